Background: an optimization exercise with open tools, aiming at small area. Do not read the settings as production practice.
Where RTL was checked, it was by simulation tests only, not by an equivalence proof against the original.
Order is by start time. A run may have started before the one above it ended, and the first run may already hold edits.
The series may have gaps, and a smaller design here may also do less where the tests do not look.
For runs 1, 23 and 24, only the layout was checked, not whether the RTL still works.
No driver is modelled on the clock port, so clocking that relies on it looks cheaper here than on a real chip.

$ cat flow/design.v
module control_unit(
    input clk,
    input reset,
    input dpp_ready_in,
    input nd_ready_in,
    input na_in,
    output reg[1:0] opcode_out
    );
    localparam OP_NOP = 2'b00;
    localparam OP_TXE = 2'b01;
    localparam OP_RXA = 2'b10;
    localparam OP_LOG = 2'b11;
    always @(*) begin 
        if (reset) begin
            opcode_out <= OP_NOP;
        end else begin
            if (na_in && nd_ready_in) begin
                opcode_out <= OP_LOG;      
            end else if (nd_ready_in) begin
                opcode_out <= OP_RXA;
            end else if (dpp_ready_in) begin
                opcode_out <= OP_TXE;
            end else begin
                opcode_out <= OP_NOP;
            end
        end        
    end
endmodule
module stage_1 #(parameter data_size = 32, parameter tag_size = 8) (
    input clk,
    input reset,
    input[1:0] opcode_in,
    output reg[1:0] opcode_out,
    input[(data_size):0] dpp_in,
    output reg[(data_size):0] dpp_out,
    input[(data_size+tag_size-1):0] ndt_in,
    output reg[(data_size+tag_size-1):0] ndt_out
);
    always @(posedge clk) begin
        if (reset) begin
            opcode_out <= 0;
            dpp_out <= 0;
            ndt_out <= 0;
        end else begin
            opcode_out <= opcode_in;
            dpp_out <= dpp_in;
            ndt_out <= ndt_in;
        end
    end
endmodule
module soft_error_detection #(parameter data_size = 32) (
    input clk,
    input reset,
    input[data_size-1:0] data,
    input parity_bit,
    output reg soft_error_flag
    );
    wire calculated_parity = ^data;
    always @(*) begin
        if (reset) begin
            soft_error_flag <= 1'b0;
        end else begin    
            if (calculated_parity == parity_bit) begin
                soft_error_flag <= 1'b0;
            end else begin
                soft_error_flag <= 1'b1;
            end
        end   
    end
endmodule
module stage_2 #(parameter data_size = 32, parameter tag_size = 8) (
    input clk,
    input reset,
    input[1:0] opcode_in,
    output reg[1:0] opcode_out,
    input soft_error_in,
    output reg soft_error_out,
    input[(data_size):0] dpp_in,
    output reg[(data_size):0] dpp_out,
    input[(data_size+tag_size-1):0] ndt_in,
    output reg[(data_size+tag_size-1):0] ndt_out,
    output[(data_size-1):0] rx_data, 
    output[(data_size-1):0] tx_data,
    output[(tag_size-1):0] rx_tag
);
    assign tx_data = dpp_out[(data_size):1];
    assign rx_data = ndt_out[(data_size+tag_size-1):tag_size];
    assign rx_tag = ndt_out[(tag_size-1):0];
    always @(posedge clk) begin
        if (reset) begin
            opcode_out <= 0;
            soft_error_out <= 0;
            dpp_out <= 0;
            ndt_out <= 0;
        end else begin
            opcode_out <= opcode_in;
            soft_error_out <= soft_error_in;
            dpp_out <= dpp_in;
            ndt_out <= ndt_in;
        end
    end
endmodule
module secret_key_register (
    output[15:0] key   
);
    assign key = 16'hDEAD;
endmodule
module tag_generation #(parameter DATA_SIZE = 32, parameter BLOCK_SIZE = DATA_SIZE / 4) (
    input clk,
    input reset,
    input [DATA_SIZE-1:0] data,
    input [15:0] secret_key,
    output reg [BLOCK_SIZE-1:0] tag
);
    wire [BLOCK_SIZE-1:0] bf_block[3:0];
    wire [BLOCK_SIZE-1:0] rls_block[3:0];
    wire [BLOCK_SIZE-1:0] tag_next;
    assign bf_block[0] = (secret_key[0] == 1'b1) ? ~data[BLOCK_SIZE-1:0] : data[BLOCK_SIZE-1:0];
    assign bf_block[1] = (secret_key[1] == 1'b1) ? ~data[2*BLOCK_SIZE-1:BLOCK_SIZE] : data[2*BLOCK_SIZE-1:BLOCK_SIZE];
    assign bf_block[2] = (secret_key[2] == 1'b1) ? ~data[3*BLOCK_SIZE-1:2*BLOCK_SIZE] : data[3*BLOCK_SIZE-1:2*BLOCK_SIZE];
    assign bf_block[3] = (secret_key[3] == 1'b1) ? ~data[4*BLOCK_SIZE-1:3*BLOCK_SIZE] : data[4*BLOCK_SIZE-1:3*BLOCK_SIZE];
    wire [2:0] shift_amount_0 = secret_key[2:0] % BLOCK_SIZE;
    wire [2:0] shift_amount_1 = secret_key[5:3] % BLOCK_SIZE;
    wire [2:0] shift_amount_2 = secret_key[8:6] % BLOCK_SIZE;
    wire [2:0] shift_amount_3 = secret_key[11:9] % BLOCK_SIZE;
    assign rls_block[0] = (bf_block[0] << shift_amount_0) | (bf_block[0] >> (BLOCK_SIZE - shift_amount_0));
    assign rls_block[1] = (bf_block[1] << shift_amount_1) | (bf_block[1] >> (BLOCK_SIZE - shift_amount_1));
    assign rls_block[2] = (bf_block[2] << shift_amount_2) | (bf_block[2] >> (BLOCK_SIZE - shift_amount_2));
    assign rls_block[3] = (bf_block[3] << shift_amount_3) | (bf_block[3] >> (BLOCK_SIZE - shift_amount_3));
    assign tag_next = rls_block[0] ^ rls_block[1] ^ rls_block[2] ^ rls_block[3];
    always @(*) begin
        if (reset) begin
            tag <= 8'hff;
        end else begin    
            tag <= tag_next;
        end
    end
endmodule
module stage_3 #(parameter data_size = 32, parameter tag_size = 8) (
    input clk,
    input reset,
    input[1:0] opcode_in,
    output reg[1:0] opcode_out,
    input soft_error_in,
    output reg soft_error_out,
    input[(data_size-1):0] tx_data_in,
    input[(tag_size-1):0] tx_tag_in,
    output reg[(data_size-1):0] tx_data_out,
    output reg[(tag_size-1):0] tx_tag_out,
    input tag_match_in,
    output reg tag_match_out,
    input[(data_size+tag_size-1):0] ndt_in,
    output reg[(data_size+tag_size-1):0] ndt_out,
    output[(data_size-1):0] rx_data_out,
    output[(data_size+tag_size-1):0] tx_data_plus_tag
);
    assign rx_data_out = ndt_out[(data_size+tag_size-1):tag_size];
    assign tx_data_plus_tag = {tx_data_out,tx_tag_out};
    always @(posedge clk) begin
        if (reset) begin
            opcode_out <= 0;
            soft_error_out <= 0;
            tx_data_out <= 0;
            tx_tag_out <= 0;
            tag_match_out <= 0;
            ndt_out <= 0;
        end else begin
            opcode_out <= opcode_in;
            soft_error_out <= soft_error_in;
            tx_data_out <= tx_data_in;
            tx_tag_out <= tx_tag_in;
            tag_match_out <= tag_match_in;
            ndt_out <= ndt_in;
        end
    end
endmodule
module output_stage #(parameter data_size = 32, parameter tag_size = 8) (
    input clk,
    input reset,
    input[1:0] opcode_in,
    input soft_error_in,
    input[(data_size-1):0] tx_data_in,
    input[(tag_size-1):0] tx_tag_in,
    input[(data_size+tag_size-1):0] tx_data_plus_tag_in,
    input tag_match_in,
    input[(data_size-1):0] rx_data_in,
    input[(data_size+tag_size-1):0] ndt_in,
    output reg parity_error_out,
    output reg host_data_ready_out,
    output reg network_data_ready_out,
    output reg network_ack_out,
    output reg[(data_size-1):0] host_data_out,
    output reg[(data_size+tag_size-1):0] ndt_out
    );
    localparam OP_RXA = 2'b10;
    localparam OP_TXE = 2'b01;
    wire and_gate_1, and_gate_2, and_gate_3, and_gate_4;
    wire or_gate_1, or_gate_2;
    assign and_gate_1 = (opcode_in == OP_RXA);
    assign and_gate_2 = (opcode_in == OP_TXE);
    assign and_gate_3 = (~parity_error_out & and_gate_2);
    assign and_gate_4 = (tag_match_in & and_gate_1);
    assign or_gate_1 = (parity_error_out | and_gate_4);
    assign or_gate_2 = (and_gate_3 | and_gate_4);
    wire [(data_size-1):0] mux_1;
    wire [(data_size+tag_size-1):0] mux_2;
    assign mux_1 = parity_error_out ? tx_data_in : rx_data_in;
    assign mux_2 = (opcode_in == OP_TXE) ? tx_data_plus_tag_in : ndt_in;
    always @(*) begin
        if (reset) begin
            parity_error_out <= 0;
            host_data_ready_out <= 0;
            network_data_ready_out <= 0;
            network_ack_out <= 0;
            host_data_out <= 0;
            ndt_out <= 0;
        end else begin
            parity_error_out <= soft_error_in;
            host_data_ready_out <= or_gate_1;
            network_data_ready_out <= or_gate_2;
            network_ack_out <= and_gate_4; 
            host_data_out <= mux_1;
            ndt_out <= mux_2;
        end
    end
endmodule
module ASP #(parameter data_size = 32, parameter tag_size = 8, parameter mem_depth = 256) (
    input clk,
    input reset,
    input data_parity_ready_in,
    input[(data_size):0] data_parity_in,
    input network_data_ready_in,
    input network_ACK_in,
    input[(data_size+tag_size-1):0] network_data_tag_in,
    output parity_error_out,
    output host_data_ready_out,
    output[(data_size-1):0] host_data_out,
    output network_data_ready_out,
    output network_ACK_out,
    output[(data_size+tag_size-1):0] network_data_tag_out
);
    wire[1:0] ID_opcode;
    wire[1:0] layer1_opcode;
    wire[(data_size):0] layer1_dpp;
    wire[(data_size+tag_size-1):0] layer1_ndt;
    wire layer1_error_detected;
    wire[1:0] layer2_opcode;
    wire[(data_size):0] layer2_dpp;
    wire[(data_size-1):0] layer2_tx_data;
    wire[(data_size-1):0] layer2_rx_data;
    wire[(tag_size-1):0] layer2_rx_tag;
    wire[(tag_size-1):0] layer2_computed_tag;
    wire layer2_tag_match;
    wire[(data_size+tag_size-1):0] layer2_ndt;
    wire layer2_error_detected;
    wire[(data_size-1):0] layer2_TGEN_data_in;
    wire[15:0] secret_key;
    wire[1:0] OL_opcode;
    wire[(data_size-1):0] OL_tx_data;
    wire[(data_size+tag_size-1):0] OL_tx_data_tagged;
    wire[(tag_size-1):0] OL_tx_tag;
    wire OL_tag_match;
    wire[(data_size-1):0] OL_rx_data;
    wire[(data_size+tag_size-1):0] OL_ndt;
    wire OL_error_detected;
    control_unit control_unit_inst(clk, reset, data_parity_ready_in, network_data_ready_in, network_ACK_in, ID_opcode);
    stage_1 #(.data_size(data_size), .tag_size(tag_size)) id_l1_pipeline_reg(clk, reset, ID_opcode, layer1_opcode, data_parity_in, layer1_dpp, network_data_tag_in, layer1_ndt);
    soft_error_detection #(.data_size(data_size)) SED_inst(clk, reset, layer1_dpp[data_size:1], layer1_dpp[0], layer1_error_detected);
    stage_2 #(.data_size(data_size), .tag_size(tag_size)) l1_l2_pipeline_reg(clk, reset, layer1_opcode, layer2_opcode, layer1_error_detected, layer2_error_detected, layer1_dpp, layer2_dpp, layer1_ndt, layer2_ndt, layer2_rx_data, layer2_tx_data, layer2_rx_tag);
    localparam OP_TXE = 2'b01;
    assign layer2_TGEN_data_in = (layer2_opcode == OP_TXE) ? layer2_tx_data : layer2_rx_data;
    secret_key_register skr_inst(secret_key);
    tag_generation #(.DATA_SIZE(data_size)) tag_gen_inst(clk, reset, layer2_TGEN_data_in, secret_key, layer2_computed_tag);
    assign layer2_tag_match = (layer2_computed_tag == layer2_rx_tag);
    stage_3 #(.data_size(data_size), .tag_size(tag_size)) l2_ol_pipeline_reg(clk, reset, layer2_opcode, OL_opcode, layer2_error_detected, OL_error_detected, layer2_tx_data, layer2_computed_tag, OL_tx_data, OL_tx_tag, layer2_tag_match, OL_tag_match, layer2_ndt, OL_ndt, OL_rx_data, OL_tx_data_tagged);
    output_stage output_stage_inst(clk, reset, OL_opcode, OL_error_detected, OL_tx_data, OL_tx_tag, OL_tx_data_tagged, OL_tag_match, OL_rx_data, OL_ndt, parity_error_out, host_data_ready_out, network_data_ready_out, network_ACK_out, host_data_out, network_data_tag_out);
endmodule
$ cat flow/run.sh
#!/bin/bash
# synth_recipe.tcl (not shown) runs the flow's synth.tcl, then flattens the netlist and writes it again
# the make line also repeats each setting of config.mk as NAME=value (left out here)
make -C /OpenROAD-flow-scripts/flow DESIGN_CONFIG=/design/flow/config.mk WORK_HOME=/design/flow/orfs CLKGATE_MAP_FILE= SYNTH_SCRIPT=/design/flow/synth_recipe.tcl finish
$ cat flow/config.mk
export PLATFORM = sky130hd
export DESIGN_NAME = ASP
export DESIGN_NICKNAME = ASP
export VERILOG_FILES = /design/flow/design.v
export SDC_FILE = /design/flow/constraint.sdc
export NUM_CORES = 4
export LEC_CHECK = 0
export CAP_MARGIN = 20
export CORE_MARGIN = 2
export CORE_UTILIZATION = 40
export SLEW_MARGIN = 20
$ cat flow/constraint.sdc
create_clock -name core_clock -period 5.0 [get_ports {clk}]
set_input_delay 1.0000 -clock core_clock [delete_from_list [all_inputs] [get_ports {clk}]]
set_output_delay 1.0000 -clock core_clock [all_outputs]
set_load 0.01 [all_outputs]
==> run summary, run 1 <==
* Core area at between 20000 and 25000 um^2
* H-tree depth at 1
* # resized after CTS at 0
* Sink Count at 234
* Hold Buf Count CTS at 0
* Die Y at between 100 and 150 um
* Syn Inst Count at 807
* Clk Latency, worst-skew pair at around 510 ps
* Seq/Total Area, Yosys at 0.571
* R2R Path Start: l1_l2_pipeline_reg.opcode_out[0]
* Fin crit share at 0.789
* Post-synth cell types at 21
* GPL Wtd Cong at around 0.74
* R2R Path End: l2_ol_pipeline_reg.tag_match_out
* Row count at 52
* Final wirelength at 18.3 mm
* First-iteration detailed-routing DRC count at about 220
* Worst-case reg-to-reg path depth at 5
* I/O Pins at approximately 150
* Post-synth EDFFs at 0
* Most frequent cell after synthesis: dfxtp_1
* Die W at between 100 and 150 um
* GRT Total Usage at 0.168
* Post-synth top area share at 0.571
* Minimum clock period at 3950 ps
* Critical path startpoint category: flop
* Post-synth top cells: dfxtp_1, nor2b_1, nand2_1, xnor2_1
* Post-synth top area cell: dfxtp_1
* Hold WC Path Type: flop to flop
* Ant diodes at 0
* Area grow syn2layout at 31.7%
* DP HPWL at around 13 mm
* Die ar. at 21700 um^2
* Hold Crit Start: id_l1_pipeline_reg.ndt_out[0]
* WP data arrival at ~3000 ps
* Slew @ Worst Pin at between 1000 and 1500 ps
* Routed vias at between 5k and 6k
* Required @ worst endpoint at roughly 4000 ps
* Port bufs at 153
* Average cell area after synthesis at 10.2 um^2
* First-pass GRT wire length at 28.3 mm
* Pins Over Slew Limit at 0
* TritonCTS clock tree: built
* CP max FO at 22
* Gr ovfl total at 0
* Synth Warn # at 7
* Design area at approximately 11000 um^2
* Ratio of cells with drive above 1 in the final layout at 0.0509
* Hold Fails Final Rpt at 0
* Setup Skew at 9.56 ps
* Nature of the critical path endpoint: output pin
* Total CTS buffers at 24
* Post-layout nets at a little over 1k
* Critical path class: flop to output pin
* Hold path cells at 1
* Launch point of the worst path: l2_ol_pipeline_reg.opcode_out[1]
* Pre-Repair DR Iteration Count at 4
* Synth Flop Type: dfxtp_1
* Post-DRT Antenna Nets at 0
* # setup viols final at 0
* Top cells by area, synth: dfxtp_1, nor2b_1, xnor2_1
* Yosys reg bits at 234
* Ys async rst share at 0
* Clock transition at the registers of the reported paths at ~60 ps
* DR WL/cell at roughly 15 um
* Number of global-route vias before repair at ~5.2k
* Setup_tns at 0 ps
* Drt drc at 0
* Max-Slew Margin vs Limit at 0.271
* Max Clk Rate at around 250 MHz
* Initial Utilization at 0.407
* R2r setup slk at 2740 ps
* Initial antenna violation count at 0
* Max-Cap Viols at 0
* Clock Path Buffers at 3
* Status: no timing/DRC/antenna violations
* Largest net degree at the start of global routing at ~130
* Vias per cell at around 4.3
* Hold EP: l1_l2_pipeline_reg.ndt_out[0]
* Placed Area at approximately 10000 um^2
* Post-CTS setup buffers at 0
* Post-synthesis instance area at between 8000 and 9000 um^2
* RSZ-0062 raised after global routing: false
* Clk root buf: clkbuf_16
==> metal layers <==
metal	vias up	global-route usage	wire, um
met1	2369	0.224	8550
met4	0	0.0452	328
li1	2764	-	-
met2	140	0.280	8420
met3	27	0.0326	1010
met5	-	0	0
==> kinds of logic (layout without fill, tap and decap cells) <==
kind of cell	count (synthesis)	count (layout)	synth area share
buffers and inverters	49	204	0.0230
XOR/XNOR	87	87	0.0946
flip-flops	234	234	0.571
AND/OR/NAND/NOR	355	355	0.236
multiplexers	40	40	0.0488
AO/OA/AOI/OAI	42	42	0.0259
==> final cells by class <==
| type | count | area (um^2) |
|---|---|---|
| clock buffer | 35 | 713 |
| clock inverter | 7 | 135 |
| fill | 1834 | 9370 |
| inverter | 1 | 3.75 |
| multi-input combinational | 524 | 3330 |
| sequential | 234 | 4690 |
| tap | 270 | 338 |
| timing repair buffer | 161 | 1600 |
==> state kept, by name, summed over array words and instances, names as in the netlist <==
name,cells
id_l1_pipeline_reg.ndt_out,40
l1_l2_pipeline_reg.ndt_out,40
l2_ol_pipeline_reg.ndt_out,40
id_l1_pipeline_reg.dpp_out,33
l1_l2_pipeline_reg.dpp_out,32
l2_ol_pipeline_reg.tx_data_out,32
l2_ol_pipeline_reg.tx_tag_out,8
id_l1_pipeline_reg.opcode_out,2
l1_l2_pipeline_reg.opcode_out,2
l2_ol_pipeline_reg.opcode_out,2
l1_l2_pipeline_reg.soft_error_out,1
l2_ol_pipeline_reg.soft_error_out,1
l2_ol_pipeline_reg.tag_match_out,1
==> worst max path at each step <==
stage,end,slack (ps),cells past startpoint
after floorplan,host_data_out[10],2060,4
after global placement,host_data_out[1],1400,4
after detailed placement,host_data_out[8],1370,4
after CTS,network_data_tag_out[23],1060,5
after global routing,network_data_tag_out[23],910,5
final,network_data_tag_out[23],1050,5
==> stage by stage <==
stage | setup WS, ps | hold WS, ps | util | cells
floorplan | 2060 | 414 | - | 807
global placement | 1400 | 419 | 0.493 | 1190
detailed placement | 1370 | 420 | 0.493 | 1190
CTS | 1060 | 436 | 0.535 | 1232
global route | 911 | 455 | 0.535 | 1232
finish | 1050 | 433 | 0.535 | 1232
==> worst max-delay path, stage by stage, from the launching register on <==
cell	delay [ps]
dfxtp_1	360
nand2b_1	750
buf_4	400
nand2_1	80
a21oi_1	250
clkdlybuf4s50_1	590
==> layout by cell type (no fill, tap or decap) <==
master | Yosys | layout
a21oi_1 | 40 | 40
buf_4 | 0 | 8
buf_8 | 0 | 1
bufinv_16 | 0 | 4
clkbuf_1 | 39 | 5
clkbuf_16 | 0 | 25
clkbuf_8 | 0 | 5
clkdlybuf4s50_1 | 0 | 152
clkinv_2 | 0 | 3
dfxtp_1 | 234 | 233
dfxtp_2 | 0 | 1
inv_1 | 1 | 1
mux2i_1 | 40 | 40
nand2_1 | 81 | 81
nand2b_1 | 2 | 2
nand3_1 | 1 | 1
nand4_1 | 1 | 1
nand4bb_1 | 1 | 1
nor2_1 | 35 | 35
nor2b_1 | 232 | 231
nor2b_2 | 1 | 2
nor4_1 | 1 | 1
o21ai_1 | 1 | 1
o31ai_1 | 1 | 1
xnor2_1 | 67 | 67
xnor3_1 | 1 | 1
xor2_1 | 19 | 19
Power of run 1 is not shown: the default activity estimate is doubtful for this run.
==> run 2, diff against run 1 <==
==> flow/design.v (replaced) <==
module ASP #(parameter data_size = 32, parameter tag_size = 8, parameter mem_depth = 256) (
    input clk,
    input reset,
    input data_parity_ready_in,
    input[(data_size):0] data_parity_in,
    input network_data_ready_in,
    input network_ACK_in,
    input[(data_size+tag_size-1):0] network_data_tag_in,
    output parity_error_out,
    output host_data_ready_out,
    output[(data_size-1):0] host_data_out,
    output network_data_ready_out,
    output network_ACK_out,
    output[(data_size+tag_size-1):0] network_data_tag_out
);
    function [7:0] tag;
        input [31:0] d;
        reg [7:0] b0, b1, b2, b3;
        begin
            b0 = ~d[7:0];
            b1 = d[15:8];
            b2 = ~d[23:16];
            b3 = ~d[31:24];
            tag = {b0[2:0], b0[7:3]} ^ {b1[2:0], b1[7:3]} ^ {b2[5:0], b2[7:6]} ^ {b3[0], b3[7:1]};
        end
    endfunction
    wire [31:0] h = data_parity_in[32:1];
    wire [31:0] n = network_data_tag_in[39:8];
    wire e_in = ^data_parity_in;
    wire m_in = (tag(n) == network_data_tag_in[7:0]);
    wire a_in = network_data_ready_in & ~network_ACK_in & m_in;
    wire t_in = ~network_data_ready_in & data_parity_ready_in & ~e_in;
    reg [31:0] x1, x2, x3, y1, y2, y3;
    reg e1, e2, e3, a1, a2, a3, t1, t2, t3;
    always @(posedge clk) begin
        x1 <= e_in ? h : n;
        y1 <= network_data_ready_in ? n : h;
        x2 <= x1;
        y2 <= y1;
        x3 <= x2;
        y3 <= y2;
        if (reset) begin
            {e1, a1, t1} <= 3'b000;
            {e2, a2, t2} <= 3'b000;
            {e3, a3, t3} <= 3'b000;
        end else begin
            {e1, a1, t1} <= {e_in, a_in, t_in};
            {e2, a2, t2} <= {e1, a1, t1};
            {e3, a3, t3} <= {e2, a2, t2};
        end
    end
    assign parity_error_out       = ~reset & e3;
    assign host_data_ready_out    = ~reset & (e3 | a3);
    assign network_data_ready_out = ~reset & (t3 | a3);
    assign network_ACK_out        = ~reset & a3;
    assign host_data_out          = x3;
    assign network_data_tag_out   = {y3, tag(y3)};
endmodule
==> run summary, run 2 <==
* Setup Skew at 9.41 ps (-0.152 ps)
* Max incr delay on CP at 700 ps (-50 ps)
* Commonest non-fill, non-tap cell in the layout: dfxtp_1
* Required @ worst endpoint at 4000 ps (about the same)
* Gr ovfl total at 0 (unchanged)
* GPL Wtd Cong at 0.745 (+1.0%)
* Synth Warn # at 1 (-6)
* GRT Total Usage at 0.146 (-0.0217)
* Core area at 13900 um^2 (-31%)
* Max Clk Rate at 279 MHz (+10%)
* Post-synth EDFFs at 0 (unchanged)
* Post-CTS setup buffers at 0 (unchanged)
* Ant diodes at 0 (unchanged)
* Seq/Total Area, Yosys at 0.706 (+0.135)
* Yosys reg bits at 201 (-14%)
* Pins Over Slew Limit at 0 (unchanged)
* Die Y at 123 um (-16%)
* GRT met1 Usage at 0.191 (-0.0339)
* Post-synth top area share at 0.706 (+0.135)
* Largest net degree at the start of global routing at 35 (-73%)
* Number of global-route vias before repair at 3244 (-38%)
* Post-DRT Antenna Nets at 0 (unchanged)
* Critical path class: input pin to output pin
* First-pass GRT wire length at 16.9 mm (-40%)
* Drt drc at 0 (unchanged)
* Post-layout nets at 625 (-39%)
* Final wirelength at 11.0 mm (-40%)
* TritonCTS clock tree: built
* Pre-Repair DR Iteration Count at 4 (unchanged)
* Die ar. at 15200 um^2 (-30%)
* Most frequent cells in the layout: dfxtp_1, clkdlybuf4s50_1, xnor2_1, mux2_2, clkbuf_16
* Top cells by area, synth: dfxtp_1, xnor2_1, mux2_2
* Max-Cap Viols at 0 (unchanged)
* Launch point of the worst path: reset
* Row count at 43 (-17%)
* Total CTS buffers at 20 (-17%)
* Die W at 123 um (-16%)
* Fill cell total of the finished layout at 1163 (-37%)
* Design area at 8050 um^2 (-25%)
* Max-Slew Margin vs Limit at 0.371 (+0.0999)
* CP max FO at 12 (-45%)
* First-iteration detailed-routing DRC count at 134 (-40%)
* Nature of the critical path endpoint: output pin
* Sink Count at 201 (-14%)
* Critical path's most frequent cell: clkdlybuf4s50_1
* Setup_tns at 0 ps (unchanged)
* Clock transition at the registers of the reported paths at 60 ps (about the same)
* RSZ-0062 raised after global routing: false
* GRT busiest layer: met2
* GR Util met3 at 0.0470 (+0.0144)
* Clk Latency, worst-skew pair at 460 ps (-50 ps)
* Crit path max-delay cell type: clkdlybuf4s50_1
* Critical path startpoint category: input pin
* Post-synth top cells: dfxtp_1, xnor2_1, mux2_2, nor2b_1
* Synth Flop Type: dfxtp_1
* Cells after DPL at 705 (-41%)
* H-tree depth at 1 (unchanged)
* Minimum clock period at 3580 ps (-367 ps)
* CP Cell Sequence: clkdlybuf4s50_1, nor2b_1, or2_2, clkdlybuf4s50_1
* Initial Utilization at 0.410 (+0.00389)
* Ys async rst share at 0 (unchanged)
* Routed vias at 3097 (-42%)
* Ratio of cells with drive above 1 in the final layout at 0.177 (+0.126)
* Slew @ Worst Pin at 943 ps (-150 ps)
* Post-synthesis instance area at 5700 um^2 (-31%)
* Clock Path Buffers at 3 (unchanged)
* Average cell area after synthesis at 15.0 um^2 (+48%)
* Initial antenna violation count at 0 (unchanged)
* Syn Inst Count at 380 (-53%)
* DR WL/cell at 14.9 um (+0.16%)
* GR Util met2 at 0.233 (-0.0467)
* Clk root buf: clkbuf_16
* R2R Path Start: e1
* Status: no timing/DRC/antenna violations
* Vias per cell at 4.19 (-2.7%)
* Final Non-Filler Cells at 740 (-40%)
* Hold Crit Start: y1[2]
* Post-synth cell types at 18 (-14%)
* R2r setup slk at 4460 ps (+1720 ps)
* Hold Fails Final Rpt at 0 (unchanged)
* Fin crit share at 0.716 (-0.0733)
* I/O Pins at 154 (unchanged)
* Post-synth top area cell: dfxtp_1
* Hold WC Path Type: flop to flop
* # resized after CTS at 0 (unchanged)
* Area grow syn2layout at 41.4%
* Most frequent cell after synthesis: dfxtp_1
* Util after Layout at 0.580 (+0.0446)
* DP HPWL at 7.95 mm (-39%)
* Placed Area at 7400 um^2 (-26%)
* Port bufs at 153 (unchanged)
* Hold Buf Count CTS at 0 (unchanged)
* # setup viols final at 0 (unchanged)
* WP data arrival at 2580 ps (-370 ps)
run 2: kinds of logic (layout without fill, tap and decap cells):
| group | count (synthesis) | count (layout) | share of synthesized area |
|---|---|---|---|
| xor+xnor | 88 | 88 | 0.138 |
| fa+ha+maj | 1 | 1 | 0.00176 |
| buf+inv | 8 | 188 | 0.00922 |
| flops | 201 | 201 | 0.706 |
| mux | 63 | 63 | 0.127 |
| simple gates | 19 | 19 | 0.0182 |
run 2: critical path: cells and delay by family:
family / cells / cell delay [ps]
buffers and inverters: 2 / 1180
and+or+nand+nor: 2 / 410
run 2: path summary, 6_finish.rpt:
| path | end | cells after the start |
|---|---|---|
| setup reg to reg | e2 | 1 |
| setup / recovery | host_data_ready_out | 4 |
| hold reg to reg | y2[2] | 0 |
| hold / removal | y2[2] | 0 |
run 2: cell type report:
class	count	area, um^2	share of cell area
timing repair buffer	153	1530	0.190
tap	180	225	0.0280
multi-input combinational	171	1620	0.201
clock inverter	7	65.1	0.00808
clock buffer	28	592	0.0735
sequential	201	4020	0.500
run 2: per-layer routing:
metal / up-vias / share of wire
met4: 0 / 0.016
met5: - / 0
met1: 1412 / 0.45
met3: 18 / 0.083
met2: 111 / 0.46
li1: 1556 / -
run 2: stage by stage:
stage / hold slack, ps / setup WS (ps)
after floorplan: 310 / 2280
after global routing: 327 / 1320
final: 319 / 1420
after detailed placement: 312 / 1070
after global placement: 310 / 1090
after CTS: 324 / 1400
Power of run 2 is not shown: the default activity estimate is doubtful for this run.
==> run 3, diff against run 2 <==
==> flow/flow/run.sh (new file) <==
#!/bin/bash
set -euo pipefail
export BUFFER_PORTS_ARGS="-buffer_cell sky130_fd_sc_hd__buf_1"
bash standard.sh > standard.log 2>&1
==> flow/standard.sh (new file) <==
#!/bin/bash
# synth_recipe.tcl (not shown) runs the flow's synth.tcl, then flattens the netlist and writes it again
# the make line also repeats each setting of config.mk as NAME=value (left out here)
make -C /OpenROAD-flow-scripts/flow DESIGN_CONFIG=/design/flow/config.mk WORK_HOME=/design/flow/orfs CLKGATE_MAP_FILE= SYNTH_SCRIPT=/design/flow/synth_recipe.tcl "${@:-finish}"
removed: flow/run.sh
==> run summary, run 3 <==
* Clk Latency, worst-skew pair at 470 ps (about the same)
* Pins Over Slew Limit at 0 (unchanged)
* Minimum clock period at 3050 ps (-529 ps)
* Post-synthesis instance area at 5700 um^2 (unchanged)
* Ant diodes at 0 (unchanged)
* Largest net degree at the start of global routing at 35 (unchanged)
* R2r setup slk at 4460 ps (about the same)
* Post-synth top area cell: dfxtp_1
* Max incr delay on CP at 900 ps (+200 ps)
* Most frequent cells in the layout: dfxtp_1, buf_1, xnor2_1, mux2_2, clkbuf_16
* Row count at 43 (unchanged)
* Die ar. at 15200 um^2 (unchanged)
* Initial antenna violation count at 0 (unchanged)
* Initial Utilization at 0.410 (unchanged)
* Seq/Total Area, Yosys at 0.706 (unchanged)
* Port bufs at 153 (unchanged)
* Post-synth top area share at 0.706 (unchanged)
* Synth Flop Type: dfxtp_1
* Syn Inst Count at 380 (unchanged)
* Hold Buf Count CTS at 0 (unchanged)
* Critical path startpoint category: input pin
* Max-Slew Margin vs Limit at 0.307 (-0.0640)
* CP Cell Sequence: buf_1, xor2_1, xnor2_1, xnor2_1, xnor2_1, xnor3_2, mux2_2
* Register area at 4020 um^2 (unchanged)
* Sink Count at 201 (unchanged)
* Max-Cap Viols at 0 (unchanged)
* Routed vias at 3134 (+1.2%)
* Vias per cell at 4.22 (+0.92%)
* Ys async rst share at 0 (unchanged)
* I/O Pins at 154 (unchanged)
* Fill cell total of the finished layout at 1276 (+9.7%)
* WP data arrival at 3400 ps (+820 ps)
* DR WL/cell at 14.3 um (-4.2%)
* Crit path max-delay cell type: xnor3_2
* Slew @ Worst Pin at 1040 ps (+96.0 ps)
* Setup_tns at 0 ps (unchanged)
* Average cell area after synthesis at 15.0 um^2 (unchanged)
* Post-synth EDFFs at 0 (unchanged)
* Die W at 123 um (unchanged)
* Final wirelength at 10.6 mm (-3.9%)
* Pre-Repair DR Iteration Count at 2 (-2)
* Hold path cells at 0 (unchanged)
* Status: no timing/DRC/antenna violations
* Area of the multi-input gates at 1620 um^2 (unchanged)
* Post-DRT Antenna Nets at 0 (unchanged)
* Number of global-route vias before repair at 3147 (-3.0%)
* Hold Fails Final Rpt at 0 (unchanged)
* Core area at 13900 um^2 (unchanged)
* R2R Path End: a3
* Clock transition at the registers of the reported paths at 60 ps (about the same)
* Ratio of cells with drive above 1 in the final layout at 0.178 (+0.00115)
* Clock Path Buffers at 3 (unchanged)
* GRT Total Usage at 0.137 (-0.00951)
* RSZ-0062 raised after global routing: false
* Hold EP: x2[28]
* Hold Crit Start: x1[28]
* Post-CTS setup buffers at 0 (unchanged)
* Post-synth top cells: dfxtp_1, xnor2_1, mux2_2, nor2b_1
* Hold WC Path Type: flop to flop
* Worst-case reg-to-reg path depth at 1 (unchanged)
* Critical path class: input pin to flop
* DP HPWL at 7.50 mm (-5.6%)
* Area grow syn2layout at 25.1%
* Most frequent cell after synthesis: dfxtp_1
* H-tree depth at 1 (unchanged)
* Max Clk Rate at 328 MHz (+17%)
* Post-layout nets at 626 (+0.16%)
* Total CTS buffers at 21 (+5.0%)
* Fin crit share at 0.610 (-0.106)
* # setup viols final at 0 (unchanged)
* First-pass GRT wire length at 15.8 mm (-6.8%)
* Clk root buf: clkbuf_16
* Drt drc at 0 (unchanged)
* First-iteration detailed-routing DRC count at 95 (-29%)
* Post-synth cell types at 18 (unchanged)
* # resized after CTS at 0 (unchanged)
* TritonCTS clock tree: built
* Die Y at 123 um (unchanged)
* Gr ovfl total at 0 (unchanged)
* R2R Path Start: a2
* GPL Wtd Cong at 0.721 (-3.2%)
* Critical path's most frequent cell: xnor2_1
* Synth Warn # at 1 (unchanged)
* Top cells by area, synth: dfxtp_1, xnor2_1, mux2_2
* Required @ worst endpoint at 5350 ps (+1350 ps)
* Setup Skew at 8.56 ps (-0.845 ps)
* Commonest non-fill, non-tap cell in the layout: dfxtp_1
* Yosys reg bits at 201 (unchanged)
* CP max FO at 33 (+21)
* Nature of the critical path endpoint: flop
==> run 3: cell counts after synthesis <==
Identical to the previous run, type by type.
==> run 3: how the worst max path moves through the flow <==
stage                     depth (start not counted)     end               start  slack (ps)
after detailed placement                          7   x1[5]  data_parity_in[16]        1360
after floorplan                                   7  x1[23]  data_parity_in[21]        2280
after CTS                                         7   x1[5]  data_parity_in[16]        1860
after global placement                            7   x1[7]  data_parity_in[16]        1420
final                                             7  x1[17]  data_parity_in[16]        1950
after global routing                              7  x1[17]  data_parity_in[16]        1820
==> run 3: final cells by class <==
type | count | share of cell area
clock buffers | 31 | 0.0874
clock inverters | 6 | 0.00860
multi-input cells | 171 | 0.227
flip-flops and latches | 201 | 0.564
well taps | 180 | 0.0316
repair buffers | 153 | 0.0807
==> run 3: kinds of logic (layout without fill, tap and decap cells) <==
group	Yosys count	after routing	synth area share
flops	201	201	0.706
fa+ha+maj	1	1	0.00176
buf+inv	8	190	0.00922
xor+xnor	88	88	0.138
simple gates	19	19	0.0182
mux	63	63	0.127
==> run 3: routing by layer <==
| layer | up-vias | GRT usage | part of all wire |
|---|---|---|---|
| met5 | - | 0 | 0 |
| met3 | 14 | 0.0424 | 0.084 |
| met1 | 1441 | 0.174 | 0.44 |
| met4 | 0 | 0.0405 | 0.014 |
| met2 | 112 | 0.224 | 0.46 |
| li1 | 1567 | - | - |
==> run 3: worst max-delay path: cells and delay by family <==
kind                   cells  cell delay (ps)
buffers and inverters      1              220
multiplexers               1              420
XOR/XNOR                   5             1750
==> run 3: stage by stage <==
step           setup slack, ps  utilization  hold WS (ps)  area, um^2  cells
6_report                  1950        0.514           314        7130    742
5_1_grt                   1820        0.514           320        7130    742
4_1_cts                   1860        0.514           317        7130    742
3_5_place_dp              1360        0.464           312        6440    705
3_3_place_gp              1420        0.464           310        6440    705
2_1_floorplan             2280            -           310        5700    380
Power of run 3 is not shown: the default activity estimate is doubtful for this run.
==> run 4, diff against run 3 <==
--- a/flow/config.mk
+++ b/flow/config.mk
@@ -5,7 +5,9 @@
 export SDC_FILE = /design/flow/constraint.sdc
 export NUM_CORES = 4
 export LEC_CHECK = 0
+export ABC_AREA = 1
 export CAP_MARGIN = 20
 export CORE_MARGIN = 2
 export CORE_UTILIZATION = 40
+export CTS_BUF_LIST = sky130_fd_sc_hd__clkbuf_4
 export SLEW_MARGIN = 20
==> run summary, run 4 <==
* GPL Wtd Cong at 0.830 (+15%)
* Core area at 15900 um^2 (+15%)
* Average cell area after synthesis at 9.87 um^2 (-34%)
* Hold slack at 312 ps (-1.67 ps)
* Port bufs at 153 (unchanged)
* DR WL/cell at 13.1 um (-8.0%)
* Hold path cells at 0 (unchanged)
* Top cells by area, synth: dfxtp_1, nand2_1, xnor2_1
* WP data arrival at 1660 ps (-1740 ps)
* Post-synth EDFFs at 0 (unchanged)
* Syn Inst Count at 664 (+75%)
* Hold WC Path Type: flop to flop
* Pre-Repair DR Iteration Count at 4 (+2)
* Yosys reg bits at 201 (unchanged)
* Critical path class: input pin to output pin
* Required @ worst endpoint at 4000 ps (-1350 ps)
* Pins Over Slew Limit at 0 (unchanged)
* Number of global-route vias before repair at 4643 (+48%)
* First-pass GRT wire length at 23.4 mm (+49%)
* Minimum clock period at 2660 ps (-395 ps)
* # setup viols final at 0 (unchanged)
* Post-synth top area cell: dfxtp_1
* Die W at 132 um (+7.0%)
* Hold Crit Start: x1[24]
* Ratio of cells with drive above 1 in the final layout at 0.141 (-0.0372)
* Initial antenna violation count at 1 (+1)
* Post-CTS setup buffers at 0 (unchanged)
* Die ar. at 17400 um^2 (+15%)
* Most frequent cells in the layout: nand2_1, dfxtp_1, buf_1, clkbuf_4, xnor2_1
* Worst-case reg-to-reg path depth at 2 (+1)
* CP max FO at 13 (-61%)
* # resized after CTS at 0 (unchanged)
* Vias per cell at 4.28 (+1.2%)
* Clk Latency, worst-skew pair at 610 ps (+140 ps)
* Setup Skew at 21.2 ps (+12.7 ps)
* Slew @ Worst Pin at 801 ps (-238 ps)
* Max-Cap Viols at 0 (unchanged)
* Post-DRT Antenna Nets at 0 (unchanged)
* Largest net degree at the start of global routing at 55 (+57%)
* Total CTS buffers at 50 (+140%)
* RSZ-0062 raised after global routing: false
* Post-synth cell types at 24 (+6)
* Gr ovfl total at 0 (unchanged)
* First-iteration detailed-routing DRC count at 146 (+54%)
* Seq/Total Area, Yosys at 0.614 (-0.0924)
* Setup_tns at 0 ps (unchanged)
* Row count at 46 (+7.0%)
* Clock Path Buffers at 3 (unchanged)
* R2R Path Start: a1
* Post-synth top area share at 0.614 (-0.0924)
* Clk root buf: clkbuf_4
* Final wirelength at 14.4 mm (+36%)
* Post-synthesis instance area at 6550 um^2 (+15%)
* Synth Warn # at 1 (unchanged)
* Routed vias at 4695 (+50%)
* Fin crit share at 0.531 (-0.0790)
* I/O Pins at 154 (unchanged)
* Sink Count at 201 (unchanged)
* Die Y at 132 um (+7.0%)
* Nature of the critical path endpoint: output pin
* Hold Fails Final Rpt at 0 (unchanged)
* DP HPWL at 10.3 mm (+37%)
* Hold EP: x2[24]
* Critical path startpoint category: input pin
* GRT Total Usage at 0.171 (+0.0336)
* Max Clk Rate at 376 MHz (+15%)
* Max-Slew Margin vs Limit at 0.465 (+0.158)
* Area grow syn2layout at 19.6%
* R2R Path End: a2
* Drt drc at 0 (unchanged)
* Status: no timing/DRC/antenna violations
* R2r setup slk at 4480 ps (+20 ps)
* Clock transition at the registers of the reported paths at 60 ps (about the same)
* Post-layout nets at 928 (+48%)
* Ys async rst share at 0 (unchanged)
* H-tree depth at 2 (+1)
* Most frequent cell after synthesis: nand2_1
* Initial Utilization at 0.411 (+0.000679)
* Synth Flop Type: dfxtp_1
* Hold Buf Count CTS at 0 (unchanged)
* TritonCTS clock tree: built
* Post-synth top cells: nand2_1, dfxtp_1, xnor2_1, inv_1, nand3_1
* Commonest non-fill, non-tap cell in the layout: nand2_1
## run 4: cells by family after synthesis
| family | synth area share |
|---|---|
| AOI/OAI and AO/OA | 0.0233 |
| buffers and inverters | 0.0504 |
| and+or+nand+nor | 0.227 |
| DFF | 0.614 |
| xor gates and xnor gates | 0.0850 |
## run 4: routing by layer
layer  track usage  vias to the layer above  wire, um
li1              -                     2459         -
met1         0.211                     2064      6430
met2         0.278                      151      6690
met3        0.0523                       21      1010
met4        0.0664                        0       270
met5             0                        -         0
## run 4: critical path, stage by stage
cell and delay, ps:
buf_1 410, nor2_1 100, buf_1 150
## run 4: metrics by stage
| step | worst slack (ps) | cells | instance area, um^2 | util |
|---|---|---|---|---|
| finish | 2340 | 1098 | 7840 | 0.492 |
| global route | 2230 | 1098 | 7840 | 0.492 |
| CTS | 2320 | 1097 | 7830 | 0.491 |
| detailed placement | 1830 | 1014 | 7240 | 0.454 |
| global placement | 1870 | 1014 | 7240 | 0.454 |
| floorplan | 2600 | 664 | 6550 | - |
## run 4: worst max-delay path by stage
stage,from,end,slack (ps),cells past startpoint
floorplan,reset,host_data_ready_out,2600,2
global placement,data_parity_in[20],x1[22],1870,11
detailed placement,data_parity_in[12],x1[8],1830,14
CTS,reset,network_data_ready_out,2320,3
global route,data_parity_in[15],x1[20],2230,14
finish,reset,network_data_ready_out,2340,3
## run 4: area by class of cell
cell class                      count  area (um^2)
Clock buffer                       67          503
Clock inverter                     16         92.6
Fill cell                        1557         8110
Sequential cell                   201         4020
Antenna cell                        1         2.50
Tap cell                          216          270
Timing Repair Buffer              154          583
Multi-Input combinational cell    400         2200
Inverter                           43          161
Power of run 4 is not shown: the default activity estimate is doubtful for this run.
==> run 5, diff against run 4 <==
==> flow/flow/run.sh (replaced) <==
#!/bin/bash
set -euo pipefail
export BUFFER_PORTS_ARGS="-buffer_cell sky130_fd_sc_hd__buf_1"
export CTS_ARGS="-sink_clustering_enable -repair_clock_nets -dont_use_dummy_load -buf_list sky130_fd_sc_hd__clkbuf_8 -sink_clustering_size 24 -sink_clustering_max_diameter 50"
bash standard.sh > standard.log 2>&1
==> flow/config.mk (replaced) <==
export PLATFORM = sky130hd
export DESIGN_NAME = ASP
export DESIGN_NICKNAME = ASP
export VERILOG_FILES = /design/flow/design.v
export SDC_FILE = /design/flow/constraint.sdc
export NUM_CORES = 4
export LEC_CHECK = 0
export CAP_MARGIN = 20
export CORE_MARGIN = 2
export CORE_UTILIZATION = 60
export SLEW_MARGIN = 20
==> run summary, run 5 <==
* Post-place setup slack at 1470 ps (-358 ps)
* Hold WC Path Type: flop to flop
* Yosys reg bits at 201 (unchanged)
* Crit path max-delay cell type: xnor3_2
* Pre-Repair DR Iteration Count at 4 (unchanged)
* Post-synth top area cell: dfxtp_1
* Port bufs at 153 (unchanged)
* Post-layout nets at 618 (-33%)
* Synth Warn # at 1 (unchanged)
* Minimum clock period at 3010 ps (+350 ps)
* Top cells by area, synth: dfxtp_1, xnor2_1, mux2_2
* Clock transition at the registers of the reported paths at 100 ps (+40 ps)
* Launch point of the worst path: data_parity_in[24]
* Core area at 9240 um^2 (-42%)
* DR WL/cell at 13.7 um (+4.6%)
* Post-DRT Antenna Nets at 0 (unchanged)
* Slew @ Worst Pin at 979 ps (+178 ps)
* Fill cell total of the finished layout at 677 (-57%)
* Synth Flop Type: dfxtp_1
* Die Y at 101 um (-23%)
* Pins Over Slew Limit at 0 (unchanged)
* R2R Path Start: t1
* Syn Inst Count at 380 (-43%)
* Setup Skew at 27.7 ps (+6.47 ps)
* First-iteration detailed-routing DRC count at 33 (-77%)
* Setup_tns at 0 ps (unchanged)
* Critical path's most frequent cell: xnor2_1
* Max-Slew Margin vs Limit at 0.347 (-0.118)
* Max incr delay on CP at 920 ps (+510 ps)
* Post-synth cell types at 18 (-25%)
* Status: no timing/DRC/antenna violations
* Clk root buf: clkbuf_8
* Ratio of cells with drive above 1 in the final layout at 0.149 (+0.00795)
* Largest net degree at the start of global routing at 35 (-36%)
* Routed length on met1 at 3.92 mm (-39%)
* Critical path class: input pin to flop
* # resized after CTS at 0 (unchanged)
* Row count at 35 (-24%)
* WP data arrival at 3330 ps (+1670 ps)
* Max-Cap Viols at 0 (unchanged)
* Post-CTS setup buffers at 0 (unchanged)
* Vias per cell at 4.50 (+5.3%)
* Hold Fails Final Rpt at 0 (unchanged)
* Hold Buf Count CTS at 0 (unchanged)
* Clk Latency, worst-skew pair at 460 ps (-150 ps)
* Post-synth top cells: dfxtp_1, xnor2_1, mux2_2, nor2b_1
* RSZ-0062 raised after global routing: false
* Area grow syn2layout at 15.2%
* Post-synth EDFFs at 0 (unchanged)
* Most frequent cell after synthesis: dfxtp_1
* I/O Pins at 154 (unchanged)
* Critical path startpoint category: input pin
* GPL Wtd Cong at 0.724 (-13%)
* TritonCTS clock tree: built
* # setup viols final at 0 (unchanged)
* GRT Total Usage at 0.176 (+0.00597)
* WL met2 at 4.33 mm (-35%)
* Routed vias at 3003 (-36%)
* Fin crit share at 0.601 (+0.0700)
* Final wirelength at 9.15 mm (-36%)
* Initial Utilization at 0.617 (+0.205)
* Average cell area after synthesis at 15.0 um^2 (+52%)
* Most frequent cells in the layout: dfxtp_1, buf_1, xnor2_1, mux2_2, clkbuf_8
* Clock Path Buffers at 3 (unchanged)
* Ant diodes at 0 (-1)
* Area of the multi-input gates at 1620 um^2 (-26%)
* WP buf/inv at 1 (-1)
* Nature of the critical path endpoint: flop
* Post-synthesis instance area at 5700 um^2 (-13%)
* Ys async rst share at 0 (unchanged)
* Die W at 101 um (-23%)
* Die ar. at 10300 um^2 (-41%)
* Sink Count at 201 (unchanged)
* CP Cell Sequence: buf_1, xor2_1, xnor2_1, xnor2_1, xnor2_1, xnor3_2, mux2_2
* Drt drc at 0 (unchanged)
* Required @ worst endpoint at 5320 ps (+1320 ps)
* Initial antenna violation count at 0 (-1)
* Seq/Total Area, Yosys at 0.706 (+0.0924)
* Post-synth top area share at 0.706 (+0.0924)
* H-tree depth at 1 (-1)
* Total CTS buffers at 13 (-74%)
* Number of global-route vias before repair at 2938 (-37%)
* CP max FO at 33 (+20)
* Register area at 4020 um^2 (unchanged)
* First-pass GRT wire length at 13.9 mm (-41%)
* Highest metal used: met4
* Metal3 WL at 813 um (-20%)
* CP delay by family, top: XOR/XNOR gates
* Final worst slack at 1990 ps (-350 ps)
* Commonest non-fill, non-tap cell in the layout: dfxtp_1
* Hold Crit Start: y2[30]
* Max Clk Rate at 333 MHz (-12%)
* DP HPWL at 6.74 mm (-34%)
* Gr ovfl total at 0 (unchanged)
==> run 5: cell count changes after synthesis, moves of 33 or more <==
cell,change
nand2_1,-203
inv_1,-42
nand3_2,-33
nand3_1,-35
xnor2_1,+36
mux2_2,+60
==> run 5: routing by layer <==
| layer | up-vias | global-route usage |
|---|---|---|
| met3 | 10 | 0.0587 |
| met5 | - | 0 |
| li1 | 1526 | - |
| met4 | 0 | 0.0447 |
| met2 | 102 | 0.302 |
| met1 | 1365 | 0.216 |
==> run 5: kinds of logic (layout without fill, tap and decap cells) <==
logic type    after synthesis  in the layout  share of synthesized area
flops                     201            201                      0.706
mux                        63             63                      0.127
simple gates               19             19                     0.0182
buf+inv                     8            166                    0.00922
fa+ha+maj                   1              1                    0.00176
xor+xnor                   88             88                      0.138
==> run 5: path summary, 6_finish.rpt <==
kind / to / slack (ps) / depth (start not counted)
worst max register to register: t2 / 4450 / 1
worst max-delay path: x1[15] / 1990 / 7
worst min register to register: y3[30] / 310 / 0
worst min-delay path: y3[30] / 310 / 0
==> run 5: per-stage QoR <==
step / hold WS [ps] / instance area (um^2) / std cells / utilization
after floorplan: 310 / 5700 / 380 / -
after global placement: 310 / 6380 / 654 / 0.691
after detailed placement: 312 / 6380 / 654 / 0.691
after CTS: 308 / 6560 / 667 / 0.710
after global routing: 307 / 6560 / 667 / 0.710
final: 307 / 6560 / 667 / 0.710
==> run 5: area by class of cell <==
| class | count | share of cell area |
|---|---|---|
| timing repair buffer | 153 | 0.0877 |
| multi-input combinational | 171 | 0.247 |
| clock buffer | 13 | 0.0273 |
| tap | 129 | 0.0246 |
| sequential | 201 | 0.613 |
Power of run 5 is not shown: the default activity estimate is doubtful for this run.
==> run 6, diff against run 5 <==
==> flow/flow/run.sh (replaced) <==
#!/bin/bash
set -euo pipefail
export BUFFER_PORTS_ARGS="-buffer_cell sky130_fd_sc_hd__buf_1"
export CTS_ARGS="-sink_clustering_enable -repair_clock_nets -dont_use_dummy_load "
bash standard.sh > standard.log 2>&1
==> run summary, run 6 <==
* Clock Path Buffers at 3 (unchanged)
* Post-layout nets at 624 (+0.97%)
* Gr ovfl total at 0 (unchanged)
* Ys async rst share at 0 (unchanged)
* Synth Flop Type: dfxtp_1
* Pre-Repair DR Iteration Count at 4 (unchanged)
* Post-DRT Antenna Nets at 0 (unchanged)
* WP data arrival at 3340 ps (about the same)
* Die Y at 101 um (unchanged)
* Synth Warn # at 1 (unchanged)
* Critical path startpoint category: input pin
* Syn Inst Count at 380 (unchanged)
* Seq/Total Area, Yosys at 0.706 (unchanged)
* Ant diodes at 0 (unchanged)
* Routed vias at 3067 (+2.1%)
* Util after Layout at 0.738 (+0.0284)
* Minimum clock period at 2980 ps (-29.8 ps)
* # setup viols final at 0 (unchanged)
* Worst-case reg-to-reg path depth at 1 (unchanged)
* Clk root buf: clkbuf_8
* Fin crit share at 0.595 (-0.00596)
* Post-synth top area cell: dfxtp_1
* Pins Over Slew Limit at 0 (unchanged)
* Required @ worst endpoint at 5360 ps (+40 ps)
* Critical path class: input pin to flop
* Top cells by area, synth: dfxtp_1, xnor2_1, mux2_2
* CP max FO at 33 (unchanged)
* Number of global-route vias before repair at 3006 (+2.3%)
* Total CTS buffers at 19 (+6)
* Ratio of cells with drive above 1 in the final layout at 0.158 (+0.00939)
* Hold WC Path Type: flop to flop
* Initial antenna violation count at 0 (unchanged)
* Nature of the critical path endpoint: flop
* Max-Cap Viols at 0 (unchanged)
* Post-CTS setup buffers at 0 (unchanged)
* Max Clk Rate at 336 MHz (+1.0%)
* Average cell area after synthesis at 15.0 um^2 (unchanged)
* DP HPWL at 6.74 mm (unchanged)
* Setup_tns at 0 ps (unchanged)
* DR WL/cell at 13.9 um (+1.2%)
* Port bufs at 153 (unchanged)
* Largest net degree at the start of global routing at 35 (unchanged)
* Die ar. at 10300 um^2 (unchanged)
* GRT Total Usage at 0.181 (+0.00444)
* Hold path cells at 0 (unchanged)
* RSZ-0062 raised after global routing: false
* Status: no timing/DRC/antenna violations
* Post-synthesis instance area at 5700 um^2 (unchanged)
* Post-synth top cells: dfxtp_1, xnor2_1, mux2_2, nor2b_1
* Clk Latency, worst-skew pair at 520 ps (+60 ps)
* Post-synth cell types at 18 (unchanged)
* H-tree depth at 1 (unchanged)
* Row count at 35 (unchanged)
* Initial Utilization at 0.617 (unchanged)
* Cells after DPL at 654 (unchanged)
* Sink Count at 201 (unchanged)
* Setup Skew at 46.3 ps (+18.6 ps)
* Clock transition at the registers of the reported paths at 60 ps (-40 ps)
* Max-Slew Margin vs Limit at 0.340 (-0.00775)
* # resized after CTS at 0 (unchanged)
* Post-synth EDFFs at 0 (unchanged)
* Area grow syn2layout at 19.8%
* Hold Buf Count CTS at 0 (unchanged)
* First-iteration detailed-routing DRC count at 32 (-3.0%)
* Hold Fails Final Rpt at 0 (unchanged)
* GPL Wtd Cong at 0.724 (unchanged)
* Most frequent cell after synthesis: dfxtp_1
* Die W at 101 um (unchanged)
* I/O Pins at 154 (unchanged)
* Final Non-Filler Cells at 673 (+0.90%)
* Fill cell total of the finished layout at 633 (-6.5%)
* Commonest non-fill, non-tap cell in the layout: dfxtp_1
* Yosys reg bits at 201 (unchanged)
* Final wirelength at 9.35 mm (+2.2%)
* Post-synth top area share at 0.706 (unchanged)
* Core area at 9240 um^2 (unchanged)
* Vias per cell at 4.56 (+1.2%)
* First-pass GRT wire length at 14.3 mm (+2.7%)
* Slew @ Worst Pin at 991 ps (+11.6 ps)
* Drt drc at 0 (unchanged)
* Most frequent cells in the layout: dfxtp_1, buf_1, xnor2_1, mux2_2, clkbuf_16
* TritonCTS clock tree: built
==> run 6: cell counts after synthesis <==
Identical to the previous run, type by type.
==> run 6: critical path, cell delays in order <==
cell and delay (ps):
buf_1 170, xor2_1 220, xnor2_1 120, xnor2_1 260, xnor2_1 220, xnor3_2 920
mux2_2 410
==> run 6: stage by stage <==
step                      instance area, um^2  setup slack (ps)  hold WS [ps]
final                                    6820              2020           284
after global routing                     6820              1880           292
after CTS                                6820              1980           280
after detailed placement                 6380              1470           312
after global placement                   6380              1520           310
after floorplan                          5700              2280           310
==> run 6: final timing paths <==
| path | start | endpoint | slack [ps] |
|---|---|---|---|
| worst max-delay path | data_parity_in[24] | x1[26] | 2020 |
| worst min-delay path | y1[24] | y2[24] | 280 |
| worst max register to register | e1 | e2 | 4460 |
| worst min register to register | y1[24] | y2[24] | 280 |
==> run 6: area by class of cell <==
type	instances	area, um^2	area share
timing repair buffer	153	576	0.0844
multi-input combinational	171	1620	0.237
tap	129	161	0.0237
clock buffer	19	442	0.0647
sequential	201	4020	0.590
==> run 6: cell families (layout without fill, tap and decap cells) <==
kind of cell / after synthesis / count (layout) / share of synthesized area
simple gates: 19 / 19 / 0.0182
flops: 201 / 201 / 0.706
fa+ha+maj: 1 / 1 / 0.00176
buf+inv: 8 / 172 / 0.00922
xor+xnor: 88 / 88 / 0.138
mux: 63 / 63 / 0.127
==> run 6: layer usage <==
metal	track usage	vias to the layer above	wire, um
met5	0	-	0
met3	0.0600	14	796
li1	-	1545	-
met1	0.221	1395	3980
met2	0.306	113	4450
met4	0.0541	0	120
Power of run 6 is not shown: the default activity estimate is doubtful for this run.
==> run 7, diff against run 6 <==
==> flow/flow/run.sh (replaced) <==
#!/bin/bash
set -euo pipefail
export BUFFER_PORTS_ARGS="-buffer_cell sky130_fd_sc_hd__buf_1"
export CTS_ARGS="-sink_clustering_enable -repair_clock_nets -dont_use_dummy_load -buf_list sky130_fd_sc_hd__clkbuf_4 -sink_clustering_size 12 -sink_clustering_max_diameter 40"
bash standard.sh > standard.log 2>&1
==> run summary, run 7 <==
* Status: no timing/DRC/antenna violations
* Slew @ Worst Pin at 977 ps (-13.5 ps)
* Hold Crit Start: y1[24]
* R2R Path Start: e2
* Ys async rst share at 0 (unchanged)
* R2R Path End: e3
* Fill cell total of the finished layout at 687 (+8.5%)
* Most frequent cells in the layout: dfxtp_1, buf_1, xnor2_1, mux2_2, clkbuf_4
* Die ar. at 10300 um^2 (unchanged)
* CP delay by family, top: buffers and inverters
* DR WL/cell at 13.5 um (-2.6%)
* Area grow syn2layout at 14.9%
* H-tree depth at 1 (unchanged)
* Most frequent cell after synthesis: dfxtp_1
* Die W at 101 um (unchanged)
* Hold path cells at 0 (unchanged)
* # resized after CTS at 0 (unchanged)
* Ant diodes at 0 (unchanged)
* Largest net degree at the start of global routing at 35 (unchanged)
* Average cell area after synthesis at 15.0 um^2 (unchanged)
* Row count at 35 (unchanged)
* # setup viols final at 0 (unchanged)
* Post-layout nets at 627 (+0.48%)
* Top cells by area, synth: dfxtp_1, xnor2_1, mux2_2
* First-iteration detailed-routing DRC count at 29 (-9.4%)
* Final wirelength at 9.15 mm (-2.2%)
* Critical path's most frequent cell: buf_1
* Crit path max-delay cell type: buf_1
* Max Clk Rate at 340 MHz (+1.1%)
* Fin crit share at 0.589 (-0.00676)
* Hold EP: y2[24]
* Minimum clock period at 2940 ps (-33.8 ps)
* Commonest non-fill, non-tap cell in the layout: dfxtp_1
* Total CTS buffers at 22 (+3)
* Clk root buf: clkbuf_4
* Post-synth cell types at 18 (unchanged)
* Synth Flop Type: dfxtp_1
* WP data arrival at 1940 ps (-1400 ps)
* Critical path class: input pin to output pin
* GRT Total Usage at 0.178 (-0.00248)
* R2r setup slk at 4420 ps (-40 ps)
* Clock Path Buffers at 3 (unchanged)
* I/O Pins at 154 (unchanged)
* Post-synth top area share at 0.706 (unchanged)
* Routed vias at 3052 (-0.49%)
* Hold Fails Final Rpt at 0 (unchanged)
* Gr ovfl total at 0 (unchanged)
* Post-DRT Antenna Nets at 0 (unchanged)
* Syn Inst Count at 380 (unchanged)
* Post-synth top cells: dfxtp_1, xnor2_1, mux2_2, nor2b_1
* Vias per cell at 4.51 (-0.93%)
* Synth Warn # at 1 (unchanged)
* Initial antenna violation count at 0 (unchanged)
* Seq/Total Area, Yosys at 0.706 (unchanged)
* Initial Utilization at 0.617 (unchanged)
* Pre-Repair DR Iteration Count at 4 (unchanged)
* Nature of the critical path endpoint: output pin
* Hold WC Path Type: flop to flop
* Sink Count at 201 (unchanged)
* Setup_tns at 0 ps (unchanged)
* Worst-case reg-to-reg path depth at 1 (unchanged)
* First-pass GRT wire length at 14.1 mm (-1.3%)
* Post-synthesis instance area at 5700 um^2 (unchanged)
* Ratio of cells with drive above 1 in the final layout at 0.163 (+0.00462)
* WP buf/inv at 2 (+1)
* Critical path startpoint category: input pin
* Post-synth top area cell: dfxtp_1
* Port bufs at 153 (unchanged)
* Setup Skew at 34.5 ps (-11.7 ps)
* CP Cell Sequence: buf_1, nor2b_1, or2_2, buf_1
* Drt drc at 0 (unchanged)
* GPL Wtd Cong at 0.724 (unchanged)
* Yosys reg bits at 201 (unchanged)
* Hold slack at 291 ps (+7.12 ps)
* Post-synth EDFFs at 0 (unchanged)
* Max incr delay on CP at 370 ps (-550 ps)
* Die Y at 101 um (unchanged)
* RSZ-0062 raised after global routing: false
* Clock transition at the registers of the reported paths at 110 ps (+50 ps)
* Max-Slew Margin vs Limit at 0.349 (+0.00899)
* Number of global-route vias before repair at 3002 (-0.13%)
* Pins Over Slew Limit at 0 (unchanged)
* Hold Buf Count CTS at 0 (unchanged)
* Core area at 9240 um^2 (unchanged)
* DP HPWL at 6.74 mm (unchanged)
* Max-Cap Viols at 0 (unchanged)
* Required @ worst endpoint at 4000 ps (-1360 ps)
* Post-CTS setup buffers at 0 (unchanged)
* Clk Latency, worst-skew pair at 550 ps (+30 ps)
* CP max FO at 12 (-64%)
* TritonCTS clock tree: built
run 7: metrics by stage:
| stage | instance area (um^2) | util | std cells | setup slack, ps |
|---|---|---|---|---|
| floorplan | 5700 | - | 380 | 2280 |
| global placement | 6380 | 0.691 | 654 | 1520 |
| detailed placement | 6380 | 0.691 | 654 | 1470 |
| CTS | 6550 | 0.708 | 676 | 2040 |
| global route | 6550 | 0.708 | 676 | 1970 |
| finish | 6550 | 0.708 | 676 | 2060 |
run 7: area by class of cell:
cell class,instances,area [um^2],share of cell area
clock buffer,22,165,0.0252
multi-input combinational,171,1620,0.248
timing repair buffer,153,576,0.0879
sequential,201,4020,0.615
tap,129,161,0.0247
run 7: worst max path at each step:
stage	start	endpoint	slack, ps	cells past startpoint
after CTS	reset	host_data_ready_out	2040	4
after floorplan	data_parity_in[21]	x1[23]	2280	7
after detailed placement	data_parity_in[24]	x1[21]	1470	7
after global placement	data_parity_in[23]	x1[26]	1520	7
final	reset	host_data_ready_out	2060	4
after global routing	data_parity_in[24]	x1[18]	1970	7
run 7: kinds of logic (layout without fill, tap and decap cells):
kind of cell,Yosys count,in the layout,synth area share
muxes,63,63,0.127
and+or+nand+nor,19,19,0.0182
adders and majority gates,1,1,0.00176
buffers and inverters,8,175,0.00922
DFF,201,201,0.706
xor gates and xnor gates,88,88,0.138
run 7: per-layer routing:
metal	up-vias	GRT usage	wire length [um]
met1	1376	0.216	3860
met3	9	0.0663	843
met5	-	0	0
met2	113	0.302	4350
met4	0	0.0489	90
li1	1554	-	-
Power of run 7 is not shown: the default activity estimate is doubtful for this run.
==> run 8, diff against run 7 <==
--- a/flow/design.v
+++ b/flow/design.v
@@ -24,19 +24,17 @@
             tag = {b0[2:0], b0[7:3]} ^ {b1[2:0], b1[7:3]} ^ {b2[5:0], b2[7:6]} ^ {b3[0], b3[7:1]};
         end
     endfunction
-    wire [31:0] h = data_parity_in[32:1];
-    wire [31:0] n = network_data_tag_in[39:8];
     wire e_in = ^data_parity_in;
-    wire m_in = (tag(n) == network_data_tag_in[7:0]);
+    wire m_in = (network_data_tag_in[7:0] == tag(network_data_tag_in[39:8]));
     wire a_in = network_data_ready_in & ~network_ACK_in & m_in;
     wire t_in = ~network_data_ready_in & data_parity_ready_in & ~e_in;
-    reg [31:0] x1, x2, x3, y1, y2, y3;
+    reg [31:0] h1, n1, x2, x3, y2, y3;
     reg e1, e2, e3, a1, a2, a3, t1, t2, t3;
     always @(posedge clk) begin
-        x1 <= e_in ? h : n;
-        y1 <= network_data_ready_in ? n : h;
-        x2 <= x1;
-        y2 <= y1;
+        h1 <= data_parity_in[32:1];
+        n1 <= network_data_tag_in[39:8];
+        x2 <= ({32{e1}} & h1) | ({32{a1 & ~e1}} & n1);
+        y2 <= ({32{a1}} & n1) | ({32{t1}} & h1);
         x3 <= x2;
         y3 <= y2;
         if (reset) begin
==> run summary, run 8 <==
* Clock Path Buffers at 3 (unchanged)
* Metal3 WL at 676 um (-20%)
* CP max FO at 13 (+1)
* Required @ worst endpoint at 4000 ps (about the same)
* Ant diodes at 0 (unchanged)
* Clk Latency, worst-skew pair at 560 ps (about the same)
* Final wirelength at 9.96 mm (+8.9%)
* TritonCTS clock tree: built
* Post-synth top cells: dfxtp_1, nand2_1, xnor2_1, o21ai_0, clkbuf_1
* Top cells by area, synth: dfxtp_1, xnor2_1, nand2_1
* Area grow syn2layout at 15.2%
* Max incr delay on CP at 390 ps (+20 ps)
* H-tree depth at 1 (unchanged)
* Most frequent cell after synthesis: dfxtp_1
* Critical path class: input pin to output pin
* Max-Cap Viols at 0 (unchanged)
* GPL Wtd Cong at 0.834 (+15%)
* Syn Inst Count at 485 (+28%)
* Ys async rst share at 0 (unchanged)
* DR WL/cell at 13.2 um (-2.8%)
* WL met2 at 4.41 mm (+1.3%)
* Row count at 35 (unchanged)
* Die Y at 101 um (-0.50%)
* Gr ovfl total at 0 (unchanged)
* Post-synth EDFFs at 0 (unchanged)
* WP data arrival at 1960 ps (+20 ps)
* Initial Utilization at 0.613 (-0.00346)
* Slew @ Worst Pin at 519 ps (-458 ps)
* Initial antenna violation count at 0 (unchanged)
* Routed length on met1 at 4.63 mm (+20%)
* CP Cell Sequence: buf_1, nor2b_1, or2_2, buf_1
* Die W at 101 um (-0.50%)
* Clock transition at the registers of the reported paths at 110 ps (about the same)
* Synth Warn # at 1 (unchanged)
* Die ar. at 10200 um^2 (-0.99%)
* Clk root buf: clkbuf_4
* Register area at 4030 um^2 (about the same)
* Max Clk Rate at 338 MHz (-0.57%)
* Post-synth cell types at 17 (-1)
* Post-layout nets at 726 (+16%)
* Hold Buf Count CTS at 0 (unchanged)
* Average cell area after synthesis at 11.6 um^2 (-22%)
* Largest net degree at the start of global routing at 66 (+89%)
* First-pass GRT wire length at 15.1 mm (+7.2%)
* Routed vias at 3468 (+14%)
* RSZ-0062 raised after global routing: false
* WP buf/inv at 2 (unchanged)
* Commonest non-fill, non-tap cell in the layout: dfxtp_1
* I/O Pins at 154 (unchanged)
* Post-CTS setup buffers at 0 (unchanged)
* Crit path max-delay cell type: buf_1
* Setup Skew at 59.8 ps (+25.3 ps)
* Pins Over Slew Limit at 0 (unchanged)
* Vias per cell at 4.58 (+1.5%)
* Hold WC Path Type: flop to flop
* Sink Count at 201 (unchanged)
* Highest metal used: met4
* Status: no timing/DRC/antenna violations
* # resized after CTS at 0 (unchanged)
* DP HPWL at 7.21 mm (+7.1%)
* GRT Total Usage at 0.194 (+0.0157)
* Total CTS buffers at 21 (-4.5%)
* Core area at 9200 um^2 (-0.47%)
* Pre-Repair DR Iteration Count at 4 (unchanged)
* Fill cell total of the finished layout at 717 (+4.4%)
* Ratio of cells with drive above 1 in the final layout at 0.0418 (-0.121)
* Critical path's most frequent cell: buf_1
* Post-synth top area cell: dfxtp_1
* Post-DRT Antenna Nets at 0 (unchanged)
* CP delay by family, top: buffers and inverters
* Fin crit share at 0.592 (+0.00338)
* Setup_tns at 0 ps (unchanged)
* Yosys reg bits at 201 (unchanged)
* Most frequent cells in the layout: dfxtp_1, buf_1, nand2_1, xnor2_1, o21ai_0
* Port bufs at 153 (unchanged)
* Nature of the critical path endpoint: output pin
* Critical path startpoint category: input pin
* Post-synth top area share at 0.714 (+0.00737)
* Seq/Total Area, Yosys at 0.714 (+0.00737)
* Number of global-route vias before repair at 3106 (+3.5%)
* Synth Flop Type: dfxtp_1
* # setup viols final at 0 (unchanged)
* Post-synthesis instance area at 5640 um^2 (-1.0%)
* Drt drc at 0 (unchanged)
* Hold Fails Final Rpt at 0 (unchanged)
* Max-Slew Margin vs Limit at 0.654 (+0.305)
* First-iteration detailed-routing DRC count at 82 (+180%)
* Area of the multi-input gates at 1550 um^2 (-4.1%)
* Minimum clock period at 2960 ps (+16.9 ps)
[run 8: changes by cell type in the layout (fill, tap and decap cells not counted), sizes merged, moves of 2 or more]
cell,delta
mux2,-62
nand2,+129
o21ai,+32
xor2,-2
clkbuf,-2
xnor2,-2
buf,+4
[run 8: stage by stage]
| stage | instances | utilization | worst slack, ps | hold WS [ps] | instance area [um^2] |
|---|---|---|---|---|---|
| final | 757 | 0.706 | 2040 | 260 | 6490 |
| after global routing | 757 | 0.706 | 1970 | 257 | 6490 |
| after CTS | 756 | 0.703 | 2070 | 257 | 6460 |
| after detailed placement | 735 | 0.686 | 2070 | 312 | 6310 |
| after global placement | 735 | 0.686 | 2120 | 311 | 6310 |
| after floorplan | 485 | - | 2620 | 310 | 5640 |
[run 8: path summary, 6_finish.rpt]
| path | start | to | slack [ps] | cells after the start |
|---|---|---|---|---|
| setup / recovery | reset | host_data_ready_out | 2040 | 4 |
| hold / removal | x2[30] | x3[30] | 260 | 0 |
| setup reg to reg | a1 | x2[12] | 3720 | 3 |
| hold reg to reg | x2[30] | x3[30] | 260 | 0 |
[run 8: layout make-up]
cell class                      instances  area share
Clock buffer                           21      0.0243
Multi-Input combinational cell        268       0.239
Sequential cell                       201       0.620
Tap cell                              111      0.0214
Timing Repair Buffer                  156      0.0950
[run 8: worst register-to-register path, delay by kind of cell, from the launching register on]
| family | cells | cell delay [ps] |
|---|---|---|
| compound gates | 1 | 180 |
| buf+inv | 1 | 360 |
| flops | 1 | 560 |
| simple gates | 1 | 130 |
[run 8: cell families (layout without fill, tap and decap cells)]
group,after synthesis,after routing,synth area share
AOI/OAI and AO/OA,32,32,0.0284
muxes,2,2,0.00444
buffers and inverters,16,177,0.0107
DFF,201,201,0.714
xor gates and xnor gates,85,85,0.137
and+or+nand+nor,149,149,0.106
[run 8: layer usage]
layer	global-route usage	vias up
li1	-	1821
met1	0.261	1503
met2	0.312	121
met3	0.0479	23
met4	0.0603	0
met5	0	-
Power of run 8 is not shown: the default activity estimate is doubtful for this run.
==> run 9, diff against run 8 <==
==> flow/flow/run.sh (replaced) <==
#!/bin/bash
# The standard layout, with three changes:
#  - the combinational logic of the standard synthesis is mapped again by ABC for area
#    (flip-flops untouched: same cells, same names);
#  - the port buffers are inserted as the smallest buffer cell;
#  - the clock tree uses small clustered buffers and no dummy loads.
set -euo pipefail
export BUFFER_PORTS_ARGS="-buffer_cell sky130_fd_sc_hd__buf_1"
export CTS_ARGS="-sink_clustering_enable -repair_clock_nets -dont_use_dummy_load -buf_list sky130_fd_sc_hd__clkbuf_4 -sink_clustering_size 12 -sink_clustering_max_diameter 40"
R=orfs/results/$FLOW_PLATFORM/ASP/base
LIB=$FLOW_HOME/platforms/$FLOW_PLATFORM/lib/sky130_fd_sc_hd__tt_025C_1v80.lib

bash standard.sh synth > standard_synth.log 2>&1

python3 flow/comblib.py $LIB comb.lib > comblib.log 2>&1
DU=$(sed -n '/DONT_USE_CELLS/,/^#/p' $FLOW_HOME/platforms/$FLOW_PLATFORM/config.mk | grep -o 'sky130_fd_sc_hd__[A-Za-z0-9_]*' | sed 's/^/-dont_use /' | tr '\n' ' ')
cp $R/1_2_yosys.v standard_1_2_yosys.v
cat > resynth.ys <<EOY
read_liberty -ignore_miss_func comb.lib
read_liberty -lib -nooverwrite $LIB
read_verilog standard_1_2_yosys.v
hierarchy -top $FLOW_TOP
flatten
rename -hide w:*.*
opt_clean
abc -liberty $LIB $DU -script flow/area.script
read_liberty -lib -overwrite $LIB
hierarchy -top $FLOW_TOP
splitnets
opt_clean -purge
hilomap -singleton -hicell sky130_fd_sc_hd__conb_1 HI -locell sky130_fd_sc_hd__conb_1 LO
insbuf -buf sky130_fd_sc_hd__buf_4 A X
check -assert -mapped
stat -liberty $LIB
write_verilog -noattr -nohex -nodec resynth.v
EOY
yosys -s resynth.ys > resynth.log 2>&1
cp resynth.v $R/1_2_yosys.v

bash standard.sh > standard.log 2>&1
==> flow/flow/area.script (new file) <==
strash
dch
amap
strash
dch
amap
topo
==> flow/flow/comblib.py (new file) <==
# Writes comb.lib: the platform's liberty file with only its combinational cells, so that
# Yosys can read their functions while the flip-flop cells stay black boxes.
import re, sys
src, dst = sys.argv[1], sys.argv[2]
t = open(src).read()
m = re.search(r'\n\s*cell\s*\(', t)
head, pos, keep = t[:m.start()], m.start(), []
while True:
    m = re.search(r'\n\s*cell\s*\(', t[pos:])
    if not m:
        break
    s = pos + m.start()
    k, d = t.index('{', s), 0
    while True:
        if t[k] == '{':
            d += 1
        elif t[k] == '}':
            d -= 1
            if d == 0:
                break
        k += 1
    cell = t[s:k + 1]
    if not re.search(r'\b(ff|latch|statetable)\s*\(', cell):
        keep.append(cell)
    pos = k + 1
open(dst, 'w').write(head + ''.join(keep) + t[pos:])
--- a/flow/config.mk
+++ b/flow/config.mk
@@ -7,5 +7,5 @@
 export LEC_CHECK = 0
 export CAP_MARGIN = 20
 export CORE_MARGIN = 2
-export CORE_UTILIZATION = 60
+export CORE_UTILIZATION = 40
 export SLEW_MARGIN = 20
==> run summary, run 9 <==
* Post-layout nets at 774 (+6.6%)
* Die ar. at 14700 um^2 (+44%)
* H-tree depth at 1 (unchanged)
* CP Cell Sequence: buf_1, nor2b_1, or2_0, buf_1
* Max-Slew Margin vs Limit at 0.335 (-0.319)
* I/O Pins at 154 (unchanged)
* Syn Inst Count at 513 (+5.8%)
* Max-Cap Viols at 0 (unchanged)
* Average cell area after synthesis at 10.7 um^2 (-7.8%)
* Critical path's most frequent cell: buf_1
* Largest net degree at the start of global routing at 34 (-48%)
* Critical path class: input pin to output pin
* Post-CTS setup buffers at 0 (unchanged)
* Row count at 42 (+20%)
* Hold Buf Count CTS at 0 (unchanged)
* Final wirelength at 12.0 mm (+21%)
* Ant diodes at 0 (unchanged)
* Die Y at 121 um (+20%)
* CP delay by family, top: buffers and inverters
* Post-synthesis instance area at 5500 um^2 (-2.5%)
* DR WL/cell at 13.8 um (+5.0%)
* Die W at 121 um (+20%)
* Status: no timing/DRC/antenna violations
* Clock transition at the registers of the reported paths at 100 ps (about the same)
* Fill cell total of the finished layout at 1287 (+79%)
* Sink Count at 201 (unchanged)
* Area grow syn2layout at 18.3%
* # setup viols final at 0 (unchanged)
* # resized after CTS at 0 (unchanged)
* Clk root buf: clkbuf_4
* Most frequent cells in the layout: dfxtp_1, buf_1, nor2_1, nand2_1, a21oi_1
* Synth Warn # at 1 (unchanged)
* Fin crit share at 0.561 (-0.0310)
* Minimum clock period at 2800 ps (-155 ps)
* Commonest non-fill, non-tap cell in the layout: dfxtp_1
* Pre-Repair DR Iteration Count at 4 (unchanged)
* Total CTS buffers at 25 (+19%)
* WP data arrival at 1800 ps (-160 ps)
* Number of global-route vias before repair at 3739 (+20%)
* GRT Total Usage at 0.164 (-0.0297)
* Crit path max-delay cell type: buf_1
* Post-DRT Antenna Nets at 0 (unchanged)
* Setup Skew at 46.3 ps (-13.5 ps)
* Slew @ Worst Pin at 992 ps (+473 ps)
* CP max FO at 12 (-1)
* GPL Wtd Cong at 0.804 (-3.6%)
* Clock Path Buffers at 3 (unchanged)
* TritonCTS clock tree: built
* Vias per cell at 4.56 (-0.39%)
* Gr ovfl total at 0 (unchanged)
* Drt drc at 0 (unchanged)
* DP HPWL at 8.53 mm (+18%)
* Max incr delay on CP at 340 ps (-50 ps)
* Routed vias at 3970 (+14%)
* Max Clk Rate at 357 MHz (+5.5%)
* Pins Over Slew Limit at 0 (unchanged)
* Ratio of cells with drive above 1 in the final layout at 0.0403 (-0.00145)
* WP buf/inv at 2 (unchanged)
* Clk Latency, worst-skew pair at 610 ps (+50 ps)
* Port bufs at 153 (unchanged)
* Initial Utilization at 0.412 (-0.201)
* RSZ-0062 raised after global routing: false
* Critical path startpoint category: input pin
* Setup_tns at 0 ps (unchanged)
* Required @ worst endpoint at 4000 ps (about the same)
* First-pass GRT wire length at 18.7 mm (+24%)
* Hold WC Path Type: flop to flop
* Nature of the critical path endpoint: output pin
* Hold Fails Final Rpt at 0 (unchanged)
* Initial antenna violation count at 0 (unchanged)
* Core area at 13300 um^2 (+45%)
* First-iteration detailed-routing DRC count at 192 (+130%)
-- run 9: final timing paths --
| kind | cells past startpoint | slack [ps] | from | to |
|---|---|---|---|---|
| max | 4 | 2200 | reset | host_data_ready_out |
| min | 0 | 300 | x2[17] | x3[17] |
| max reg2reg | 2 | 3420 | t1 | y2[15] |
| min reg2reg | 0 | 300 | x2[17] | x3[17] |
-- run 9: through the flow --
stage	worst slack, ps	hold slack (ps)	util	instances	cell area, um^2
floorplan	2580	310	-	513	5500
global placement	1850	310	0.473	845	6310
detailed placement	1910	312	0.473	845	6310
CTS	2200	297	0.487	870	6500
global route	2080	301	0.487	870	6500
finish	2200	295	0.487	870	6500
-- run 9: final cells by class --
cell class,instances,area [um^2],share of cell area
clock buffer,25,188,0.0289
inverter,34,128,0.0196
multi-input combinational,278,1350,0.207
sequential,201,4020,0.619
tap,176,220,0.0339
timing repair buffer,156,597,0.0918
-- run 9: metal layers --
layer | global-route usage | share of wire | vias to the layer above
li1 | - | - | 2082
met1 | 0.200 | 0.44 | 1734
met2 | 0.285 | 0.47 | 127
met3 | 0.0399 | 0.065 | 27
met4 | 0.0546 | 0.026 | 0
met5 | 0 | 0 | -
Power of run 9 is not shown: the default activity estimate is doubtful for this run.
==> run 10, diff against run 9 <==
--- a/flow/config.mk
+++ b/flow/config.mk
@@ -7,5 +7,5 @@
 export LEC_CHECK = 0
 export CAP_MARGIN = 20
 export CORE_MARGIN = 2
-export CORE_UTILIZATION = 40
+export CORE_UTILIZATION = 75
 export SLEW_MARGIN = 20
==> run summary, run 10 <==
* # resized after CTS at 0 (unchanged)
* Core area at 7180 um^2 (-46%)
* Total CTS buffers at 20 (-20%)
* Average cell area after synthesis at 10.7 um^2 (unchanged)
* Commonest non-fill, non-tap cell in the layout: dfxtp_1
* DR WL/cell at 15.0 um (+8.2%)
* Gr ovfl total at 0 (unchanged)
* Clock transition at the registers of the reported paths at 120 ps (+20 ps)
* First-pass GRT wire length at 17.3 mm (-7.7%)
* Crit path max-delay cell type: buf_1
* Ant diodes at 0 (unchanged)
* Pre-Repair DR Iteration Count at 5 (+1)
* Slew @ Worst Pin at 939 ps (-53.1 ps)
* Number of global-route vias before repair at 3962 (+6.0%)
* First-iteration detailed-routing DRC count at 169 (-12%)
* Max-Cap Viols at 0 (unchanged)
* Max Clk Rate at 354 MHz (-0.64%)
* Die Y at 89.6 um (-26%)
* Die W at 89.6 um (-26%)
* Nature of the critical path endpoint: output pin
* Drt drc at 0 (unchanged)
* Routed vias at 4216 (+6.2%)
* CP Cell Sequence: buf_1, nor2b_1, or2_0, buf_1
* Clk Latency, worst-skew pair at 550 ps (-60 ps)
* Post-layout nets at 769 (-0.65%)
* Hold Fails Final Rpt at 0 (unchanged)
* WP buf/inv at 2 (unchanged)
* Initial antenna violation count at 0 (unchanged)
* Max-Slew Margin vs Limit at 0.370 (+0.0356)
* Largest net degree at the start of global routing at 34 (unchanged)
* Critical path's most frequent cell: buf_1
* Clock Path Buffers at 3 (unchanged)
* Post-DRT Antenna Nets at 0 (unchanged)
* Ratio of cells with drive above 1 in the final layout at 0.0334 (-0.00696)
* Required @ worst endpoint at 4000 ps (about the same)
* Vias per cell at 5.35 (+17%)
* Setup_tns at 0 ps (unchanged)
* CP delay by family, top: buffers and inverters
* Critical path startpoint category: input pin
* RSZ-0062 raised after global routing: false
* Critical path class: input pin to output pin
* H-tree depth at 1 (unchanged)
* Post-synthesis instance area at 5500 um^2 (unchanged)
* Hold WC Path Type: flop to flop
* # setup viols final at 0 (unchanged)
* Area grow syn2layout at 16.2%
* Minimum clock period at 2820 ps (+18.1 ps)
* GPL Wtd Cong at 0.810 (+0.71%)
* GRT Total Usage at 0.283 (+0.118)
* Pins Over Slew Limit at 0 (unchanged)
* Synth Warn # at 1 (unchanged)
* DP HPWL at 8.51 mm (-0.24%)
* Setup Skew at 20.0 ps (-26.3 ps)
* Fin crit share at 0.565 (+0.00362)
* Initial Utilization at 0.766 (+0.354)
* WP data arrival at 1820 ps (+20 ps)
* Port bufs at 153 (unchanged)
* CP max FO at 12 (unchanged)
* Sink Count at 201 (unchanged)
* Syn Inst Count at 513 (unchanged)
* Final wirelength at 11.8 mm (-2.0%)
* Clk root buf: clkbuf_4
* Row count at 31 (-26%)
* Max incr delay on CP at 340 ps (about the same)
* Die ar. at 8030 um^2 (-45%)
* I/O Pins at 154 (unchanged)
* Hold Buf Count CTS at 0 (unchanged)
* Post-CTS setup buffers at 0 (unchanged)
* TritonCTS clock tree: built
* Status: no timing/DRC/antenna violations
* Most frequent cells in the layout: dfxtp_1, buf_1, nor2_1, nand2_1, a21oi_1
==> run 10: cell count changes in the layout (fill, tap and decap cells not counted) <==
cell / before / now
clkbuf_4: 25 / 20
buf_16: 0 / 1
buf_4: 3 / 2
==> run 10: per-layer routing <==
layer | wire length (um) | global-route usage | share of wire
met5 | 0 | 0 | 0
met4 | 275 | 0.106 | 0.023
met3 | 881 | 0.0530 | 0.075
met2 | 6290 | 0.541 | 0.53
met1 | 4340 | 0.306 | 0.37
==> run 10: path summary, 6_finish.rpt <==
path | slack [ps] | start | end | depth (start not counted)
worst max-delay path | 2180 | reset | host_data_ready_out | 4
worst min-delay path | 330 | x2[12] | x3[12] | 0
worst max register to register | 3360 | t1 | y2[19] | 2
worst min register to register | 330 | x2[12] | x3[12] | 0
==> run 10: per-stage QoR <==
step                      area, um^2  worst slack [ps]  hold slack, ps  std cells   util
after CTS                       6360              2190             329        787  0.886
final                           6390              2180             330        788  0.890
after floorplan                 5500              2580             310        513      -
after global placement          6210              2220             310        767  0.865
after global routing            6390              2100             337        788  0.890
after detailed placement        6210              1970             312        767  0.865
==> run 10: area by class of cell <==
class / instances / area [um^2]
flip-flops and latches: 201 / 4020
multi-input cells: 278 / 1350
inverters: 34 / 128
clock buffers: 20 / 150
fillers: 378 / 788
repair buffers: 156 / 617
well taps: 99 / 124
Power of run 10 is not shown: the default activity estimate is doubtful for this run.
==> run 11, diff against run 10 <==
--- a/flow/flow/run.sh
+++ b/flow/flow/run.sh
@@ -6,7 +6,7 @@
 #  - the clock tree uses small clustered buffers and no dummy loads.
 set -euo pipefail
 export BUFFER_PORTS_ARGS="-buffer_cell sky130_fd_sc_hd__buf_1"
-export CTS_ARGS="-sink_clustering_enable -repair_clock_nets -dont_use_dummy_load -buf_list sky130_fd_sc_hd__clkbuf_4 -sink_clustering_size 12 -sink_clustering_max_diameter 40"
+export CTS_ARGS="-sink_clustering_enable -repair_clock_nets -dont_use_dummy_load -buf_list sky130_fd_sc_hd__clkbuf_16 -sink_clustering_size 45 -sink_clustering_max_diameter 60"
 R=orfs/results/$FLOW_PLATFORM/ASP/base
 LIB=$FLOW_HOME/platforms/$FLOW_PLATFORM/lib/sky130_fd_sc_hd__tt_025C_1v80.lib
 
--- a/flow/config.mk
+++ b/flow/config.mk
@@ -7,5 +7,5 @@
 export LEC_CHECK = 0
 export CAP_MARGIN = 20
 export CORE_MARGIN = 2
-export CORE_UTILIZATION = 75
+export CORE_UTILIZATION = 70
 export SLEW_MARGIN = 20
==> run summary, run 11 <==
* # setup viols final at 0 (unchanged)
* Sink Count at 201 (unchanged)
* Critical path class: input pin to output pin
* Critical path's most frequent cell: buf_1
* CP delay by family, top: buffers and inverters
* Die Y at 92.6 um (+3.4%)
* Setup Skew at 39.8 ps (+19.7 ps)
* R2r setup slk at 3300 ps (-60 ps)
* Nature of the critical path endpoint: output pin
* Minimum clock period at 2810 ps (-9.30 ps)
* Core area at 7650 um^2 (+6.6%)
* Most frequent cells in the layout: dfxtp_1, buf_1, nor2_1, nand2_1, a21oi_1
* TritonCTS clock tree: built
* Max Clk Rate at 355 MHz (+0.33%)
* Post-CTS setup buffers at 0 (unchanged)
* Vias per cell at 5.20 (-2.9%)
* Hold Buf Count CTS at 0 (unchanged)
* H-tree depth at 1 (unchanged)
* Initial antenna violation count at 0 (unchanged)
* CP Cell Sequence: buf_1, nor2b_1, or2_0, buf_1
* R2R Path End: y2[14]
* Clock Path Buffers at 3 (unchanged)
* Hold slack at 286 ps (-44.6 ps)
* WP buf/inv at 2 (unchanged)
* Drt drc at 0 (unchanged)
* Ant diodes at 0 (unchanged)
* Hold Crit Start: y2[17]
* First-pass GRT wire length at 18.0 mm (+3.9%)
* First-iteration detailed-routing DRC count at 134 (-21%)
* Average cell area after synthesis at 10.7 um^2 (unchanged)
* Port bufs at 153 (unchanged)
* GRT Total Usage at 0.268 (-0.0146)
* Routed vias at 4059 (-3.7%)
* RSZ-0062 raised after global routing: false
* Worst-case reg-to-reg path depth at 2 (unchanged)
* Status: no timing/DRC/antenna violations
* Fill cell total of the finished layout at 448 (+19%)
* Post-synthesis instance area at 5500 um^2 (unchanged)
* Synth Warn # at 1 (unchanged)
* Area grow syn2layout at 18.1%
* Final wirelength at 11.7 mm (-0.72%)
* Initial Utilization at 0.719 (-0.0472)
* Required @ worst endpoint at 4000 ps (about the same)
* Critical path startpoint category: input pin
* Max-Cap Viols at 0 (unchanged)
* Largest net degree at the start of global routing at 39 (+15%)
* Register area at 4020 um^2 (unchanged)
* Clk root buf: clkbuf_16
* Ratio of cells with drive above 1 in the final layout at 0.0206 (-0.0128)
* Post-layout nets at 759 (-1.3%)
* Hold Fails Final Rpt at 0 (unchanged)
* Die W at 92.6 um (+3.4%)
* I/O Pins at 154 (unchanged)
* Row count at 32 (+3.2%)
* DR WL/cell at 15.0 um (+0.17%)
* Hold EP: y3[17]
* Critical Path Stages at 4 (unchanged)
* Pins Over Slew Limit at 0 (unchanged)
* Pre-Repair DR Iteration Count at 4 (-1)
* WP data arrival at 1810 ps (about the same)
* Post-DRT Antenna Nets at 0 (unchanged)
* # resized after CTS at 0 (unchanged)
* Hold path cells at 0 (unchanged)
* R2R Path Start: t1
* Commonest non-fill, non-tap cell in the layout: dfxtp_1
* Clock transition at the registers of the reported paths at 120 ps (about the same)
* Gr ovfl total at 0 (unchanged)
* Number of global-route vias before repair at 3965 (+0.076%)
* Clk Latency, worst-skew pair at 460 ps (-90 ps)
* Fin crit share at 0.563 (-0.00186)
* DP HPWL at 8.02 mm (-5.7%)
* Setup_tns at 0 ps (unchanged)
* CP max FO at 12 (unchanged)
* Area of the multi-input gates at 1350 um^2 (unchanged)
* GPL Wtd Cong at 0.858 (+6.0%)
* Total CTS buffers at 11 (-45%)
* Syn Inst Count at 513 (unchanged)
* Hold WC Path Type: flop to flop
* Die ar. at 8580 um^2 (+6.8%)
* Slew @ Worst Pin at 992 ps (+53.3 ps)
* Placed Area at 6210 um^2 (about the same)
* Max incr delay on CP at 340 ps (about the same)
* Max-Slew Margin vs Limit at 0.335 (-0.0357)
* Design area at 6490 um^2 (+1.6%)
* Util after Layout at 0.848 (-0.0417)
* Crit path max-delay cell type: buf_1
[run 11: layout make-up]
type,instances,share of cell area
clock buffers,11,0.0424
inverters,34,0.0197
multi-input cells,278,0.207
flip-flops and latches,201,0.620
well taps,102,0.0197
repair buffers,155,0.0908
[run 11: how the worst max path moves through the flow]
stage,from,slack (ps),endpoint
after global routing,reset,2120,host_data_ready_out
after detailed placement,data_parity_in[2],2110,t1
after CTS,reset,2190,host_data_ready_out
final,reset,2190,host_data_ready_out
after floorplan,reset,2580,host_data_ready_out
after global placement,network_data_tag_in[33],2190,a1
[run 11: routing by layer]
metal  global-route usage  share of wire  up-vias
met4               0.0833          0.021        0
met1                0.305           0.39     1853
met5                    0              0        -
met3               0.0521          0.061       22
li1                     -              -     2049
met2                0.506           0.53      135
[run 11: metrics by stage]
| step | worst slack [ps] | std cells |
|---|---|---|
| floorplan | 2580 | 513 |
| global placement | 2190 | 770 |
| detailed placement | 2110 | 770 |
| CTS | 2190 | 781 |
| global route | 2120 | 781 |
| finish | 2190 | 781 |
Power of run 11 is not shown: the default activity estimate is doubtful for this run.
==> run 12, diff against run 11 <==
--- a/flow/flow/run.sh
+++ b/flow/flow/run.sh
@@ -6,7 +6,7 @@
 #  - the clock tree uses small clustered buffers and no dummy loads.
 set -euo pipefail
 export BUFFER_PORTS_ARGS="-buffer_cell sky130_fd_sc_hd__buf_1"
-export CTS_ARGS="-sink_clustering_enable -repair_clock_nets -dont_use_dummy_load -buf_list sky130_fd_sc_hd__clkbuf_16 -sink_clustering_size 45 -sink_clustering_max_diameter 60"
+export CTS_ARGS="-sink_clustering_enable -repair_clock_nets -dont_use_dummy_load -buf_list sky130_fd_sc_hd__clkbuf_8 -sink_clustering_size 20 -sink_clustering_max_diameter 45"
 R=orfs/results/$FLOW_PLATFORM/ASP/base
 LIB=$FLOW_HOME/platforms/$FLOW_PLATFORM/lib/sky130_fd_sc_hd__tt_025C_1v80.lib
 
==> run summary, run 12 <==
* Hold Fails Final Rpt at 0 (unchanged)
* Most frequent cells in the layout: dfxtp_1, buf_1, nor2_1, nand2_1, a21oi_1
* Util after Layout at 0.839 (-0.00900)
* Gr ovfl total at 0 (unchanged)
* Post-layout nets at 763 (+0.53%)
* # setup viols final at 0 (unchanged)
* Max incr delay on CP at 330 ps (about the same)
* Clock transition at the registers of the reported paths at 110 ps (about the same)
* GPL Wtd Cong at 0.858 (unchanged)
* Final worst slack at 2190 ps (+5.97 ps)
* Critical path's most frequent cell: buf_1
* WP buf/inv at 2 (unchanged)
* Drt drc at 0 (unchanged)
* WP data arrival at 1810 ps (about the same)
* First-iteration detailed-routing DRC count at 137 (+2.2%)
* Ratio of cells with drive above 1 in the final layout at 0.0264 (+0.00574)
* Crit path max-delay cell type: buf_1
* RSZ-0062 raised after global routing: false
* Critical path endpoint: host_data_ready_out
* Die Y at 92.6 um (unchanged)
* Critical Path Stages at 4 (unchanged)
* Post-synthesis instance area at 5500 um^2 (unchanged)
* Ant diodes at 0 (unchanged)
* Launch point of the worst path: reset
* DR WL/cell at 14.4 um (-4.2%)
* CP Cell Sequence: buf_1, nor2b_1, or2_0, buf_1
* Minimum clock period at 2810 ps (-5.97 ps)
* Critical path startpoint category: input pin
* Status: no timing/DRC/antenna violations
* GRT Total Usage at 0.259 (-0.00900)
* Syn Inst Count at 513 (unchanged)
* Design area at 6420 um^2 (-1.1%)
* Setup_tns at 0 ps (unchanged)
* Clk Latency, worst-skew pair at 480 ps (+20 ps)
* Pre-Repair DR Iteration Count at 4 (unchanged)
* Initial Utilization at 0.719 (unchanged)
* Core area at 7650 um^2 (unchanged)
* Routed vias at 4046 (-0.32%)
* # resized after CTS at 0 (unchanged)
* Hold WC Path Type: flop to flop
* I/O Pins at 154 (unchanged)
* Max-Slew Margin vs Limit at 0.356 (+0.0214)
* Row count at 32 (unchanged)
* Critical path class: input pin to output pin
* TritonCTS clock tree: built
* Worst-case reg-to-reg path depth at 2 (unchanged)
* R2R Path Start: t1
* CP max FO at 12 (unchanged)
* Port bufs at 153 (unchanged)
* Fin crit share at 0.562 (-0.00119)
* Commonest non-fill, non-tap cell in the layout: dfxtp_1
* Setup Skew at 49.5 ps (+9.70 ps)
* DP HPWL at 8.02 mm (unchanged)
* Nature of the critical path endpoint: output pin
* Die ar. at 8580 um^2 (unchanged)
* Die W at 92.6 um (unchanged)
* Largest net degree at the start of global routing at 34 (-13%)
* Sink Count at 201 (unchanged)
* Synth Warn # at 1 (unchanged)
* Placed Area at 6210 um^2 (unchanged)
* R2R Path End: y2[25]
* Max-Cap Viols at 0 (unchanged)
* First-pass GRT wire length at 17.4 mm (-3.2%)
* Clock Path Buffers at 3 (unchanged)
* Pins Over Slew Limit at 0 (unchanged)
* Area grow syn2layout at 16.8%
* Post-CTS setup buffers at 0 (unchanged)
* Required @ worst endpoint at 4000 ps (about the same)
* Final wirelength at 11.3 mm (-3.7%)
* CP delay by family, top: buffers and inverters
* H-tree depth at 1 (unchanged)
* Number of global-route vias before repair at 3845 (-3.0%)
* Max Clk Rate at 356 MHz (+0.21%)
* Initial antenna violation count at 0 (unchanged)
* Total CTS buffers at 15 (+4)
* Vias per cell at 5.15 (-0.83%)
* Slew @ Worst Pin at 960 ps (-31.8 ps)
* Clk root buf: clkbuf_8
* R2r setup slk at 3320 ps (+20 ps)
* Hold Buf Count CTS at 0 (unchanged)
* Average cell area after synthesis at 10.7 um^2 (unchanged)
* Post-place setup slack at 2110 ps (unchanged)
* Post-DRT Antenna Nets at 0 (unchanged)
run 12: worst min-delay path by stage:
stage               startpoint     end  slack [ps]  cells past startpoint
floorplan                x2[0]   x3[0]         310                      0
global placement         y2[3]   y3[3]         310                      0
detailed placement      x2[10]  x3[10]         310                      0
CTS                     x2[11]  x3[11]         300                      0
global route            x2[11]  x3[11]         300                      0
finish                  x2[11]  x3[11]         310                      0
run 12: routing by layer:
layer | wire [um] | vias to the layer above | GRT usage
li1 | - | 2059 | -
met1 | 4570 | 1836 | 0.303
met2 | 5810 | 135 | 0.477
met3 | 736 | 16 | 0.0537
met4 | 159 | 0 | 0.0797
met5 | 0 | - | 0
run 12: cell type report:
cell class	count	area [um^2]
clock buffers	15	206
well taps	102	128
flip-flops and latches	201	4020
inverters	34	128
repair buffers	155	589
multi-input cells	278	1350
fillers	470	1230
run 12: stage by stage:
stage	cells	hold WS [ps]
floorplan	513	310
global placement	770	310
detailed placement	770	312
CTS	785	297
global route	785	301
finish	785	305
Power of run 12 is not shown: the default activity estimate is doubtful for this run.
==> run 13, diff against run 12 <==
--- a/flow/design.v
+++ b/flow/design.v
@@ -30,10 +30,12 @@
     wire t_in = ~network_data_ready_in & data_parity_ready_in & ~e_in;
     reg [31:0] h1, n1, x2, x3, y2, y3;
     reg e1, e2, e3, a1, a2, a3, t1, t2, t3;
+    reg xn1;   
     always @(posedge clk) begin
         h1 <= data_parity_in[32:1];
         n1 <= network_data_tag_in[39:8];
-        x2 <= ({32{e1}} & h1) | ({32{a1 & ~e1}} & n1);
+        xn1 <= a_in & ~e_in;
+        x2 <= ({32{e1}} & h1) | ({32{xn1}} & n1);
         y2 <= ({32{a1}} & n1) | ({32{t1}} & h1);
         x3 <= x2;
         y3 <= y2;
==> flow/flow/run.sh (replaced) <==
#!/bin/bash
set -euo pipefail
export BUFFER_PORTS_ARGS="-buffer_cell sky130_fd_sc_hd__buf_1"
export CTS_ARGS="-sink_clustering_enable -repair_clock_nets -dont_use_dummy_load -buf_list sky130_fd_sc_hd__clkbuf_4 -sink_clustering_size 10 -sink_clustering_max_diameter 40"
bash standard.sh > standard.log 2>&1
removed: flow/flow/area.script
removed: flow/flow/comblib.py
==> run summary, run 13 <==
* Status: no timing/DRC/antenna violations
* Minimum clock period at 2900 ps (+88.4 ps)
* Fin crit share at 0.579 (+0.0177)
* Row count at 32 (unchanged)
* # setup viols final at 0 (unchanged)
* Initial antenna violation count at 0 (unchanged)
* Hold Fails Final Rpt at 0 (unchanged)
* Seq/Total Area, Yosys at 0.728
* TritonCTS clock tree: built
* Gr ovfl total at 0 (unchanged)
* Die W at 93.1 um (+0.53%)
* Clk root buf: clkbuf_4
* Post-layout nets at 633 (-17%)
* Max-Cap Viols at 0 (unchanged)
* Max-Slew Margin vs Limit at 0.416 (+0.0597)
* Setup_tns at 0 ps (unchanged)
* Final wirelength at 10.5 mm (-6.5%)
* Post-synth top cells: dfxtp_1, xnor2_1, a22o_1, clkbuf_1, xor2_1
* Post-place setup slack at 2100 ps (-6.53 ps)
* Area grow syn2layout at 15.3%
* Post-CTS setup buffers at 0 (unchanged)
* Pre-Repair DR Iteration Count at 4 (unchanged)
* Hold slack at 326 ps (+20.5 ps)
* First-pass GRT wire length at 16.3 mm (-6.4%)
* Total CTS buffers at 24 (+9)
* Clock transition at the registers of the reported paths at 100 ps (about the same)
* H-tree depth at 1 (unchanged)
* Post-synth cell types at 14
* Top cells by area, synth: dfxtp_1, xnor2_1, a22o_1
* DR WL/cell at 16.1 um (+12%)
* First-iteration detailed-routing DRC count at 101 (-26%)
* Clk Latency, worst-skew pair at 560 ps (+80 ps)
* Die ar. at 8670 um^2 (+1.1%)
* Max Clk Rate at 345 MHz (-3.1%)
* Largest net degree at the start of global routing at 24 (-29%)
* Synth Warn # at 1 (unchanged)
* CP max FO at 12 (unchanged)
* Routed vias at 3343 (-17%)
* Nature of the critical path endpoint: output pin
* Most frequent cells in the layout: dfxtp_1, buf_1, xnor2_1, a22o_1, clkbuf_4
* Post-synthesis instance area at 5560 um^2 (+1.1%)
* Vias per cell at 5.10 (-0.98%)
* Sink Count at 202 (+0.50%)
* Post-DRT Antenna Nets at 0 (unchanged)
* RSZ-0062 raised after global routing: false
* Post-synth EDFFs at 0
* Clock Path Buffers at 3 (unchanged)
* Design area at 6410 um^2 (-0.16%)
* Most frequent cell after synthesis: dfxtp_1
* Post-synth top area cell: dfxtp_1
* Port bufs at 153 (unchanged)
* Ys async rst share at 0
* Syn Inst Count at 388 (-24%)
* DP HPWL at 7.88 mm (-1.8%)
* WP data arrival at 1900 ps (+90 ps)
* Ratio of cells with drive above 1 in the final layout at 0.0542 (+0.0279)
* Hold Buf Count CTS at 0 (unchanged)
* Initial Utilization at 0.719 (about the same)
* Number of global-route vias before repair at 3384 (-12%)
* Hold WC Path Type: flop to flop
* Critical path class: input pin to output pin
* # resized after CTS at 0 (unchanged)
* Ant diodes at 0 (unchanged)
* Pins Over Slew Limit at 0 (unchanged)
* Placed Area at 6230 um^2 (+0.26%)
* Setup Skew at 42.6 ps (-6.91 ps)
* Drt drc at 0 (unchanged)
* Average cell area after synthesis at 14.3 um^2 (+34%)
* Required @ worst endpoint at 4000 ps (about the same)
* GRT Total Usage at 0.246 (-0.0134)
* Final worst slack at 2100 ps (-88.4 ps)
* Commonest non-fill, non-tap cell in the layout: dfxtp_1
* Slew @ Worst Pin at 875 ps (-84.9 ps)
* Core area at 7730 um^2 (+1.0%)
* I/O Pins at 154 (unchanged)
* Post-synth top area share at 0.728
* Critical path startpoint category: input pin
* GPL Wtd Cong at 0.792 (-7.7%)
* Die Y at 93.1 um (+0.53%)
* Yosys reg bits at roughly 200
* Synth Flop Type: dfxtp_1
run 13: kinds of logic after synthesis:
group           after synthesis  synth area share
flops                       202             0.728
buf+inv                      16            0.0108
compound gates               64             0.101
xor+xnor                     87             0.141
simple gates                 19            0.0198
run 13: final cells by class:
cell class	instances	area, um^2
timing repair buffer	157	604
clock buffer	24	180
sequential	202	4040
fill	460	1320
tap	102	128
multi-input combinational	170	1450
run 13: worst max-delay path, cell delays in order:
cell and delay, ps:
buf_1 350, nor2b_1 110, or2_2 310, buf_1 130
run 13: metal layers:
metal,up-vias,share of wire,wire length [um],global-route usage
met1,1549,0.39,4100,0.281
met5,-,0,0,0
met2,136,0.52,5510,0.447
li1,1638,-,-,-
met3,20,0.062,657,0.0588
met4,0,0.025,266,0.0870
run 13: worst paths after layout:
| check | from | endpoint | slack [ps] | cells after the start |
|---|---|---|---|---|
| max | reset | host_data_ready_out | 2100 | 4 |
| min | y2[4] | y3[4] | 330 | 0 |
| max reg2reg | t1 | y2[7] | 3470 | 2 |
| min reg2reg | y2[4] | y3[4] | 330 | 0 |
run 13: through the flow:
step / util / cells
6_report: 0.830 / 655
5_1_grt: 0.830 / 655
4_1_cts: 0.830 / 655
3_5_place_dp: 0.806 / 631
3_3_place_gp: 0.806 / 631
2_1_floorplan: - / 388
Power of run 13 is not shown: the default activity estimate is doubtful for this run.
==> run 14, diff against run 13 <==
==> flow/flow/run.sh (replaced) <==
#!/bin/bash
set -euo pipefail
export BUFFER_PORTS_ARGS="-buffer_cell sky130_fd_sc_hd__buf_1"
export CTS_ARGS="-sink_clustering_enable -repair_clock_nets -dont_use_dummy_load -buf_list sky130_fd_sc_hd__clkbuf_4 -sink_clustering_size 12 -sink_clustering_max_diameter 40"
bash standard.sh > standard.log 2>&1
==> run summary, run 14 <==
* Status: no timing/DRC/antenna violations
* DR WL/cell at 16.2 um (+0.81%)
* H-tree depth at 1 (unchanged)
* Post-DRT Antenna Nets at 0 (unchanged)
* Post-synth top cells: dfxtp_1, xnor2_1, a22o_1, clkbuf_1, xor2_1
* Area grow syn2layout at 14.8%
* Post-synth top area share at 0.728 (unchanged)
* DP HPWL at 7.88 mm (unchanged)
* Seq/Total Area, Yosys at 0.728 (unchanged)
* Most frequent cells in the layout: dfxtp_1, buf_1, xnor2_1, a22o_1, clkbuf_4
* CP delay by family, top: buffers and inverters
* Sink Count at 202 (unchanged)
* First-pass GRT wire length at 16.3 mm (-0.13%)
* First-iteration detailed-routing DRC count at 123 (+22%)
* Ys async rst share at 0 (unchanged)
* Setup_tns at 0 ps (unchanged)
* Hold Fails Final Rpt at 0 (unchanged)
* Minimum clock period at 2900 ps (+7.59 ps)
* Setup Skew at 22.7 ps (-19.9 ps)
* Clk root buf: clkbuf_4
* Fin crit share at 0.581 (+0.00152)
* Util after Layout at 0.826 (-0.00389)
* Critical path class: input pin to output pin
* Commonest non-fill, non-tap cell in the layout: dfxtp_1
* WP data arrival at 1900 ps (about the same)
* Largest net degree at the start of global routing at 24 (unchanged)
* Critical path startpoint category: input pin
* Number of global-route vias before repair at 3355 (-0.86%)
* Post-synth cell types at 14 (unchanged)
* Post-synthesis instance area at 5560 um^2 (unchanged)
* Total CTS buffers at 20 (-17%)
* # resized after CTS at 0 (unchanged)
* Hold Buf Count CTS at 0 (unchanged)
* Post-synth EDFFs at 0 (unchanged)
* Post-layout nets at 629 (-0.63%)
* Max-Slew Margin vs Limit at 0.412 (-0.00371)
* Synth Warn # at 1 (unchanged)
* Max Clk Rate at 344 MHz (-0.26%)
* TritonCTS clock tree: built
* I/O Pins at 154 (unchanged)
* Final worst slack at 2100 ps (-7.59 ps)
* Crit path max-delay cell type: buf_1
* Post-synth top area cell: dfxtp_1
* Pre-Repair DR Iteration Count at 4 (unchanged)
* Ant diodes at 0 (unchanged)
* GRT Total Usage at 0.246 (+0.000481)
* Port bufs at 153 (unchanged)
* Post-place setup slack at 2100 ps (unchanged)
* Syn Inst Count at 388 (unchanged)
* Die Y at 93.1 um (unchanged)
* Hold WC Path Type: flop to flop
* Slew @ Worst Pin at 881 ps (+5.56 ps)
* Row count at 32 (unchanged)
* Yosys reg bits at 202 (unchanged)
* Synth Flop Type: dfxtp_1
* CP max FO at 12 (unchanged)
* GPL Wtd Cong at 0.792 (unchanged)
* # setup viols final at 0 (unchanged)
* Max incr delay on CP at 350 ps (about the same)
* Ratio of cells with drive above 1 in the final layout at 0.0474 (-0.00689)
* Nature of the critical path endpoint: output pin
* Final wirelength at 10.6 mm (+0.20%)
* Drt drc at 0 (unchanged)
* Core area at 7730 um^2 (unchanged)
* Clock Path Buffers at 3 (unchanged)
* Top cells by area, synth: dfxtp_1, xnor2_1, a22o_1
* Critical path's most frequent cell: buf_1
* Max-Cap Viols at 0 (unchanged)
* Vias per cell at 5.11 (about the same)
* Design area at 6380 um^2 (-0.47%)
* Die W at 93.1 um (unchanged)
* Gr ovfl total at 0 (unchanged)
* Average cell area after synthesis at 14.3 um^2 (unchanged)
* Required @ worst endpoint at 4000 ps (about the same)
* Clock transition at the registers of the reported paths at 110 ps (about the same)
* Placed Area at 6230 um^2 (unchanged)
* Most frequent cell after synthesis: dfxtp_1
* Clk Latency, worst-skew pair at 550 ps (about the same)
* Initial antenna violation count at 0 (unchanged)
* Post-CTS setup buffers at 0 (unchanged)
* RSZ-0062 raised after global routing: false
* Pins Over Slew Limit at 0 (unchanged)
* WP buf/inv at 2 (unchanged)
* Initial Utilization at 0.719 (unchanged)
* Die ar. at 8670 um^2 (unchanged)
* Routed vias at 3324 (-0.57%)
* CP Cell Sequence: buf_1, nor2b_1, or2_2, buf_1
[run 14: worst register-to-register path: stages, from the launching register on]
cell     delay, ps
dfxtp_1        910
buf_4          350
a22o_1         200
[run 14: final timing paths]
check              start                   to  slack, ps  depth (start not counted)
hold reg to reg   x2[29]               x3[29]        320                          0
setup reg to reg      t1                y2[7]       3490                          2
setup / recovery   reset  host_data_ready_out       2100                          4
hold / removal    x2[29]               x3[29]        320                          0
[run 14: metal layers]
layer	track usage	wire [um]
met1	0.285	4120
met2	0.444	5480
met3	0.0548	650
met4	0.0944	310
met5	0	0
[run 14: area by class of cell]
type / count / area, um^2
repair buffers: 157 / 604
well taps: 102 / 128
clock buffers: 20 / 150
flip-flops and latches: 202 / 4040
multi-input cells: 170 / 1450
fillers: 458 / 1350
[run 14: cells by family (layout without fill, tap and decap cells)]
logic type,Yosys count,after routing,synth area share
AO/OA/AOI/OAI,64,64,0.101
XOR/XNOR,87,87,0.141
buffers and inverters,16,177,0.0108
flip-flops,202,202,0.728
AND/OR/NAND/NOR,19,19,0.0198
[run 14: metrics by stage]
step,hold WS (ps),std cells
finish,316,651
global route,315,651
CTS,323,651
detailed placement,312,631
global placement,310,631
floorplan,310,388
Power of run 14 is not shown: the default activity estimate is doubtful for this run.
==> run 15, diff against run 14 <==
--- a/flow/config.mk
+++ b/flow/config.mk
@@ -5,7 +5,7 @@
 export SDC_FILE = /design/flow/constraint.sdc
 export NUM_CORES = 4
 export LEC_CHECK = 0
-export CAP_MARGIN = 20
+export CAP_MARGIN = 0
 export CORE_MARGIN = 2
 export CORE_UTILIZATION = 70
-export SLEW_MARGIN = 20
+export SLEW_MARGIN = 0
==> run summary, run 15 <==
* Area grow syn2layout at 14.8% (unchanged)
* Synth Flop Type: dfxtp_1
* Hold slack at 316 ps (unchanged)
* Port bufs at 153 (unchanged)
* Vias per cell at 5.11 (unchanged)
* GPL Wtd Cong at 0.792 (unchanged)
* Die ar. at 8670 um^2 (unchanged)
* Final wirelength at 10.6 mm (unchanged)
* Pre-Repair DR Iteration Count at 4 (unchanged)
* Post-synth EDFFs at 0 (unchanged)
* Pins Over Slew Limit at 0 (unchanged)
* Hold WC Path Type: flop to flop
* Clock transition at the registers of the reported paths at 110 ps (about the same)
* DR WL/cell at 16.2 um (unchanged)
* Most frequent cell after synthesis: dfxtp_1
* Post-synth cell types at 14 (unchanged)
* Max-Cap Viols at 0 (unchanged)
* Design area at 6380 um^2 (unchanged)
* Setup_tns at 0 ps (unchanged)
* Minimum clock period at 2900 ps (unchanged)
* Max-Slew Margin vs Limit at 0.412 (unchanged)
* Max Clk Rate at 344 MHz (unchanged)
* DP HPWL at 7.88 mm (unchanged)
* Slew @ Worst Pin at 881 ps (unchanged)
* Core area at 7730 um^2 (unchanged)
* Required @ worst endpoint at 4000 ps (about the same)
* Clk root buf: clkbuf_4
* TritonCTS clock tree: built
* Top cells by area, synth: dfxtp_1, xnor2_1, a22o_1
* Initial antenna violation count at 0 (unchanged)
* # resized after CTS at 0 (unchanged)
* Status: no timing/DRC/antenna violations
* Clock Path Buffers at 3 (unchanged)
* First-pass GRT wire length at 16.3 mm (unchanged)
* R2R Path Start: t1
* R2r setup slk at 3490 ps (about the same)
* Drt drc at 0 (unchanged)
* Final worst slack at 2100 ps (unchanged)
* H-tree depth at 1 (unchanged)
* Fill cell total of the finished layout at 458 (unchanged)
* # setup viols final at 0 (unchanged)
* Setup Skew at 22.7 ps (unchanged)
* Initial Utilization at 0.719 (unchanged)
* Gr ovfl total at 0 (unchanged)
* Most frequent cells in the layout: dfxtp_1, buf_1, xnor2_1, a22o_1, clkbuf_4
* Post-DRT Antenna Nets at 0 (unchanged)
* Row count at 32 (unchanged)
* RSZ-0062 raised after global routing: false
* CP max FO at 12 (unchanged)
* Worst-case reg-to-reg path depth at 2 (unchanged)
* Register area at 4040 um^2 (unchanged)
* Average cell area after synthesis at 14.3 um^2 (unchanged)
* Hold Fails Final Rpt at 0 (unchanged)
* Commonest non-fill, non-tap cell in the layout: dfxtp_1
* Fin crit share at 0.581 (unchanged)
* Placed Area at 6230 um^2 (unchanged)
* Largest net degree at the start of global routing at 24 (unchanged)
* Hold Buf Count CTS at 0 (unchanged)
* Post-synth top area cell: dfxtp_1
* Ys async rst share at 0 (unchanged)
* Seq/Total Area, Yosys at 0.728 (unchanged)
* Routed vias at 3324 (unchanged)
* Syn Inst Count at 388 (unchanged)
* Post-synthesis instance area at 5560 um^2 (unchanged)
* Post-CTS setup buffers at 0 (unchanged)
* Post-place setup slack at 2100 ps (unchanged)
* Die W at 93.1 um (unchanged)
* Number of global-route vias before repair at 3355 (unchanged)
* Critical path class: input pin to output pin
* Die Y at 93.1 um (unchanged)
* Ant diodes at 0 (unchanged)
* Total CTS buffers at 20 (unchanged)
* Nature of the critical path endpoint: output pin
* Post-layout nets at 629 (unchanged)
* Critical path endpoint: host_data_ready_out
* Post-synth top area share at 0.728 (unchanged)
* Yosys reg bits at 202 (unchanged)
* Synth Warn # at 1 (unchanged)
* Launch point of the worst path: reset
* I/O Pins at 154 (unchanged)
* Area of the multi-input gates at 1450 um^2 (unchanged)
* Ratio of cells with drive above 1 in the final layout at 0.0474 (unchanged)
* Sink Count at 202 (unchanged)
* GRT Total Usage at 0.246 (unchanged)
* First-iteration detailed-routing DRC count at 123 (unchanged)
* Clk Latency, worst-skew pair at 550 ps (about the same)
* WP data arrival at 1900 ps (about the same)
* Post-synth top cells: dfxtp_1, xnor2_1, a22o_1, clkbuf_1, xor2_1
* R2R Path End: y2[7]
* Critical path startpoint category: input pin
## run 15: cell counts in the layout (fill, tap and decap cells not counted)
No cell type changed its count.
## run 15: how the worst min path moves through the flow
| stage | startpoint | to | slack, ps | cells after the start |
|---|---|---|---|---|
| floorplan | x2[0] | x3[0] | 310 | 0 |
| global placement | x2[4] | x3[4] | 310 | 0 |
| detailed placement | y2[23] | y3[23] | 310 | 0 |
| CTS | x2[29] | x3[29] | 320 | 0 |
| global route | x2[29] | x3[29] | 320 | 0 |
| finish | x2[29] | x3[29] | 320 | 0 |
## run 15: stage by stage
step                      cells  utilization
after CTS                   651        0.826
after global routing        651        0.826
final                       651        0.826
after global placement      631        0.806
after floorplan             388            -
after detailed placement    631        0.806
## run 15: critical path, stage by stage
cell     delay (ps)
buf_1           350
nor2b_1         120
or2_2           310
buf_1           130
## run 15: area by class of cell
| cell class | instances | share of cell area |
|---|---|---|
| Clock buffer | 20 | 0.0235 |
| Multi-Input combinational cell | 170 | 0.228 |
| Sequential cell | 202 | 0.634 |
| Tap cell | 102 | 0.0200 |
| Timing Repair Buffer | 157 | 0.0947 |
## run 15: kinds of logic (layout without fill, tap and decap cells)
family                 after synthesis  count (layout)  share of synthesized area
AO/OA/AOI/OAI                       64              64                      0.101
XOR/XNOR                            87              87                      0.141
buffers and inverters               16             177                     0.0108
flip-flops                         202             202                      0.728
AND/OR/NAND/NOR                     19              19                     0.0198
## run 15: routing by layer
metal  GRT usage  part of all wire
met1       0.285              0.39
met5           0                 0
met2       0.444              0.52
met4      0.0944             0.029
met3      0.0548             0.062
Power of run 15 is not shown: the default activity estimate is doubtful for this run.
==> run 16, diff against run 15 <==
==> flow/flow/run.sh (replaced) <==
#!/bin/bash
set -euo pipefail
export BUFFER_PORTS_ARGS="-buffer_cell sky130_fd_sc_hd__buf_1"
export CTS_ARGS="-sink_clustering_enable -repair_clock_nets -dont_use_dummy_load -buf_list sky130_fd_sc_hd__clkbuf_4 -sink_clustering_size 12 -sink_clustering_max_diameter 50"
bash standard.sh > standard.log 2>&1
--- a/flow/config.mk
+++ b/flow/config.mk
@@ -5,7 +5,7 @@
 export SDC_FILE = /design/flow/constraint.sdc
 export NUM_CORES = 4
 export LEC_CHECK = 0
-export CAP_MARGIN = 0
+export CAP_MARGIN = 20
 export CORE_MARGIN = 2
 export CORE_UTILIZATION = 70
-export SLEW_MARGIN = 0
+export SLEW_MARGIN = 20
==> run summary, run 16 <==
* Top cells by area, synth: dfxtp_1, xnor2_1, a22o_1
* Core area at 7730 um^2 (unchanged)
* Design area at 6380 um^2 (unchanged)
* Final Non-Filler Cells at 651 (unchanged)
* Pins Over Slew Limit at 0 (unchanged)
* Gr ovfl total at 0 (unchanged)
* Hold Fails Final Rpt at 0 (unchanged)
* Setup Skew at 20.0 ps (-2.65 ps)
* GRT Total Usage at 0.243 (-0.00280)
* Required @ worst endpoint at 4000 ps (about the same)
* Area grow syn2layout at 14.8% (unchanged)
* Syn Inst Count at 388 (unchanged)
* Clk root buf: clkbuf_4
* Total CTS buffers at 20 (unchanged)
* # setup viols final at 0 (unchanged)
* I/O Pins at 154 (unchanged)
* Synth Area in Adders at 0 (unchanged)
* Most frequent cells in the layout: dfxtp_1, buf_1, xnor2_1, a22o_1, clkbuf_4
* Clk Latency, worst-skew pair at 540 ps (about the same)
* R2R Path End: y2[7]
* Critical path endpoint: host_data_ready_out
* Ant diodes at 0 (unchanged)
* Max-Cap Viols at 0 (unchanged)
* Max Clk Rate at 346 MHz (+0.34%)
* Post-synth top area share at 0.728 (unchanged)
* Pre-Repair DR Iteration Count at 4 (unchanged)
* Minimum clock period at 2890 ps (-9.75 ps)
* RSZ-0062 raised after global routing: false
* Post-synth top cells: dfxtp_1, xnor2_1, a22o_1, clkbuf_1, xor2_1
* DP HPWL at 7.88 mm (unchanged)
* Drt drc at 0 (unchanged)
* Final wirelength at 10.6 mm (+0.12%)
* Fin crit share at 0.579 (-0.00195)
* Initial antenna violation count at 0 (unchanged)
* Die W at 93.1 um (unchanged)
* Largest net degree at the start of global routing at 24 (unchanged)
* # resized after CTS at 0 (unchanged)
* R2r setup slk at 3450 ps (-40 ps)
* Post-CTS setup buffers at 0 (unchanged)
* Number of global-route vias before repair at 3326 (-0.86%)
* Critical path class: input pin to output pin
* Port bufs at 153 (unchanged)
* Row count at 32 (unchanged)
* Crit path max-delay cell type: buf_1
* Xor and xnor area share after synthesis at 0.141 (unchanged)
* First-pass GRT wire length at 16.2 mm (-0.47%)
* Status: no timing/DRC/antenna violations
* CP Cell Sequence: buf_1, nor2b_1, or2_2, buf_1
* Cells after DPL at 631 (unchanged)
* Hold WC Path Type: flop to flop
* Yosys reg bits at 202 (unchanged)
* Average cell area after synthesis at 14.3 um^2 (unchanged)
* Largest family of logic cells by synthesized area: XOR/XNOR gates
* Clock Path Buffers at 3 (unchanged)
* Slew @ Worst Pin at 893 ps (+12.1 ps)
* Synth Flop Type: dfxtp_1
* Setup_tns at 0 ps (unchanged)
* TritonCTS clock tree: built
* Placed Area at 6230 um^2 (unchanged)
* Clock transition at the registers of the reported paths at 110 ps (about the same)
* Synth Warn # at 1 (unchanged)
* Max-Slew Margin vs Limit at 0.404 (-0.00807)
* Max incr delay on CP at 350 ps (about the same)
* Routed vias at 3298 (-0.78%)
* Mux cell area share after synthesis at 0 (unchanged)
* Post-DRT Antenna Nets at 0 (unchanged)
* Critical path startpoint category: input pin
* Critical path's most frequent cell: buf_1
* Post-synth cell types at 14 (unchanged)
* Post-synthesis instance area at 5560 um^2 (unchanged)
* Most frequent cell after synthesis: dfxtp_1
* Nature of the critical path endpoint: output pin
* Vias per cell at 5.07 (-0.78%)
* Post-layout nets at 629 (unchanged)
* Post-synth top area cell: dfxtp_1
* Launch point of the worst path: reset
* CP max FO at 12 (unchanged)
* First-iteration detailed-routing DRC count at 114 (-7.3%)
* Seq/Total Area, Yosys at 0.728 (unchanged)
* Simple-Gate Fraction of Synth Area at 0.0198 (unchanged)
* Post-synth EDFFs at 0 (unchanged)
* WP data arrival at 1890 ps (about the same)
* Initial Utilization at 0.719 (unchanged)
* Die Y at 93.1 um (unchanged)
* DR WL/cell at 16.2 um (+0.12%)
* Commonest non-fill, non-tap cell in the layout: dfxtp_1
* R2R Path Start: t1
* Die ar. at 8670 um^2 (unchanged)
* Sink Count at 202 (unchanged)
* H-tree depth at 1 (unchanged)
* Hold Buf Count CTS at 0 (unchanged)
* Ratio of cells with drive above 1 in the final layout at 0.0474 (unchanged)
* GPL Wtd Cong at 0.792 (unchanged)
* Compound-Gate Fraction of Synth Area at 0.101 (unchanged)
* Worst-case reg-to-reg path depth at 2 (unchanged)
* Ys async rst share at 0 (unchanged)
[run 16: final cells by class]
class	count	area, um^2
repair buffers	157	604
flip-flops and latches	202	4040
multi-input cells	170	1450
fillers	462	1350
clock buffers	20	150
well taps	102	128
[run 16: cells by family after synthesis]
kind of cell,count (synthesis)
flip-flops,202
XOR/XNOR,87
AO/OA/AOI/OAI,64
AND/OR/NAND/NOR,19
buffers and inverters,16
[run 16: through the flow]
step                utilization  hold slack [ps]  worst slack (ps)
floorplan                     -              310              2620
global placement          0.806              310              2140
detailed placement        0.806              312              2100
CTS                       0.826              328              2100
global route              0.826              332              2000
finish                    0.826              331              2110
[run 16: how the worst min path moves through the flow]
stage,startpoint,cells after the start,slack (ps),to
2_1_floorplan,x2[0],0,310,x3[0]
3_3_place_gp,x2[4],0,310,x3[4]
3_5_place_dp,y2[23],0,310,y3[23]
4_1_cts,x2[24],0,330,x3[24]
5_1_grt,x2[20],0,330,x3[20]
6_report,y2[6],0,330,y3[6]
[run 16: critical path, delay by kind of cell]
| family | cells | cell delay (ps) |
|---|---|---|
| buffers and inverters | 2 | 480 |
| and+or+nand+nor | 2 | 420 |
[run 16: per-layer routing]
| metal | routed length (um) | up-vias | part of all wire | track usage |
|---|---|---|---|---|
| li1 | - | 1628 | - | - |
| met1 | 4170 | 1534 | 0.39 | 0.286 |
| met2 | 5480 | 117 | 0.52 | 0.446 |
| met3 | 671 | 19 | 0.063 | 0.0508 |
| met4 | 241 | 0 | 0.023 | 0.0760 |
| met5 | 0 | - | 0 | 0 |
Power of run 16 is not shown: the default activity estimate is doubtful for this run.
==> run 17, diff against run 16 <==
==> flow/flow/run.sh (replaced) <==
#!/bin/bash
set -euo pipefail
export BUFFER_PORTS_ARGS="-buffer_cell sky130_fd_sc_hd__buf_1"
export CTS_ARGS="-sink_clustering_enable -repair_clock_nets -dont_use_dummy_load -buf_list sky130_fd_sc_hd__clkbuf_4 -sink_clustering_size 12 -sink_clustering_max_diameter 40"
bash standard.sh > standard.log 2>&1
--- a/flow/config.mk
+++ b/flow/config.mk
@@ -8,4 +8,5 @@
 export CAP_MARGIN = 20
 export CORE_MARGIN = 2
 export CORE_UTILIZATION = 70
+export GPL_TIMING_DRIVEN = 0
 export SLEW_MARGIN = 20
==> run summary, run 17 <==
* Status: no timing/DRC/antenna violations
* Syn Inst Count at 388 (unchanged)
* Yosys reg bits at 202 (unchanged)
* Clk Latency, worst-skew pair at 570 ps (+30 ps)
* Clock Path Buffers at 3 (unchanged)
* Nature of the critical path endpoint: output pin
* TritonCTS clock tree: built
* Xor and xnor area share after synthesis at 0.141 (unchanged)
* Drt drc at 0 (unchanged)
* Required @ worst endpoint at 4000 ps (about the same)
* H-tree depth at 1 (unchanged)
* Max-Slew Margin vs Limit at 0.588 (+0.184)
* Post-synth top area share at 0.728 (unchanged)
* Die W at 93.1 um (unchanged)
* Row count at 32 (unchanged)
* Simple-Gate Fraction of Synth Area at 0.0198 (unchanged)
* Setup_tns at 0 ps (unchanged)
* Hold path cells at 0 (unchanged)
* Crit path max-delay cell type: clkbuf_1
* Worst-case reg-to-reg path depth at 3 (+1)
* Hold Fails Final Rpt at 0 (unchanged)
* WP buf/inv at 3 (+1)
* Final wirelength at 11.0 mm (+3.9%)
* Max Clk Rate at 370 MHz (+7.2%)
* RSZ-0062 raised after global routing: false
* Area grow syn2layout at 15.3%
* Core area at 7730 um^2 (unchanged)
* CP delay by family, top: buffers and inverters
* # resized after CTS at 0 (unchanged)
* Fill cell total of the finished layout at 431 (-6.7%)
* Fin crit share at 0.540 (-0.0389)
* I/O Pins at 154 (unchanged)
* Routed vias at 3415 (+3.5%)
* Hold Buf Count CTS at 0 (unchanged)
* Vias per cell at 5.15 (+1.7%)
* R2R Path Start: e1
* Slew @ Worst Pin at 617 ps (-276 ps)
* Total CTS buffers at 20 (unchanged)
* Port bufs at 153 (unchanged)
* Commonest non-fill, non-tap cell in the layout: dfxtp_1
* Post-synth cell types at 14 (unchanged)
* Largest net degree at the start of global routing at 13 (-46%)
* CP Cell Sequence: buf_1, clkbuf_1, nor2_1, buf_1
* Critical path class: input pin to output pin
* Design area at 6410 um^2 (+0.47%)
* WP data arrival at 1700 ps (-190 ps)
* Ratio of cells with drive above 1 in the final layout at 0.0392 (-0.00814)
* Pins Over Slew Limit at 0 (unchanged)
* Hold Crit Start: x2[2]
* Pre-Repair DR Iteration Count at 4 (unchanged)
* Initial antenna violation count at 0 (unchanged)
* Util after Layout at 0.830 (+0.00389)
* Hold EP: x3[2]
* Placed Area at 6260 um^2 (+0.48%)
* Hold WC Path Type: flop to flop
* # setup viols final at 0 (unchanged)
* Minimum clock period at 2700 ps (-194 ps)
* Post-layout nets at 641 (+1.9%)
* First-iteration detailed-routing DRC count at 108 (-5.3%)
* Critical path startpoint category: input pin
* Max incr delay on CP at 340 ps (about the same)
* Die ar. at 8670 um^2 (unchanged)
* Launch point of the worst path: reset
* Clk root buf: clkbuf_4
* Max-Cap Viols at 0 (unchanged)
* Synth Warn # at 1 (unchanged)
* CP max FO at 10 (-2)
* R2r setup slk at 3560 ps (+110 ps)
* Synth Area in Adders at 0 (unchanged)
* DR WL/cell at 16.6 um (+2.0%)
* Average cell area after synthesis at 14.3 um^2 (unchanged)
* Most frequent cells in the layout: dfxtp_1, buf_1, xnor2_1, a22o_1, clkbuf_4
* Seq/Total Area, Yosys at 0.728 (unchanged)
* DP HPWL at 8.12 mm (+3.1%)
* Post-synth top cells: dfxtp_1, xnor2_1, a22o_1, clkbuf_1, xor2_1
* R2R Path End: x2[7]
* Post-CTS setup buffers at 0 (unchanged)
* Post-DRT Antenna Nets at 0 (unchanged)
* GRT Total Usage at 0.255 (+0.0116)
* Number of global-route vias before repair at 3362 (+1.1%)
* Ant diodes at 0 (unchanged)
* Synth Flop Type: dfxtp_1
* Post-synthesis instance area at 5560 um^2 (unchanged)
* Initial Utilization at 0.719 (unchanged)
* Clock transition at the registers of the reported paths at 110 ps (about the same)
* Largest family of logic cells by synthesized area: XOR/XNOR gates
* Setup Skew at 14.8 ps (-5.28 ps)
* Top cells by area, synth: dfxtp_1, xnor2_1, a22o_1
* Most frequent cell after synthesis: dfxtp_1
* Post-synth EDFFs at 0 (unchanged)
* Gr ovfl total at 0 (unchanged)
* GPL Wtd Cong at 0.798 (+0.75%)
* Die Y at 93.1 um (unchanged)
* Critical path's most frequent cell: buf_1
* Critical Path Stages at 4 (unchanged)
* First-pass GRT wire length at 16.4 mm (+1.4%)
* Ys async rst share at 0 (unchanged)
* Sink Count at 202 (unchanged)
* Mux cell area share after synthesis at 0 (unchanged)
* Compound-Gate Fraction of Synth Area at 0.101 (unchanged)
* Post-synth top area cell: dfxtp_1
## run 17: cells by family after synthesis
| kind of cell | count (synthesis) |
|---|---|
| and+or+nand+nor | 19 |
| DFF | 202 |
| buffers and inverters | 16 |
| xor gates and xnor gates | 87 |
| AOI/OAI and AO/OA | 64 |
## run 17: how the worst max path moves through the flow
stage                                  end
CTS                 network_data_ready_out
finish              network_data_ready_out
global route        network_data_ready_out
floorplan              host_data_ready_out
global placement    network_data_ready_out
detailed placement  network_data_ready_out
## run 17: worst register-to-register path: cells and delay by family, from the launching register on
family	cells	cell delay, ps
flops	1	320
compound gates	1	250
buf+inv	2	810
## run 17: per-stage QoR
stage	worst slack, ps	hold WS [ps]	std cells
floorplan	2620	310	388
global placement	2290	310	643
detailed placement	2290	312	643
CTS	2280	324	663
global route	2190	321	663
finish	2300	318	663
## run 17: routing by layer
| layer | vias up | routed length [um] | track usage | share of wire |
|---|---|---|---|---|
| met5 | - | 0 | 0 | 0 |
| li1 | 1646 | - | - | - |
| met2 | 132 | 5700 | 0.469 | 0.52 |
| met1 | 1613 | 4310 | 0.297 | 0.39 |
| met3 | 24 | 667 | 0.0427 | 0.061 |
| met4 | 0 | 301 | 0.0980 | 0.027 |
## run 17: area by class of cell
cell class | count | area, um^2 | share of cell area
clock buffer | 20 | 150 | 0.0234
buffer | 16 | 60.1 | 0.00937
tap | 102 | 128 | 0.0199
sequential | 202 | 4040 | 0.631
multi-input combinational | 170 | 1450 | 0.227
timing repair buffer | 153 | 574 | 0.0896
Power of run 17 is not shown: the default activity estimate is doubtful for this run.
==> run 18, diff against run 17 <==
==> flow/flow/run.sh (replaced) <==
#!/bin/bash
set -euo pipefail
export BUFFER_PORTS_ARGS="-buffer_cell sky130_fd_sc_hd__buf_1"
export REMOVE_ABC_BUFFERS=1
export CTS_ARGS="-sink_clustering_enable -repair_clock_nets -dont_use_dummy_load -buf_list sky130_fd_sc_hd__clkbuf_4 -sink_clustering_size 12 -sink_clustering_max_diameter 40"
bash standard.sh > standard.log 2>&1
==> run summary, run 18 <==
* Status: no timing/DRC/antenna violations
* WP buf/inv at 2 (-1)
* Post-synth EDFFs at 0 (unchanged)
* TritonCTS clock tree: built
* Hold Buf Count CTS at 0 (unchanged)
* DR WL/cell at 15.4 um (-6.9%)
* Largest net degree at the start of global routing at 34 (+21)
* Clk root buf: clkbuf_4
* Post-synthesis instance area at 5560 um^2 (unchanged)
* Hold EP: y3[5]
* Initial antenna violation count at 0 (unchanged)
* Post-synth top area cell: dfxtp_1
* Row count at 32 (unchanged)
* Initial Utilization at 0.719 (unchanged)
* Setup_tns at 0 ps (unchanged)
* R2R Path Start: e1
* Die ar. at 8670 um^2 (unchanged)
* Required @ worst endpoint at 4000 ps (about the same)
* Routed vias at 3295 (-3.5%)
* Register area at 4050 um^2 (+0.12%)
* Post-DRT Antenna Nets at 0 (unchanged)
* Post-synth top cells: dfxtp_1, xnor2_1, a22o_1, clkbuf_1, xor2_1
* Area of the multi-input gates at 1450 um^2 (unchanged)
* Worst-case reg-to-reg path depth at 1 (-2)
* Fill cell total of the finished layout at 491 (+14%)
* Post-synth top area share at 0.728 (unchanged)
* Setup Skew at 31.3 ps (+16.5 ps)
* Sink Count at 202 (unchanged)
* Average cell area after synthesis at 14.3 um^2 (unchanged)
* Synth Warn # at 1 (unchanged)
* H-tree depth at 1 (unchanged)
* Port bufs at 153 (unchanged)
* Critical path startpoint category: input pin
* Fin crit share at 0.583 (+0.0435)
* Max-Slew Margin vs Limit at 0.506 (-0.0823)
* Post-synth cell types at 14 (unchanged)
* Clock Path Buffers at 3 (unchanged)
* R2r setup slk at 3830 ps (+270 ps)
* Gr ovfl total at 0 (unchanged)
* Ratio of cells with drive above 1 in the final layout at 0.0477 (+0.00849)
* First-pass GRT wire length at 15.3 mm (-6.5%)
* GPL Wtd Cong at 0.834 (+4.5%)
* Ys async rst share at 0 (unchanged)
* Max-Cap Viols at 0 (unchanged)
* Die Y at 93.1 um (unchanged)
* Hold Fails Final Rpt at 0 (unchanged)
* Commonest non-fill, non-tap cell in the layout: dfxtp_1
* Critical path class: input pin to output pin
* Hold path cells at 0 (unchanged)
* Post-layout nets at 625 (-2.5%)
* Drt drc at 0 (unchanged)
* Ant diodes at 0 (unchanged)
* Max incr delay on CP at 370 ps (+30 ps)
* Synth Flop Type: dfxtp_1
* Minimum clock period at 2920 ps (+217 ps)
* R2R Path End: x2[1]
* Max Clk Rate at 343 MHz (-7.5%)
* # resized after CTS at 0 (unchanged)
* Yosys reg bits at 202 (unchanged)
* Hold WC Path Type: flop to flop
* I/O Pins at 154 (unchanged)
* Seq/Total Area, Yosys at 0.728 (unchanged)
* Vias per cell at 5.09 (-1.1%)
* Most frequent cell after synthesis: dfxtp_1
* Core area at 7730 um^2 (unchanged)
* DP HPWL at 6.90 mm (-15%)
* CP max FO at 12 (+2)
* Slew @ Worst Pin at 741 ps (+123 ps)
* Number of global-route vias before repair at 3313 (-1.5%)
* Final wirelength at 9.98 mm (-9.2%)
* Area grow syn2layout at 14.3%
* Syn Inst Count at 388 (unchanged)
* # setup viols final at 0 (unchanged)
* GRT Total Usage at 0.230 (-0.0251)
* First-iteration detailed-routing DRC count at 85 (-21%)
* WP data arrival at 1920 ps (+220 ps)
* Critical path's most frequent cell: buf_1
* Hold Crit Start: y2[5]
* RSZ-0062 raised after global routing: false
* Top cells by area, synth: dfxtp_1, xnor2_1, a22o_1
* Most frequent cells in the layout: dfxtp_1, buf_1, xnor2_1, a22o_1, clkbuf_4
* Die W at 93.1 um (unchanged)
* Post-CTS setup buffers at 0 (unchanged)
* Nature of the critical path endpoint: output pin
* Clock transition at the registers of the reported paths at 120 ps (about the same)
* Total CTS buffers at 20 (unchanged)
* CP delay by family, top: buffers and inverters
* Pre-Repair DR Iteration Count at 4 (unchanged)
* CP Cell Sequence: buf_1, nor2b_1, or2_2, buf_1
* Clk Latency, worst-skew pair at 560 ps (about the same)
* Pins Over Slew Limit at 0 (unchanged)
* Crit path max-delay cell type: buf_1
==> run 18: cell count changes in the layout (fill, tap and decap cells not counted), sizes merged <==
cell    before  now
clkbuf      36   20
==> run 18: cell families (layout without fill, tap and decap cells) <==
logic type / Yosys count / after routing / synth area share
flip-flops: 202 / 202 / 0.728
XOR/XNOR: 87 / 87 / 0.141
AO/OA/AOI/OAI: 64 / 64 / 0.101
AND/OR/NAND/NOR: 19 / 19 / 0.0198
buffers and inverters: 16 / 173 / 0.0108
==> run 18: layer usage <==
layer,global-route usage,wire length (um),up-vias
met2,0.415,5040,136
met1,0.271,4070,1526
met4,0.0760,193,0
li1,-,-,1619
met5,0,0,-
met3,0.0516,670,14
==> run 18: how the worst max path moves through the flow <==
stage,to,cells past startpoint,from,slack (ps)
floorplan,host_data_ready_out,2,reset,2620
global placement,host_data_ready_out,4,reset,2120
detailed placement,host_data_ready_out,4,reset,2110
CTS,host_data_ready_out,4,reset,2080
global route,host_data_ready_out,4,reset,1960
finish,host_data_ready_out,4,reset,2080
==> run 18: layout make-up <==
class / instances / share of cell area
timing repair buffer: 153 / 0.0904
multi-input combinational: 170 / 0.229
tap: 102 / 0.0201
clock buffer: 20 / 0.0236
sequential: 202 / 0.637
==> run 18: metrics by stage <==
stage / setup WS [ps] / area, um^2 / utilization / hold WS, ps / instances
after floorplan: 2620 / 5500 / - / 310 / 372
after global placement: 2120 / 6200 / 0.802 / 310 / 627
after detailed placement: 2110 / 6200 / 0.803 / 312 / 627
after CTS: 2080 / 6350 / 0.822 / 327 / 647
after global routing: 1960 / 6350 / 0.822 / 334 / 647
final: 2080 / 6350 / 0.822 / 320 / 647
Power of run 18 is not shown: the default activity estimate is doubtful for this run.
==> run 19, diff against run 18 <==
--- a/flow/design.v
+++ b/flow/design.v
@@ -29,26 +29,25 @@
     wire a_in = network_data_ready_in & ~network_ACK_in & m_in;
     wire t_in = ~network_data_ready_in & data_parity_ready_in & ~e_in;
     reg [31:0] h1, n1, x2, x3, y2, y3;
-    reg e1, e2, e3, a1, a2, a3, t1, t2, t3;
-    reg xn1;   
+    reg e1, e2, e3, a1, a2, a3, t1, xn1;
     always @(posedge clk) begin
         h1 <= data_parity_in[32:1];
         n1 <= network_data_tag_in[39:8];
-        xn1 <= a_in & ~e_in;
-        x2 <= ({32{e1}} & h1) | ({32{xn1}} & n1);
+        x2[31:1] <= ({31{e1}} & h1[31:1]) | ({31{xn1}} & n1[31:1]);
         y2 <= ({32{a1}} & n1) | ({32{t1}} & h1);
-        x3 <= x2;
+        x3[31:1] <= x2[31:1];
         y3 <= y2;
         if (reset) begin
-            {e1, a1, t1} <= 3'b000;
-            {e2, a2, t2} <= 3'b000;
-            {e3, a3, t3} <= 3'b000;
+            {e1, a1, t1, xn1} <= 4'b0000;
+            {e2, a2, x2[0]} <= 3'b000;
+            {e3, a3, x3[0]} <= 3'b000;
         end else begin
-            {e1, a1, t1} <= {e_in, a_in, t_in};
-            {e2, a2, t2} <= {e1, a1, t1};
-            {e3, a3, t3} <= {e2, a2, t2};
+            {e1, a1, t1, xn1} <= {e_in, a_in, t_in, a_in & ~e_in};
+            {e2, a2, x2[0]} <= {e1, a1, (e1 & h1[0]) | (xn1 & n1[0]) | t1};
+            {e3, a3, x3[0]} <= {e2, a2, x2[0]};
         end
     end
+    wire t3 = ~e3 & ~a3 & x3[0];
     assign parity_error_out       = ~reset & e3;
     assign host_data_ready_out    = ~reset & (e3 | a3);
     assign network_data_ready_out = ~reset & (t3 | a3);
==> flow/flow/run.sh (replaced) <==
#!/bin/bash
set -euo pipefail
export BUFFER_PORTS_ARGS="-buffer_cell sky130_fd_sc_hd__buf_1"
export REMOVE_ABC_BUFFERS=1
export CTS_ARGS="-sink_clustering_enable -repair_clock_nets -dont_use_dummy_load -buf_list {sky130_fd_sc_hd__clkbuf_4 sky130_fd_sc_hd__clkbuf_8} -sink_clustering_size 12 -sink_clustering_max_diameter 40"
bash standard.sh > standard.log 2>&1
==> run summary, run 19 <==
* Max Clk Rate at 344 MHz (+0.40%)
* Minimum clock period at 2910 ps (-11.8 ps)
* Post-synthesis instance area at 5510 um^2 (-0.79%)
* # resized after CTS at 0 (unchanged)
* H-tree depth at 4 (+3)
* RSZ-0062 raised after global routing: false
* Post-place setup slack at 2110 ps (-2.10 ps)
* Post-DRT Antenna Nets at 0 (unchanged)
* Sink Count at 200 (-0.99%)
* # setup viols final at 0 (unchanged)
* TritonCTS clock tree: built
* Simple-Gate Fraction of Synth Area at 0.0191 (-0.000750)
* Setup Skew at 32.9 ps (+1.60 ps)
* Final worst slack at 2090 ps (+11.8 ps)
* First-iteration detailed-routing DRC count at 115 (+35%)
* Crit path max-delay cell type: buf_1
* Post-synth top area share at 0.726 (-0.00148)
* DP HPWL at 7.10 mm (+2.9%)
* Yosys reg bits at 200 (-0.99%)
* Status: no timing/DRC/antenna violations
* Post-synth top area cell: dfxtp_1
* Required @ worst endpoint at 4000 ps (about the same)
* Clk root buf: clkbuf_8
* Max-Slew Margin vs Limit at 0.509 (+0.00319)
* Final Non-Filler Cells at 643 (-0.62%)
* WP buf/inv at 2 (unchanged)
* Post-synth EDFFs at 0 (unchanged)
* Clock Path Buffers at 2 (-1)
* Mux cell area share after synthesis at 0 (unchanged)
* Die Y at 92.8 um (-0.38%)
* I/O Pins at 154 (unchanged)
* WP data arrival at 1910 ps (about the same)
* DR WL/cell at 16.0 um (+3.7%)
* Total CTS buffers at 17 (-15%)
* Hold Fails Final Rpt at 0 (unchanged)
* GPL Wtd Cong at 0.841 (+0.86%)
* Synth Area in Adders at 0 (unchanged)
* Most frequent cell after synthesis: dfxtp_1
* Post-synth top cells: dfxtp_1, xnor2_1, a22o_1, clkbuf_1, xor2_1
* Post-CTS setup buffers at 0 (unchanged)
* Core area at 7690 um^2 (-0.52%)
* Most frequent cells in the layout: dfxtp_1, buf_1, xnor2_1, a22o_1, clkbuf_8
* Initial antenna violation count at 0 (unchanged)
* Critical path class: input pin to output pin
* Largest family of logic cells by synthesized area: XOR/XNOR gates
* Max-Cap Viols at 0 (unchanged)
* Slew @ Worst Pin at 736 ps (-4.79 ps)
* Clk Latency, worst-skew pair at 440 ps (-120 ps)
* Hold WC Path Type: flop to flop
* Drt drc at 0 (unchanged)
* Top cells by area, synth: dfxtp_1, xnor2_1, a22o_1
* Post-synth cell types at 17 (+3)
* Xor and xnor area share after synthesis at 0.141 (-0.000242)
* Syn Inst Count at 387 (-0.26%)
* Ratio of cells with drive above 1 in the final layout at 0.0425 (-0.00519)
* Die ar. at 8600 um^2 (-0.75%)
* Setup_tns at 0 ps (unchanged)
* CP delay by family, top: buffers and inverters
* Clock transition at the registers of the reported paths at 100 ps (-20 ps)
* Cells after DPL at 626 (-0.16%)
* Ys async rst share at 0 (unchanged)
* Fin crit share at 0.581 (-0.00235)
* Critical path's most frequent cell: buf_1
* Nature of the critical path endpoint: output pin
* Vias per cell at 5.22 (+2.4%)
* GRT Total Usage at 0.249 (+0.0187)
* Die W at 92.8 um (-0.38%)
* Seq/Total Area, Yosys at 0.726 (-0.00148)
* Pre-Repair DR Iteration Count at 5 (+1)
* Final wirelength at 10.3 mm (+3.1%)
* Pins Over Slew Limit at 0 (unchanged)
* Routed vias at 3354 (+1.8%)
* Ant diodes at 0 (unchanged)
* Post-layout nets at 621 (-0.64%)
* Synth Flop Type: dfxtp_1
* Compound-Gate Fraction of Synth Area at 0.103 (+0.00171)
* Average cell area after synthesis at 14.2 um^2 (-0.53%)
* Critical path startpoint category: input pin
* Port bufs at 153 (unchanged)
* Initial Utilization at 0.717 (-0.00195)
* Design area at 6390 um^2 (+0.63%)
* Gr ovfl total at 0 (unchanged)
* Placed Area at 6160 um^2 (-0.71%)
* First-pass GRT wire length at 15.8 mm (+2.7%)
* Max incr delay on CP at 380 ps (about the same)
* Area grow syn2layout at 16.0%
* Commonest non-fill, non-tap cell in the layout: dfxtp_1
* CP Cell Sequence: buf_1, nor2_1, or2_2, buf_1
* Row count at 32 (unchanged)
* CP max FO at 12 (unchanged)
* Hold Buf Count CTS at 0 (unchanged)
* Number of global-route vias before repair at 3337 (+0.72%)
* Largest net degree at the start of global routing at 34 (unchanged)
* Synth Warn # at 1 (unchanged)
==> run 19: cell types whose count changed in the layout (fill, tap and decap cells not counted), moves of 2 or more <==
cell,before,now
nor2b_1,9,7
clkbuf_4,20,0
dfxtp_1,198,196
clkbuf_8,0,17
==> run 19: area by class of cell <==
| cell class | instances | area [um^2] |
|---|---|---|
| clock buffers | 17 | 234 |
| fillers | 453 | 1290 |
| inverters | 1 | 3.75 |
| multi-input cells | 170 | 1450 |
| flip-flops and latches | 200 | 4010 |
| well taps | 102 | 128 |
| repair buffers | 153 | 574 |
==> run 19: per-layer routing <==
metal | global-route usage | part of all wire | routed length (um)
met5 | 0 | 0 | 0
met4 | 0.0858 | 0.0087 | 89
met3 | 0.0814 | 0.070 | 722
met2 | 0.454 | 0.53 | 5430
met1 | 0.270 | 0.39 | 4040
==> run 19: cells by family after synthesis <==
kind of cell,count (synthesis)
AO/OA/AOI/OAI,65
flip-flops,200
XOR/XNOR,87
buffers and inverters,17
AND/OR/NAND/NOR,18
==> run 19: path summary, 6_finish.rpt <==
path,startpoint,endpoint,slack (ps),cells past startpoint
setup reg to reg,e1,x2[0],3770,2
hold reg to reg,x2[5],x3[5],310,0
setup / recovery,reset,host_data_ready_out,2090,4
hold / removal,x2[5],x3[5],310,0
==> run 19: stage by stage <==
stage | util | hold slack (ps)
finish | 0.832 | 311
global route | 0.832 | 308
CTS | 0.832 | 311
detailed placement | 0.801 | 312
global placement | 0.801 | 310
floorplan | - | 310
Power of run 19 is not shown: the default activity estimate is doubtful for this run.
==> run 20, diff against run 19 <==
==> flow/flow/run.sh (replaced) <==
#!/bin/bash
set -euo pipefail
export BUFFER_PORTS_ARGS="-buffer_cell sky130_fd_sc_hd__buf_1"
export REMOVE_ABC_BUFFERS=1
export CTS_ARGS="-sink_clustering_enable -repair_clock_nets -dont_use_dummy_load -buf_list sky130_fd_sc_hd__clkbuf_4 -sink_clustering_size 12 -sink_clustering_max_diameter 40"
export POST_CTS_TCL="$PWD/flow/post_cts.tcl"
bash standard.sh > standard.log 2>&1
==> flow/flow/post_cts.tcl (new file) <==
set block [ord::get_db_block]
set big [[ord::get_db] findMaster sky130_fd_sc_hd__clkbuf_8]
set upsized 0
foreach inst [$block getInsts] {
  if { [[$inst getMaster] getName] ne "sky130_fd_sc_hd__clkbuf_4" } {
    continue
  }
  set net [[$inst findITerm X] getNet]
  if { $net eq "NULL" } {
    continue
  }
  set loads [expr { [llength [$net getITerms]] - 1 }]
  if { $loads > 12 } {
    $inst swapMaster $big
    incr upsized
  }
}
puts "post_cts: upsized $upsized clock buffers to clkbuf_8"
if { $upsized > 0 } {
  detailed_placement
  check_placement -verbose
}
==> run summary, run 20 <==
* Commonest non-fill, non-tap cell in the layout: dfxtp_1
* First-pass GRT wire length at 15.8 mm (+0.57%)
* Sink Count at 200 (unchanged)
* Post-synth top cells: dfxtp_1, xnor2_1, a22o_1, clkbuf_1, xor2_1
* Setup_tns at 0 ps (unchanged)
* Routed length on met1 at 4.32 mm (+6.9%)
* Seq/Total Area, Yosys at 0.726 (unchanged)
* GRT Total Usage at 0.253 (+0.00436)
* Nature of the critical path endpoint: output pin
* Post-DRT Antenna Nets at 0 (unchanged)
* RSZ-0062 raised after global routing: false
* Row count at 32 (unchanged)
* Fill cell total of the finished layout at 461 (+1.8%)
* Post-layout nets at 621 (unchanged)
* WL met2 at 5.33 mm (-1.8%)
* WP data arrival at 1890 ps (-20 ps)
* Slew @ Worst Pin at 749 ps (+12.6 ps)
* Initial antenna violation count at 0 (unchanged)
* Post-synth top area share at 0.726 (unchanged)
* Synth Flop Type: dfxtp_1
* Max-Cap Viols at 0 (unchanged)
* Initial Utilization at 0.717 (unchanged)
* Required @ worst endpoint at 4000 ps (about the same)
* Syn Inst Count at 387 (unchanged)
* Setup Skew at 32.1 ps (-0.815 ps)
* Fin crit share at 0.578 (-0.00317)
* Area of the multi-input gates at 1450 um^2 (unchanged)
* CP max FO at 12 (unchanged)
* Gr ovfl total at 0 (unchanged)
* Synth Warn # at 1 (unchanged)
* Routed vias at 3318 (-1.1%)
* Top cells by area, synth: dfxtp_1, xnor2_1, a22o_1
* GPL Wtd Cong at 0.841 (unchanged)
* Vias per cell at 5.16 (-1.1%)
* Final wirelength at 10.4 mm (+1.2%)
* Most frequent cell after synthesis: dfxtp_1
* I/O Pins at 154 (unchanged)
* TritonCTS clock tree: built
* Hold slack at 312 ps (+1.44 ps)
* Pre-Repair DR Iteration Count at 4 (-1)
* Area grow syn2layout at 15.1%
* Ys async rst share at 0 (unchanged)
* Critical path startpoint category: input pin
* Core area at 7690 um^2 (unchanged)
* Post-synth top area cell: dfxtp_1
* Post-synth cell types at 17 (unchanged)
* Minimum clock period at 2890 ps (-15.9 ps)
* Post-synthesis instance area at 5510 um^2 (unchanged)
* Max Clk Rate at 346 MHz (+0.55%)
* Metal3 WL at 605 um (-16%)
* First-iteration detailed-routing DRC count at 108 (-6.1%)
* Ratio of cells with drive above 1 in the final layout at 0.0425 (unchanged)
* Port bufs at 153 (unchanged)
* DP HPWL at 7.10 mm (unchanged)
* Most frequent cells in the layout: dfxtp_1, buf_1, xnor2_1, a22o_1, xor2_1
* Hold WC Path Type: flop to flop
* Critical path class: input pin to output pin
* Die Y at 92.8 um (unchanged)
* Die ar. at 8600 um^2 (unchanged)
* Highest metal used: met4
* # setup viols final at 0 (unchanged)
* Ant diodes at 0 (unchanged)
* Largest net degree at the start of global routing at 34 (unchanged)
* Pins Over Slew Limit at 0 (unchanged)
* DR WL/cell at 16.2 um (+1.2%)
* Yosys reg bits at 200 (unchanged)
* Die W at 92.8 um (unchanged)
* Drt drc at 0 (unchanged)
* Average cell area after synthesis at 14.2 um^2 (unchanged)
* Hold Fails Final Rpt at 0 (unchanged)
* Clock transition at the registers of the reported paths at 100 ps (about the same)
* Number of global-route vias before repair at 3343 (+0.18%)
* Clk Latency, worst-skew pair at 430 ps (about the same)
* Post-synth EDFFs at 0 (unchanged)
* Register area at 4010 um^2 (unchanged)
* Status: no timing/DRC/antenna violations
* Max-Slew Margin vs Limit at 0.501 (-0.00840)
## run 20: cell counts after synthesis
Identical to the previous run, type by type.
## run 20: cell families (layout without fill, tap and decap cells)
logic type	after synthesis	count (layout)	synth area share
DFF	200	200	0.726
xor gates and xnor gates	87	87	0.141
AOI/OAI and AO/OA	65	65	0.103
and+or+nand+nor	18	18	0.0191
buffers and inverters	17	171	0.0116
## run 20: path summary, 6_finish.rpt
path         slack [ps]  depth (start not counted)                   to   from
min                 310                          0                x3[5]  x2[5]
max reg2reg        3760                          2                x2[0]     e1
max                2110                          4  host_data_ready_out  reset
min reg2reg         310                          0                x3[5]  x2[5]
## run 20: critical path: stages
cell    delay [ps]
buf_1          360
nor2_1         100
or2_2          300
buf_1          130
## run 20: cell type report
| type | count | area share |
|---|---|---|
| sequential | 200 | 0.632 |
| multi-input combinational | 170 | 0.228 |
| timing repair buffer | 153 | 0.0905 |
| clock buffer | 17 | 0.0290 |
| tap | 102 | 0.0201 |
| inverter | 1 | 0.000592 |
## run 20: metrics by stage
step	std cells	utilization	instance area, um^2	setup slack (ps)
final	643	0.825	6340	2110
after detailed placement	626	0.801	6160	2110
after global placement	626	0.801	6160	2150
after floorplan	371	-	5450	2620
after global routing	643	0.825	6340	2000
## run 20: per-layer routing
metal  vias to the layer above  GRT usage
li1                       1602          -
met1                      1587      0.282
met2                       117      0.448
met3                        12     0.0887
met4                         0     0.0907
met5                         -          0
Power of run 20 is not shown: the default activity estimate is doubtful for this run.
==> run 21, diff against run 20 <==
--- a/flow/flow/run.sh
+++ b/flow/flow/run.sh
@@ -1,4 +1,10 @@
 #!/bin/bash
+# The standard layout, with these changes:
+#  - the port buffers are inserted as the smallest buffer cell;
+#  - the buffers that synthesis put on high-fanout nets are removed before placement
+#    (REMOVE_ABC_BUFFERS);
+#  - the clock tree is built from clkbuf_4 cells without dummy loads, and flow/post_cts.tcl
+#    upsizes any leaf buffer with too many flip-flops for the clock-pin slew limit.
 set -euo pipefail
 export BUFFER_PORTS_ARGS="-buffer_cell sky130_fd_sc_hd__buf_1"
 export REMOVE_ABC_BUFFERS=1
==> run summary, run 21 <==
* DP HPWL at 7.10 mm (unchanged)
* Util after Layout at 0.825 (unchanged)
* Ant diodes at 0 (unchanged)
* Drt drc at 0 (unchanged)
* Average cell area after synthesis at 14.2 um^2 (unchanged)
* Ratio of cells with drive above 1 in the final layout at 0.0425 (unchanged)
* Number of global-route vias before repair at 3343 (unchanged)
* Synth Warn # at 1 (unchanged)
* Vias per cell at 5.16 (unchanged)
* Die W at 92.8 um (unchanged)
* Routed vias at 3318 (unchanged)
* Post-synth top area cell: dfxtp_1
* Hold Fails Final Rpt at 0 (unchanged)
* DR WL/cell at 16.2 um (unchanged)
* Post-synth cell types at 17 (unchanged)
* RSZ-0062 raised after global routing: false
* Compound-Gate Fraction of Synth Area at 0.103 (unchanged)
* Mux cell area share after synthesis at 0 (unchanged)
* Initial antenna violation count at 0 (unchanged)
* Die ar. at 8600 um^2 (unchanged)
* Syn Inst Count at 387 (unchanged)
* Post-layout nets at 621 (unchanged)
* GRT Total Usage at 0.253 (unchanged)
* Required @ worst endpoint at 4000 ps (about the same)
* Synth Flop Type: dfxtp_1
* Most frequent cells in the layout: dfxtp_1, buf_1, xnor2_1, a22o_1, xor2_1
* Clk Latency, worst-skew pair at 430 ps (about the same)
* Minimum clock period at 2890 ps (unchanged)
* WP data arrival at 1890 ps (about the same)
* Slew @ Worst Pin at 749 ps (unchanged)
* Gr ovfl total at 0 (unchanged)
* Top cells by area, synth: dfxtp_1, xnor2_1, a22o_1
* GPL Wtd Cong at 0.841 (unchanged)
* TritonCTS clock tree: built
* Post-synth top area share at 0.726 (unchanged)
* Pins Over Slew Limit at 0 (unchanged)
* Simple-Gate Fraction of Synth Area at 0.0191 (unchanged)
* Critical path class: input pin to output pin
* Final wirelength at 10.4 mm (unchanged)
* Nature of the critical path endpoint: output pin
* First-pass GRT wire length at 15.8 mm (unchanged)
* Critical path startpoint category: input pin
* Die Y at 92.8 um (unchanged)
* Sink Count at 200 (unchanged)
* Post-DRT Antenna Nets at 0 (unchanged)
* Core area at 7690 um^2 (unchanged)
* Max-Cap Viols at 0 (unchanged)
* Area grow syn2layout at 15.1% (unchanged)
* First-iteration detailed-routing DRC count at 108 (unchanged)
* Status: no timing/DRC/antenna violations
* Setup_tns at 0 ps (unchanged)
* Ys async rst share at 0 (unchanged)
* CP max FO at 12 (unchanged)
* I/O Pins at 154 (unchanged)
* Pre-Repair DR Iteration Count at 4 (unchanged)
* Max-Slew Margin vs Limit at 0.501 (unchanged)
* Hold slack at 312 ps (unchanged)
* Setup Skew at 32.1 ps (unchanged)
* # setup viols final at 0 (unchanged)
* Initial Utilization at 0.717 (unchanged)
* Largest net degree at the start of global routing at 34 (unchanged)
* Yosys reg bits at 200 (unchanged)
* Port bufs at 153 (unchanged)
* Row count at 32 (unchanged)
* Hold WC Path Type: flop to flop
* Xor and xnor area share after synthesis at 0.141 (unchanged)
* Post-synthesis instance area at 5510 um^2 (unchanged)
* Clock transition at the registers of the reported paths at 100 ps (about the same)
* Post-synth EDFFs at 0 (unchanged)
* Largest family of logic cells by synthesized area: XOR/XNOR gates
* Fin crit share at 0.578 (unchanged)
* Max Clk Rate at 346 MHz (unchanged)
* Most frequent cell after synthesis: dfxtp_1
* Post-synth top cells: dfxtp_1, xnor2_1, a22o_1, clkbuf_1, xor2_1
* Seq/Total Area, Yosys at 0.726 (unchanged)
* Synth Area in Adders at 0 (unchanged)
* Commonest non-fill, non-tap cell in the layout: dfxtp_1
run 21: cell type report:
class	count	area, um^2
Timing Repair Buffer	153	574
Sequential cell	200	4010
Multi-Input combinational cell	170	1450
Tap cell	102	128
Clock buffer	17	184
Fill cell	461	1340
Inverter	1	3.75
run 21: cells by family after synthesis:
family | Yosys count
compound gates | 65
simple gates | 18
buf+inv | 17
flops | 200
xor+xnor | 87
run 21: per-layer routing:
metal	wire, um	vias to the layer above	GRT usage
li1	-	1602	-
met1	4320	1587	0.282
met2	5330	117	0.448
met3	605	12	0.0887
met4	151	0	0.0907
met5	0	-	0
run 21: worst max-delay path: stages:
cell	delay [ps]
buf_1	360
nor2_1	100
or2_2	300
buf_1	130
run 21: path summary, 6_finish.rpt:
kind,start,endpoint,depth (start not counted),slack (ps)
max,reset,host_data_ready_out,4,2110
min,x2[5],x3[5],0,310
max reg2reg,e1,x2[0],2,3760
min reg2reg,x2[5],x3[5],0,310
run 21: stage by stage:
| stage | setup slack (ps) | instances | cell area (um^2) |
|---|---|---|---|
| 2_1_floorplan | 2620 | 371 | 5450 |
| 5_1_grt | 2000 | 643 | 6340 |
| 6_report | 2110 | 643 | 6340 |
| 3_5_place_dp | 2110 | 626 | 6160 |
| 3_3_place_gp | 2150 | 626 | 6160 |
Power of run 21 is not shown: the default activity estimate is doubtful for this run.
==> run 22, diff against run 21 <==
--- a/flow/flow/run.sh
+++ b/flow/flow/run.sh
@@ -1,5 +1,7 @@
 #!/bin/bash
 # The standard layout, with these changes:
+#  - the combinational logic of the standard synthesis is mapped again by ABC for area
+#    (flow/area.script); the flip-flops keep their cells and names;
 #  - the port buffers are inserted as the smallest buffer cell;
 #  - the buffers that synthesis put on high-fanout nets are removed before placement
 #    (REMOVE_ABC_BUFFERS);
@@ -10,4 +12,34 @@
 export REMOVE_ABC_BUFFERS=1
 export CTS_ARGS="-sink_clustering_enable -repair_clock_nets -dont_use_dummy_load -buf_list sky130_fd_sc_hd__clkbuf_4 -sink_clustering_size 12 -sink_clustering_max_diameter 40"
 export POST_CTS_TCL="$PWD/flow/post_cts.tcl"
+R=orfs/results/$FLOW_PLATFORM/ASP/base
+LIB=$FLOW_HOME/platforms/$FLOW_PLATFORM/lib/sky130_fd_sc_hd__tt_025C_1v80.lib
+
+bash standard.sh synth > standard_synth.log 2>&1
+
+python3 flow/comblib.py $LIB comb.lib > comblib.log 2>&1
+DU=$(sed -n '/DONT_USE_CELLS/,/^#/p' $FLOW_HOME/platforms/$FLOW_PLATFORM/config.mk | grep -o 'sky130_fd_sc_hd__[A-Za-z0-9_]*' | sed 's/^/-dont_use /' | tr '\n' ' ')
+cp $R/1_2_yosys.v standard_1_2_yosys.v
+cat > resynth.ys <<EOY
+read_liberty -ignore_miss_func comb.lib
+read_liberty -lib -nooverwrite $LIB
+read_verilog standard_1_2_yosys.v
+hierarchy -top $FLOW_TOP
+flatten
+rename -hide w:*.*
+opt_clean
+abc -liberty $LIB $DU -script flow/area.script
+read_liberty -lib -overwrite $LIB
+hierarchy -top $FLOW_TOP
+splitnets
+opt_clean -purge
+hilomap -singleton -hicell sky130_fd_sc_hd__conb_1 HI -locell sky130_fd_sc_hd__conb_1 LO
+insbuf -buf sky130_fd_sc_hd__buf_4 A X
+check -assert -mapped
+stat -liberty $LIB
+write_verilog -noattr -nohex -nodec resynth.v
+EOY
+yosys -s resynth.ys > resynth.log 2>&1
+cp resynth.v $R/1_2_yosys.v
+
 bash standard.sh > standard.log 2>&1
==> flow/flow/area.script (new file) <==
strash
&get -n
&st
&dch
&nf -R 1000
&put
==> flow/flow/comblib.py (new file) <==
# Writes comb.lib: the platform's liberty file with only its combinational cells, so that
# Yosys can read their functions while the flip-flop cells stay black boxes.
import re, sys
src, dst = sys.argv[1], sys.argv[2]
t = open(src).read()
m = re.search(r'\n\s*cell\s*\(', t)
head, pos, keep = t[:m.start()], m.start(), []
while True:
    m = re.search(r'\n\s*cell\s*\(', t[pos:])
    if not m:
        break
    s = pos + m.start()
    k, d = t.index('{', s), 0
    while True:
        if t[k] == '{':
            d += 1
        elif t[k] == '}':
            d -= 1
            if d == 0:
                break
        k += 1
    cell = t[s:k + 1]
    if not re.search(r'\b(ff|latch|statetable)\s*\(', cell):
        keep.append(cell)
    pos = k + 1
open(dst, 'w').write(head + ''.join(keep) + t[pos:])
==> run summary, run 22 <==
* Nature of the critical path endpoint: output pin
* Syn Inst Count at 373 (-3.6%)
* Required @ worst endpoint at 4000 ps (about the same)
* Cells after DPL at 628 (+0.32%)
* Critical path startpoint category: input pin
* Fin crit share at 0.583 (+0.00486)
* Number of global-route vias before repair at 3294 (-1.5%)
* Setup_tns at 0 ps (unchanged)
* Die ar. at 8490 um^2 (-1.4%)
* Routed vias at 3297 (-0.63%)
* Commonest non-fill, non-tap cell in the layout: dfxtp_1
* Post-DRT Antenna Nets at 0 (unchanged)
* I/O Pins at 154 (unchanged)
* Minimum clock period at 2910 ps (+24.3 ps)
* Status: no timing/DRC/antenna violations
* Largest net degree at the start of global routing at 34 (unchanged)
* Sink Count at 200 (unchanged)
* Final Non-Filler Cells at 645 (+0.31%)
* # setup viols final at 0 (unchanged)
* Launch point of the worst path: reset
* First-iteration detailed-routing DRC count at 120 (+11%)
* Pins Over Slew Limit at 0 (unchanged)
* Area grow syn2layout at 16.3%
* Initial Utilization at 0.714 (-0.00281)
* RSZ-0062 raised after global routing: false
* Max-Cap Viols at 0 (unchanged)
* Average cell area after synthesis at 14.6 um^2 (+2.3%)
* GRT busiest layer: met2
* CP max FO at 12 (unchanged)
* DP HPWL at 7.21 mm (+1.6%)
* Initial antenna violation count at 0 (unchanged)
* GR Util met3 at 0.0813 (-0.00734)
* Row count at 32 (unchanged)
* Die Y at 92.1 um (-0.69%)
* Max Clk Rate at 343 MHz (-0.83%)
* Final wirelength at 10.4 mm (-0.37%)
* Hold Fails Final Rpt at 0 (unchanged)
* R2R Path End: x2[0]
* Max-Slew Margin vs Limit at 0.494 (-0.00651)
* Final worst slack at 2090 ps (-24.3 ps)
* Hold slack at 298 ps (-14.1 ps)
* R2R Path Start: e1
* GR Util met2 at 0.456 (+0.00819)
* Slew @ Worst Pin at 758 ps (+9.77 ps)
* Ratio of cells with drive above 1 in the final layout at 0.0387 (-0.00384)
* Core area at 7610 um^2 (-1.0%)
* Critical path class: input pin to output pin
* Gr ovfl total at 0 (unchanged)
* First-pass GRT wire length at 15.6 mm (-1.4%)
* Clk Latency, worst-skew pair at 430 ps (about the same)
* Vias per cell at 5.11 (-0.94%)
* Setup Skew at 37.2 ps (+5.14 ps)
* GRT met1 Usage at 0.278 (-0.00462)
* Post-layout nets at 623 (+0.32%)
* Critical path endpoint: host_data_ready_out
* Drt drc at 0 (unchanged)
* Pre-Repair DR Iteration Count at 4 (unchanged)
* Clock transition at the registers of the reported paths at 110 ps (about the same)
* Worst-case reg-to-reg path depth at 2 (unchanged)
* GPL Wtd Cong at 0.753 (-10%)
* Die W at 92.1 um (-0.69%)
* WP data arrival at 1910 ps (+20 ps)
* R2r setup slk at 3720 ps (-40 ps)
* TritonCTS clock tree: built
* Most frequent cells in the layout: dfxtp_1, buf_1, a22o_1, xnor2_1, xor2_1
* Synth Warn # at 1 (unchanged)
* Post-place setup slack at 2080 ps (-28.4 ps)
* Hold Crit Start: y2[6]
* Fill cell total of the finished layout at 449 (-2.6%)
* GRT Total Usage at 0.252 (-0.00122)
* Ant diodes at 0 (unchanged)
* DR WL/cell at 16.1 um (-0.68%)
* Post-synthesis instance area at 5440 um^2 (-1.4%)
* Port bufs at 153 (unchanged)
* Hold WC Path Type: flop to flop
[run 22: final cells by class]
cell class / instances / area (um^2) / share of cell area
clock buffers: 17 / 178 / 0.0281
flip-flops and latches: 200 / 4010 / 0.634
multi-input cells: 172 / 1430 / 0.226
inverters: 1 / 3.75 / 0.000594
well taps: 102 / 128 / 0.0202
repair buffers: 153 / 574 / 0.0909
[run 22: worst max-delay path: stages]
cell,delay (ps)
buf_1,390
nor2b_1,150
or2_0,250
buf_1,130
[run 22: routing by layer]
| metal | vias up | share of wire | wire length (um) |
|---|---|---|---|
| li1 | 1622 | - | - |
| met1 | 1542 | 0.40 | 4110 |
| met2 | 126 | 0.53 | 5520 |
| met3 | 7 | 0.063 | 650 |
| met4 | 0 | 0.0089 | 92 |
| met5 | - | 0 | 0 |
[run 22: through the flow]
step                      area, um^2   util
after floorplan                 5440      -
after global placement          6140  0.807
after detailed placement        6140  0.807
after global routing            6320  0.831
final                           6320  0.831
[run 22: worst min path at each step]
stage	endpoint	cells after the start
after detailed placement	x3[25]	0
after global routing	x3[14]	0
final	y3[6]	0
after global placement	y3[27]	0
after floorplan	x3[10]	0
Power of run 22 is not shown: the default activity estimate is doubtful for this run.
==> run 23, diff against run 22 <==
==> flow/design.v (replaced) <==
module asp_sel2 (
    input s0,
    input d0,
    input s1,
    input d1,
    output y
);
    assign y = (s0 & d0) | (s1 & d1);
endmodule
module asp_xor2 (
    input a,
    input b,
    output y
);
    assign y = a ^ b;
endmodule
module asp_xnor2 (
    input a,
    input b,
    output y
);
    assign y = ~(a ^ b);
endmodule
module ASP #(parameter data_size = 32, parameter tag_size = 8, parameter mem_depth = 256) (
    input clk,
    input reset,
    input data_parity_ready_in,
    input[(data_size):0] data_parity_in,
    input network_data_ready_in,
    input network_ACK_in,
    input[(data_size+tag_size-1):0] network_data_tag_in,
    output parity_error_out,
    output host_data_ready_out,
    output[(data_size-1):0] host_data_out,
    output network_data_ready_out,
    output network_ACK_out,
    output[(data_size+tag_size-1):0] network_data_tag_out
);
    wire [31:0] h = data_parity_in[32:1];
    wire [31:0] n = network_data_tag_in[39:8];
    wire e_in;           
    wire [7:0] m_bit;    
    wire [7:0] tag_out;  
    wire m_in = &m_bit;
    wire a_in = network_data_ready_in & ~network_ACK_in & m_in;
    wire t_in = ~network_data_ready_in & data_parity_ready_in & ~e_in;
    reg [31:0] x1, x2, x3, y1, y2, y3;
    reg e1, e2, e3, a1, a2, a3;
    wire x_n = ~e_in & network_data_ready_in;
    wire y_h = ~network_data_ready_in & data_parity_ready_in;
    wire [31:1] x_in;
    wire [31:0] y_in;
    genvar i;
    generate
        for (i = 0; i < 32; i = i + 1) begin : sel
            if (i > 0) begin : x
                asp_sel2 x_sel (.s0(e_in), .d0(h[i]), .s1(x_n), .d1(n[i]), .y(x_in[i]));
            end
            asp_sel2 y_sel (.s0(network_data_ready_in), .d0(n[i]), .s1(y_h), .d1(h[i]), .y(y_in[i]));
        end
    endgenerate
    always @(posedge clk) begin
        x1[31:1] <= x_in;
        y1 <= y_in;
        x2[31:1] <= x1[31:1];
        y2 <= y1;
        x3[31:1] <= x2[31:1];
        y3 <= y2;
        if (reset) begin
            {e1, a1, x1[0]} <= 3'b000;
            {e2, a2, x2[0]} <= 3'b000;
            {e3, a3, x3[0]} <= 3'b000;
        end else begin
            {e1, a1, x1[0]} <= {e_in, a_in, (e_in & h[0]) | (a_in & ~e_in & n[0]) | t_in};
            {e2, a2, x2[0]} <= {e1, a1, x1[0]};
            {e3, a3, x3[0]} <= {e2, a2, x2[0]};
        end
    end
    wire t3 = ~e3 & ~a3 & x3[0];
    assign parity_error_out       = ~reset & e3;
    assign host_data_ready_out    = ~reset & (e3 | a3);
    assign network_data_ready_out = ~reset & (t3 | a3);
    assign network_ACK_out        = ~reset & a3;
    assign host_data_out          = x3;
    assign network_data_tag_out   = {y3, tag_out};
    wire xt_1;
    asp_xor2 u_xt_1 (.a(data_parity_in[0]), .b(data_parity_in[1]), .y(xt_1));
    wire xt_2;
    asp_xor2 u_xt_2 (.a(data_parity_in[2]), .b(data_parity_in[3]), .y(xt_2));
    wire xt_3;
    asp_xor2 u_xt_3 (.a(data_parity_in[4]), .b(data_parity_in[5]), .y(xt_3));
    wire xt_4;
    asp_xor2 u_xt_4 (.a(data_parity_in[6]), .b(data_parity_in[7]), .y(xt_4));
    wire xt_5;
    asp_xor2 u_xt_5 (.a(data_parity_in[8]), .b(data_parity_in[9]), .y(xt_5));
    wire xt_6;
    asp_xor2 u_xt_6 (.a(data_parity_in[10]), .b(data_parity_in[11]), .y(xt_6));
    wire xt_7;
    asp_xor2 u_xt_7 (.a(data_parity_in[12]), .b(data_parity_in[13]), .y(xt_7));
    wire xt_8;
    asp_xor2 u_xt_8 (.a(data_parity_in[14]), .b(data_parity_in[15]), .y(xt_8));
    wire xt_9;
    asp_xor2 u_xt_9 (.a(data_parity_in[16]), .b(data_parity_in[17]), .y(xt_9));
    wire xt_10;
    asp_xor2 u_xt_10 (.a(data_parity_in[18]), .b(data_parity_in[19]), .y(xt_10));
    wire xt_11;
    asp_xor2 u_xt_11 (.a(data_parity_in[20]), .b(data_parity_in[21]), .y(xt_11));
    wire xt_12;
    asp_xor2 u_xt_12 (.a(data_parity_in[22]), .b(data_parity_in[23]), .y(xt_12));
    wire xt_13;
    asp_xor2 u_xt_13 (.a(data_parity_in[24]), .b(data_parity_in[25]), .y(xt_13));
    wire xt_14;
    asp_xor2 u_xt_14 (.a(data_parity_in[26]), .b(data_parity_in[27]), .y(xt_14));
    wire xt_15;
    asp_xor2 u_xt_15 (.a(data_parity_in[28]), .b(data_parity_in[29]), .y(xt_15));
    wire xt_16;
    asp_xor2 u_xt_16 (.a(data_parity_in[30]), .b(data_parity_in[31]), .y(xt_16));
    wire xt_17;
    asp_xor2 u_xt_17 (.a(xt_1), .b(xt_2), .y(xt_17));
    wire xt_18;
    asp_xor2 u_xt_18 (.a(xt_3), .b(xt_4), .y(xt_18));
    wire xt_19;
    asp_xor2 u_xt_19 (.a(xt_5), .b(xt_6), .y(xt_19));
    wire xt_20;
    asp_xor2 u_xt_20 (.a(xt_7), .b(xt_8), .y(xt_20));
    wire xt_21;
    asp_xor2 u_xt_21 (.a(xt_9), .b(xt_10), .y(xt_21));
    wire xt_22;
    asp_xor2 u_xt_22 (.a(xt_11), .b(xt_12), .y(xt_22));
    wire xt_23;
    asp_xor2 u_xt_23 (.a(xt_13), .b(xt_14), .y(xt_23));
    wire xt_24;
    asp_xor2 u_xt_24 (.a(xt_15), .b(xt_16), .y(xt_24));
    wire xt_25;
    asp_xor2 u_xt_25 (.a(xt_17), .b(xt_18), .y(xt_25));
    wire xt_26;
    asp_xor2 u_xt_26 (.a(xt_19), .b(xt_20), .y(xt_26));
    wire xt_27;
    asp_xor2 u_xt_27 (.a(xt_21), .b(xt_22), .y(xt_27));
    wire xt_28;
    asp_xor2 u_xt_28 (.a(xt_23), .b(xt_24), .y(xt_28));
    wire xt_29;
    asp_xor2 u_xt_29 (.a(xt_25), .b(xt_26), .y(xt_29));
    wire xt_30;
    asp_xor2 u_xt_30 (.a(xt_27), .b(xt_28), .y(xt_30));
    wire xt_31;
    asp_xor2 u_xt_31 (.a(xt_29), .b(xt_30), .y(xt_31));
    wire xt_32;
    asp_xor2 u_xt_32 (.a(xt_31), .b(data_parity_in[32]), .y(xt_32));
    wire xt_33;
    asp_xor2 u_xt_33 (.a(network_data_tag_in[0]), .b(n[3]), .y(xt_33));
    wire xt_34;
    asp_xor2 u_xt_34 (.a(n[11]), .b(n[22]), .y(xt_34));
    wire xt_35;
    asp_xor2 u_xt_35 (.a(xt_33), .b(xt_34), .y(xt_35));
    wire xt_36;
    asp_xor2 u_xt_36 (.a(xt_35), .b(n[25]), .y(xt_36));
    wire xt_37;
    asp_xor2 u_xt_37 (.a(network_data_tag_in[1]), .b(n[4]), .y(xt_37));
    wire xt_38;
    asp_xor2 u_xt_38 (.a(n[12]), .b(n[23]), .y(xt_38));
    wire xt_39;
    asp_xor2 u_xt_39 (.a(xt_37), .b(xt_38), .y(xt_39));
    wire xt_40;
    asp_xor2 u_xt_40 (.a(xt_39), .b(n[26]), .y(xt_40));
    wire xt_41;
    asp_xor2 u_xt_41 (.a(network_data_tag_in[2]), .b(n[5]), .y(xt_41));
    wire xt_42;
    asp_xor2 u_xt_42 (.a(n[13]), .b(n[16]), .y(xt_42));
    wire xt_43;
    asp_xor2 u_xt_43 (.a(xt_41), .b(xt_42), .y(xt_43));
    wire xt_44;
    asp_xor2 u_xt_44 (.a(xt_43), .b(n[27]), .y(xt_44));
    wire xt_45;
    asp_xor2 u_xt_45 (.a(network_data_tag_in[3]), .b(n[6]), .y(xt_45));
    wire xt_46;
    asp_xor2 u_xt_46 (.a(n[14]), .b(n[17]), .y(xt_46));
    wire xt_47;
    asp_xor2 u_xt_47 (.a(xt_45), .b(xt_46), .y(xt_47));
    wire xt_48;
    asp_xor2 u_xt_48 (.a(xt_47), .b(n[28]), .y(xt_48));
    wire xt_49;
    asp_xor2 u_xt_49 (.a(network_data_tag_in[4]), .b(n[7]), .y(xt_49));
    wire xt_50;
    asp_xor2 u_xt_50 (.a(n[15]), .b(n[18]), .y(xt_50));
    wire xt_51;
    asp_xor2 u_xt_51 (.a(xt_49), .b(xt_50), .y(xt_51));
    wire xt_52;
    asp_xor2 u_xt_52 (.a(xt_51), .b(n[29]), .y(xt_52));
    wire xt_53;
    asp_xor2 u_xt_53 (.a(network_data_tag_in[5]), .b(n[0]), .y(xt_53));
    wire xt_54;
    asp_xor2 u_xt_54 (.a(n[8]), .b(n[19]), .y(xt_54));
    wire xt_55;
    asp_xor2 u_xt_55 (.a(xt_53), .b(xt_54), .y(xt_55));
    wire xt_56;
    asp_xor2 u_xt_56 (.a(xt_55), .b(n[30]), .y(xt_56));
    wire xt_57;
    asp_xor2 u_xt_57 (.a(network_data_tag_in[6]), .b(n[1]), .y(xt_57));
    wire xt_58;
    asp_xor2 u_xt_58 (.a(n[9]), .b(n[20]), .y(xt_58));
    wire xt_59;
    asp_xor2 u_xt_59 (.a(xt_57), .b(xt_58), .y(xt_59));
    wire xt_60;
    asp_xor2 u_xt_60 (.a(xt_59), .b(n[31]), .y(xt_60));
    wire xt_61;
    asp_xor2 u_xt_61 (.a(network_data_tag_in[7]), .b(n[2]), .y(xt_61));
    wire xt_62;
    asp_xor2 u_xt_62 (.a(n[10]), .b(n[21]), .y(xt_62));
    wire xt_63;
    asp_xor2 u_xt_63 (.a(xt_61), .b(xt_62), .y(xt_63));
    wire xt_64;
    asp_xor2 u_xt_64 (.a(xt_63), .b(n[24]), .y(xt_64));
    wire xt_65;
    asp_xor2 u_xt_65 (.a(y3[3]), .b(y3[11]), .y(xt_65));
    wire xt_66;
    asp_xor2 u_xt_66 (.a(y3[22]), .b(y3[25]), .y(xt_66));
    wire xt_67;
    asp_xnor2 u_xt_67 (.a(xt_65), .b(xt_66), .y(xt_67));
    wire xt_68;
    asp_xor2 u_xt_68 (.a(y3[4]), .b(y3[12]), .y(xt_68));
    wire xt_69;
    asp_xor2 u_xt_69 (.a(y3[23]), .b(y3[26]), .y(xt_69));
    wire xt_70;
    asp_xnor2 u_xt_70 (.a(xt_68), .b(xt_69), .y(xt_70));
    wire xt_71;
    asp_xor2 u_xt_71 (.a(y3[5]), .b(y3[13]), .y(xt_71));
    wire xt_72;
    asp_xor2 u_xt_72 (.a(y3[16]), .b(y3[27]), .y(xt_72));
    wire xt_73;
    asp_xnor2 u_xt_73 (.a(xt_71), .b(xt_72), .y(xt_73));
    wire xt_74;
    asp_xor2 u_xt_74 (.a(y3[6]), .b(y3[14]), .y(xt_74));
    wire xt_75;
    asp_xor2 u_xt_75 (.a(y3[17]), .b(y3[28]), .y(xt_75));
    wire xt_76;
    asp_xnor2 u_xt_76 (.a(xt_74), .b(xt_75), .y(xt_76));
    wire xt_77;
    asp_xor2 u_xt_77 (.a(y3[7]), .b(y3[15]), .y(xt_77));
    wire xt_78;
    asp_xor2 u_xt_78 (.a(y3[18]), .b(y3[29]), .y(xt_78));
    wire xt_79;
    asp_xnor2 u_xt_79 (.a(xt_77), .b(xt_78), .y(xt_79));
    wire xt_80;
    asp_xor2 u_xt_80 (.a(y3[0]), .b(y3[8]), .y(xt_80));
    wire xt_81;
    asp_xor2 u_xt_81 (.a(y3[19]), .b(y3[30]), .y(xt_81));
    wire xt_82;
    asp_xnor2 u_xt_82 (.a(xt_80), .b(xt_81), .y(xt_82));
    wire xt_83;
    asp_xor2 u_xt_83 (.a(y3[1]), .b(y3[9]), .y(xt_83));
    wire xt_84;
    asp_xor2 u_xt_84 (.a(y3[20]), .b(y3[31]), .y(xt_84));
    wire xt_85;
    asp_xnor2 u_xt_85 (.a(xt_83), .b(xt_84), .y(xt_85));
    wire xt_86;
    asp_xor2 u_xt_86 (.a(y3[2]), .b(y3[10]), .y(xt_86));
    wire xt_87;
    asp_xor2 u_xt_87 (.a(y3[21]), .b(y3[24]), .y(xt_87));
    wire xt_88;
    asp_xnor2 u_xt_88 (.a(xt_86), .b(xt_87), .y(xt_88));
    assign e_in = xt_32;
    assign m_bit[0] = xt_36;
    assign m_bit[1] = xt_40;
    assign m_bit[2] = xt_44;
    assign m_bit[3] = xt_48;
    assign m_bit[4] = xt_52;
    assign m_bit[5] = xt_56;
    assign m_bit[6] = xt_60;
    assign m_bit[7] = xt_64;
    assign tag_out[0] = xt_67;
    assign tag_out[1] = xt_70;
    assign tag_out[2] = xt_73;
    assign tag_out[3] = xt_76;
    assign tag_out[4] = xt_79;
    assign tag_out[5] = xt_82;
    assign tag_out[6] = xt_85;
    assign tag_out[7] = xt_88;
endmodule
==> flow/flow/run.sh (replaced) <==
#!/bin/bash
# The standard layout, with these changes:
#  - the port buffers are inserted as the smallest buffer cell;
#  - the buffers that synthesis put on high-fanout nets are removed before placement
#    (REMOVE_ABC_BUFFERS);
#  - the clock tree is built from clkbuf_4 cells without dummy loads, and flow/post_cts.tcl
#    upsizes any leaf buffer with too many flip-flops for the clock-pin slew limit.
set -euo pipefail
export BUFFER_PORTS_ARGS="-buffer_cell sky130_fd_sc_hd__buf_1"
export REMOVE_ABC_BUFFERS=1
export CTS_ARGS="-sink_clustering_enable -repair_clock_nets -dont_use_dummy_load -buf_list sky130_fd_sc_hd__clkbuf_4 -sink_clustering_size 12 -sink_clustering_max_diameter 40"
export POST_CTS_TCL="$PWD/flow/post_cts.tcl"
bash standard.sh > standard.log 2>&1
--- a/flow/config.mk
+++ b/flow/config.mk
@@ -10,3 +10,5 @@
 export CORE_UTILIZATION = 70
 export GPL_TIMING_DRIVEN = 0
 export SLEW_MARGIN = 20
+export SYNTH_HIERARCHICAL = 1
+export SYNTH_MINIMUM_KEEP_SIZE = 0
removed: flow/flow/area.script
removed: flow/flow/comblib.py
==> run summary, run 23 <==
* Status: no timing/DRC/antenna violations
* Minimum clock period at 3450 ps (+541 ps)
* Routed vias at 3287 (-0.30%)
* GRT Total Usage at 0.240 (-0.0119)
* Post-DRT Antenna Nets at 0 (unchanged)
* Top cells by area, synth: dfxtp_1, xor2_1, a22o_1
* Average cell area after synthesis at 14.4 um^2 (-1.3%)
* Initial Utilization at 0.718 (+0.00362)
* Hold Fails Final Rpt at 0 (unchanged)
* Max Clk Rate at 290 MHz (-16%)
* Nature of the critical path endpoint: flop
* Post-synth cell types at 16
* CP Cell Sequence: buf_1, xor2_1, xor2_1, xor2_1, xor2_1, xor2_1, xor2_4, buf_16, nor2b_4, buf_16, a22o_1
* Port bufs at 153 (unchanged)
* Row count at 32 (unchanged)
* Post-synth top area share at 0.722
* Sink Count at 198 (-1.0%)
* Post-synthesis instance area at 5490 um^2 (+1.0%)
* Max-Cap Viols at 0 (unchanged)
* Drt drc at 0 (unchanged)
* Crit path max-delay cell type: xor2_4
* WP data arrival at 3740 ps (+1830 ps)
* # setup viols final at 0 (unchanged)
* Yosys reg bits at 198
* Max-Slew Margin vs Limit at 0.491 (-0.00377)
* Final wirelength at 9.89 mm (-4.6%)
* Most frequent cells in the layout: dfxtp_1, buf_1, xor2_1, a22o_1, clkbuf_8
* Post-synth top cells: dfxtp_1, xor2_1, a22o_1, nor2b_1
* Setup Skew at 38.8 ps (+1.55 ps)
* Area grow syn2layout at 17.1%
* Clk Latency, worst-skew pair at 430 ps (about the same)
* Hold WC Path Type: flop to flop
* TritonCTS clock tree: built
* Clock transition at the registers of the reported paths at 120 ps (about the same)
* Vias per cell at 5.07 (-0.76%)
* Largest net degree at the start of global routing at 36 (+5.9%)
* Required @ worst endpoint at 5280 ps (+1280 ps)
* Syn Inst Count at 382 (+2.4%)
* RSZ-0062 raised after global routing: false
* Synth Flop Type: dfxtp_1
* First-iteration detailed-routing DRC count at 118 (-1.7%)
* Synth Warn # at 7 (+6)
* Number of global-route vias before repair at 3226 (-2.1%)
* Ant diodes at 0 (unchanged)
* Pins Over Slew Limit at 0 (unchanged)
* Gr ovfl total at 0 (unchanged)
* Post-synth top area cell: dfxtp_1
* Initial antenna violation count at 0 (unchanged)
* Critical path's most frequent cell: xor2_1
* Fin crit share at 0.691 (+0.108)
* Most frequent cell after synthesis: dfxtp_1
* DP HPWL at 7.16 mm (-0.67%)
* DR WL/cell at 15.3 um (-5.0%)
* Max incr delay on CP at 530 ps (+140 ps)
* Critical path startpoint category: input pin
* Commonest non-fill, non-tap cell in the layout: dfxtp_1
* Pre-Repair DR Iteration Count at 4 (unchanged)
* Setup_tns at 0 ps (unchanged)
* Ratio of cells with drive above 1 in the final layout at 0.0458 (+0.00711)
* CP max FO at 19 (+7)
* Die Y at 92.6 um (+0.49%)
* GPL Wtd Cong at 0.855 (+14%)
* First-pass GRT wire length at 15.2 mm (-2.7%)
* Core area at 7650 um^2 (+0.53%)
* Seq/Total Area, Yosys at 0.722
* Die W at 92.6 um (+0.49%)
* Post-synth EDFFs at 0
* I/O Pins at 154 (unchanged)
* Die ar. at 8570 um^2 (+0.99%)
* Post-layout nets at 626 (+0.48%)
* Slew @ Worst Pin at 764 ps (+5.66 ps)
* Ys async rst share at 0
* Critical path class: input pin to flop
==> run 23: per-layer routing <==
layer	global-route usage	wire, um	vias to the layer above	share of wire
met2	0.406	4950	128	0.50
met3	0.0732	604	19	0.061
met1	0.273	4100	1526	0.41
li1	-	-	1614	-
met4	0.126	237	0	0.024
met5	0	0	-	0
==> run 23: per-module statistics from Yosys (local to each module, per instance) <==
module     cells inside  cell area [um^2]  copies in the design
asp_xnor2             1              8.76                     8
asp_sel2              1              8.76                    63
ASP                 231              4170                     1
asp_xor2              1              8.76                    80
==> run 23: logic make-up after synthesis <==
group	after synthesis	synth area share
buffers and inverters	12	0.0139
XOR/XNOR	88	0.140
AO/OA/AOI/OAI	66	0.104
flip-flops	198	0.722
AND/OR/NAND/NOR	18	0.0201
==> run 23: path summary, 6_finish.rpt <==
path / start / end / slack, ps / cells after the start
worst max-delay path: data_parity_in[15] / x1[14] / 1550 / 11
worst min-delay path: y2[22] / y3[22] / 290 / 0
worst max register to register: a1 / a2 / 4430 / 1
worst min register to register: y2[22] / y3[22] / 290 / 0
==> run 23: through the flow <==
step / area (um^2) / setup slack (ps) / hold WS, ps / utilization / std cells
final: 6430 / 1550 / 289 / 0.841 / 648
after floorplan: 5430 / 655 / 310 / - / 373
after global placement: 6130 / -1670 / 310 / 0.801 / 628
after detailed placement: 6250 / 1150 / 312 / 0.817 / 631
after global routing: 6430 / 1450 / 292 / 0.841 / 648
==> run 23: cell type report <==
cell class,instances,area [um^2]
multi-input combinational,172,1490
tap,102,128
timing repair buffer,156,658
clock buffer,17,184
sequential,198,3960
fill,420,1220
inverter,3,11.3
==> run 23: critical path, delay by kind of cell <==
family,cells,cell delay [ps]
compound gates,1,220
buf+inv,3,570
simple gates,1,110
xor+xnor,6,1810
Power of run 23 is not shown: the default activity estimate is doubtful for this run.
==> run 24, diff against run 23 <==
--- a/flow/config.mk
+++ b/flow/config.mk
@@ -5,10 +5,10 @@
 export SDC_FILE = /design/flow/constraint.sdc
 export NUM_CORES = 4
 export LEC_CHECK = 0
-export CAP_MARGIN = 20
+export CAP_MARGIN = 0
 export CORE_MARGIN = 2
 export CORE_UTILIZATION = 70
 export GPL_TIMING_DRIVEN = 0
-export SLEW_MARGIN = 20
+export SLEW_MARGIN = 0
 export SYNTH_HIERARCHICAL = 1
 export SYNTH_MINIMUM_KEEP_SIZE = 0
==> run summary, run 24 <==
* Fin crit share at 0.705 (+0.0143)
* Max Clk Rate at 284 MHz (-2.0%)
* GPL Wtd Cong at 0.855 (unchanged)
* Initial Utilization at 0.718 (unchanged)
* First-iteration detailed-routing DRC count at 112 (-5.1%)
* Most frequent cells in the layout: dfxtp_1, buf_1, xor2_1, a22o_1, clkbuf_8
* Setup Skew at 41.5 ps (+2.72 ps)
* Hold Fails Final Rpt at 0 (unchanged)
* DR WL/cell at 15.1 um (-0.90%)
* Post-synth top cells: dfxtp_1, xor2_1, a22o_1, nor2b_1
* Die Y at 92.6 um (unchanged)
* Die W at 92.6 um (unchanged)
* Util after Layout at 0.837 (-0.00425)
* Required @ worst endpoint at 5340 ps (+60 ps)
* Port bufs at 153 (unchanged)
* Pins Over Slew Limit at 0 (unchanged)
* Pre-Repair DR Iteration Count at 4 (unchanged)
* Clock transition at the registers of the reported paths at 120 ps (about the same)
* Critical path class: input pin to flop
* Hold WC Path Type: flop to flop
* Minimum clock period at 3530 ps (+71.5 ps)
* Ys async rst share at 0 (unchanged)
* Clk Latency, worst-skew pair at 430 ps (about the same)
* Syn Inst Count at 382 (unchanged)
* Area grow syn2layout at 16.5%
* Routed vias at 3277 (-0.30%)
* TritonCTS clock tree: built
* Status: no timing/DRC/antenna violations
* Final worst slack at 1470 ps (-71.5 ps)
* Sink Count at 198 (unchanged)
* Post-place setup slack at 1060 ps (-94.1 ps)
* Post-layout nets at 625 (-0.16%)
* Die ar. at 8570 um^2 (unchanged)
* Max-Cap Viols at 0 (unchanged)
* I/O Pins at 154 (unchanged)
* Hold Crit Start: x2[27]
* Largest net degree at the start of global routing at 36 (unchanged)
* Seq/Total Area, Yosys at 0.722 (unchanged)
* Vias per cell at 5.06 (-0.15%)
* DP HPWL at 6.90 mm (-3.8%)
* Top cells by area, synth: dfxtp_1, xor2_1, a22o_1
* Ratio of cells with drive above 1 in the final layout at 0.0440 (-0.00175)
* Slew @ Worst Pin at 865 ps (+101 ps)
* R2R Path Start: x1[0]
* Max-Slew Margin vs Limit at 0.422 (-0.0683)
* Synth Warn # at 7 (unchanged)
* Max incr delay on CP at 650 ps (+120 ps)
* # setup viols final at 0 (unchanged)
* Number of global-route vias before repair at 3219 (-0.22%)
* Most frequent cell after synthesis: dfxtp_1
* Commonest non-fill, non-tap cell in the layout: dfxtp_1
* Ant diodes at 0 (unchanged)
* Post-synth EDFFs at 0 (unchanged)
* RSZ-0062 raised after global routing: false
* Drt drc at 0 (unchanged)
* CP Cell Sequence: buf_1, xor2_1, xor2_1, xor2_1, xor2_1, xor2_1, xor2_4, buf_16, nor2b_2, buf_16, a22o_1
* Critical path's most frequent cell: xor2_1
* GRT Total Usage at 0.238 (-0.00187)
* Post-synth cell types at 16 (unchanged)
* Setup_tns at 0 ps (unchanged)
* Final wirelength at 9.79 mm (-1.1%)
* Post-synth top area share at 0.722 (unchanged)
* CP delay by family, top: XOR/XNOR gates
* Row count at 32 (unchanged)
* Synth Flop Type: dfxtp_1
* Hold slack at 285 ps (-4.06 ps)
* Gr ovfl total at 0 (unchanged)
* Initial antenna violation count at 0 (unchanged)
* WP data arrival at 3870 ps (+130 ps)
* Crit path max-delay cell type: nor2b_2
* Post-synth top area cell: dfxtp_1
* Core area at 7650 um^2 (unchanged)
* Post-synthesis instance area at 5490 um^2 (unchanged)
* Yosys reg bits at 198 (unchanged)
* First-pass GRT wire length at 15.1 mm (-0.82%)
* Critical path startpoint category: input pin
* WP buf/inv at 3 (unchanged)
* CP max FO at 27 (+8)
* Post-DRT Antenna Nets at 0 (unchanged)
* Launch point of the worst path: data_parity_in[14]
* Nature of the critical path endpoint: flop
* Average cell area after synthesis at 14.4 um^2 (unchanged)
-- run 24: cell counts after synthesis --
No cell type changed its count.
-- run 24: path summary, 6_finish.rpt --
path / endpoint / slack, ps / cells after the start
worst max-delay path: x1[14] / 1470 / 11
worst max register to register: x2[0] / 4460 / 1
worst min-delay path: x3[27] / 290 / 0
worst min register to register: x3[27] / 290 / 0
-- run 24: area by class of cell --
type	count	area (um^2)
clock buffers	17	184
fillers	441	1250
inverters	3	11.3
multi-input cells	172	1480
flip-flops and latches	198	3960
well taps	102	128
repair buffers	155	631
-- run 24: stage by stage --
step	instance area, um^2	cells
2_1_floorplan	5430	373
3_3_place_gp	6130	628
3_5_place_dp	6210	630
5_1_grt	6400	647
6_report	6400	647
-- run 24: logic make-up (layout without fill, tap and decap cells) --
logic type             Yosys count  in the layout  share of synthesized area
AO/OA/AOI/OAI                   66             66                      0.104
XOR/XNOR                        88             88                      0.140
buffers and inverters           12            175                     0.0139
flip-flops                     198            198                      0.722
AND/OR/NAND/NOR                 18             18                     0.0201
-- run 24: Yosys stat by module (local to each module, per instance) --
module	flip-flops and latches	area [um^2]	copies in the design	cells inside
ASP	198	4170	1	231
asp_xnor2	0	8.76	8	1
asp_sel2	0	8.76	63	1
asp_xor2	0	8.76	80	1
-- run 24: per-layer routing --
layer / track usage / routed length [um] / vias to the layer above
met2: 0.401 / 4930 / 131
met5: 0 / 0 / -
met4: 0.116 / 213 / 0
met3: 0.0830 / 700 / 16
met1: 0.269 / 3950 / 1519
li1: - / - / 1611
Power of run 24 is not shown: the default activity estimate is doubtful for this run.
==> run 25, diff against run 24 <==
==> flow/design.v (replaced) <==
module ASP #(parameter data_size = 32, parameter tag_size = 8, parameter mem_depth = 256) (
    input clk,
    input reset,
    input data_parity_ready_in,
    input[(data_size):0] data_parity_in,
    input network_data_ready_in,
    input network_ACK_in,
    input[(data_size+tag_size-1):0] network_data_tag_in,
    output parity_error_out,
    output host_data_ready_out,
    output[(data_size-1):0] host_data_out,
    output network_data_ready_out,
    output network_ACK_out,
    output[(data_size+tag_size-1):0] network_data_tag_out
);
    function [7:0] tag;
        input [31:0] d;
        reg [7:0] b0, b1, b2, b3;
        begin
            b0 = ~d[7:0];
            b1 = d[15:8];
            b2 = ~d[23:16];
            b3 = ~d[31:24];
            tag = {b0[2:0], b0[7:3]} ^ {b1[2:0], b1[7:3]} ^ {b2[5:0], b2[7:6]} ^ {b3[0], b3[7:1]};
        end
    endfunction
    wire e_in = ^data_parity_in;
    wire m_in = (network_data_tag_in[7:0] == tag(network_data_tag_in[39:8]));
    wire a_in = network_data_ready_in & ~network_ACK_in & m_in;
    wire t_in = ~network_data_ready_in & data_parity_ready_in & ~e_in;
    reg [31:0] h1, n1, x2, x3, y2, y3;
    reg e1, e2, e3, a1, a2, a3, t1, xn1;
    always @(posedge clk) begin
        h1 <= data_parity_in[32:1];
        n1 <= network_data_tag_in[39:8];
        x2[31:1] <= ({31{e1}} & h1[31:1]) | ({31{xn1}} & n1[31:1]);
        y2 <= ({32{a1}} & n1) | ({32{t1}} & h1);
        x3[31:1] <= x2[31:1];
        y3 <= y2;
        if (reset) begin
            {e1, a1, t1, xn1} <= 4'b0000;
            {e2, a2, x2[0]} <= 3'b000;
            {e3, a3, x3[0]} <= 3'b000;
        end else begin
            {e1, a1, t1, xn1} <= {e_in, a_in, t_in, a_in & ~e_in};
            {e2, a2, x2[0]} <= {e1, a1, (e1 & h1[0]) | (xn1 & n1[0]) | t1};
            {e3, a3, x3[0]} <= {e2, a2, x2[0]};
        end
    end
    wire t3 = ~e3 & ~a3 & x3[0];
    assign parity_error_out       = ~reset & e3;
    assign host_data_ready_out    = ~reset & (e3 | a3);
    assign network_data_ready_out = ~reset & (t3 | a3);
    assign network_ACK_out        = ~reset & a3;
    assign host_data_out          = x3;
    assign network_data_tag_out   = {y3, tag(y3)};
endmodule
--- a/flow/flow/run.sh
+++ b/flow/flow/run.sh
@@ -1,5 +1,7 @@
 #!/bin/bash
 # The standard layout, with these changes:
+#  - the combinational logic of the standard synthesis is mapped again by ABC for area
+#    (flow/area.script); the flip-flops keep their cells and names;
 #  - the port buffers are inserted as the smallest buffer cell;
 #  - the buffers that synthesis put on high-fanout nets are removed before placement
 #    (REMOVE_ABC_BUFFERS);
@@ -10,4 +12,34 @@
 export REMOVE_ABC_BUFFERS=1
 export CTS_ARGS="-sink_clustering_enable -repair_clock_nets -dont_use_dummy_load -buf_list sky130_fd_sc_hd__clkbuf_4 -sink_clustering_size 12 -sink_clustering_max_diameter 40"
 export POST_CTS_TCL="$PWD/flow/post_cts.tcl"
+R=orfs/results/$FLOW_PLATFORM/ASP/base
+LIB=$FLOW_HOME/platforms/$FLOW_PLATFORM/lib/sky130_fd_sc_hd__tt_025C_1v80.lib
+
+bash standard.sh synth > standard_synth.log 2>&1
+
+python3 flow/comblib.py $LIB comb.lib > comblib.log 2>&1
+DU=$(sed -n '/DONT_USE_CELLS/,/^#/p' $FLOW_HOME/platforms/$FLOW_PLATFORM/config.mk | grep -o 'sky130_fd_sc_hd__[A-Za-z0-9_]*' | sed 's/^/-dont_use /' | tr '\n' ' ')
+cp $R/1_2_yosys.v standard_1_2_yosys.v
+cat > resynth.ys <<EOY
+read_liberty -ignore_miss_func comb.lib
+read_liberty -lib -nooverwrite $LIB
+read_verilog standard_1_2_yosys.v
+hierarchy -top $FLOW_TOP
+flatten
+rename -hide w:*.*
+opt_clean
+abc -liberty $LIB $DU -script flow/area.script
+read_liberty -lib -overwrite $LIB
+hierarchy -top $FLOW_TOP
+splitnets
+opt_clean -purge
+hilomap -singleton -hicell sky130_fd_sc_hd__conb_1 HI -locell sky130_fd_sc_hd__conb_1 LO
+insbuf -buf sky130_fd_sc_hd__buf_4 A X
+check -assert -mapped
+stat -liberty $LIB
+write_verilog -noattr -nohex -nodec resynth.v
+EOY
+yosys -s resynth.ys > resynth.log 2>&1
+cp resynth.v $R/1_2_yosys.v
+
 bash standard.sh > standard.log 2>&1
==> flow/flow/area.script (new file) <==
strash
&get -n
&st
&dch
&nf -R 1000
&put
==> flow/flow/comblib.py (new file) <==
# Writes comb.lib: the platform's liberty file with only its combinational cells, so that
# Yosys can read their functions while the flip-flop cells stay black boxes.
import re, sys
src, dst = sys.argv[1], sys.argv[2]
t = open(src).read()
m = re.search(r'\n\s*cell\s*\(', t)
head, pos, keep = t[:m.start()], m.start(), []
while True:
    m = re.search(r'\n\s*cell\s*\(', t[pos:])
    if not m:
        break
    s = pos + m.start()
    k, d = t.index('{', s), 0
    while True:
        if t[k] == '{':
            d += 1
        elif t[k] == '}':
            d -= 1
            if d == 0:
                break
        k += 1
    cell = t[s:k + 1]
    if not re.search(r'\b(ff|latch|statetable)\s*\(', cell):
        keep.append(cell)
    pos = k + 1
open(dst, 'w').write(head + ''.join(keep) + t[pos:])
==> flow/flow/post_cts.tcl (replaced) <==
set block [ord::get_db_block]
set big [[ord::get_db] findMaster sky130_fd_sc_hd__buf_6]
set upsized 0
foreach inst [$block getInsts] {
  if { [[$inst getMaster] getName] ne "sky130_fd_sc_hd__clkbuf_4" } {
    continue
  }
  set net [[$inst findITerm X] getNet]
  if { $net eq "NULL" } {
    continue
  }
  set loads [expr { [llength [$net getITerms]] - 1 }]
  if { $loads > 12 } {
    $inst swapMaster $big
    incr upsized
  }
}
puts "post_cts: upsized $upsized clock buffers to buf_6"
if { $upsized > 0 } {
  detailed_placement
  check_placement -verbose
}
==> flow/config.mk (replaced) <==
export PLATFORM = sky130hd
export DESIGN_NAME = ASP
export DESIGN_NICKNAME = ASP
export VERILOG_FILES = /design/flow/design.v
export SDC_FILE = /design/flow/constraint.sdc
export NUM_CORES = 4
export LEC_CHECK = 0
export CAP_MARGIN = 20
export CORE_MARGIN = 2
export CORE_UTILIZATION = 70
export GPL_TIMING_DRIVEN = 0
export SLEW_MARGIN = 20
==> run summary, run 25 <==
* Status: no timing/DRC/antenna violations
* Commonest non-fill, non-tap cell in the layout: dfxtp_1
* Port bufs at 153 (unchanged)
* I/O Pins at 154 (unchanged)
* Launch point of the worst path: reset
* Core area at 7610 um^2 (-0.52%)
* Critical path startpoint category: input pin
* TritonCTS clock tree: built
* Gr ovfl total at 0 (unchanged)
* First-pass GRT wire length at 15.5 mm (+3.1%)
* WP data arrival at 1920 ps (-1950 ps)
* Average cell area after synthesis at 14.6 um^2 (+1.4%)
* Syn Inst Count at 373 (-2.4%)
* Post-layout nets at 623 (-0.32%)
* Initial antenna violation count at 0 (unchanged)
* Routed vias at 3324 (+1.4%)
* DP HPWL at 7.21 mm (+4.6%)
* Crit path max-delay cell type: buf_1
* Clk Latency, worst-skew pair at 430 ps (about the same)
* Final wirelength at 10.2 mm (+4.7%)
* Largest net degree at the start of global routing at 34 (-5.6%)
* R2R Path Start: t1
* Sink Count at 200 (+1.0%)
* DR WL/cell at 15.9 um (+5.0%)
* Slew @ Worst Pin at 761 ps (-103 ps)
* First-iteration detailed-routing DRC count at 109 (-2.7%)
* GPL Wtd Cong at 0.753 (-12%)
* Vias per cell at 5.15 (+1.7%)
* Critical path class: input pin to output pin
* Setup Skew at 72.0 ps (+30.5 ps)
* Initial Utilization at 0.714 (-0.00362)
* Minimum clock period at 2920 ps (-602 ps)
* Hold Crit Start: y2[6]
* Max Clk Rate at 342 MHz (+21%)
* Fill cell total of the finished layout at 455 (+3.2%)
* Die W at 92.1 um (-0.49%)
* Design area at 6300 um^2 (-1.5%)
* Die Y at 92.1 um (-0.49%)
* Die ar. at 8490 um^2 (-0.98%)
* RSZ-0062 raised after global routing: false
* Pins Over Slew Limit at 0 (unchanged)
* Clock transition at the registers of the reported paths at 110 ps (about the same)
* Post-DRT Antenna Nets at 0 (unchanged)
* CP max FO at 12 (-56%)
* Max incr delay on CP at 390 ps (-260 ps)
* Row count at 32 (unchanged)
* Nature of the critical path endpoint: output pin
* Fin crit share at 0.585 (-0.120)
* Synth Warn # at 1 (-6)
* Required @ worst endpoint at 4000 ps (-1340 ps)
* Max-Cap Viols at 0 (unchanged)
* Hold Fails Final Rpt at 0 (unchanged)
* Setup_tns at 0 ps (unchanged)
* Area grow syn2layout at 15.9%
* Critical path's most frequent cell: buf_1
* Ant diodes at 0 (unchanged)
* Post-synthesis instance area at 5440 um^2 (-1.0%)
* Hold slack at 264 ps (-21.4 ps)
* Max-Slew Margin vs Limit at 0.492 (+0.0700)
* Placed Area at 6140 um^2 (-1.1%)
* Most frequent cells in the layout: dfxtp_1, buf_1, a22o_1, xnor2_1, xor2_1
* Drt drc at 0 (unchanged)
* # setup viols final at 0 (unchanged)
* Hold WC Path Type: flop to flop
* Pre-Repair DR Iteration Count at 4 (unchanged)
* Ratio of cells with drive above 1 in the final layout at 0.0387 (-0.00536)
* GRT Total Usage at 0.249 (+0.0114)
* CP Cell Sequence: buf_1, nor2b_1, or2_0, buf_1
* Number of global-route vias before repair at 3319 (+3.1%)
[run 25: area by class of cell]
class | instances | area (um^2) | area share
Timing Repair Buffer | 153 | 574 | 0.0912
Inverter | 1 | 3.75 | 0.000596
Multi-Input combinational cell | 172 | 1430 | 0.227
Clock buffer | 17 | 158 | 0.0250
Tap cell | 102 | 128 | 0.0203
Sequential cell | 200 | 4010 | 0.636
[run 25: path summary, 6_finish.rpt]
kind	end	slack, ps	cells past startpoint
setup reg to reg	y2[7]	3770	1
hold / removal	y3[6]	260	0
hold reg to reg	y3[6]	260	0
setup / recovery	host_data_ready_out	2080	4
[run 25: metrics by stage]
stage                     utilization  cells  worst slack, ps
final                           0.828    645             2080
after global routing            0.828    645             2000
after detailed placement        0.807    628             2080
after global placement          0.807    628             2140
after floorplan                     -    373             2580
[run 25: critical path: cells and delay by family]
kind,cells,cell delay [ps]
AND/OR/NAND/NOR,2,400
buffers and inverters,2,520
[run 25: layer usage]
layer	track usage	wire length [um]	vias to the layer above
met5	0	0	-
met4	0.0833	85	0
met3	0.0813	621	11
met2	0.451	5470	124
met1	0.276	4070	1566
li1	-	-	1623
Power of run 25 is not shown: the default activity estimate is doubtful for this run.
==> run 26, diff against run 25 <==
--- a/flow/flow/run.sh
+++ b/flow/flow/run.sh
@@ -6,7 +6,8 @@
 #  - the buffers that synthesis put on high-fanout nets are removed before placement
 #    (REMOVE_ABC_BUFFERS);
 #  - the clock tree is built from clkbuf_4 cells without dummy loads, and flow/post_cts.tcl
-#    upsizes any leaf buffer with too many flip-flops for the clock-pin slew limit.
+#    gives any leaf buffer with too many flip-flops for the clock-pin slew limit the
+#    stronger buf_6 cell.
 set -euo pipefail
 export BUFFER_PORTS_ARGS="-buffer_cell sky130_fd_sc_hd__buf_1"
 export REMOVE_ABC_BUFFERS=1
==> run summary, run 26 <==
* Max-Slew Margin vs Limit at 0.492 (unchanged)
* Setup_tns at 0 ps (unchanged)
* CP max FO at 12 (unchanged)
* Ant diodes at 0 (unchanged)
* Post-DRT Antenna Nets at 0 (unchanged)
* Fill cell total of the finished layout at 455 (unchanged)
* I/O Pins at 154 (unchanged)
* Design area at 6300 um^2 (unchanged)
* Util after Layout at 0.828 (unchanged)
* R2R Path End: y2[7]
* Slew @ Worst Pin at 761 ps (unchanged)
* Clock transition at the registers of the reported paths at 110 ps (about the same)
* Ratio of cells with drive above 1 in the final layout at 0.0387 (unchanged)
* Critical path class: input pin to output pin
* Hold WC Path Type: flop to flop
* Syn Inst Count at 373 (unchanged)
* Post-synthesis instance area at 5440 um^2 (unchanged)
* Status: no timing/DRC/antenna violations
* WP data arrival at 1920 ps (about the same)
* Synth Warn # at 1 (unchanged)
* Placed Area at 6140 um^2 (unchanged)
* Worst-case reg-to-reg path depth at 1 (unchanged)
* Clk Latency, worst-skew pair at 430 ps (about the same)
* Vias per cell at 5.15 (unchanged)
* Row count at 32 (unchanged)
* # setup viols final at 0 (unchanged)
* Required @ worst endpoint at 4000 ps (about the same)
* DR WL/cell at 15.9 um (unchanged)
* Pre-Repair DR Iteration Count at 4 (unchanged)
* Max-Cap Viols at 0 (unchanged)
* Die ar. at 8490 um^2 (unchanged)
* Sink Count at 200 (unchanged)
* Core area at 7610 um^2 (unchanged)
* Hold path cells at 0 (unchanged)
* Commonest non-fill, non-tap cell in the layout: dfxtp_1
* Most frequent cells in the layout: dfxtp_1, buf_1, a22o_1, xnor2_1, xor2_1
* Initial Utilization at 0.714 (unchanged)
* Routed vias at 3324 (unchanged)
* Port bufs at 153 (unchanged)
* GRT Total Usage at 0.249 (unchanged)
* Gr ovfl total at 0 (unchanged)
* Launch point of the worst path: reset
* TritonCTS clock tree: built
* Minimum clock period at 2920 ps (unchanged)
* Critical path startpoint category: input pin
* R2R Path Start: t1
* Die W at 92.1 um (unchanged)
* Die Y at 92.1 um (unchanged)
* RSZ-0062 raised after global routing: false
* Pins Over Slew Limit at 0 (unchanged)
* R2r setup slk at 3770 ps (about the same)
* First-iteration detailed-routing DRC count at 109 (unchanged)
* Max Clk Rate at 342 MHz (unchanged)
* Drt drc at 0 (unchanged)
* Largest net degree at the start of global routing at 34 (unchanged)
* DP HPWL at 7.21 mm (unchanged)
* Setup Skew at 72.0 ps (unchanged)
* Number of global-route vias before repair at 3319 (unchanged)
* Post-layout nets at 623 (unchanged)
* Critical path endpoint: host_data_ready_out
* Initial antenna violation count at 0 (unchanged)
* Nature of the critical path endpoint: output pin
* Average cell area after synthesis at 14.6 um^2 (unchanged)
* Final wirelength at 10.2 mm (unchanged)
* First-pass GRT wire length at 15.5 mm (unchanged)
* Hold Fails Final Rpt at 0 (unchanged)
* Area grow syn2layout at 15.9% (unchanged)
* Fin crit share at 0.585 (unchanged)
* GPL Wtd Cong at 0.753 (unchanged)
[run 26: routing by layer]
| layer | GRT usage | routed length (um) |
|---|---|---|
| met3 | 0.0813 | 621 |
| met1 | 0.276 | 4070 |
| met2 | 0.451 | 5470 |
| met4 | 0.0833 | 85 |
| met5 | 0 | 0 |
[run 26: final cells by class]
cell class	count	area, um^2	share of cell area
tap	102	128	0.0203
clock buffer	17	158	0.0250
multi-input combinational	172	1430	0.227
sequential	200	4010	0.636
timing repair buffer	153	574	0.0912
inverter	1	3.75	0.000596
[run 26: worst min path at each step]
| stage | from | endpoint | slack [ps] |
|---|---|---|---|
| final | y2[6] | y3[6] | 260 |
| after detailed placement | x2[25] | x3[25] | 310 |
| after global routing | x2[14] | x3[14] | 270 |
| after floorplan | x2[10] | x3[10] | 310 |
| after global placement | y2[27] | y3[27] | 310 |
[run 26: worst max-delay path, stage by stage]
cell and delay [ps]:
buf_1 390, nor2b_1 150, or2_0 250, buf_1 130
[run 26: through the flow]
step	setup WS (ps)	hold WS, ps	cells
final	2080	264	645
after global routing	2000	267	645
after floorplan	2580	310	373
after detailed placement	2080	312	628
after global placement	2140	310	628
Power of run 26 is not shown: the default activity estimate is doubtful for this run.

-- re-timing with driven ports --
The flow's constraints put no driver on any port. The routed layouts listed below were extracted and timed again, unchanged, in two steps.
Step 1: set_driving_cell puts a clkbuf_16 on clk and a buf_2 on each other input, an assumption about the parent block.
Step 2 adds t to the input delays and takes it off the output delays; t is the mean of the earliest and latest rising clock arrival at the registers after step 1. Input paths then give back, and output paths get back, about the clock's delay inside the block.
Slacks: no drivers / after step 1 / after step 2; pairs: no drivers / after step 1.
| run | t, ns | slack for setup (ns) | clock arrival spread, ns | worst data-port slew with drivers (ns) | cell pins on the clock port's net |
|---|---|---|---|---|---|
| run 1 | 0.545 | 1.053 / 1.010 / 1.384 | 0.010 / 0.010 | 0.06 | 1 |
| run 2 | 0.498 | 1.419 / 1.395 / 1.168 | 0.013 / 0.013 | 0.05 | 1 |
| run 3 | 0.504 | 1.949 / 1.965 / 1.461 | 0.010 / 0.010 | 0.05 | 1 |
| run 4 | 0.639 | 2.344 / 2.318 / 1.839 | 0.030 / 0.031 | 0.05 | 1 |
| run 5 | 0.486 | 1.994 / 2.002 / 1.517 | 0.046 / 0.045 | 0.06 | 1 |
| run 6 | 0.520 | 2.024 / 2.024 / 1.503 | 0.065 / 0.065 | 0.06 | 1 |
| run 7 | 0.556 | 2.057 / 2.035 / 1.520 | 0.039 / 0.039 | 0.06 | 1 |
| run 8 | 0.558 | 2.040 / 2.017 / 2.017 | 0.060 / 0.060 | 0.06 | 1 |
| run 9 | 0.609 | 2.195 / 2.173 / 2.012 | 0.059 / 0.058 | 0.05 | 1 |
| run 10 | 0.573 | 2.177 / 2.152 / 1.965 | 0.021 / 0.021 | 0.06 | 1 |
| run 11 | 0.481 | 2.186 / 2.164 / 2.064 | 0.040 / 0.040 | 0.05 | 1 |
| run 12 | 0.487 | 2.192 / 2.170 / 2.086 | 0.051 / 0.052 | 0.05 | 1 |
| run 13 | 0.574 | 2.104 / 2.074 / 2.074 | 0.048 / 0.048 | 0.06 | 1 |
| run 14 | 0.574 | 2.096 / 2.066 / 2.066 | 0.030 / 0.029 | 0.06 | 1 |
| run 15 | 0.574 | 2.096 / 2.066 / 2.066 | 0.030 / 0.029 | 0.06 | 1 |
| run 16 | 0.566 | 2.106 / 2.075 / 2.075 | 0.021 / 0.021 | 0.06 | 1 |
| run 17 | 0.600 | 2.301 / 2.266 / 2.266 | 0.019 / 0.018 | 0.06 | 1 |
| run 18 | 0.573 | 2.083 / 2.059 / 2.059 | 0.034 / 0.034 | 0.05 | 1 |
| run 19 | 0.459 | 2.095 / 2.073 / 2.073 | 0.033 / 0.033 | 0.05 | 1 |
| run 20 | 0.450 | 2.111 / 2.089 / 2.089 | 0.032 / 0.033 | 0.05 | 1 |
| run 21 | 0.450 | 2.111 / 2.089 / 2.089 | 0.032 / 0.033 | 0.05 | 1 |
| run 22 | 0.441 | 2.086 / 2.049 / 2.049 | 0.037 / 0.037 | 0.05 | 1 |
| run 23 | 0.447 | 1.546 / 1.556 / 1.109 | 0.045 / 0.045 | 0.06 | 1 |
| run 24 | 0.448 | 1.474 / 1.484 / 1.037 | 0.044 / 0.045 | 0.06 | 1 |
| run 25 | 0.426 | 2.077 / 2.039 / 2.039 | 0.072 / 0.072 | 0.05 | 1 |
| run 26 | 0.426 | 2.077 / 2.039 / 2.039 | 0.072 / 0.072 | 0.05 | 1 |
After both steps setup and hold are still met in every run listed. For run 7, which loses most, drivers alone change the setup slack by -0.022 ns; drivers and shift together by -0.537 ns.
